This is an optimization exercise on Yosys and OpenROAD, whose aim is small area and a short achievable clock period, not a production implementation. At most, simulation tests tie the RTL to the original design; equivalence was not proved. Runs are listed by start time; runs that overlapped did not see each other's results, and the first one shown may already differ from the original design. Not every run is shown, and edits may drop behaviour that the tests do not exercise. The RTL of runs 4, 5 and 10 was laid out without a check of its function. Power is estimated from default activity; no workload was simulated.

==> design/flow/config.mk <==
export PLATFORM = sky130hd
export DESIGN_NAME = Main
export DESIGN_NICKNAME = Main
export VERILOG_FILES = /design/flow/design.v
export SDC_FILE = /design/flow/constraint.sdc
export NUM_CORES = 8
export LEC_CHECK = 0
export CAP_MARGIN = 40
export CORE_MARGIN = 2
export CORE_UTILIZATION = 40
export SLEW_MARGIN = 40
==> design/flow/constraint.sdc <==
create_clock -name core_clock -period 9.0 [get_ports {clk}]
set_input_delay 1.8000 -clock core_clock [delete_from_list [all_inputs] [get_ports {clk}]]
set_output_delay 1.8000 -clock core_clock [all_outputs]
set_load 0.01 [all_outputs]
==> design/flow/design.v <==
module PipeIF(input clk, input reset,
    input [1:0] io_pcsource,
    input [31:0] io_bpc,
    input [31:0] io_jpc,
    input [31:0] io_jrpc,
    input  io_stall,
    input  io_brt,
    input [31:0] io_imem,
    output[31:0] io_inst,
    output[31:0] io_pc
);
  reg [31:0] pc_r;
  wire[31:0] T12;
  wire[31:0] T0;
  wire[31:0] next_pc;
  wire[31:0] T1;
  wire[31:0] T2;
  wire[31:0] T3;
  wire[31:0] T4;
  wire T5;
  wire T6;
  wire T7;
  wire[31:0] pc_plus_4;
  wire T8;
  wire T9;
  wire[31:0] T10;
  reg [31:0] inst_r;
  wire[31:0] T13;
  wire[31:0] T11;
  assign io_pc = pc_r;
  assign T12 = reset ? 32'h0 : T0;
  assign T0 = T9 ? next_pc : pc_r;
  assign next_pc = T1;
  assign T1 = T8 ? pc_plus_4 : T2;
  assign T2 = T7 ? io_jpc : T3;
  assign T3 = T6 ? io_bpc : T4;
  assign T4 = T5 ? io_jrpc : pc_plus_4;
  assign T5 = io_pcsource == 2'h3;
  assign T6 = io_pcsource == 2'h1;
  assign T7 = io_pcsource == 2'h2;
  assign pc_plus_4 = pc_r + 32'h4;
  assign T8 = io_pcsource == 2'h0;
  assign T9 = io_stall ^ 1'h1;
  assign io_inst = T10;
  assign T10 = io_brt ? 32'h0 : inst_r;
  assign T13 = reset ? 32'h0 : T11;
  assign T11 = T9 ? io_imem : inst_r;
  always @(posedge clk) begin
    if(reset) begin
      pc_r <= 32'h0;
    end else if(T9) begin
      pc_r <= next_pc;
    end
    if(reset) begin
      inst_r <= 32'h0;
    end else if(T9) begin
      inst_r <= io_imem;
    end
  end
endmodule
module RegisterFile(input clk, input reset,
    input [4:0] io_addr_a,
    output[31:0] io_data_a,
    input [4:0] io_addr_b,
    output[31:0] io_data_b,
    input [4:0] io_addr_t,
    output[31:0] io_data_t,
    input [4:0] io_addr_w,
    input [31:0] io_data_w,
    input  io_wen,
    output[1023:0] io_regs
);
  wire[1023:0] T0;
  wire[1023:0] T1;
  wire[511:0] T2;
  wire[255:0] T3;
  wire[127:0] T4;
  wire[63:0] T5;
  reg [31:0] regfile_0;
  wire[31:0] T325;
  wire[31:0] T6;
  wire T7;
  wire T8;
  wire[31:0] T9;
  wire[4:0] T10;
  wire T11;
  wire T12;
  reg [31:0] regfile_1;
  wire[31:0] T326;
  wire[31:0] T13;
  wire T14;
  wire T15;
  wire[63:0] T16;
  reg [31:0] regfile_2;
  wire[31:0] T327;
  wire[31:0] T17;
  wire T18;
  wire T19;
  reg [31:0] regfile_3;
  wire[31:0] T328;
  wire[31:0] T20;
  wire T21;
  wire T22;
  wire[127:0] T23;
  wire[63:0] T24;
  reg [31:0] regfile_4;
  wire[31:0] T329;
  wire[31:0] T25;
  wire T26;
  wire T27;
  reg [31:0] regfile_5;
  wire[31:0] T330;
  wire[31:0] T28;
  wire T29;
  wire T30;
  wire[63:0] T31;
  reg [31:0] regfile_6;
  wire[31:0] T331;
  wire[31:0] T32;
  wire T33;
  wire T34;
  reg [31:0] regfile_7;
  wire[31:0] T332;
  wire[31:0] T35;
  wire T36;
  wire T37;
  wire[255:0] T38;
  wire[127:0] T39;
  wire[63:0] T40;
  reg [31:0] regfile_8;
  wire[31:0] T333;
  wire[31:0] T41;
  wire T42;
  wire T43;
  reg [31:0] regfile_9;
  wire[31:0] T334;
  wire[31:0] T44;
  wire T45;
  wire T46;
  wire[63:0] T47;
  reg [31:0] regfile_10;
  wire[31:0] T335;
  wire[31:0] T48;
  wire T49;
  wire T50;
  reg [31:0] regfile_11;
  wire[31:0] T336;
  wire[31:0] T51;
  wire T52;
  wire T53;
  wire[127:0] T54;
  wire[63:0] T55;
  reg [31:0] regfile_12;
  wire[31:0] T337;
  wire[31:0] T56;
  wire T57;
  wire T58;
  reg [31:0] regfile_13;
  wire[31:0] T338;
  wire[31:0] T59;
  wire T60;
  wire T61;
  wire[63:0] T62;
  reg [31:0] regfile_14;
  wire[31:0] T339;
  wire[31:0] T63;
  wire T64;
  wire T65;
  reg [31:0] regfile_15;
  wire[31:0] T340;
  wire[31:0] T66;
  wire T67;
  wire T68;
  wire[511:0] T69;
  wire[255:0] T70;
  wire[127:0] T71;
  wire[63:0] T72;
  reg [31:0] regfile_16;
  wire[31:0] T341;
  wire[31:0] T73;
  wire T74;
  wire T75;
  reg [31:0] regfile_17;
  wire[31:0] T342;
  wire[31:0] T76;
  wire T77;
  wire T78;
  wire[63:0] T79;
  reg [31:0] regfile_18;
  wire[31:0] T343;
  wire[31:0] T80;
  wire T81;
  wire T82;
  reg [31:0] regfile_19;
  wire[31:0] T344;
  wire[31:0] T83;
  wire T84;
  wire T85;
  wire[127:0] T86;
  wire[63:0] T87;
  reg [31:0] regfile_20;
  wire[31:0] T345;
  wire[31:0] T88;
  wire T89;
  wire T90;
  reg [31:0] regfile_21;
  wire[31:0] T346;
  wire[31:0] T91;
  wire T92;
  wire T93;
  wire[63:0] T94;
  reg [31:0] regfile_22;
  wire[31:0] T347;
  wire[31:0] T95;
  wire T96;
  wire T97;
  reg [31:0] regfile_23;
  wire[31:0] T348;
  wire[31:0] T98;
  wire T99;
  wire T100;
  wire[255:0] T101;
  wire[127:0] T102;
  wire[63:0] T103;
  reg [31:0] regfile_24;
  wire[31:0] T349;
  wire[31:0] T104;
  wire T105;
  wire T106;
  reg [31:0] regfile_25;
  wire[31:0] T350;
  wire[31:0] T107;
  wire T108;
  wire T109;
  wire[63:0] T110;
  reg [31:0] regfile_26;
  wire[31:0] T351;
  wire[31:0] T111;
  wire T112;
  wire T113;
  reg [31:0] regfile_27;
  wire[31:0] T352;
  wire[31:0] T114;
  wire T115;
  wire T116;
  wire[127:0] T117;
  wire[63:0] T118;
  reg [31:0] regfile_28;
  wire[31:0] T353;
  wire[31:0] T119;
  wire T120;
  wire T121;
  reg [31:0] regfile_29;
  wire[31:0] T354;
  wire[31:0] T122;
  wire T123;
  wire T124;
  wire[63:0] T125;
  reg [31:0] regfile_30;
  wire[31:0] T355;
  wire[31:0] T126;
  wire T127;
  wire T128;
  reg [31:0] regfile_31;
  wire[31:0] T356;
  wire[31:0] T129;
  wire T130;
  wire T131;
  wire[31:0] T132;
  wire[31:0] T133;
  wire[31:0] T134;
  wire[31:0] T135;
  wire[31:0] T136;
  wire T137;
  wire[4:0] T138;
  wire[31:0] T139;
  wire T140;
  wire T141;
  wire[31:0] T142;
  wire[31:0] T143;
  wire T144;
  wire[31:0] T145;
  wire T146;
  wire T147;
  wire T148;
  wire[31:0] T149;
  wire[31:0] T150;
  wire[31:0] T151;
  wire T152;
  wire[31:0] T153;
  wire T154;
  wire T155;
  wire[31:0] T156;
  wire[31:0] T157;
  wire T158;
  wire[31:0] T159;
  wire T160;
  wire T161;
  wire T162;
  wire T163;
  wire[31:0] T164;
  wire[31:0] T165;
  wire[31:0] T166;
  wire[31:0] T167;
  wire T168;
  wire[31:0] T169;
  wire T170;
  wire T171;
  wire[31:0] T172;
  wire[31:0] T173;
  wire T174;
  wire[31:0] T175;
  wire T176;
  wire T177;
  wire T178;
  wire[31:0] T179;
  wire[31:0] T180;
  wire[31:0] T181;
  wire T182;
  wire[31:0] T183;
  wire T184;
  wire T185;
  wire[31:0] T186;
  wire[31:0] T187;
  wire T188;
  wire[31:0] T189;
  wire T190;
  wire T191;
  wire T192;
  wire T193;
  wire T194;
  wire[31:0] T195;
  wire[31:0] T196;
  wire[31:0] T197;
  wire[31:0] T198;
  wire[31:0] T199;
  wire[31:0] T200;
  wire T201;
  wire[4:0] T202;
  wire[31:0] T203;
  wire T204;
  wire T205;
  wire[31:0] T206;
  wire[31:0] T207;
  wire T208;
  wire[31:0] T209;
  wire T210;
  wire T211;
  wire T212;
  wire[31:0] T213;
  wire[31:0] T214;
  wire[31:0] T215;
  wire T216;
  wire[31:0] T217;
  wire T218;
  wire T219;
  wire[31:0] T220;
  wire[31:0] T221;
  wire T222;
  wire[31:0] T223;
  wire T224;
  wire T225;
  wire T226;
  wire T227;
  wire[31:0] T228;
  wire[31:0] T229;
  wire[31:0] T230;
  wire[31:0] T231;
  wire T232;
  wire[31:0] T233;
  wire T234;
  wire T235;
  wire[31:0] T236;
  wire[31:0] T237;
  wire T238;
  wire[31:0] T239;
  wire T240;
  wire T241;
  wire T242;
  wire[31:0] T243;
  wire[31:0] T244;
  wire[31:0] T245;
  wire T246;
  wire[31:0] T247;
  wire T248;
  wire T249;
  wire[31:0] T250;
  wire[31:0] T251;
  wire T252;
  wire[31:0] T253;
  wire T254;
  wire T255;
  wire T256;
  wire T257;
  wire T258;
  wire T259;
  wire[31:0] T260;
  wire[31:0] T261;
  wire[31:0] T262;
  wire[31:0] T263;
  wire[31:0] T264;
  wire[31:0] T265;
  wire T266;
  wire[4:0] T267;
  wire[31:0] T268;
  wire T269;
  wire T270;
  wire[31:0] T271;
  wire[31:0] T272;
  wire T273;
  wire[31:0] T274;
  wire T275;
  wire T276;
  wire T277;
  wire[31:0] T278;
  wire[31:0] T279;
  wire[31:0] T280;
  wire T281;
  wire[31:0] T282;
  wire T283;
  wire T284;
  wire[31:0] T285;
  wire[31:0] T286;
  wire T287;
  wire[31:0] T288;
  wire T289;
  wire T290;
  wire T291;
  wire T292;
  wire[31:0] T293;
  wire[31:0] T294;
  wire[31:0] T295;
  wire[31:0] T296;
  wire T297;
  wire[31:0] T298;
  wire T299;
  wire T300;
  wire[31:0] T301;
  wire[31:0] T302;
  wire T303;
  wire[31:0] T304;
  wire T305;
  wire T306;
  wire T307;
  wire[31:0] T308;
  wire[31:0] T309;
  wire[31:0] T310;
  wire T311;
  wire[31:0] T312;
  wire T313;
  wire T314;
  wire[31:0] T315;
  wire[31:0] T316;
  wire T317;
  wire[31:0] T318;
  wire T319;
  wire T320;
  wire T321;
  wire T322;
  wire T323;
  wire T324;
  assign io_regs = T0;
  assign T0 = T1;
  assign T1 = {T69, T2};
  assign T2 = {T38, T3};
  assign T3 = {T23, T4};
  assign T4 = {T16, T5};
  assign T5 = {regfile_1, regfile_0};
  assign T325 = reset ? 32'h0 : T6;
  assign T6 = T7 ? io_data_w : regfile_0;
  assign T7 = T11 & T8;
  assign T8 = T9[1'h0:1'h0];
  assign T9 = 1'h1 << T10;
  assign T10 = io_addr_w;
  assign T11 = io_wen & T12;
  assign T12 = io_addr_w != 5'h0;
  assign T326 = reset ? 32'h0 : T13;
  assign T13 = T14 ? io_data_w : regfile_1;
  assign T14 = T11 & T15;
  assign T15 = T9[1'h1:1'h1];
  assign T16 = {regfile_3, regfile_2};
  assign T327 = reset ? 32'h0 : T17;
  assign T17 = T18 ? io_data_w : regfile_2;
  assign T18 = T11 & T19;
  assign T19 = T9[2'h2:2'h2];
  assign T328 = reset ? 32'h0 : T20;
  assign T20 = T21 ? io_data_w : regfile_3;
  assign T21 = T11 & T22;
  assign T22 = T9[2'h3:2'h3];
  assign T23 = {T31, T24};
  assign T24 = {regfile_5, regfile_4};
  assign T329 = reset ? 32'h0 : T25;
  assign T25 = T26 ? io_data_w : regfile_4;
  assign T26 = T11 & T27;
  assign T27 = T9[3'h4:3'h4];
  assign T330 = reset ? 32'h0 : T28;
  assign T28 = T29 ? io_data_w : regfile_5;
  assign T29 = T11 & T30;
  assign T30 = T9[3'h5:3'h5];
  assign T31 = {regfile_7, regfile_6};
  assign T331 = reset ? 32'h0 : T32;
  assign T32 = T33 ? io_data_w : regfile_6;
  assign T33 = T11 & T34;
  assign T34 = T9[3'h6:3'h6];
  assign T332 = reset ? 32'h0 : T35;
  assign T35 = T36 ? io_data_w : regfile_7;
  assign T36 = T11 & T37;
  assign T37 = T9[3'h7:3'h7];
  assign T38 = {T54, T39};
  assign T39 = {T47, T40};
  assign T40 = {regfile_9, regfile_8};
  assign T333 = reset ? 32'h0 : T41;
  assign T41 = T42 ? io_data_w : regfile_8;
  assign T42 = T11 & T43;
  assign T43 = T9[4'h8:4'h8];
  assign T334 = reset ? 32'h0 : T44;
  assign T44 = T45 ? io_data_w : regfile_9;
  assign T45 = T11 & T46;
  assign T46 = T9[4'h9:4'h9];
  assign T47 = {regfile_11, regfile_10};
  assign T335 = reset ? 32'h0 : T48;
  assign T48 = T49 ? io_data_w : regfile_10;
  assign T49 = T11 & T50;
  assign T50 = T9[4'ha:4'ha];
  assign T336 = reset ? 32'h0 : T51;
  assign T51 = T52 ? io_data_w : regfile_11;
  assign T52 = T11 & T53;
  assign T53 = T9[4'hb:4'hb];
  assign T54 = {T62, T55};
  assign T55 = {regfile_13, regfile_12};
  assign T337 = reset ? 32'h0 : T56;
  assign T56 = T57 ? io_data_w : regfile_12;
  assign T57 = T11 & T58;
  assign T58 = T9[4'hc:4'hc];
  assign T338 = reset ? 32'h0 : T59;
  assign T59 = T60 ? io_data_w : regfile_13;
  assign T60 = T11 & T61;
  assign T61 = T9[4'hd:4'hd];
  assign T62 = {regfile_15, regfile_14};
  assign T339 = reset ? 32'h0 : T63;
  assign T63 = T64 ? io_data_w : regfile_14;
  assign T64 = T11 & T65;
  assign T65 = T9[4'he:4'he];
  assign T340 = reset ? 32'h0 : T66;
  assign T66 = T67 ? io_data_w : regfile_15;
  assign T67 = T11 & T68;
  assign T68 = T9[4'hf:4'hf];
  assign T69 = {T101, T70};
  assign T70 = {T86, T71};
  assign T71 = {T79, T72};
  assign T72 = {regfile_17, regfile_16};
  assign T341 = reset ? 32'h0 : T73;
  assign T73 = T74 ? io_data_w : regfile_16;
  assign T74 = T11 & T75;
  assign T75 = T9[5'h10:5'h10];
  assign T342 = reset ? 32'h0 : T76;
  assign T76 = T77 ? io_data_w : regfile_17;
  assign T77 = T11 & T78;
  assign T78 = T9[5'h11:5'h11];
  assign T79 = {regfile_19, regfile_18};
  assign T343 = reset ? 32'h0 : T80;
  assign T80 = T81 ? io_data_w : regfile_18;
  assign T81 = T11 & T82;
  assign T82 = T9[5'h12:5'h12];
  assign T344 = reset ? 32'h0 : T83;
  assign T83 = T84 ? io_data_w : regfile_19;
  assign T84 = T11 & T85;
  assign T85 = T9[5'h13:5'h13];
  assign T86 = {T94, T87};
  assign T87 = {regfile_21, regfile_20};
  assign T345 = reset ? 32'h0 : T88;
  assign T88 = T89 ? io_data_w : regfile_20;
  assign T89 = T11 & T90;
  assign T90 = T9[5'h14:5'h14];
  assign T346 = reset ? 32'h0 : T91;
  assign T91 = T92 ? io_data_w : regfile_21;
  assign T92 = T11 & T93;
  assign T93 = T9[5'h15:5'h15];
  assign T94 = {regfile_23, regfile_22};
  assign T347 = reset ? 32'h0 : T95;
  assign T95 = T96 ? io_data_w : regfile_22;
  assign T96 = T11 & T97;
  assign T97 = T9[5'h16:5'h16];
  assign T348 = reset ? 32'h0 : T98;
  assign T98 = T99 ? io_data_w : regfile_23;
  assign T99 = T11 & T100;
  assign T100 = T9[5'h17:5'h17];
  assign T101 = {T117, T102};
  assign T102 = {T110, T103};
  assign T103 = {regfile_25, regfile_24};
  assign T349 = reset ? 32'h0 : T104;
  assign T104 = T105 ? io_data_w : regfile_24;
  assign T105 = T11 & T106;
  assign T106 = T9[5'h18:5'h18];
  assign T350 = reset ? 32'h0 : T107;
  assign T107 = T108 ? io_data_w : regfile_25;
  assign T108 = T11 & T109;
  assign T109 = T9[5'h19:5'h19];
  assign T110 = {regfile_27, regfile_26};
  assign T351 = reset ? 32'h0 : T111;
  assign T111 = T112 ? io_data_w : regfile_26;
  assign T112 = T11 & T113;
  assign T113 = T9[5'h1a:5'h1a];
  assign T352 = reset ? 32'h0 : T114;
  assign T114 = T115 ? io_data_w : regfile_27;
  assign T115 = T11 & T116;
  assign T116 = T9[5'h1b:5'h1b];
  assign T117 = {T125, T118};
  assign T118 = {regfile_29, regfile_28};
  assign T353 = reset ? 32'h0 : T119;
  assign T119 = T120 ? io_data_w : regfile_28;
  assign T120 = T11 & T121;
  assign T121 = T9[5'h1c:5'h1c];
  assign T354 = reset ? 32'h0 : T122;
  assign T122 = T123 ? io_data_w : regfile_29;
  assign T123 = T11 & T124;
  assign T124 = T9[5'h1d:5'h1d];
  assign T125 = {regfile_31, regfile_30};
  assign T355 = reset ? 32'h0 : T126;
  assign T126 = T127 ? io_data_w : regfile_30;
  assign T127 = T11 & T128;
  assign T128 = T9[5'h1e:5'h1e];
  assign T356 = reset ? 32'h0 : T129;
  assign T129 = T130 ? io_data_w : regfile_31;
  assign T130 = T11 & T131;
  assign T131 = T9[5'h1f:5'h1f];
  assign io_data_t = T132;
  assign T132 = T194 ? T164 : T133;
  assign T133 = T163 ? T149 : T134;
  assign T134 = T148 ? T142 : T135;
  assign T135 = T141 ? T139 : T136;
  assign T136 = T137 ? regfile_1 : regfile_0;
  assign T137 = T138[1'h0:1'h0];
  assign T138 = io_addr_t;
  assign T139 = T140 ? regfile_3 : regfile_2;
  assign T140 = T138[1'h0:1'h0];
  assign T141 = T138[1'h1:1'h1];
  assign T142 = T147 ? T145 : T143;
  assign T143 = T144 ? regfile_5 : regfile_4;
  assign T144 = T138[1'h0:1'h0];
  assign T145 = T146 ? regfile_7 : regfile_6;
  assign T146 = T138[1'h0:1'h0];
  assign T147 = T138[1'h1:1'h1];
  assign T148 = T138[2'h2:2'h2];
  assign T149 = T162 ? T156 : T150;
  assign T150 = T155 ? T153 : T151;
  assign T151 = T152 ? regfile_9 : regfile_8;
  assign T152 = T138[1'h0:1'h0];
  assign T153 = T154 ? regfile_11 : regfile_10;
  assign T154 = T138[1'h0:1'h0];
  assign T155 = T138[1'h1:1'h1];
  assign T156 = T161 ? T159 : T157;
  assign T157 = T158 ? regfile_13 : regfile_12;
  assign T158 = T138[1'h0:1'h0];
  assign T159 = T160 ? regfile_15 : regfile_14;
  assign T160 = T138[1'h0:1'h0];
  assign T161 = T138[1'h1:1'h1];
  assign T162 = T138[2'h2:2'h2];
  assign T163 = T138[2'h3:2'h3];
  assign T164 = T193 ? T179 : T165;
  assign T165 = T178 ? T172 : T166;
  assign T166 = T171 ? T169 : T167;
  assign T167 = T168 ? regfile_17 : regfile_16;
  assign T168 = T138[1'h0:1'h0];
  assign T169 = T170 ? regfile_19 : regfile_18;
  assign T170 = T138[1'h0:1'h0];
  assign T171 = T138[1'h1:1'h1];
  assign T172 = T177 ? T175 : T173;
  assign T173 = T174 ? regfile_21 : regfile_20;
  assign T174 = T138[1'h0:1'h0];
  assign T175 = T176 ? regfile_23 : regfile_22;
  assign T176 = T138[1'h0:1'h0];
  assign T177 = T138[1'h1:1'h1];
  assign T178 = T138[2'h2:2'h2];
  assign T179 = T192 ? T186 : T180;
  assign T180 = T185 ? T183 : T181;
  assign T181 = T182 ? regfile_25 : regfile_24;
  assign T182 = T138[1'h0:1'h0];
  assign T183 = T184 ? regfile_27 : regfile_26;
  assign T184 = T138[1'h0:1'h0];
  assign T185 = T138[1'h1:1'h1];
  assign T186 = T191 ? T189 : T187;
  assign T187 = T188 ? regfile_29 : regfile_28;
  assign T188 = T138[1'h0:1'h0];
  assign T189 = T190 ? regfile_31 : regfile_30;
  assign T190 = T138[1'h0:1'h0];
  assign T191 = T138[1'h1:1'h1];
  assign T192 = T138[2'h2:2'h2];
  assign T193 = T138[2'h3:2'h3];
  assign T194 = T138[3'h4:3'h4];
  assign io_data_b = T195;
  assign T195 = T259 ? io_data_w : T196;
  assign T196 = T258 ? T228 : T197;
  assign T197 = T227 ? T213 : T198;
  assign T198 = T212 ? T206 : T199;
  assign T199 = T205 ? T203 : T200;
  assign T200 = T201 ? regfile_1 : regfile_0;
  assign T201 = T202[1'h0:1'h0];
  assign T202 = io_addr_b;
  assign T203 = T204 ? regfile_3 : regfile_2;
  assign T204 = T202[1'h0:1'h0];
  assign T205 = T202[1'h1:1'h1];
  assign T206 = T211 ? T209 : T207;
  assign T207 = T208 ? regfile_5 : regfile_4;
  assign T208 = T202[1'h0:1'h0];
  assign T209 = T210 ? regfile_7 : regfile_6;
  assign T210 = T202[1'h0:1'h0];
  assign T211 = T202[1'h1:1'h1];
  assign T212 = T202[2'h2:2'h2];
  assign T213 = T226 ? T220 : T214;
  assign T214 = T219 ? T217 : T215;
  assign T215 = T216 ? regfile_9 : regfile_8;
  assign T216 = T202[1'h0:1'h0];
  assign T217 = T218 ? regfile_11 : regfile_10;
  assign T218 = T202[1'h0:1'h0];
  assign T219 = T202[1'h1:1'h1];
  assign T220 = T225 ? T223 : T221;
  assign T221 = T222 ? regfile_13 : regfile_12;
  assign T222 = T202[1'h0:1'h0];
  assign T223 = T224 ? regfile_15 : regfile_14;
  assign T224 = T202[1'h0:1'h0];
  assign T225 = T202[1'h1:1'h1];
  assign T226 = T202[2'h2:2'h2];
  assign T227 = T202[2'h3:2'h3];
  assign T228 = T257 ? T243 : T229;
  assign T229 = T242 ? T236 : T230;
  assign T230 = T235 ? T233 : T231;
  assign T231 = T232 ? regfile_17 : regfile_16;
  assign T232 = T202[1'h0:1'h0];
  assign T233 = T234 ? regfile_19 : regfile_18;
  assign T234 = T202[1'h0:1'h0];
  assign T235 = T202[1'h1:1'h1];
  assign T236 = T241 ? T239 : T237;
  assign T237 = T238 ? regfile_21 : regfile_20;
  assign T238 = T202[1'h0:1'h0];
  assign T239 = T240 ? regfile_23 : regfile_22;
  assign T240 = T202[1'h0:1'h0];
  assign T241 = T202[1'h1:1'h1];
  assign T242 = T202[2'h2:2'h2];
  assign T243 = T256 ? T250 : T244;
  assign T244 = T249 ? T247 : T245;
  assign T245 = T246 ? regfile_25 : regfile_24;
  assign T246 = T202[1'h0:1'h0];
  assign T247 = T248 ? regfile_27 : regfile_26;
  assign T248 = T202[1'h0:1'h0];
  assign T249 = T202[1'h1:1'h1];
  assign T250 = T255 ? T253 : T251;
  assign T251 = T252 ? regfile_29 : regfile_28;
  assign T252 = T202[1'h0:1'h0];
  assign T253 = T254 ? regfile_31 : regfile_30;
  assign T254 = T202[1'h0:1'h0];
  assign T255 = T202[1'h1:1'h1];
  assign T256 = T202[2'h2:2'h2];
  assign T257 = T202[2'h3:2'h3];
  assign T258 = T202[3'h4:3'h4];
  assign T259 = io_addr_b == io_addr_w;
  assign io_data_a = T260;
  assign T260 = T324 ? io_data_w : T261;
  assign T261 = T323 ? T293 : T262;
  assign T262 = T292 ? T278 : T263;
  assign T263 = T277 ? T271 : T264;
  assign T264 = T270 ? T268 : T265;
  assign T265 = T266 ? regfile_1 : regfile_0;
  assign T266 = T267[1'h0:1'h0];
  assign T267 = io_addr_a;
  assign T268 = T269 ? regfile_3 : regfile_2;
  assign T269 = T267[1'h0:1'h0];
  assign T270 = T267[1'h1:1'h1];
  assign T271 = T276 ? T274 : T272;
  assign T272 = T273 ? regfile_5 : regfile_4;
  assign T273 = T267[1'h0:1'h0];
  assign T274 = T275 ? regfile_7 : regfile_6;
  assign T275 = T267[1'h0:1'h0];
  assign T276 = T267[1'h1:1'h1];
  assign T277 = T267[2'h2:2'h2];
  assign T278 = T291 ? T285 : T279;
  assign T279 = T284 ? T282 : T280;
  assign T280 = T281 ? regfile_9 : regfile_8;
  assign T281 = T267[1'h0:1'h0];
  assign T282 = T283 ? regfile_11 : regfile_10;
  assign T283 = T267[1'h0:1'h0];
  assign T284 = T267[1'h1:1'h1];
  assign T285 = T290 ? T288 : T286;
  assign T286 = T287 ? regfile_13 : regfile_12;
  assign T287 = T267[1'h0:1'h0];
  assign T288 = T289 ? regfile_15 : regfile_14;
  assign T289 = T267[1'h0:1'h0];
  assign T290 = T267[1'h1:1'h1];
  assign T291 = T267[2'h2:2'h2];
  assign T292 = T267[2'h3:2'h3];
  assign T293 = T322 ? T308 : T294;
  assign T294 = T307 ? T301 : T295;
  assign T295 = T300 ? T298 : T296;
  assign T296 = T297 ? regfile_17 : regfile_16;
  assign T297 = T267[1'h0:1'h0];
  assign T298 = T299 ? regfile_19 : regfile_18;
  assign T299 = T267[1'h0:1'h0];
  assign T300 = T267[1'h1:1'h1];
  assign T301 = T306 ? T304 : T302;
  assign T302 = T303 ? regfile_21 : regfile_20;
  assign T303 = T267[1'h0:1'h0];
  assign T304 = T305 ? regfile_23 : regfile_22;
  assign T305 = T267[1'h0:1'h0];
  assign T306 = T267[1'h1:1'h1];
  assign T307 = T267[2'h2:2'h2];
  assign T308 = T321 ? T315 : T309;
  assign T309 = T314 ? T312 : T310;
  assign T310 = T311 ? regfile_25 : regfile_24;
  assign T311 = T267[1'h0:1'h0];
  assign T312 = T313 ? regfile_27 : regfile_26;
  assign T313 = T267[1'h0:1'h0];
  assign T314 = T267[1'h1:1'h1];
  assign T315 = T320 ? T318 : T316;
  assign T316 = T317 ? regfile_29 : regfile_28;
  assign T317 = T267[1'h0:1'h0];
  assign T318 = T319 ? regfile_31 : regfile_30;
  assign T319 = T267[1'h0:1'h0];
  assign T320 = T267[1'h1:1'h1];
  assign T321 = T267[2'h2:2'h2];
  assign T322 = T267[2'h3:2'h3];
  assign T323 = T267[3'h4:3'h4];
  assign T324 = io_addr_a == io_addr_w;
  always @(posedge clk) begin
    if(reset) begin
      regfile_0 <= 32'h0;
    end else if(T7) begin
      regfile_0 <= io_data_w;
    end
    if(reset) begin
      regfile_1 <= 32'h0;
    end else if(T14) begin
      regfile_1 <= io_data_w;
    end
    if(reset) begin
      regfile_2 <= 32'h0;
    end else if(T18) begin
      regfile_2 <= io_data_w;
    end
    if(reset) begin
      regfile_3 <= 32'h0;
    end else if(T21) begin
      regfile_3 <= io_data_w;
    end
    if(reset) begin
      regfile_4 <= 32'h0;
    end else if(T26) begin
      regfile_4 <= io_data_w;
    end
    if(reset) begin
      regfile_5 <= 32'h0;
    end else if(T29) begin
      regfile_5 <= io_data_w;
    end
    if(reset) begin
      regfile_6 <= 32'h0;
    end else if(T33) begin
      regfile_6 <= io_data_w;
    end
    if(reset) begin
      regfile_7 <= 32'h0;
    end else if(T36) begin
      regfile_7 <= io_data_w;
    end
    if(reset) begin
      regfile_8 <= 32'h0;
    end else if(T42) begin
      regfile_8 <= io_data_w;
    end
    if(reset) begin
      regfile_9 <= 32'h0;
    end else if(T45) begin
      regfile_9 <= io_data_w;
    end
    if(reset) begin
      regfile_10 <= 32'h0;
    end else if(T49) begin
      regfile_10 <= io_data_w;
    end
    if(reset) begin
      regfile_11 <= 32'h0;
    end else if(T52) begin
      regfile_11 <= io_data_w;
    end
    if(reset) begin
      regfile_12 <= 32'h0;
    end else if(T57) begin
      regfile_12 <= io_data_w;
    end
    if(reset) begin
      regfile_13 <= 32'h0;
    end else if(T60) begin
      regfile_13 <= io_data_w;
    end
    if(reset) begin
      regfile_14 <= 32'h0;
    end else if(T64) begin
      regfile_14 <= io_data_w;
    end
    if(reset) begin
      regfile_15 <= 32'h0;
    end else if(T67) begin
      regfile_15 <= io_data_w;
    end
    if(reset) begin
      regfile_16 <= 32'h0;
    end else if(T74) begin
      regfile_16 <= io_data_w;
    end
    if(reset) begin
      regfile_17 <= 32'h0;
    end else if(T77) begin
      regfile_17 <= io_data_w;
    end
    if(reset) begin
      regfile_18 <= 32'h0;
    end else if(T81) begin
      regfile_18 <= io_data_w;
    end
    if(reset) begin
      regfile_19 <= 32'h0;
    end else if(T84) begin
      regfile_19 <= io_data_w;
    end
    if(reset) begin
      regfile_20 <= 32'h0;
    end else if(T89) begin
      regfile_20 <= io_data_w;
    end
    if(reset) begin
      regfile_21 <= 32'h0;
    end else if(T92) begin
      regfile_21 <= io_data_w;
    end
    if(reset) begin
      regfile_22 <= 32'h0;
    end else if(T96) begin
      regfile_22 <= io_data_w;
    end
    if(reset) begin
      regfile_23 <= 32'h0;
    end else if(T99) begin
      regfile_23 <= io_data_w;
    end
    if(reset) begin
      regfile_24 <= 32'h0;
    end else if(T105) begin
      regfile_24 <= io_data_w;
    end
    if(reset) begin
      regfile_25 <= 32'h0;
    end else if(T108) begin
      regfile_25 <= io_data_w;
    end
    if(reset) begin
      regfile_26 <= 32'h0;
    end else if(T112) begin
      regfile_26 <= io_data_w;
    end
    if(reset) begin
      regfile_27 <= 32'h0;
    end else if(T115) begin
      regfile_27 <= io_data_w;
    end
    if(reset) begin
      regfile_28 <= 32'h0;
    end else if(T120) begin
      regfile_28 <= io_data_w;
    end
    if(reset) begin
      regfile_29 <= 32'h0;
    end else if(T123) begin
      regfile_29 <= io_data_w;
    end
    if(reset) begin
      regfile_30 <= 32'h0;
    end else if(T127) begin
      regfile_30 <= io_data_w;
    end
    if(reset) begin
      regfile_31 <= 32'h0;
    end else if(T130) begin
      regfile_31 <= io_data_w;
    end
  end
endmodule
module PipeID(input clk, input reset,
    input [31:0] io_inst,
    input [31:0] io_pc4,
    output[1:0] io_pcsource,
    output[31:0] io_bpc,
    output[31:0] io_jpc,
    output[31:0] io_jrpc,
    input  io_stall,
    output[4:0] io_rs,
    output[4:0] io_rt,
    input  io_wb_rf_wen,
    input [4:0] io_wb_rf_addr,
    input [31:0] io_wb_rf_data,
    output[31:0] io_ctrl_inst,
    output[31:0] io_ctrl_data_a,
    output[31:0] io_ctrl_data_b,
    output[31:0] io_ctrl_imm,
    output[4:0] io_ctrl_shamt,
    output[31:0] io_ctrl_pc4,
    output[3:0] io_ctrl_alu_op,
    output io_ctrl_op1_sel,
    output io_ctrl_op2_sel,
    output[1:0] io_ctrl_wb_sel,
    output[4:0] io_ctrl_wb_dst,
    output[2:0] io_ctrl_br_type,
    output io_ctrl_rf_wen,
    output io_ctrl_mem_ren,
    output io_ctrl_mem_wen,
    output io_ctrl_brt,
    output[4:0] io_ctrl_rs,
    output[4:0] io_ctrl_rt,
    input [4:0] io_rf_addr_t,
    output[31:0] io_rf_data_t,
    output[1023:0] io_regs,
    input [31:0] io_exe_out,
    input [31:0] io_mem_out,
    input [4:0] io_mem_dst
);
  wire[4:0] rt;
  wire[4:0] rs;
  reg [4:0] reg_irt;
  wire[4:0] T386;
  wire[4:0] T0;
  reg [4:0] reg_irs;
  wire[4:0] T387;
  wire[4:0] T1;
  reg  reg_brt;
  wire T388;
  wire brt;
  wire T2;
  wire T3;
  wire T4;
  wire T5;
  wire[4:0] br_type;
  wire[4:0] T6;
  wire[4:0] T7;
  wire[4:0] T8;
  wire[4:0] T9;
  wire[4:0] T10;
  wire[4:0] T11;
  wire[4:0] T12;
  wire[4:0] T13;
  wire[4:0] T14;
  wire[4:0] T15;
  wire[4:0] T16;
  wire[4:0] T17;
  wire[4:0] T18;
  wire[4:0] T19;
  wire[4:0] T20;
  wire[4:0] T21;
  wire[4:0] T22;
  wire[4:0] T23;
  wire[4:0] T24;
  wire[4:0] T25;
  wire[4:0] T26;
  wire[4:0] T27;
  wire[4:0] T28;
  wire[4:0] T29;
  wire[4:0] T30;
  wire[4:0] T31;
  wire[4:0] T32;
  wire[4:0] T33;
  wire[4:0] T34;
  wire[4:0] T35;
  wire[4:0] T36;
  wire[4:0] T37;
  wire T38;
  wire[31:0] T39;
  wire[31:0] inst;
  wire T40;
  wire[31:0] T41;
  wire T42;
  wire[31:0] T43;
  wire T44;
  wire[31:0] T45;
  wire T46;
  wire[31:0] T47;
  wire T48;
  wire[31:0] T49;
  wire T50;
  wire[31:0] T51;
  wire T52;
  wire[31:0] T53;
  wire T54;
  wire[31:0] T55;
  wire T56;
  wire[31:0] T57;
  wire T58;
  wire[31:0] T59;
  wire T60;
  wire[31:0] T61;
  wire T62;
  wire[31:0] T63;
  wire T64;
  wire[31:0] T65;
  wire T66;
  wire[31:0] T67;
  wire T68;
  wire[31:0] T69;
  wire T70;
  wire[31:0] T71;
  wire T72;
  wire[31:0] T73;
  wire T74;
  wire[31:0] T75;
  wire T76;
  wire[31:0] T77;
  wire T78;
  wire[31:0] T79;
  wire T80;
  wire[31:0] T81;
  wire T82;
  wire[31:0] T83;
  wire T84;
  wire[31:0] T85;
  wire T86;
  wire[31:0] T87;
  wire T88;
  wire[31:0] T89;
  wire T90;
  wire[31:0] T91;
  wire T92;
  wire[31:0] T93;
  wire T94;
  wire[31:0] T95;
  wire T96;
  wire[31:0] T97;
  wire T98;
  wire[31:0] T99;
  wire T100;
  wire[31:0] T101;
  wire T102;
  wire T103;
  wire T104;
  wire T105;
  wire equ;
  wire[31:0] op2;
  wire[31:0] T106;
  wire[31:0] T107;
  wire T108;
  wire T109;
  reg [4:0] reg_wb_dst;
  wire[4:0] T389;
  wire[4:0] id_wb_addr;
  wire[4:0] T110;
  wire[4:0] T111;
  wire[4:0] rd;
  wire T112;
  wire[3:0] reg_dst;
  wire[3:0] T113;
  wire[3:0] T114;
  wire[3:0] T115;
  wire[3:0] T116;
  wire[3:0] T117;
  wire[3:0] T118;
  wire[3:0] T119;
  wire[3:0] T120;
  wire[3:0] T121;
  wire[3:0] T122;
  wire[3:0] T123;
  wire[3:0] T124;
  wire[3:0] T125;
  wire[3:0] T126;
  wire[3:0] T127;
  wire[3:0] T128;
  wire[3:0] T129;
  wire[3:0] T130;
  wire[3:0] T131;
  wire[3:0] T132;
  wire[3:0] T133;
  wire[3:0] T134;
  wire[3:0] T135;
  wire[3:0] T136;
  wire[3:0] T137;
  wire[3:0] T138;
  wire[3:0] T139;
  wire[3:0] T140;
  wire[3:0] T141;
  wire[3:0] T142;
  wire[3:0] T143;
  wire[3:0] T144;
  wire T145;
  wire T146;
  wire T147;
  wire T148;
  wire T149;
  wire T150;
  wire T151;
  wire[31:0] op1;
  wire[31:0] T152;
  wire[31:0] T153;
  wire T154;
  wire T155;
  wire T156;
  wire T157;
  wire T158;
  wire T159;
  wire T160;
  wire T161;
  wire T162;
  reg  reg_mem_wen;
  wire T390;
  wire mem_wen;
  wire T163;
  wire T164;
  wire T165;
  wire T166;
  wire T167;
  wire T168;
  wire T169;
  wire T170;
  wire T171;
  wire T172;
  wire T173;
  wire T174;
  wire T175;
  wire T176;
  wire T177;
  wire T178;
  wire T179;
  wire T180;
  wire T181;
  wire T182;
  wire T183;
  wire T184;
  wire T185;
  wire T186;
  wire T187;
  wire T188;
  reg  reg_mem_ren;
  wire T391;
  wire mem_ren;
  wire T189;
  wire T190;
  wire T191;
  wire T192;
  wire T193;
  wire T194;
  wire T195;
  wire T196;
  wire T197;
  wire T198;
  wire T199;
  wire T200;
  wire T201;
  wire T202;
  wire T203;
  wire T204;
  wire T205;
  wire T206;
  wire T207;
  wire T208;
  wire T209;
  wire T210;
  wire T211;
  wire T212;
  wire T213;
  reg  reg_rf_wen;
  wire T392;
  wire rf_wen;
  wire T214;
  wire T215;
  wire T216;
  wire T217;
  wire T218;
  wire T219;
  wire T220;
  wire T221;
  wire T222;
  wire T223;
  wire T224;
  wire T225;
  wire T226;
  wire T227;
  wire T228;
  wire T229;
  wire T230;
  wire T231;
  wire T232;
  wire T233;
  wire T234;
  wire T235;
  wire T236;
  wire T237;
  wire T238;
  wire T239;
  wire T240;
  wire T241;
  wire T242;
  wire T243;
  wire T244;
  wire[2:0] T393;
  reg [4:0] reg_br_type;
  wire[4:0] T394;
  wire[1:0] T395;
  reg [2:0] reg_wb_sel;
  wire[2:0] T396;
  wire[2:0] wb_sel;
  wire[2:0] T245;
  wire[2:0] T246;
  wire[2:0] T247;
  wire[2:0] T248;
  wire[2:0] T249;
  wire[2:0] T250;
  wire[2:0] T251;
  wire[2:0] T252;
  wire[2:0] T253;
  wire[2:0] T254;
  wire[2:0] T255;
  wire[2:0] T256;
  wire[2:0] T257;
  wire[2:0] T258;
  wire[2:0] T259;
  wire[2:0] T260;
  wire[2:0] T261;
  wire[2:0] T262;
  wire[2:0] T263;
  wire[2:0] T264;
  wire[2:0] T265;
  wire[2:0] T266;
  wire[2:0] T267;
  wire[2:0] T268;
  wire[2:0] T269;
  wire[2:0] T270;
  wire[2:0] T271;
  wire[2:0] T272;
  wire[2:0] T273;
  wire[2:0] T274;
  wire[2:0] T275;
  wire[2:0] T276;
  reg  reg_op2_sel;
  wire T397;
  wire op2_sel;
  wire T277;
  wire T278;
  wire T279;
  wire T280;
  wire T281;
  wire T282;
  wire T283;
  wire T284;
  wire T285;
  wire T286;
  wire T287;
  wire T288;
  wire T289;
  wire T290;
  wire T291;
  wire T292;
  wire T293;
  wire T294;
  wire T295;
  wire T296;
  wire T297;
  wire T298;
  wire T299;
  wire T300;
  wire T301;
  wire T302;
  wire T303;
  wire T304;
  wire T305;
  reg  reg_op1_sel;
  reg [3:0] reg_alu_op;
  wire[3:0] T398;
  wire[3:0] alu_op;
  wire[3:0] T306;
  wire[3:0] T307;
  wire[3:0] T308;
  wire[3:0] T309;
  wire[3:0] T310;
  wire[3:0] T311;
  wire[3:0] T312;
  wire[3:0] T313;
  wire[3:0] T314;
  wire[3:0] T315;
  wire[3:0] T316;
  wire[3:0] T317;
  wire[3:0] T318;
  wire[3:0] T319;
  wire[3:0] T320;
  wire[3:0] T321;
  wire[3:0] T322;
  wire[3:0] T323;
  wire[3:0] T324;
  wire[3:0] T325;
  wire[3:0] T326;
  wire[3:0] T327;
  wire[3:0] T328;
  wire[3:0] T329;
  wire[3:0] T330;
  wire[3:0] T331;
  wire[3:0] T332;
  wire[3:0] T333;
  wire[3:0] T334;
  wire[3:0] T335;
  reg [31:0] reg_pc4;
  wire[31:0] T399;
  reg [4:0] reg_shamt;
  wire[4:0] T400;
  wire[4:0] sa;
  reg [31:0] reg_imm;
  wire[31:0] T401;
  wire[31:0] id_ext_imm;
  wire[31:0] T336;
  wire[31:0] zero_imm;
  wire[15:0] imm;
  wire T337;
  wire extend_type;
  wire T338;
  wire T339;
  wire T340;
  wire T341;
  wire T342;
  wire T343;
  wire T344;
  wire T345;
  wire T346;
  wire T347;
  wire T348;
  wire T349;
  wire T350;
  wire T351;
  wire T352;
  wire T353;
  wire T354;
  wire T355;
  wire T356;
  wire T357;
  wire T358;
  wire T359;
  wire T360;
  wire T361;
  wire T362;
  wire T363;
  wire T364;
  wire T365;
  wire[31:0] sign_imm;
  wire[15:0] T366;
  wire[15:0] T402;
  wire sign;
  wire T367;
  reg [31:0] reg_data_b;
  wire[31:0] T403;
  reg [31:0] reg_data_a;
  wire[31:0] T404;
  reg [31:0] reg_inst;
  wire[31:0] T405;
  wire[4:0] T368;
  wire[4:0] T369;
  wire[31:0] T370;
  wire[27:0] T371;
  wire[25:0] addr;
  wire[3:0] T372;
  wire[31:0] T406;
  wire[33:0] T373;
  wire[33:0] T374;
  wire[33:0] T407;
  wire[1:0] T375;
  wire[1:0] T376;
  wire[1:0] T377;
  wire[1:0] T378;
  wire[1:0] T379;
  wire[1:0] T380;
  wire T381;
  wire T382;
  wire T383;
  wire T384;
  wire T385;
  wire[31:0] RegisterFile_io_data_a;
  wire[31:0] RegisterFile_io_data_b;
  wire[31:0] RegisterFile_io_data_t;
  wire[1023:0] RegisterFile_io_regs;
  assign rt = io_inst[5'h14:5'h10];
  assign rs = io_inst[5'h19:5'h15];
  assign io_regs = RegisterFile_io_regs;
  assign io_rf_data_t = RegisterFile_io_data_t;
  assign io_ctrl_rt = reg_irt;
  assign T386 = reset ? 5'h0 : T0;
  assign T0 = io_stall ? 5'h0 : rt;
  assign io_ctrl_rs = reg_irs;
  assign T387 = reset ? 5'h0 : T1;
  assign T1 = io_stall ? 5'h0 : rs;
  assign io_ctrl_brt = reg_brt;
  assign T388 = reset ? 1'h0 : brt;
  assign brt = T162 ? 1'h0 : T2;
  assign T2 = T161 ? equ : T3;
  assign T3 = T105 ? T104 : T4;
  assign T4 = T103 ? 1'h1 : T5;
  assign T5 = br_type == 5'h3;
  assign br_type = T102 ? 5'h0 : T6;
  assign T6 = T100 ? 5'h0 : T7;
  assign T7 = T98 ? 5'h0 : T8;
  assign T8 = T96 ? 5'h0 : T9;
  assign T9 = T94 ? 5'h0 : T10;
  assign T10 = T92 ? 5'h0 : T11;
  assign T11 = T90 ? 5'h0 : T12;
  assign T12 = T88 ? 5'h0 : T13;
  assign T13 = T86 ? 5'h0 : T14;
  assign T14 = T84 ? 5'h0 : T15;
  assign T15 = T82 ? 5'h0 : T16;
  assign T16 = T80 ? 5'h0 : T17;
  assign T17 = T78 ? 5'h0 : T18;
  assign T18 = T76 ? 5'h0 : T19;
  assign T19 = T74 ? 5'h0 : T20;
  assign T20 = T72 ? 5'h0 : T21;
  assign T21 = T70 ? 5'h0 : T22;
  assign T22 = T68 ? 5'h3 : T23;
  assign T23 = T66 ? 5'h3 : T24;
  assign T24 = T64 ? 5'h0 : T25;
  assign T25 = T62 ? 5'h0 : T26;
  assign T26 = T60 ? 5'h0 : T27;
  assign T27 = T58 ? 5'h0 : T28;
  assign T28 = T56 ? 5'h0 : T29;
  assign T29 = T54 ? 5'h0 : T30;
  assign T30 = T52 ? 5'h0 : T31;
  assign T31 = T50 ? 5'h0 : T32;
  assign T32 = T48 ? 5'h0 : T33;
  assign T33 = T46 ? 5'h1 : T34;
  assign T34 = T44 ? 5'h2 : T35;
  assign T35 = T42 ? 5'h0 : T36;
  assign T36 = T40 ? 5'h4 : T37;
  assign T37 = T38 ? 5'h4 : 5'h0;
  assign T38 = T39 == 32'hc000000;
  assign T39 = inst & 32'hfc000000;
  assign inst = io_stall ? 32'h0 : io_inst;
  assign T40 = T41 == 32'h8000000;
  assign T41 = inst & 32'hfc000000;
  assign T42 = T43 == 32'h3c000000;
  assign T43 = inst & 32'hfc000000;
  assign T44 = T45 == 32'h14000000;
  assign T45 = inst & 32'hfc000000;
  assign T46 = T47 == 32'h10000000;
  assign T47 = inst & 32'hfc000000;
  assign T48 = T49 == 32'hac000000;
  assign T49 = inst & 32'hfc000000;
  assign T50 = T51 == 32'h8c000000;
  assign T51 = inst & 32'hfc000000;
  assign T52 = T53 == 32'h24000000;
  assign T53 = inst & 32'hfc000000;
  assign T54 = T55 == 32'h2c000000;
  assign T55 = inst & 32'hfc000000;
  assign T56 = T57 == 32'h28000000;
  assign T57 = inst & 32'hfc000000;
  assign T58 = T59 == 32'h38000000;
  assign T59 = inst & 32'hfc000000;
  assign T60 = T61 == 32'h34000000;
  assign T61 = inst & 32'hfc000000;
  assign T62 = T63 == 32'h30000000;
  assign T63 = inst & 32'hfc000000;
  assign T64 = T65 == 32'h20000000;
  assign T65 = inst & 32'hfc000000;
  assign T66 = T67 == 32'h9;
  assign T67 = inst & 32'hfc00003f;
  assign T68 = T69 == 32'h8;
  assign T69 = inst & 32'hfc00003f;
  assign T70 = T71 == 32'h7;
  assign T71 = inst & 32'hfc00003f;
  assign T72 = T73 == 32'h6;
  assign T73 = inst & 32'hfc00003f;
  assign T74 = T75 == 32'h4;
  assign T75 = inst & 32'hfc00003f;
  assign T76 = T77 == 32'h2b;
  assign T77 = inst & 32'hfc00003f;
  assign T78 = T79 == 32'h3;
  assign T79 = inst & 32'hfc00003f;
  assign T80 = T81 == 32'h2;
  assign T81 = inst & 32'hfc00003f;
  assign T82 = T83 == 32'h0;
  assign T83 = inst & 32'hfc00003f;
  assign T84 = T85 == 32'h2a;
  assign T85 = inst & 32'hfc00003f;
  assign T86 = T87 == 32'h26;
  assign T87 = inst & 32'hfc00003f;
  assign T88 = T89 == 32'h27;
  assign T89 = inst & 32'hfc00003f;
  assign T90 = T91 == 32'h25;
  assign T91 = inst & 32'hfc00003f;
  assign T92 = T93 == 32'h24;
  assign T93 = inst & 32'hfc00003f;
  assign T94 = T95 == 32'h23;
  assign T95 = inst & 32'hfc00003f;
  assign T96 = T97 == 32'h21;
  assign T97 = inst & 32'hfc00003f;
  assign T98 = T99 == 32'h22;
  assign T99 = inst & 32'hfc00003f;
  assign T100 = T101 == 32'h20;
  assign T101 = inst & 32'hfc00003f;
  assign T102 = inst == 32'h0;
  assign T103 = br_type == 5'h4;
  assign T104 = equ ^ 1'h1;
  assign T105 = br_type == 5'h2;
  assign equ = op1 == op2;
  assign op2 = T106;
  assign T106 = T148 ? io_mem_out : T107;
  assign T107 = T108 ? io_exe_out : RegisterFile_io_data_b;
  assign T108 = T147 & T109;
  assign T109 = rt == reg_wb_dst;
  assign T389 = reset ? 5'h0 : id_wb_addr;
  assign id_wb_addr = T146 ? 5'h1f : T110;
  assign T110 = T145 ? rt : T111;
  assign T111 = T112 ? rd : 5'h0;
  assign rd = io_inst[4'hf:4'hb];
  assign T112 = reg_dst == 4'h2;
  assign reg_dst = T102 ? 4'h0 : T113;
  assign T113 = T100 ? 4'h2 : T114;
  assign T114 = T98 ? 4'h2 : T115;
  assign T115 = T96 ? 4'h2 : T116;
  assign T116 = T94 ? 4'h2 : T117;
  assign T117 = T92 ? 4'h2 : T118;
  assign T118 = T90 ? 4'h2 : T119;
  assign T119 = T88 ? 4'h2 : T120;
  assign T120 = T86 ? 4'h2 : T121;
  assign T121 = T84 ? 4'h2 : T122;
  assign T122 = T82 ? 4'h2 : T123;
  assign T123 = T80 ? 4'h2 : T124;
  assign T124 = T78 ? 4'h2 : T125;
  assign T125 = T76 ? 4'h2 : T126;
  assign T126 = T74 ? 4'h2 : T127;
  assign T127 = T72 ? 4'h2 : T128;
  assign T128 = T70 ? 4'h2 : T129;
  assign T129 = T68 ? 4'h0 : T130;
  assign T130 = T66 ? 4'h3 : T131;
  assign T131 = T64 ? 4'h1 : T132;
  assign T132 = T62 ? 4'h1 : T133;
  assign T133 = T60 ? 4'h1 : T134;
  assign T134 = T58 ? 4'h1 : T135;
  assign T135 = T56 ? 4'h1 : T136;
  assign T136 = T54 ? 4'h1 : T137;
  assign T137 = T52 ? 4'h1 : T138;
  assign T138 = T50 ? 4'h1 : T139;
  assign T139 = T48 ? 4'h0 : T140;
  assign T140 = T46 ? 4'h1 : T141;
  assign T141 = T44 ? 4'h1 : T142;
  assign T142 = T42 ? 4'h1 : T143;
  assign T143 = T40 ? 4'h0 : T144;
  assign T144 = T38 ? 4'h3 : 4'h0;
  assign T145 = reg_dst == 4'h1;
  assign T146 = reg_dst == 4'h3;
  assign T147 = rt != 5'h0;
  assign T148 = T147 & T149;
  assign T149 = T151 & T150;
  assign T150 = rt == io_mem_dst;
  assign T151 = T109 ^ 1'h1;
  assign op1 = T152;
  assign T152 = T157 ? io_mem_out : T153;
  assign T153 = T154 ? io_exe_out : RegisterFile_io_data_a;
  assign T154 = T156 & T155;
  assign T155 = rs == reg_wb_dst;
  assign T156 = rs != 5'h0;
  assign T157 = T156 & T158;
  assign T158 = T160 & T159;
  assign T159 = rs == io_mem_dst;
  assign T160 = T155 ^ 1'h1;
  assign T161 = br_type == 5'h1;
  assign T162 = br_type == 5'h0;
  assign io_ctrl_mem_wen = reg_mem_wen;
  assign T390 = reset ? 1'h0 : mem_wen;
  assign mem_wen = T102 ? 1'h0 : T163;
  assign T163 = T100 ? 1'h0 : T164;
  assign T164 = T98 ? 1'h0 : T165;
  assign T165 = T96 ? 1'h0 : T166;
  assign T166 = T94 ? 1'h0 : T167;
  assign T167 = T92 ? 1'h0 : T168;
  assign T168 = T90 ? 1'h0 : T169;
  assign T169 = T88 ? 1'h0 : T170;
  assign T170 = T86 ? 1'h0 : T171;
  assign T171 = T84 ? 1'h0 : T172;
  assign T172 = T82 ? 1'h0 : T173;
  assign T173 = T80 ? 1'h0 : T174;
  assign T174 = T78 ? 1'h0 : T175;
  assign T175 = T76 ? 1'h0 : T176;
  assign T176 = T74 ? 1'h0 : T177;
  assign T177 = T72 ? 1'h0 : T178;
  assign T178 = T70 ? 1'h0 : T179;
  assign T179 = T68 ? 1'h0 : T180;
  assign T180 = T66 ? 1'h0 : T181;
  assign T181 = T64 ? 1'h0 : T182;
  assign T182 = T62 ? 1'h0 : T183;
  assign T183 = T60 ? 1'h0 : T184;
  assign T184 = T58 ? 1'h0 : T185;
  assign T185 = T56 ? 1'h0 : T186;
  assign T186 = T54 ? 1'h0 : T187;
  assign T187 = T52 ? 1'h0 : T188;
  assign T188 = T50 ? 1'h0 : T48;
  assign io_ctrl_mem_ren = reg_mem_ren;
  assign T391 = reset ? 1'h0 : mem_ren;
  assign mem_ren = T102 ? 1'h0 : T189;
  assign T189 = T100 ? 1'h0 : T190;
  assign T190 = T98 ? 1'h0 : T191;
  assign T191 = T96 ? 1'h0 : T192;
  assign T192 = T94 ? 1'h0 : T193;
  assign T193 = T92 ? 1'h0 : T194;
  assign T194 = T90 ? 1'h0 : T195;
  assign T195 = T88 ? 1'h0 : T196;
  assign T196 = T86 ? 1'h0 : T197;
  assign T197 = T84 ? 1'h0 : T198;
  assign T198 = T82 ? 1'h0 : T199;
  assign T199 = T80 ? 1'h0 : T200;
  assign T200 = T78 ? 1'h0 : T201;
  assign T201 = T76 ? 1'h0 : T202;
  assign T202 = T74 ? 1'h0 : T203;
  assign T203 = T72 ? 1'h0 : T204;
  assign T204 = T70 ? 1'h0 : T205;
  assign T205 = T68 ? 1'h0 : T206;
  assign T206 = T66 ? 1'h0 : T207;
  assign T207 = T64 ? 1'h0 : T208;
  assign T208 = T62 ? 1'h0 : T209;
  assign T209 = T60 ? 1'h0 : T210;
  assign T210 = T58 ? 1'h0 : T211;
  assign T211 = T56 ? 1'h0 : T212;
  assign T212 = T54 ? 1'h0 : T213;
  assign T213 = T52 ? 1'h0 : T50;
  assign io_ctrl_rf_wen = reg_rf_wen;
  assign T392 = reset ? 1'h0 : rf_wen;
  assign rf_wen = T102 ? 1'h0 : T214;
  assign T214 = T100 ? 1'h1 : T215;
  assign T215 = T98 ? 1'h1 : T216;
  assign T216 = T96 ? 1'h1 : T217;
  assign T217 = T94 ? 1'h1 : T218;
  assign T218 = T92 ? 1'h1 : T219;
  assign T219 = T90 ? 1'h1 : T220;
  assign T220 = T88 ? 1'h1 : T221;
  assign T221 = T86 ? 1'h1 : T222;
  assign T222 = T84 ? 1'h1 : T223;
  assign T223 = T82 ? 1'h1 : T224;
  assign T224 = T80 ? 1'h1 : T225;
  assign T225 = T78 ? 1'h1 : T226;
  assign T226 = T76 ? 1'h1 : T227;
  assign T227 = T74 ? 1'h1 : T228;
  assign T228 = T72 ? 1'h1 : T229;
  assign T229 = T70 ? 1'h1 : T230;
  assign T230 = T68 ? 1'h0 : T231;
  assign T231 = T66 ? 1'h1 : T232;
  assign T232 = T64 ? 1'h1 : T233;
  assign T233 = T62 ? 1'h1 : T234;
  assign T234 = T60 ? 1'h1 : T235;
  assign T235 = T58 ? 1'h1 : T236;
  assign T236 = T56 ? 1'h1 : T237;
  assign T237 = T54 ? 1'h1 : T238;
  assign T238 = T52 ? 1'h1 : T239;
  assign T239 = T50 ? 1'h1 : T240;
  assign T240 = T48 ? 1'h0 : T241;
  assign T241 = T46 ? 1'h0 : T242;
  assign T242 = T44 ? 1'h0 : T243;
  assign T243 = T42 ? 1'h1 : T244;
  assign T244 = T40 ? 1'h0 : T38;
  assign io_ctrl_br_type = T393;
  assign T393 = reg_br_type[2'h2:1'h0];
  assign T394 = reset ? 5'h0 : br_type;
  assign io_ctrl_wb_dst = reg_wb_dst;
  assign io_ctrl_wb_sel = T395;
  assign T395 = reg_wb_sel[1'h1:1'h0];
  assign T396 = reset ? 3'h0 : wb_sel;
  assign wb_sel = T102 ? 3'h0 : T245;
  assign T245 = T100 ? 3'h0 : T246;
  assign T246 = T98 ? 3'h0 : T247;
  assign T247 = T96 ? 3'h0 : T248;
  assign T248 = T94 ? 3'h0 : T249;
  assign T249 = T92 ? 3'h0 : T250;
  assign T250 = T90 ? 3'h0 : T251;
  assign T251 = T88 ? 3'h0 : T252;
  assign T252 = T86 ? 3'h0 : T253;
  assign T253 = T84 ? 3'h0 : T254;
  assign T254 = T82 ? 3'h0 : T255;
  assign T255 = T80 ? 3'h0 : T256;
  assign T256 = T78 ? 3'h0 : T257;
  assign T257 = T76 ? 3'h0 : T258;
  assign T258 = T74 ? 3'h0 : T259;
  assign T259 = T72 ? 3'h0 : T260;
  assign T260 = T70 ? 3'h0 : T261;
  assign T261 = T68 ? 3'h0 : T262;
  assign T262 = T66 ? 3'h1 : T263;
  assign T263 = T64 ? 3'h0 : T264;
  assign T264 = T62 ? 3'h0 : T265;
  assign T265 = T60 ? 3'h0 : T266;
  assign T266 = T58 ? 3'h0 : T267;
  assign T267 = T56 ? 3'h0 : T268;
  assign T268 = T54 ? 3'h0 : T269;
  assign T269 = T52 ? 3'h0 : T270;
  assign T270 = T50 ? 3'h2 : T271;
  assign T271 = T48 ? 3'h2 : T272;
  assign T272 = T46 ? 3'h0 : T273;
  assign T273 = T44 ? 3'h0 : T274;
  assign T274 = T42 ? 3'h0 : T275;
  assign T275 = T40 ? 3'h0 : T276;
  assign T276 = T38 ? 3'h1 : 3'h0;
  assign io_ctrl_op2_sel = reg_op2_sel;
  assign T397 = reset ? 1'h0 : op2_sel;
  assign op2_sel = T102 ? 1'h0 : T277;
  assign T277 = T100 ? 1'h0 : T278;
  assign T278 = T98 ? 1'h0 : T279;
  assign T279 = T96 ? 1'h0 : T280;
  assign T280 = T94 ? 1'h0 : T281;
  assign T281 = T92 ? 1'h0 : T282;
  assign T282 = T90 ? 1'h0 : T283;
  assign T283 = T88 ? 1'h0 : T284;
  assign T284 = T86 ? 1'h0 : T285;
  assign T285 = T84 ? 1'h0 : T286;
  assign T286 = T82 ? 1'h0 : T287;
  assign T287 = T80 ? 1'h0 : T288;
  assign T288 = T78 ? 1'h0 : T289;
  assign T289 = T76 ? 1'h0 : T290;
  assign T290 = T74 ? 1'h0 : T291;
  assign T291 = T72 ? 1'h0 : T292;
  assign T292 = T70 ? 1'h0 : T293;
  assign T293 = T68 ? 1'h0 : T294;
  assign T294 = T66 ? 1'h0 : T295;
  assign T295 = T64 ? 1'h1 : T296;
  assign T296 = T62 ? 1'h1 : T297;
  assign T297 = T60 ? 1'h1 : T298;
  assign T298 = T58 ? 1'h1 : T299;
  assign T299 = T56 ? 1'h1 : T300;
  assign T300 = T54 ? 1'h1 : T301;
  assign T301 = T52 ? 1'h1 : T302;
  assign T302 = T50 ? 1'h1 : T303;
  assign T303 = T48 ? 1'h1 : T304;
  assign T304 = T46 ? 1'h1 : T305;
  assign T305 = T44 ? 1'h1 : T42;
  assign io_ctrl_op1_sel = reg_op1_sel;
  assign io_ctrl_alu_op = reg_alu_op;
  assign T398 = reset ? 4'h0 : alu_op;
  assign alu_op = T102 ? 4'h0 : T306;
  assign T306 = T100 ? 4'h0 : T307;
  assign T307 = T98 ? 4'h1 : T308;
  assign T308 = T96 ? 4'h0 : T309;
  assign T309 = T94 ? 4'h1 : T310;
  assign T310 = T92 ? 4'h3 : T311;
  assign T311 = T90 ? 4'h2 : T312;
  assign T312 = T88 ? 4'hb : T313;
  assign T313 = T86 ? 4'h4 : T314;
  assign T314 = T84 ? 4'h5 : T315;
  assign T315 = T82 ? 4'h7 : T316;
  assign T316 = T80 ? 4'h8 : T317;
  assign T317 = T78 ? 4'h9 : T318;
  assign T318 = T76 ? 4'h6 : T319;
  assign T319 = T74 ? 4'hc : T320;
  assign T320 = T72 ? 4'hd : T321;
  assign T321 = T70 ? 4'he : T322;
  assign T322 = T68 ? 4'h0 : T323;
  assign T323 = T66 ? 4'h0 : T324;
  assign T324 = T64 ? 4'h0 : T325;
  assign T325 = T62 ? 4'h3 : T326;
  assign T326 = T60 ? 4'h2 : T327;
  assign T327 = T58 ? 4'h4 : T328;
  assign T328 = T56 ? 4'h5 : T329;
  assign T329 = T54 ? 4'h6 : T330;
  assign T330 = T52 ? 4'h0 : T331;
  assign T331 = T50 ? 4'h0 : T332;
  assign T332 = T48 ? 4'h0 : T333;
  assign T333 = T46 ? 4'h0 : T334;
  assign T334 = T44 ? 4'h3 : T335;
  assign T335 = T42 ? 4'ha : 4'h0;
  assign io_ctrl_pc4 = reg_pc4;
  assign T399 = reset ? 32'h0 : io_pc4;
  assign io_ctrl_shamt = reg_shamt;
  assign T400 = reset ? 5'h0 : sa;
  assign sa = io_inst[4'ha:3'h6];
  assign io_ctrl_imm = reg_imm;
  assign T401 = reset ? 32'h0 : id_ext_imm;
  assign id_ext_imm = T367 ? sign_imm : T336;
  assign T336 = T337 ? zero_imm : sign_imm;
  assign zero_imm = {16'h0, imm};
  assign imm = io_inst[4'hf:1'h0];
  assign T337 = extend_type == 1'h0;
  assign extend_type = T102 ? 1'h0 : T338;
  assign T338 = T100 ? 1'h0 : T339;
  assign T339 = T98 ? 1'h0 : T340;
  assign T340 = T96 ? 1'h0 : T341;
  assign T341 = T94 ? 1'h0 : T342;
  assign T342 = T92 ? 1'h0 : T343;
  assign T343 = T90 ? 1'h0 : T344;
  assign T344 = T88 ? 1'h0 : T345;
  assign T345 = T86 ? 1'h0 : T346;
  assign T346 = T84 ? 1'h0 : T347;
  assign T347 = T82 ? 1'h0 : T348;
  assign T348 = T80 ? 1'h0 : T349;
  assign T349 = T78 ? 1'h0 : T350;
  assign T350 = T76 ? 1'h0 : T351;
  assign T351 = T74 ? 1'h0 : T352;
  assign T352 = T72 ? 1'h0 : T353;
  assign T353 = T70 ? 1'h0 : T354;
  assign T354 = T68 ? 1'h0 : T355;
  assign T355 = T66 ? 1'h0 : T356;
  assign T356 = T64 ? 1'h1 : T357;
  assign T357 = T62 ? 1'h0 : T358;
  assign T358 = T60 ? 1'h0 : T359;
  assign T359 = T58 ? 1'h0 : T360;
  assign T360 = T56 ? 1'h1 : T361;
  assign T361 = T54 ? 1'h1 : T362;
  assign T362 = T52 ? 1'h0 : T363;
  assign T363 = T50 ? 1'h1 : T364;
  assign T364 = T48 ? 1'h1 : T365;
  assign T365 = T46 ? 1'h1 : T44;
  assign sign_imm = {T366, imm};
  assign T366 = 16'h0 - T402;
  assign T402 = {15'h0, sign};
  assign sign = io_inst[4'hf:4'hf];
  assign T367 = extend_type == 1'h1;
  assign io_ctrl_data_b = reg_data_b;
  assign T403 = reset ? 32'h0 : op2;
  assign io_ctrl_data_a = reg_data_a;
  assign T404 = reset ? 32'h0 : op1;
  assign io_ctrl_inst = reg_inst;
  assign T405 = reset ? 32'h0 : inst;
  assign io_rt = T368;
  assign T368 = io_inst[5'h14:5'h10];
  assign io_rs = T369;
  assign T369 = io_inst[5'h19:5'h15];
  assign io_jrpc = op1;
  assign io_jpc = T370;
  assign T370 = {T372, T371};
  assign T371 = {addr, 2'h0};
  assign addr = io_inst[5'h19:1'h0];
  assign T372 = io_pc4[5'h1f:5'h1c];
  assign io_bpc = T406;
  assign T406 = T373[5'h1f:1'h0];
  assign T373 = T407 + T374;
  assign T374 = sign_imm << 2'h2;
  assign T407 = {2'h0, io_pc4};
  assign io_pcsource = T375;
  assign T375 = brt ? T376 : 2'h0;
  assign T376 = T385 ? 2'h1 : T377;
  assign T377 = T384 ? 2'h1 : T378;
  assign T378 = T383 ? 2'h2 : T379;
  assign T379 = T382 ? 2'h0 : T380;
  assign T380 = T381 ? 2'h3 : 2'h0;
  assign T381 = br_type == 5'h3;
  assign T382 = br_type == 5'h0;
  assign T383 = br_type == 5'h4;
  assign T384 = br_type == 5'h2;
  assign T385 = br_type == 5'h1;
  RegisterFile RegisterFile(.clk(clk), .reset(reset),
       .io_addr_a( rs ),
       .io_data_a( RegisterFile_io_data_a ),
       .io_addr_b( rt ),
       .io_data_b( RegisterFile_io_data_b ),
       .io_addr_t( io_rf_addr_t ),
       .io_data_t( RegisterFile_io_data_t ),
       .io_addr_w( io_wb_rf_addr ),
       .io_data_w( io_wb_rf_data ),
       .io_wen( io_wb_rf_wen ),
       .io_regs( RegisterFile_io_regs )
  );
  always @(posedge clk) begin
    if(reset) begin
      reg_irt <= 5'h0;
    end else if(io_stall) begin
      reg_irt <= 5'h0;
    end else begin
      reg_irt <= rt;
    end
    if(reset) begin
      reg_irs <= 5'h0;
    end else if(io_stall) begin
      reg_irs <= 5'h0;
    end else begin
      reg_irs <= rs;
    end
    if(reset) begin
      reg_brt <= 1'h0;
    end else if(T162) begin
      reg_brt <= 1'h0;
    end else if(T161) begin
      reg_brt <= equ;
    end else if(T105) begin
      reg_brt <= T104;
    end else if(T103) begin
      reg_brt <= 1'h1;
    end else begin
      reg_brt <= T5;
    end
    if(reset) begin
      reg_wb_dst <= 5'h0;
    end else if(T146) begin
      reg_wb_dst <= 5'h1f;
    end else if(T145) begin
      reg_wb_dst <= rt;
    end else if(T112) begin
      reg_wb_dst <= rd;
    end else begin
      reg_wb_dst <= 5'h0;
    end
    if(reset) begin
      reg_mem_wen <= 1'h0;
    end else if(T102) begin
      reg_mem_wen <= 1'h0;
    end else if(T100) begin
      reg_mem_wen <= 1'h0;
    end else if(T98) begin
      reg_mem_wen <= 1'h0;
    end else if(T96) begin
      reg_mem_wen <= 1'h0;
    end else if(T94) begin
      reg_mem_wen <= 1'h0;
    end else if(T92) begin
      reg_mem_wen <= 1'h0;
    end else if(T90) begin
      reg_mem_wen <= 1'h0;
    end else if(T88) begin
      reg_mem_wen <= 1'h0;
    end else if(T86) begin
      reg_mem_wen <= 1'h0;
    end else if(T84) begin
      reg_mem_wen <= 1'h0;
    end else if(T82) begin
      reg_mem_wen <= 1'h0;
    end else if(T80) begin
      reg_mem_wen <= 1'h0;
    end else if(T78) begin
      reg_mem_wen <= 1'h0;
    end else if(T76) begin
      reg_mem_wen <= 1'h0;
    end else if(T74) begin
      reg_mem_wen <= 1'h0;
    end else if(T72) begin
      reg_mem_wen <= 1'h0;
    end else if(T70) begin
      reg_mem_wen <= 1'h0;
    end else if(T68) begin
      reg_mem_wen <= 1'h0;
    end else if(T66) begin
      reg_mem_wen <= 1'h0;
    end else if(T64) begin
      reg_mem_wen <= 1'h0;
    end else if(T62) begin
      reg_mem_wen <= 1'h0;
    end else if(T60) begin
      reg_mem_wen <= 1'h0;
    end else if(T58) begin
      reg_mem_wen <= 1'h0;
    end else if(T56) begin
      reg_mem_wen <= 1'h0;
    end else if(T54) begin
      reg_mem_wen <= 1'h0;
    end else if(T52) begin
      reg_mem_wen <= 1'h0;
    end else if(T50) begin
      reg_mem_wen <= 1'h0;
    end else begin
      reg_mem_wen <= T48;
    end
    if(reset) begin
      reg_mem_ren <= 1'h0;
    end else if(T102) begin
      reg_mem_ren <= 1'h0;
    end else if(T100) begin
      reg_mem_ren <= 1'h0;
    end else if(T98) begin
      reg_mem_ren <= 1'h0;
    end else if(T96) begin
      reg_mem_ren <= 1'h0;
    end else if(T94) begin
      reg_mem_ren <= 1'h0;
    end else if(T92) begin
      reg_mem_ren <= 1'h0;
    end else if(T90) begin
      reg_mem_ren <= 1'h0;
    end else if(T88) begin
      reg_mem_ren <= 1'h0;
    end else if(T86) begin
      reg_mem_ren <= 1'h0;
    end else if(T84) begin
      reg_mem_ren <= 1'h0;
    end else if(T82) begin
      reg_mem_ren <= 1'h0;
    end else if(T80) begin
      reg_mem_ren <= 1'h0;
    end else if(T78) begin
      reg_mem_ren <= 1'h0;
    end else if(T76) begin
      reg_mem_ren <= 1'h0;
    end else if(T74) begin
      reg_mem_ren <= 1'h0;
    end else if(T72) begin
      reg_mem_ren <= 1'h0;
    end else if(T70) begin
      reg_mem_ren <= 1'h0;
    end else if(T68) begin
      reg_mem_ren <= 1'h0;
    end else if(T66) begin
      reg_mem_ren <= 1'h0;
    end else if(T64) begin
      reg_mem_ren <= 1'h0;
    end else if(T62) begin
      reg_mem_ren <= 1'h0;
    end else if(T60) begin
      reg_mem_ren <= 1'h0;
    end else if(T58) begin
      reg_mem_ren <= 1'h0;
    end else if(T56) begin
      reg_mem_ren <= 1'h0;
    end else if(T54) begin
      reg_mem_ren <= 1'h0;
    end else if(T52) begin
      reg_mem_ren <= 1'h0;
    end else begin
      reg_mem_ren <= T50;
    end
    if(reset) begin
      reg_rf_wen <= 1'h0;
    end else if(T102) begin
      reg_rf_wen <= 1'h0;
    end else if(T100) begin
      reg_rf_wen <= 1'h1;
    end else if(T98) begin
      reg_rf_wen <= 1'h1;
    end else if(T96) begin
      reg_rf_wen <= 1'h1;
    end else if(T94) begin
      reg_rf_wen <= 1'h1;
    end else if(T92) begin
      reg_rf_wen <= 1'h1;
    end else if(T90) begin
      reg_rf_wen <= 1'h1;
    end else if(T88) begin
      reg_rf_wen <= 1'h1;
    end else if(T86) begin
      reg_rf_wen <= 1'h1;
    end else if(T84) begin
      reg_rf_wen <= 1'h1;
    end else if(T82) begin
      reg_rf_wen <= 1'h1;
    end else if(T80) begin
      reg_rf_wen <= 1'h1;
    end else if(T78) begin
      reg_rf_wen <= 1'h1;
    end else if(T76) begin
      reg_rf_wen <= 1'h1;
    end else if(T74) begin
      reg_rf_wen <= 1'h1;
    end else if(T72) begin
      reg_rf_wen <= 1'h1;
    end else if(T70) begin
      reg_rf_wen <= 1'h1;
    end else if(T68) begin
      reg_rf_wen <= 1'h0;
    end else if(T66) begin
      reg_rf_wen <= 1'h1;
    end else if(T64) begin
      reg_rf_wen <= 1'h1;
    end else if(T62) begin
      reg_rf_wen <= 1'h1;
    end else if(T60) begin
      reg_rf_wen <= 1'h1;
    end else if(T58) begin
      reg_rf_wen <= 1'h1;
    end else if(T56) begin
      reg_rf_wen <= 1'h1;
    end else if(T54) begin
      reg_rf_wen <= 1'h1;
    end else if(T52) begin
      reg_rf_wen <= 1'h1;
    end else if(T50) begin
      reg_rf_wen <= 1'h1;
    end else if(T48) begin
      reg_rf_wen <= 1'h0;
    end else if(T46) begin
      reg_rf_wen <= 1'h0;
    end else if(T44) begin
      reg_rf_wen <= 1'h0;
    end else if(T42) begin
      reg_rf_wen <= 1'h1;
    end else if(T40) begin
      reg_rf_wen <= 1'h0;
    end else begin
      reg_rf_wen <= T38;
    end
    if(reset) begin
      reg_br_type <= 5'h0;
    end else if(T102) begin
      reg_br_type <= 5'h0;
    end else if(T100) begin
      reg_br_type <= 5'h0;
    end else if(T98) begin
      reg_br_type <= 5'h0;
    end else if(T96) begin
      reg_br_type <= 5'h0;
    end else if(T94) begin
      reg_br_type <= 5'h0;
    end else if(T92) begin
      reg_br_type <= 5'h0;
    end else if(T90) begin
      reg_br_type <= 5'h0;
    end else if(T88) begin
      reg_br_type <= 5'h0;
    end else if(T86) begin
      reg_br_type <= 5'h0;
    end else if(T84) begin
      reg_br_type <= 5'h0;
    end else if(T82) begin
      reg_br_type <= 5'h0;
    end else if(T80) begin
      reg_br_type <= 5'h0;
    end else if(T78) begin
      reg_br_type <= 5'h0;
    end else if(T76) begin
      reg_br_type <= 5'h0;
    end else if(T74) begin
      reg_br_type <= 5'h0;
    end else if(T72) begin
      reg_br_type <= 5'h0;
    end else if(T70) begin
      reg_br_type <= 5'h0;
    end else if(T68) begin
      reg_br_type <= 5'h3;
    end else if(T66) begin
      reg_br_type <= 5'h3;
    end else if(T64) begin
      reg_br_type <= 5'h0;
    end else if(T62) begin
      reg_br_type <= 5'h0;
    end else if(T60) begin
      reg_br_type <= 5'h0;
    end else if(T58) begin
      reg_br_type <= 5'h0;
    end else if(T56) begin
      reg_br_type <= 5'h0;
    end else if(T54) begin
      reg_br_type <= 5'h0;
    end else if(T52) begin
      reg_br_type <= 5'h0;
    end else if(T50) begin
      reg_br_type <= 5'h0;
    end else if(T48) begin
      reg_br_type <= 5'h0;
    end else if(T46) begin
      reg_br_type <= 5'h1;
    end else if(T44) begin
      reg_br_type <= 5'h2;
    end else if(T42) begin
      reg_br_type <= 5'h0;
    end else if(T40) begin
      reg_br_type <= 5'h4;
    end else if(T38) begin
      reg_br_type <= 5'h4;
    end else begin
      reg_br_type <= 5'h0;
    end
    if(reset) begin
      reg_wb_sel <= 3'h0;
    end else if(T102) begin
      reg_wb_sel <= 3'h0;
    end else if(T100) begin
      reg_wb_sel <= 3'h0;
    end else if(T98) begin
      reg_wb_sel <= 3'h0;
    end else if(T96) begin
      reg_wb_sel <= 3'h0;
    end else if(T94) begin
      reg_wb_sel <= 3'h0;
    end else if(T92) begin
      reg_wb_sel <= 3'h0;
    end else if(T90) begin
      reg_wb_sel <= 3'h0;
    end else if(T88) begin
      reg_wb_sel <= 3'h0;
    end else if(T86) begin
      reg_wb_sel <= 3'h0;
    end else if(T84) begin
      reg_wb_sel <= 3'h0;
    end else if(T82) begin
      reg_wb_sel <= 3'h0;
    end else if(T80) begin
      reg_wb_sel <= 3'h0;
    end else if(T78) begin
      reg_wb_sel <= 3'h0;
    end else if(T76) begin
      reg_wb_sel <= 3'h0;
    end else if(T74) begin
      reg_wb_sel <= 3'h0;
    end else if(T72) begin
      reg_wb_sel <= 3'h0;
    end else if(T70) begin
      reg_wb_sel <= 3'h0;
    end else if(T68) begin
      reg_wb_sel <= 3'h0;
    end else if(T66) begin
      reg_wb_sel <= 3'h1;
    end else if(T64) begin
      reg_wb_sel <= 3'h0;
    end else if(T62) begin
      reg_wb_sel <= 3'h0;
    end else if(T60) begin
      reg_wb_sel <= 3'h0;
    end else if(T58) begin
      reg_wb_sel <= 3'h0;
    end else if(T56) begin
      reg_wb_sel <= 3'h0;
    end else if(T54) begin
      reg_wb_sel <= 3'h0;
    end else if(T52) begin
      reg_wb_sel <= 3'h0;
    end else if(T50) begin
      reg_wb_sel <= 3'h2;
    end else if(T48) begin
      reg_wb_sel <= 3'h2;
    end else if(T46) begin
      reg_wb_sel <= 3'h0;
    end else if(T44) begin
      reg_wb_sel <= 3'h0;
    end else if(T42) begin
      reg_wb_sel <= 3'h0;
    end else if(T40) begin
      reg_wb_sel <= 3'h0;
    end else if(T38) begin
      reg_wb_sel <= 3'h1;
    end else begin
      reg_wb_sel <= 3'h0;
    end
    if(reset) begin
      reg_op2_sel <= 1'h0;
    end else if(T102) begin
      reg_op2_sel <= 1'h0;
    end else if(T100) begin
      reg_op2_sel <= 1'h0;
    end else if(T98) begin
      reg_op2_sel <= 1'h0;
    end else if(T96) begin
      reg_op2_sel <= 1'h0;
    end else if(T94) begin
      reg_op2_sel <= 1'h0;
    end else if(T92) begin
      reg_op2_sel <= 1'h0;
    end else if(T90) begin
      reg_op2_sel <= 1'h0;
    end else if(T88) begin
      reg_op2_sel <= 1'h0;
    end else if(T86) begin
      reg_op2_sel <= 1'h0;
    end else if(T84) begin
      reg_op2_sel <= 1'h0;
    end else if(T82) begin
      reg_op2_sel <= 1'h0;
    end else if(T80) begin
      reg_op2_sel <= 1'h0;
    end else if(T78) begin
      reg_op2_sel <= 1'h0;
    end else if(T76) begin
      reg_op2_sel <= 1'h0;
    end else if(T74) begin
      reg_op2_sel <= 1'h0;
    end else if(T72) begin
      reg_op2_sel <= 1'h0;
    end else if(T70) begin
      reg_op2_sel <= 1'h0;
    end else if(T68) begin
      reg_op2_sel <= 1'h0;
    end else if(T66) begin
      reg_op2_sel <= 1'h0;
    end else if(T64) begin
      reg_op2_sel <= 1'h1;
    end else if(T62) begin
      reg_op2_sel <= 1'h1;
    end else if(T60) begin
      reg_op2_sel <= 1'h1;
    end else if(T58) begin
      reg_op2_sel <= 1'h1;
    end else if(T56) begin
      reg_op2_sel <= 1'h1;
    end else if(T54) begin
      reg_op2_sel <= 1'h1;
    end else if(T52) begin
      reg_op2_sel <= 1'h1;
    end else if(T50) begin
      reg_op2_sel <= 1'h1;
    end else if(T48) begin
      reg_op2_sel <= 1'h1;
    end else if(T46) begin
      reg_op2_sel <= 1'h1;
    end else if(T44) begin
      reg_op2_sel <= 1'h1;
    end else begin
      reg_op2_sel <= T42;
    end
    reg_op1_sel <= 1'h0;
    if(reset) begin
      reg_alu_op <= 4'h0;
    end else if(T102) begin
      reg_alu_op <= 4'h0;
    end else if(T100) begin
      reg_alu_op <= 4'h0;
    end else if(T98) begin
      reg_alu_op <= 4'h1;
    end else if(T96) begin
      reg_alu_op <= 4'h0;
    end else if(T94) begin
      reg_alu_op <= 4'h1;
    end else if(T92) begin
      reg_alu_op <= 4'h3;
    end else if(T90) begin
      reg_alu_op <= 4'h2;
    end else if(T88) begin
      reg_alu_op <= 4'hb;
    end else if(T86) begin
      reg_alu_op <= 4'h4;
    end else if(T84) begin
      reg_alu_op <= 4'h5;
    end else if(T82) begin
      reg_alu_op <= 4'h7;
    end else if(T80) begin
      reg_alu_op <= 4'h8;
    end else if(T78) begin
      reg_alu_op <= 4'h9;
    end else if(T76) begin
      reg_alu_op <= 4'h6;
    end else if(T74) begin
      reg_alu_op <= 4'hc;
    end else if(T72) begin
      reg_alu_op <= 4'hd;
    end else if(T70) begin
      reg_alu_op <= 4'he;
    end else if(T68) begin
      reg_alu_op <= 4'h0;
    end else if(T66) begin
      reg_alu_op <= 4'h0;
    end else if(T64) begin
      reg_alu_op <= 4'h0;
    end else if(T62) begin
      reg_alu_op <= 4'h3;
    end else if(T60) begin
      reg_alu_op <= 4'h2;
    end else if(T58) begin
      reg_alu_op <= 4'h4;
    end else if(T56) begin
      reg_alu_op <= 4'h5;
    end else if(T54) begin
      reg_alu_op <= 4'h6;
    end else if(T52) begin
      reg_alu_op <= 4'h0;
    end else if(T50) begin
      reg_alu_op <= 4'h0;
    end else if(T48) begin
      reg_alu_op <= 4'h0;
    end else if(T46) begin
      reg_alu_op <= 4'h0;
    end else if(T44) begin
      reg_alu_op <= 4'h3;
    end else if(T42) begin
      reg_alu_op <= 4'ha;
    end else begin
      reg_alu_op <= 4'h0;
    end
    if(reset) begin
      reg_pc4 <= 32'h0;
    end else begin
      reg_pc4 <= io_pc4;
    end
    if(reset) begin
      reg_shamt <= 5'h0;
    end else begin
      reg_shamt <= sa;
    end
    if(reset) begin
      reg_imm <= 32'h0;
    end else if(T367) begin
      reg_imm <= sign_imm;
    end else if(T337) begin
      reg_imm <= zero_imm;
    end else begin
      reg_imm <= sign_imm;
    end
    if(reset) begin
      reg_data_b <= 32'h0;
    end else begin
      reg_data_b <= op2;
    end
    if(reset) begin
      reg_data_a <= 32'h0;
    end else begin
      reg_data_a <= op1;
    end
    if(reset) begin
      reg_inst <= 32'h0;
    end else if(io_stall) begin
      reg_inst <= 32'h0;
    end else begin
      reg_inst <= io_inst;
    end
  end
endmodule
module PipeEXE(input clk, input reset,
    input [31:0] io_id_inst,
    input [31:0] io_id_data_a,
    input [31:0] io_id_data_b,
    input [31:0] io_id_imm,
    input [4:0] io_id_shamt,
    input [31:0] io_id_pc4,
    input [3:0] io_id_alu_op,
    input  io_id_op1_sel,
    input  io_id_op2_sel,
    input [1:0] io_id_wb_sel,
    input [4:0] io_id_wb_dst,
    input [2:0] io_id_br_type,
    input  io_id_rf_wen,
    input  io_id_mem_ren,
    input  io_id_mem_wen,
    input  io_id_brt,
    input [4:0] io_id_rs,
    input [4:0] io_id_rt,
    output[31:0] io_ctrl_inst,
    output[31:0] io_ctrl_pc4,
    output[31:0] io_ctrl_alu_out,
    output[31:0] io_ctrl_data_b,
    output[4:0] io_ctrl_wb_dst,
    output[4:0] io_ctrl_rs,
    output[4:0] io_ctrl_rt,
    output[1:0] io_ctrl_wb_sel,
    output io_ctrl_rf_wen,
    output io_ctrl_mem_ren,
    output io_ctrl_mem_wen,
    output[4:0] io_rd,
    output io_wreg,
    output[31:0] io_exe_out
);
  wire[31:0] exec_alu_out;
  wire[31:0] T0;
  wire[31:0] T1;
  wire[31:0] T2;
  wire[31:0] T3;
  wire[31:0] T4;
  wire[31:0] T5;
  wire[31:0] T6;
  wire[31:0] T7;
  wire[31:0] T8;
  wire[31:0] T9;
  wire[31:0] T10;
  wire[31:0] T11;
  wire[31:0] T12;
  wire[31:0] T13;
  wire[31:0] T14;
  wire[31:0] T15;
  wire[15:0] T16;
  wire[31:0] op2;
  wire[31:0] T17;
  wire T18;
  wire T19;
  wire T20;
  wire[31:0] T21;
  wire[31:0] T22;
  wire[31:0] op1;
  wire T23;
  wire[31:0] T24;
  wire T25;
  wire[31:0] T26;
  wire[31:0] T27;
  wire[31:0] T28;
  wire T29;
  wire[31:0] T30;
  wire[31:0] T31;
  wire[31:0] T32;
  wire T33;
  wire[31:0] T34;
  wire[31:0] T35;
  wire[31:0] T36;
  wire T37;
  wire[31:0] T38;
  wire[31:0] T39;
  wire[31:0] T40;
  wire T41;
  wire[31:0] T42;
  wire[31:0] T43;
  wire[62:0] T44;
  wire T45;
  wire[31:0] T68;
  wire T46;
  wire T47;
  wire T48;
  wire[31:0] T69;
  wire T49;
  wire T50;
  wire[31:0] T51;
  wire[31:0] T52;
  wire T53;
  wire[31:0] T54;
  wire[31:0] T55;
  wire T56;
  wire[31:0] T57;
  wire T58;
  wire[31:0] T59;
  wire T60;
  wire[31:0] T61;
  wire T62;
  wire[31:0] T63;
  wire T64;
  wire[31:0] T65;
  wire[31:0] T66;
  wire T67;
  reg  reg_mem_wen;
  wire T70;
  reg  reg_mem_ren;
  wire T71;
  reg  reg_rf_wen;
  wire T72;
  reg [1:0] reg_wb_sel;
  wire[1:0] T73;
  reg [4:0] reg_rt;
  wire[4:0] T74;
  reg [4:0] reg_rs;
  wire[4:0] T75;
  reg [4:0] reg_wb_dst;
  wire[4:0] T76;
  reg [31:0] reg_data_b;
  wire[31:0] T77;
  reg [31:0] reg_exec_out;
  wire[31:0] T78;
  reg [31:0] reg_pc4;
  wire[31:0] T79;
  reg [31:0] reg_inst;
  wire[31:0] T80;
  assign io_exe_out = exec_alu_out;
  assign exec_alu_out = T0;
  assign T0 = T67 ? T65 : T1;
  assign T1 = T64 ? T63 : T2;
  assign T2 = T62 ? T61 : T3;
  assign T3 = T60 ? T59 : T4;
  assign T4 = T58 ? T57 : T5;
  assign T5 = T56 ? T54 : T6;
  assign T6 = T53 ? T69 : T7;
  assign T7 = T48 ? T68 : T8;
  assign T8 = T45 ? T42 : T9;
  assign T9 = T41 ? T38 : T10;
  assign T10 = T37 ? T34 : T11;
  assign T11 = T33 ? T30 : T12;
  assign T12 = T29 ? T26 : T13;
  assign T13 = T25 ? T21 : T14;
  assign T14 = T20 ? T15 : 32'h0;
  assign T15 = {T16, 16'h0};
  assign T16 = op2[4'hf:1'h0];
  assign op2 = T19 ? io_id_data_b : T17;
  assign T17 = T18 ? io_id_imm : 32'h0;
  assign T18 = io_id_op2_sel == 1'h1;
  assign T19 = io_id_op2_sel == 1'h0;
  assign T20 = io_id_alu_op == 4'ha;
  assign T21 = T22;
  assign T22 = $signed(T24) >>> op1;
  assign op1 = T23 ? io_id_data_a : 32'h0;
  assign T23 = io_id_op1_sel == 1'h0;
  assign T24 = op2;
  assign T25 = io_id_alu_op == 4'he;
  assign T26 = T27;
  assign T27 = T28[5'h1f:1'h0];
  assign T28 = op2 >> op1;
  assign T29 = io_id_alu_op == 4'hd;
  assign T30 = T31;
  assign T31 = T32[5'h1f:1'h0];
  assign T32 = op2 << op1;
  assign T33 = io_id_alu_op == 4'hc;
  assign T34 = T35;
  assign T35 = $signed(T36) >>> io_id_shamt;
  assign T36 = op2;
  assign T37 = io_id_alu_op == 4'h9;
  assign T38 = T39;
  assign T39 = T40[5'h1f:1'h0];
  assign T40 = op2 >> io_id_shamt;
  assign T41 = io_id_alu_op == 4'h8;
  assign T42 = T43;
  assign T43 = T44[5'h1f:1'h0];
  assign T44 = op2 << io_id_shamt;
  assign T45 = io_id_alu_op == 4'h7;
  assign T68 = {31'h0, T46};
  assign T46 = T47;
  assign T47 = op1 < op2;
  assign T48 = io_id_alu_op == 4'h6;
  assign T69 = {31'h0, T49};
  assign T49 = T50;
  assign T50 = $signed(T52) < $signed(T51);
  assign T51 = op2;
  assign T52 = op1;
  assign T53 = io_id_alu_op == 4'h5;
  assign T54 = ~ T55;
  assign T55 = op1 | op2;
  assign T56 = io_id_alu_op == 4'hb;
  assign T57 = op1 ^ op2;
  assign T58 = io_id_alu_op == 4'h4;
  assign T59 = op1 | op2;
  assign T60 = io_id_alu_op == 4'h2;
  assign T61 = op1 & op2;
  assign T62 = io_id_alu_op == 4'h3;
  assign T63 = op1 - op2;
  assign T64 = io_id_alu_op == 4'h1;
  assign T65 = T66[5'h1f:1'h0];
  assign T66 = op1 + op2;
  assign T67 = io_id_alu_op == 4'h0;
  assign io_wreg = io_id_rf_wen;
  assign io_rd = io_id_wb_dst;
  assign io_ctrl_mem_wen = reg_mem_wen;
  assign T70 = reset ? 1'h0 : io_id_mem_wen;
  assign io_ctrl_mem_ren = reg_mem_ren;
  assign T71 = reset ? 1'h0 : io_id_mem_ren;
  assign io_ctrl_rf_wen = reg_rf_wen;
  assign T72 = reset ? 1'h0 : io_id_rf_wen;
  assign io_ctrl_wb_sel = reg_wb_sel;
  assign T73 = reset ? 2'h0 : io_id_wb_sel;
  assign io_ctrl_rt = reg_rt;
  assign T74 = reset ? 5'h0 : io_id_rt;
  assign io_ctrl_rs = reg_rs;
  assign T75 = reset ? 5'h0 : io_id_rs;
  assign io_ctrl_wb_dst = reg_wb_dst;
  assign T76 = reset ? 5'h0 : io_id_wb_dst;
  assign io_ctrl_data_b = reg_data_b;
  assign T77 = reset ? 32'h0 : io_id_data_b;
  assign io_ctrl_alu_out = reg_exec_out;
  assign T78 = reset ? 32'h0 : exec_alu_out;
  assign io_ctrl_pc4 = reg_pc4;
  assign T79 = reset ? 32'h0 : io_id_pc4;
  assign io_ctrl_inst = reg_inst;
  assign T80 = reset ? 32'h0 : io_id_inst;
  always @(posedge clk) begin
    if(reset) begin
      reg_mem_wen <= 1'h0;
    end else begin
      reg_mem_wen <= io_id_mem_wen;
    end
    if(reset) begin
      reg_mem_ren <= 1'h0;
    end else begin
      reg_mem_ren <= io_id_mem_ren;
    end
    if(reset) begin
      reg_rf_wen <= 1'h0;
    end else begin
      reg_rf_wen <= io_id_rf_wen;
    end
    if(reset) begin
      reg_wb_sel <= 2'h0;
    end else begin
      reg_wb_sel <= io_id_wb_sel;
    end
    if(reset) begin
      reg_rt <= 5'h0;
    end else begin
      reg_rt <= io_id_rt;
    end
    if(reset) begin
      reg_rs <= 5'h0;
    end else begin
      reg_rs <= io_id_rs;
    end
    if(reset) begin
      reg_wb_dst <= 5'h0;
    end else begin
      reg_wb_dst <= io_id_wb_dst;
    end
    if(reset) begin
      reg_data_b <= 32'h0;
    end else begin
      reg_data_b <= io_id_data_b;
    end
    if(reset) begin
      reg_exec_out <= 32'h0;
    end else begin
      reg_exec_out <= exec_alu_out;
    end
    if(reset) begin
      reg_pc4 <= 32'h0;
    end else begin
      reg_pc4 <= io_id_pc4;
    end
    if(reset) begin
      reg_inst <= 32'h0;
    end else begin
      reg_inst <= io_id_inst;
    end
  end
endmodule
module PipeMEM(input clk, input reset,
    input [31:0] io_exe_inst,
    input [31:0] io_exe_pc4,
    input [31:0] io_exe_alu_out,
    input [31:0] io_exe_data_b,
    input [4:0] io_exe_wb_dst,
    input [4:0] io_exe_rs,
    input [4:0] io_exe_rt,
    input [1:0] io_exe_wb_sel,
    input  io_exe_rf_wen,
    input  io_exe_mem_ren,
    input  io_exe_mem_wen,
    output io_mem_wen,
    output[31:0] io_mem_addr,
    output[31:0] io_mem_data_a,
    input [31:0] io_mem_data_b,
    output[31:0] io_ctrl_inst,
    output[31:0] io_ctrl_pc4,
    output[31:0] io_ctrl_mem_data,
    output io_ctrl_mem_ren,
    output[4:0] io_ctrl_wb_dst,
    output[1:0] io_ctrl_wb_sel,
    output io_ctrl_rf_wen,
    output[4:0] io_rd,
    output io_wreg,
    output[31:0] io_mem_out,
    output[4:0] io_mem_dst
);
  wire[31:0] mem_out;
  wire[31:0] T0;
  wire[31:0] T1;
  wire T2;
  wire[2:0] T10;
  wire[31:0] T3;
  wire T4;
  wire[2:0] T11;
  wire T5;
  wire[2:0] T12;
  reg  reg_rf_wen;
  wire T13;
  reg [1:0] reg_wb_sel;
  wire[1:0] T14;
  reg [4:0] reg_wb_dst;
  wire[4:0] T15;
  reg  reg_mem_ren;
  wire T16;
  reg [31:0] reg_mem_out;
  wire[31:0] T17;
  reg [31:0] reg_pc4;
  wire[31:0] T18;
  reg [31:0] reg_inst;
  wire[31:0] T19;
  wire[31:0] T6;
  wire T7;
  wire T8;
  reg [4:0] reg_rd;
  wire[4:0] T20;
  wire[31:0] T21;
  wire[29:0] T9;
  assign io_mem_dst = io_exe_wb_dst;
  assign io_mem_out = mem_out;
  assign mem_out = T5 ? io_exe_alu_out : T0;
  assign T0 = T4 ? T3 : T1;
  assign T1 = T2 ? io_exe_pc4 : 32'h0;
  assign T2 = T10 == 3'h1;
  assign T10 = {1'h0, io_exe_wb_sel};
  assign T3 = io_exe_mem_wen ? io_exe_data_b : io_mem_data_b;
  assign T4 = T11 == 3'h2;
  assign T11 = {1'h0, io_exe_wb_sel};
  assign T5 = T12 == 3'h0;
  assign T12 = {1'h0, io_exe_wb_sel};
  assign io_wreg = io_exe_rf_wen;
  assign io_rd = io_exe_wb_dst;
  assign io_ctrl_rf_wen = reg_rf_wen;
  assign T13 = reset ? 1'h0 : io_exe_rf_wen;
  assign io_ctrl_wb_sel = reg_wb_sel;
  assign T14 = reset ? 2'h0 : io_exe_wb_sel;
  assign io_ctrl_wb_dst = reg_wb_dst;
  assign T15 = reset ? 5'h0 : io_exe_wb_dst;
  assign io_ctrl_mem_ren = reg_mem_ren;
  assign T16 = reset ? 1'h0 : io_exe_mem_ren;
  assign io_ctrl_mem_data = reg_mem_out;
  assign T17 = reset ? 32'h0 : mem_out;
  assign io_ctrl_pc4 = reg_pc4;
  assign T18 = reset ? 32'h0 : io_exe_pc4;
  assign io_ctrl_inst = reg_inst;
  assign T19 = reset ? 32'h0 : io_exe_inst;
  assign io_mem_data_a = T6;
  assign T6 = T7 ? reg_mem_out : io_exe_data_b;
  assign T7 = reg_mem_ren & T8;
  assign T8 = io_exe_rt == reg_rd;
  assign T20 = reset ? 5'h0 : io_exe_wb_dst;
  assign io_mem_addr = T21;
  assign T21 = {2'h0, T9};
  assign T9 = io_exe_alu_out >> 2'h2;
  assign io_mem_wen = io_exe_mem_wen;
  always @(posedge clk) begin
    if(reset) begin
      reg_rf_wen <= 1'h0;
    end else begin
      reg_rf_wen <= io_exe_rf_wen;
    end
    if(reset) begin
      reg_wb_sel <= 2'h0;
    end else begin
      reg_wb_sel <= io_exe_wb_sel;
    end
    if(reset) begin
      reg_wb_dst <= 5'h0;
    end else begin
      reg_wb_dst <= io_exe_wb_dst;
    end
    if(reset) begin
      reg_mem_ren <= 1'h0;
    end else begin
      reg_mem_ren <= io_exe_mem_ren;
    end
    if(reset) begin
      reg_mem_out <= 32'h0;
    end else if(T5) begin
      reg_mem_out <= io_exe_alu_out;
    end else if(T4) begin
      reg_mem_out <= T3;
    end else if(T2) begin
      reg_mem_out <= io_exe_pc4;
    end else begin
      reg_mem_out <= 32'h0;
    end
    if(reset) begin
      reg_pc4 <= 32'h0;
    end else begin
      reg_pc4 <= io_exe_pc4;
    end
    if(reset) begin
      reg_inst <= 32'h0;
    end else begin
      reg_inst <= io_exe_inst;
    end
    if(reset) begin
      reg_rd <= 5'h0;
    end else begin
      reg_rd <= io_exe_wb_dst;
    end
  end
endmodule
module PipeWB(input clk, input reset,
    input [31:0] io_mem_inst,
    input [31:0] io_mem_pc4,
    input [31:0] io_mem_mem_data,
    input  io_mem_mem_ren,
    input [4:0] io_mem_wb_dst,
    input [1:0] io_mem_wb_sel,
    input  io_mem_rf_wen,
    output io_ctrl_rf_wen,
    output[4:0] io_ctrl_rf_addr,
    output[31:0] io_ctrl_rf_data,
    output[31:0] io_inst,
    output[4:0] io_rd,
    output io_wreg
);
  reg [31:0] reg_inst;
  wire[31:0] T0;
  assign io_wreg = io_mem_rf_wen;
  assign io_rd = io_mem_wb_dst;
  assign io_inst = reg_inst;
  assign T0 = reset ? 32'h0 : io_mem_inst;
  assign io_ctrl_rf_data = io_mem_mem_data;
  assign io_ctrl_rf_addr = io_mem_wb_dst;
  assign io_ctrl_rf_wen = io_mem_rf_wen;
  always @(posedge clk) begin
    if(reset) begin
      reg_inst <= 32'h0;
    end else begin
      reg_inst <= io_mem_inst;
    end
  end
endmodule
module PipeStall(
    input [4:0] io_rs_id,
    input [4:0] io_rt_id,
    input [4:0] io_rd_mem,
    input [4:0] io_rd_exe,
    input [4:0] io_rd_wb,
    input  io_wreg_mem,
    input  io_wreg_exe,
    input  io_wreg_wb,
    input  io_exe_mem_ren,
    input [31:0] io_inst,
    output io_stall
);
  wire T0;
  wire T1;
  wire T2;
  wire T3;
  wire T4;
  wire T5;
  wire T6;
  wire T7;
  wire T8;
  wire[31:0] T9;
  assign io_stall = T0;
  assign T0 = T7 & T1;
  assign T1 = T3 & T2;
  assign T2 = io_rd_exe != 5'h0;
  assign T3 = io_exe_mem_ren & T4;
  assign T4 = T6 | T5;
  assign T5 = io_rt_id == io_rd_exe;
  assign T6 = io_rs_id == io_rd_exe;
  assign T7 = T8 == 1'h0;
  assign T8 = T9 == 32'hac000000;
  assign T9 = io_inst & 32'hfc000000;
endmodule
module CoreCPU(input clk, input reset,
    output io_mem_wen,
    output[31:0] io_mem_addr,
    output[31:0] io_mem_data_a,
    input [31:0] io_mem_data_b,
    output[31:0] io_pc,
    input [31:0] io_inst,
    output[1023:0] io_debug_regs,
    output[31:0] io_debug_if_inst,
    output[31:0] io_debug_id_inst,
    output[31:0] io_debug_exe_inst,
    output[31:0] io_debug_mem_inst,
    output[31:0] io_debug_wb_inst
);
  wire[31:0] PipeIF_io_inst;
  wire[31:0] PipeIF_io_pc;
  wire[31:0] PipeEXE_io_ctrl_inst;
  wire[31:0] PipeEXE_io_ctrl_pc4;
  wire[31:0] PipeEXE_io_ctrl_alu_out;
  wire[31:0] PipeEXE_io_ctrl_data_b;
  wire[4:0] PipeEXE_io_ctrl_wb_dst;
  wire[4:0] PipeEXE_io_ctrl_rs;
  wire[4:0] PipeEXE_io_ctrl_rt;
  wire[1:0] PipeEXE_io_ctrl_wb_sel;
  wire PipeEXE_io_ctrl_rf_wen;
  wire PipeEXE_io_ctrl_mem_ren;
  wire PipeEXE_io_ctrl_mem_wen;
  wire[4:0] PipeEXE_io_rd;
  wire PipeEXE_io_wreg;
  wire[31:0] PipeEXE_io_exe_out;
  wire PipeMEM_io_mem_wen;
  wire[31:0] PipeMEM_io_mem_addr;
  wire[31:0] PipeMEM_io_mem_data_a;
  wire[31:0] PipeMEM_io_ctrl_inst;
  wire[31:0] PipeMEM_io_ctrl_pc4;
  wire[31:0] PipeMEM_io_ctrl_mem_data;
  wire PipeMEM_io_ctrl_mem_ren;
  wire[4:0] PipeMEM_io_ctrl_wb_dst;
  wire[1:0] PipeMEM_io_ctrl_wb_sel;
  wire PipeMEM_io_ctrl_rf_wen;
  wire[4:0] PipeMEM_io_rd;
  wire PipeMEM_io_wreg;
  wire[31:0] PipeMEM_io_mem_out;
  wire[4:0] PipeMEM_io_mem_dst;
  wire PipeWB_io_ctrl_rf_wen;
  wire[4:0] PipeWB_io_ctrl_rf_addr;
  wire[31:0] PipeWB_io_ctrl_rf_data;
  wire[31:0] PipeWB_io_inst;
  wire[4:0] PipeWB_io_rd;
  wire PipeWB_io_wreg;
  wire PipeStall_io_stall;
  wire[1:0] PipeID_io_pcsource;
  wire[31:0] PipeID_io_bpc;
  wire[31:0] PipeID_io_jpc;
  wire[31:0] PipeID_io_jrpc;
  wire[4:0] PipeID_io_rs;
  wire[4:0] PipeID_io_rt;
  wire[31:0] PipeID_io_ctrl_inst;
  wire[31:0] PipeID_io_ctrl_data_a;
  wire[31:0] PipeID_io_ctrl_data_b;
  wire[31:0] PipeID_io_ctrl_imm;
  wire[4:0] PipeID_io_ctrl_shamt;
  wire[31:0] PipeID_io_ctrl_pc4;
  wire[3:0] PipeID_io_ctrl_alu_op;
  wire PipeID_io_ctrl_op1_sel;
  wire PipeID_io_ctrl_op2_sel;
  wire[1:0] PipeID_io_ctrl_wb_sel;
  wire[4:0] PipeID_io_ctrl_wb_dst;
  wire[2:0] PipeID_io_ctrl_br_type;
  wire PipeID_io_ctrl_rf_wen;
  wire PipeID_io_ctrl_mem_ren;
  wire PipeID_io_ctrl_mem_wen;
  wire PipeID_io_ctrl_brt;
  wire[4:0] PipeID_io_ctrl_rs;
  wire[4:0] PipeID_io_ctrl_rt;
  wire[1023:0] PipeID_io_regs;
  assign io_debug_wb_inst = PipeWB_io_inst;
  assign io_debug_mem_inst = PipeMEM_io_ctrl_inst;
  assign io_debug_exe_inst = PipeEXE_io_ctrl_inst;
  assign io_debug_id_inst = PipeID_io_ctrl_inst;
  assign io_debug_if_inst = PipeIF_io_inst;
  assign io_debug_regs = PipeID_io_regs;
  assign io_pc = PipeIF_io_pc;
  assign io_mem_data_a = PipeMEM_io_mem_data_a;
  assign io_mem_addr = PipeMEM_io_mem_addr;
  assign io_mem_wen = PipeMEM_io_mem_wen;
  PipeIF PipeIF(.clk(clk), .reset(reset),
       .io_pcsource( PipeID_io_pcsource ),
       .io_bpc( PipeID_io_bpc ),
       .io_jpc( PipeID_io_jpc ),
       .io_jrpc( PipeID_io_jrpc ),
       .io_stall( PipeStall_io_stall ),
       .io_brt( PipeID_io_ctrl_brt ),
       .io_imem( io_inst ),
       .io_inst( PipeIF_io_inst ),
       .io_pc( PipeIF_io_pc )
  );
  PipeID PipeID(.clk(clk), .reset(reset),
       .io_inst( PipeIF_io_inst ),
       .io_pc4( PipeIF_io_pc ),
       .io_pcsource( PipeID_io_pcsource ),
       .io_bpc( PipeID_io_bpc ),
       .io_jpc( PipeID_io_jpc ),
       .io_jrpc( PipeID_io_jrpc ),
       .io_stall( PipeStall_io_stall ),
       .io_rs( PipeID_io_rs ),
       .io_rt( PipeID_io_rt ),
       .io_wb_rf_wen( PipeWB_io_ctrl_rf_wen ),
       .io_wb_rf_addr( PipeWB_io_ctrl_rf_addr ),
       .io_wb_rf_data( PipeWB_io_ctrl_rf_data ),
       .io_ctrl_inst( PipeID_io_ctrl_inst ),
       .io_ctrl_data_a( PipeID_io_ctrl_data_a ),
       .io_ctrl_data_b( PipeID_io_ctrl_data_b ),
       .io_ctrl_imm( PipeID_io_ctrl_imm ),
       .io_ctrl_shamt( PipeID_io_ctrl_shamt ),
       .io_ctrl_pc4( PipeID_io_ctrl_pc4 ),
       .io_ctrl_alu_op( PipeID_io_ctrl_alu_op ),
       .io_ctrl_op1_sel( PipeID_io_ctrl_op1_sel ),
       .io_ctrl_op2_sel( PipeID_io_ctrl_op2_sel ),
       .io_ctrl_wb_sel( PipeID_io_ctrl_wb_sel ),
       .io_ctrl_wb_dst( PipeID_io_ctrl_wb_dst ),
       .io_ctrl_br_type( PipeID_io_ctrl_br_type ),
       .io_ctrl_rf_wen( PipeID_io_ctrl_rf_wen ),
       .io_ctrl_mem_ren( PipeID_io_ctrl_mem_ren ),
       .io_ctrl_mem_wen( PipeID_io_ctrl_mem_wen ),
       .io_ctrl_brt( PipeID_io_ctrl_brt ),
       .io_ctrl_rs( PipeID_io_ctrl_rs ),
       .io_ctrl_rt( PipeID_io_ctrl_rt ),
       .io_regs( PipeID_io_regs ),
       .io_exe_out( PipeEXE_io_exe_out ),
       .io_mem_out( PipeMEM_io_mem_out ),
       .io_mem_dst( PipeMEM_io_mem_dst )
  );
  PipeEXE PipeEXE(.clk(clk), .reset(reset),
       .io_id_inst( PipeID_io_ctrl_inst ),
       .io_id_data_a( PipeID_io_ctrl_data_a ),
       .io_id_data_b( PipeID_io_ctrl_data_b ),
       .io_id_imm( PipeID_io_ctrl_imm ),
       .io_id_shamt( PipeID_io_ctrl_shamt ),
       .io_id_pc4( PipeID_io_ctrl_pc4 ),
       .io_id_alu_op( PipeID_io_ctrl_alu_op ),
       .io_id_op1_sel( PipeID_io_ctrl_op1_sel ),
       .io_id_op2_sel( PipeID_io_ctrl_op2_sel ),
       .io_id_wb_sel( PipeID_io_ctrl_wb_sel ),
       .io_id_wb_dst( PipeID_io_ctrl_wb_dst ),
       .io_id_br_type( PipeID_io_ctrl_br_type ),
       .io_id_rf_wen( PipeID_io_ctrl_rf_wen ),
       .io_id_mem_ren( PipeID_io_ctrl_mem_ren ),
       .io_id_mem_wen( PipeID_io_ctrl_mem_wen ),
       .io_id_brt( PipeID_io_ctrl_brt ),
       .io_id_rs( PipeID_io_ctrl_rs ),
       .io_id_rt( PipeID_io_ctrl_rt ),
       .io_ctrl_inst( PipeEXE_io_ctrl_inst ),
       .io_ctrl_pc4( PipeEXE_io_ctrl_pc4 ),
       .io_ctrl_alu_out( PipeEXE_io_ctrl_alu_out ),
       .io_ctrl_data_b( PipeEXE_io_ctrl_data_b ),
       .io_ctrl_wb_dst( PipeEXE_io_ctrl_wb_dst ),
       .io_ctrl_rs( PipeEXE_io_ctrl_rs ),
       .io_ctrl_rt( PipeEXE_io_ctrl_rt ),
       .io_ctrl_wb_sel( PipeEXE_io_ctrl_wb_sel ),
       .io_ctrl_rf_wen( PipeEXE_io_ctrl_rf_wen ),
       .io_ctrl_mem_ren( PipeEXE_io_ctrl_mem_ren ),
       .io_ctrl_mem_wen( PipeEXE_io_ctrl_mem_wen ),
       .io_rd( PipeEXE_io_rd ),
       .io_wreg( PipeEXE_io_wreg ),
       .io_exe_out( PipeEXE_io_exe_out )
  );
  PipeMEM PipeMEM(.clk(clk), .reset(reset),
       .io_exe_inst( PipeEXE_io_ctrl_inst ),
       .io_exe_pc4( PipeEXE_io_ctrl_pc4 ),
       .io_exe_alu_out( PipeEXE_io_ctrl_alu_out ),
       .io_exe_data_b( PipeEXE_io_ctrl_data_b ),
       .io_exe_wb_dst( PipeEXE_io_ctrl_wb_dst ),
       .io_exe_rs( PipeEXE_io_ctrl_rs ),
       .io_exe_rt( PipeEXE_io_ctrl_rt ),
       .io_exe_wb_sel( PipeEXE_io_ctrl_wb_sel ),
       .io_exe_rf_wen( PipeEXE_io_ctrl_rf_wen ),
       .io_exe_mem_ren( PipeEXE_io_ctrl_mem_ren ),
       .io_exe_mem_wen( PipeEXE_io_ctrl_mem_wen ),
       .io_mem_wen( PipeMEM_io_mem_wen ),
       .io_mem_addr( PipeMEM_io_mem_addr ),
       .io_mem_data_a( PipeMEM_io_mem_data_a ),
       .io_mem_data_b( io_mem_data_b ),
       .io_ctrl_inst( PipeMEM_io_ctrl_inst ),
       .io_ctrl_pc4( PipeMEM_io_ctrl_pc4 ),
       .io_ctrl_mem_data( PipeMEM_io_ctrl_mem_data ),
       .io_ctrl_mem_ren( PipeMEM_io_ctrl_mem_ren ),
       .io_ctrl_wb_dst( PipeMEM_io_ctrl_wb_dst ),
       .io_ctrl_wb_sel( PipeMEM_io_ctrl_wb_sel ),
       .io_ctrl_rf_wen( PipeMEM_io_ctrl_rf_wen ),
       .io_rd( PipeMEM_io_rd ),
       .io_wreg( PipeMEM_io_wreg ),
       .io_mem_out( PipeMEM_io_mem_out ),
       .io_mem_dst( PipeMEM_io_mem_dst )
  );
  PipeWB PipeWB(.clk(clk), .reset(reset),
       .io_mem_inst( PipeMEM_io_ctrl_inst ),
       .io_mem_pc4( PipeMEM_io_ctrl_pc4 ),
       .io_mem_mem_data( PipeMEM_io_ctrl_mem_data ),
       .io_mem_mem_ren( PipeMEM_io_ctrl_mem_ren ),
       .io_mem_wb_dst( PipeMEM_io_ctrl_wb_dst ),
       .io_mem_wb_sel( PipeMEM_io_ctrl_wb_sel ),
       .io_mem_rf_wen( PipeMEM_io_ctrl_rf_wen ),
       .io_ctrl_rf_wen( PipeWB_io_ctrl_rf_wen ),
       .io_ctrl_rf_addr( PipeWB_io_ctrl_rf_addr ),
       .io_ctrl_rf_data( PipeWB_io_ctrl_rf_data ),
       .io_inst( PipeWB_io_inst ),
       .io_rd( PipeWB_io_rd ),
       .io_wreg( PipeWB_io_wreg )
  );
  PipeStall PipeStall(
       .io_rs_id( PipeID_io_rs ),
       .io_rt_id( PipeID_io_rt ),
       .io_rd_mem( PipeMEM_io_rd ),
       .io_rd_exe( PipeEXE_io_rd ),
       .io_rd_wb( PipeWB_io_rd ),
       .io_wreg_mem( PipeMEM_io_wreg ),
       .io_wreg_exe( PipeEXE_io_wreg ),
       .io_wreg_wb( PipeWB_io_wreg ),
       .io_exe_mem_ren( PipeID_io_ctrl_mem_ren ),
       .io_inst( PipeIF_io_inst ),
       .io_stall( PipeStall_io_stall )
  );
endmodule
module Memory(input clk, input reset,
    input  io_wen,
    input [31:0] io_addr,
    input [31:0] io_data_a,
    output[31:0] io_data_b
);
  wire[31:0] T0;
  wire[31:0] T1;
  wire[31:0] T2;
  wire[31:0] T3;
  wire[31:0] T4;
  wire[31:0] T5;
  reg [31:0] memory_0;
  wire[31:0] T163;
  wire[31:0] T6;
  wire T7;
  wire T8;
  wire[31:0] T9;
  wire[4:0] T10;
  wire[4:0] T164;
  reg [31:0] memory_1;
  wire[31:0] T165;
  wire[31:0] T11;
  wire T12;
  wire T13;
  wire T14;
  wire[31:0] T15;
  reg [31:0] memory_2;
  wire[31:0] T166;
  wire[31:0] T16;
  wire T17;
  wire T18;
  reg [31:0] memory_3;
  wire[31:0] T167;
  wire[31:0] T19;
  wire T20;
  wire T21;
  wire T22;
  wire T23;
  wire[31:0] T24;
  wire[31:0] T25;
  reg [31:0] memory_4;
  wire[31:0] T168;
  wire[31:0] T26;
  wire T27;
  wire T28;
  reg [31:0] memory_5;
  wire T31;
  wire T32;
  wire T33;
  wire[31:0] T34;
  reg [31:0] memory_6;
  wire T37;
  wire T38;
  reg [31:0] memory_7;
  wire[31:0] T173;
  wire[31:0] T39;
  wire T40;
  wire T41;
  wire T42;
  wire T43;
  wire T44;
  wire[31:0] T45;
  wire[31:0] T46;
  wire[31:0] T47;
  reg [31:0] memory_8;
  wire[31:0] T174;
  wire[31:0] T48;
  wire T49;
  wire T50;
  reg [31:0] memory_9;
  wire[31:0] T175;
  wire[31:0] T51;
  wire T52;
  wire T53;
  wire T54;
  wire[31:0] T55;
  reg [31:0] memory_10;
  wire[31:0] T176;
  wire[31:0] T56;
  wire T57;
  wire T58;
  reg [31:0] memory_11;
  wire[31:0] T177;
  wire[31:0] T59;
  wire T60;
  wire T61;
  wire T62;
  wire T63;
  wire[31:0] T64;
  wire[31:0] T65;
  reg [31:0] memory_12;
  wire[31:0] T178;
  wire[31:0] T66;
  wire T67;
  wire T68;
  reg [31:0] memory_13;
  wire[31:0] T179;
  wire[31:0] T69;
  wire T70;
  wire T71;
  wire T72;
  wire[31:0] T73;
  reg [31:0] memory_14;
  wire[31:0] T180;
  wire[31:0] T74;
  wire T75;
  wire T76;
  reg [31:0] memory_15;
  wire[31:0] T181;
  wire[31:0] T77;
  wire T78;
  wire T79;
  wire T80;
  wire T81;
  wire T82;
  wire T83;
  wire[31:0] T84;
  wire[31:0] T85;
  wire[31:0] T86;
  wire[31:0] T87;
  reg [31:0] memory_16;
  wire[31:0] T182;
  wire[31:0] T88;
  wire T89;
  wire T90;
  reg [31:0] memory_17;
  wire[31:0] T183;
  wire[31:0] T91;
  wire T92;
  wire T93;
  wire T94;
  wire[31:0] T95;
  reg [31:0] memory_18;
  wire[31:0] T184;
  wire[31:0] T96;
  wire T97;
  wire T98;
  reg [31:0] memory_19;
  wire[31:0] T185;
  wire[31:0] T99;
  wire T100;
  wire T101;
  wire T102;
  wire T103;
  wire[31:0] T104;
  wire[31:0] T105;
  reg [31:0] memory_20;
  wire[31:0] T186;
  wire[31:0] T106;
  wire T107;
  wire T108;
  reg [31:0] memory_21;
  wire[31:0] T187;
  wire[31:0] T109;
  wire T110;
  wire T111;
  wire T112;
  wire[31:0] T113;
  reg [31:0] memory_22;
  wire[31:0] T188;
  wire[31:0] T114;
  wire T115;
  wire T116;
  reg [31:0] memory_23;
  wire[31:0] T189;
  wire[31:0] T117;
  wire T118;
  wire T119;
  wire T120;
  wire T121;
  wire T122;
  wire[31:0] T123;
  wire[31:0] T124;
  wire[31:0] T125;
  reg [31:0] memory_24;
  wire[31:0] T190;
  wire[31:0] T126;
  wire T127;
  wire T128;
  reg [31:0] memory_25;
  wire[31:0] T191;
  wire[31:0] T129;
  wire T130;
  wire T131;
  wire T132;
  wire[31:0] T133;
  reg [31:0] memory_26;
  wire[31:0] T192;
  wire[31:0] T134;
  wire T135;
  wire T136;
  reg [31:0] memory_27;
  wire[31:0] T193;
  wire[31:0] T137;
  wire T138;
  wire T139;
  wire T140;
  wire T141;
  wire[31:0] T142;
  wire[31:0] T143;
  reg [31:0] memory_28;
  wire[31:0] T194;
  wire[31:0] T144;
  wire T145;
  wire T146;
  reg [31:0] memory_29;
  wire[31:0] T195;
  wire[31:0] T147;
  wire T148;
  wire T149;
  wire T150;
  wire[31:0] T151;
  reg [31:0] memory_30;
  wire[31:0] T196;
  wire[31:0] T152;
  wire T153;
  wire T154;
  reg [31:0] memory_31;
  wire[31:0] T197;
  wire[31:0] T155;
  wire T156;
  wire T157;
  wire T158;
  wire T159;
  wire T160;
  wire T161;
  wire T162;
  assign io_data_b = T0;
  assign T0 = io_wen ? 32'h0 : T1;
  assign T1 = T162 ? T84 : T2;
  assign T2 = T83 ? T45 : T3;
  assign T3 = T44 ? T24 : T4;
  assign T4 = T23 ? T15 : T5;
  assign T5 = T14 ? memory_1 : memory_0;
  assign T163 = reset ? 32'h0 : T6;
  assign T6 = T7 ? io_data_a : memory_0;
  assign T7 = io_wen & T8;
  assign T8 = T9[1'h0:1'h0];
  assign T9 = 1'h1 << T10;
  assign T10 = T164;
  assign T164 = io_addr[3'h4:1'h0];
  assign T165 = reset ? 32'h0 : T11;
  assign T11 = T12 ? io_data_a : memory_1;
  assign T12 = io_wen & T13;
  assign T13 = T9[1'h1:1'h1];
  assign T14 = T10[1'h0:1'h0];
  assign T15 = T22 ? memory_3 : memory_2;
  assign T166 = reset ? 32'h0 : T16;
  assign T16 = T17 ? io_data_a : memory_2;
  assign T17 = io_wen & T18;
  assign T18 = T9[2'h2:2'h2];
  assign T167 = reset ? 32'h0 : T19;
  assign T19 = T20 ? io_data_a : memory_3;
  assign T20 = io_wen & T21;
  assign T21 = T9[2'h3:2'h3];
  assign T22 = T10[1'h0:1'h0];
  assign T23 = T10[1'h1:1'h1];
  assign T24 = T43 ? T34 : T25;
  assign T25 = T33 ? memory_5 : memory_4;
  assign T168 = reset ? 32'h0 : T26;
  assign T26 = T27 ? io_data_a : memory_4;
  assign T27 = io_wen & T28;
  assign T28 = T9[3'h4:3'h4];
  assign T31 = io_wen & T32;
  assign T32 = T9[3'h5:3'h5];
  assign T33 = T10[1'h0:1'h0];
  assign T34 = T42 ? memory_7 : memory_6;
  assign T37 = io_wen & T38;
  assign T38 = T9[3'h6:3'h6];
  assign T173 = reset ? 32'h0 : T39;
  assign T39 = T40 ? io_data_a : memory_7;
  assign T40 = io_wen & T41;
  assign T41 = T9[3'h7:3'h7];
  assign T42 = T10[1'h0:1'h0];
  assign T43 = T10[1'h1:1'h1];
  assign T44 = T10[2'h2:2'h2];
  assign T45 = T82 ? T64 : T46;
  assign T46 = T63 ? T55 : T47;
  assign T47 = T54 ? memory_9 : memory_8;
  assign T174 = reset ? 32'h0 : T48;
  assign T48 = T49 ? io_data_a : memory_8;
  assign T49 = io_wen & T50;
  assign T50 = T9[4'h8:4'h8];
  assign T175 = reset ? 32'h0 : T51;
  assign T51 = T52 ? io_data_a : memory_9;
  assign T52 = io_wen & T53;
  assign T53 = T9[4'h9:4'h9];
  assign T54 = T10[1'h0:1'h0];
  assign T55 = T62 ? memory_11 : memory_10;
  assign T176 = reset ? 32'h0 : T56;
  assign T56 = T57 ? io_data_a : memory_10;
  assign T57 = io_wen & T58;
  assign T58 = T9[4'ha:4'ha];
  assign T177 = reset ? 32'h0 : T59;
  assign T59 = T60 ? io_data_a : memory_11;
  assign T60 = io_wen & T61;
  assign T61 = T9[4'hb:4'hb];
  assign T62 = T10[1'h0:1'h0];
  assign T63 = T10[1'h1:1'h1];
  assign T64 = T81 ? T73 : T65;
  assign T65 = T72 ? memory_13 : memory_12;
  assign T178 = reset ? 32'h0 : T66;
  assign T66 = T67 ? io_data_a : memory_12;
  assign T67 = io_wen & T68;
  assign T68 = T9[4'hc:4'hc];
  assign T179 = reset ? 32'h0 : T69;
  assign T69 = T70 ? io_data_a : memory_13;
  assign T70 = io_wen & T71;
  assign T71 = T9[4'hd:4'hd];
  assign T72 = T10[1'h0:1'h0];
  assign T73 = T80 ? memory_15 : memory_14;
  assign T180 = reset ? 32'h0 : T74;
  assign T74 = T75 ? io_data_a : memory_14;
  assign T75 = io_wen & T76;
  assign T76 = T9[4'he:4'he];
  assign T181 = reset ? 32'h0 : T77;
  assign T77 = T78 ? io_data_a : memory_15;
  assign T78 = io_wen & T79;
  assign T79 = T9[4'hf:4'hf];
  assign T80 = T10[1'h0:1'h0];
  assign T81 = T10[1'h1:1'h1];
  assign T82 = T10[2'h2:2'h2];
  assign T83 = T10[2'h3:2'h3];
  assign T84 = T161 ? T123 : T85;
  assign T85 = T122 ? T104 : T86;
  assign T86 = T103 ? T95 : T87;
  assign T87 = T94 ? memory_17 : memory_16;
  assign T182 = reset ? 32'h0 : T88;
  assign T88 = T89 ? io_data_a : memory_16;
  assign T89 = io_wen & T90;
  assign T90 = T9[5'h10:5'h10];
  assign T183 = reset ? 32'h0 : T91;
  assign T91 = T92 ? io_data_a : memory_17;
  assign T92 = io_wen & T93;
  assign T93 = T9[5'h11:5'h11];
  assign T94 = T10[1'h0:1'h0];
  assign T95 = T102 ? memory_19 : memory_18;
  assign T184 = reset ? 32'h0 : T96;
  assign T96 = T97 ? io_data_a : memory_18;
  assign T97 = io_wen & T98;
  assign T98 = T9[5'h12:5'h12];
  assign T185 = reset ? 32'h0 : T99;
  assign T99 = T100 ? io_data_a : memory_19;
  assign T100 = io_wen & T101;
  assign T101 = T9[5'h13:5'h13];
  assign T102 = T10[1'h0:1'h0];
  assign T103 = T10[1'h1:1'h1];
  assign T104 = T121 ? T113 : T105;
  assign T105 = T112 ? memory_21 : memory_20;
  assign T186 = reset ? 32'h0 : T106;
  assign T106 = T107 ? io_data_a : memory_20;
  assign T107 = io_wen & T108;
  assign T108 = T9[5'h14:5'h14];
  assign T187 = reset ? 32'h0 : T109;
  assign T109 = T110 ? io_data_a : memory_21;
  assign T110 = io_wen & T111;
  assign T111 = T9[5'h15:5'h15];
  assign T112 = T10[1'h0:1'h0];
  assign T113 = T120 ? memory_23 : memory_22;
  assign T188 = reset ? 32'h0 : T114;
  assign T114 = T115 ? io_data_a : memory_22;
  assign T115 = io_wen & T116;
  assign T116 = T9[5'h16:5'h16];
  assign T189 = reset ? 32'h0 : T117;
  assign T117 = T118 ? io_data_a : memory_23;
  assign T118 = io_wen & T119;
  assign T119 = T9[5'h17:5'h17];
  assign T120 = T10[1'h0:1'h0];
  assign T121 = T10[1'h1:1'h1];
  assign T122 = T10[2'h2:2'h2];
  assign T123 = T160 ? T142 : T124;
  assign T124 = T141 ? T133 : T125;
  assign T125 = T132 ? memory_25 : memory_24;
  assign T190 = reset ? 32'h0 : T126;
  assign T126 = T127 ? io_data_a : memory_24;
  assign T127 = io_wen & T128;
  assign T128 = T9[5'h18:5'h18];
  assign T191 = reset ? 32'h0 : T129;
  assign T129 = T130 ? io_data_a : memory_25;
  assign T130 = io_wen & T131;
  assign T131 = T9[5'h19:5'h19];
  assign T132 = T10[1'h0:1'h0];
  assign T133 = T140 ? memory_27 : memory_26;
  assign T192 = reset ? 32'h0 : T134;
  assign T134 = T135 ? io_data_a : memory_26;
  assign T135 = io_wen & T136;
  assign T136 = T9[5'h1a:5'h1a];
  assign T193 = reset ? 32'h0 : T137;
  assign T137 = T138 ? io_data_a : memory_27;
  assign T138 = io_wen & T139;
  assign T139 = T9[5'h1b:5'h1b];
  assign T140 = T10[1'h0:1'h0];
  assign T141 = T10[1'h1:1'h1];
  assign T142 = T159 ? T151 : T143;
  assign T143 = T150 ? memory_29 : memory_28;
  assign T194 = reset ? 32'h0 : T144;
  assign T144 = T145 ? io_data_a : memory_28;
  assign T145 = io_wen & T146;
  assign T146 = T9[5'h1c:5'h1c];
  assign T195 = reset ? 32'h0 : T147;
  assign T147 = T148 ? io_data_a : memory_29;
  assign T148 = io_wen & T149;
  assign T149 = T9[5'h1d:5'h1d];
  assign T150 = T10[1'h0:1'h0];
  assign T151 = T158 ? memory_31 : memory_30;
  assign T196 = reset ? 32'h0 : T152;
  assign T152 = T153 ? io_data_a : memory_30;
  assign T153 = io_wen & T154;
  assign T154 = T9[5'h1e:5'h1e];
  assign T197 = reset ? 32'h0 : T155;
  assign T155 = T156 ? io_data_a : memory_31;
  assign T156 = io_wen & T157;
  assign T157 = T9[5'h1f:5'h1f];
  assign T158 = T10[1'h0:1'h0];
  assign T159 = T10[1'h1:1'h1];
  assign T160 = T10[2'h2:2'h2];
  assign T161 = T10[2'h3:2'h3];
  assign T162 = T10[3'h4:3'h4];
  always @(posedge clk) begin
    if(reset) begin
      memory_0 <= 32'h0;
    end else if(T7) begin
      memory_0 <= io_data_a;
    end
    if(reset) begin
      memory_1 <= 32'h0;
    end else if(T12) begin
      memory_1 <= io_data_a;
    end
    if(reset) begin
      memory_2 <= 32'h0;
    end else if(T17) begin
      memory_2 <= io_data_a;
    end
    if(reset) begin
      memory_3 <= 32'h0;
    end else if(T20) begin
      memory_3 <= io_data_a;
    end
    if(reset) begin
      memory_4 <= 32'h0;
    end else if(T27) begin
      memory_4 <= io_data_a;
    end
    if(reset) begin
      memory_5 <= 32'h4;
    end else if(T31) begin
      memory_5 <= io_data_a;
    end
    if(reset) begin
      memory_6 <= 32'h10;
    end else if(T37) begin
      memory_6 <= io_data_a;
    end
    if(reset) begin
      memory_7 <= 32'h0;
    end else if(T40) begin
      memory_7 <= io_data_a;
    end
    if(reset) begin
      memory_8 <= 32'h0;
    end else if(T49) begin
      memory_8 <= io_data_a;
    end
    if(reset) begin
      memory_9 <= 32'h0;
    end else if(T52) begin
      memory_9 <= io_data_a;
    end
    if(reset) begin
      memory_10 <= 32'h0;
    end else if(T57) begin
      memory_10 <= io_data_a;
    end
    if(reset) begin
      memory_11 <= 32'h0;
    end else if(T60) begin
      memory_11 <= io_data_a;
    end
    if(reset) begin
      memory_12 <= 32'h0;
    end else if(T67) begin
      memory_12 <= io_data_a;
    end
    if(reset) begin
      memory_13 <= 32'h0;
    end else if(T70) begin
      memory_13 <= io_data_a;
    end
    if(reset) begin
      memory_14 <= 32'h0;
    end else if(T75) begin
      memory_14 <= io_data_a;
    end
    if(reset) begin
      memory_15 <= 32'h0;
    end else if(T78) begin
      memory_15 <= io_data_a;
    end
    if(reset) begin
      memory_16 <= 32'h0;
    end else if(T89) begin
      memory_16 <= io_data_a;
    end
    if(reset) begin
      memory_17 <= 32'h0;
    end else if(T92) begin
      memory_17 <= io_data_a;
    end
    if(reset) begin
      memory_18 <= 32'h0;
    end else if(T97) begin
      memory_18 <= io_data_a;
    end
    if(reset) begin
      memory_19 <= 32'h0;
    end else if(T100) begin
      memory_19 <= io_data_a;
    end
    if(reset) begin
      memory_20 <= 32'h0;
    end else if(T107) begin
      memory_20 <= io_data_a;
    end
    if(reset) begin
      memory_21 <= 32'h0;
    end else if(T110) begin
      memory_21 <= io_data_a;
    end
    if(reset) begin
      memory_22 <= 32'h0;
    end else if(T115) begin
      memory_22 <= io_data_a;
    end
    if(reset) begin
      memory_23 <= 32'h0;
    end else if(T118) begin
      memory_23 <= io_data_a;
    end
    if(reset) begin
      memory_24 <= 32'h0;
    end else if(T127) begin
      memory_24 <= io_data_a;
    end
    if(reset) begin
      memory_25 <= 32'h0;
    end else if(T130) begin
      memory_25 <= io_data_a;
    end
    if(reset) begin
      memory_26 <= 32'h0;
    end else if(T135) begin
      memory_26 <= io_data_a;
    end
    if(reset) begin
      memory_27 <= 32'h0;
    end else if(T138) begin
      memory_27 <= io_data_a;
    end
    if(reset) begin
      memory_28 <= 32'h0;
    end else if(T145) begin
      memory_28 <= io_data_a;
    end
    if(reset) begin
      memory_29 <= 32'h0;
    end else if(T148) begin
      memory_29 <= io_data_a;
    end
    if(reset) begin
      memory_30 <= 32'h0;
    end else if(T153) begin
      memory_30 <= io_data_a;
    end
    if(reset) begin
      memory_31 <= 32'h0;
    end else if(T156) begin
      memory_31 <= io_data_a;
    end
  end
endmodule
module Main(input clk, input reset,
    output[31:0] io_pc,
    input [31:0] io_inst,
    output[1023:0] io_debug_regs,
    output[31:0] io_debug_if_inst,
    output[31:0] io_debug_id_inst,
    output[31:0] io_debug_exe_inst,
    output[31:0] io_debug_mem_inst,
    output[31:0] io_debug_wb_inst
);
  wire[31:0] Memory_io_data_b;
  wire CoreCPU_io_mem_wen;
  wire[31:0] CoreCPU_io_mem_addr;
  wire[31:0] CoreCPU_io_mem_data_a;
  wire[31:0] CoreCPU_io_pc;
  wire[1023:0] CoreCPU_io_debug_regs;
  wire[31:0] CoreCPU_io_debug_if_inst;
  wire[31:0] CoreCPU_io_debug_id_inst;
  wire[31:0] CoreCPU_io_debug_exe_inst;
  wire[31:0] CoreCPU_io_debug_mem_inst;
  wire[31:0] CoreCPU_io_debug_wb_inst;
  assign io_debug_wb_inst = CoreCPU_io_debug_wb_inst;
  assign io_debug_mem_inst = CoreCPU_io_debug_mem_inst;
  assign io_debug_exe_inst = CoreCPU_io_debug_exe_inst;
  assign io_debug_id_inst = CoreCPU_io_debug_id_inst;
  assign io_debug_if_inst = CoreCPU_io_debug_if_inst;
  assign io_debug_regs = CoreCPU_io_debug_regs;
  assign io_pc = CoreCPU_io_pc;
  CoreCPU CoreCPU(.clk(clk), .reset(reset),
       .io_mem_wen( CoreCPU_io_mem_wen ),
       .io_mem_addr( CoreCPU_io_mem_addr ),
       .io_mem_data_a( CoreCPU_io_mem_data_a ),
       .io_mem_data_b( Memory_io_data_b ),
       .io_pc( CoreCPU_io_pc ),
       .io_inst( io_inst ),
       .io_debug_regs( CoreCPU_io_debug_regs ),
       .io_debug_if_inst( CoreCPU_io_debug_if_inst ),
       .io_debug_id_inst( CoreCPU_io_debug_id_inst ),
       .io_debug_exe_inst( CoreCPU_io_debug_exe_inst ),
       .io_debug_mem_inst( CoreCPU_io_debug_mem_inst ),
       .io_debug_wb_inst( CoreCPU_io_debug_wb_inst )
  );
  Memory Memory(.clk(clk), .reset(reset),
       .io_wen( CoreCPU_io_mem_wen ),
       .io_addr( CoreCPU_io_mem_addr ),
       .io_data_a( CoreCPU_io_mem_data_a ),
       .io_data_b( Memory_io_data_b )
  );
endmodule
==> design/flow/run.sh <==
#!/bin/bash
# synth_recipe.tcl (not shown) runs the flow's synth.tcl, then flattens the netlist and writes it again
# the make line also repeats each setting of config.mk as NAME=value (left out here)
make -C /OpenROAD-flow-scripts/flow DESIGN_CONFIG=/design/flow/config.mk WORK_HOME=/design/flow/orfs CLKGATE_MAP_FILE= SYNTH_SCRIPT=/design/flow/synth_recipe.tcl finish
==> results of run 1 <==
==> cells in the mapped netlist (65+ instances only) <==
master | count | share of area, %
a31oi_1 | 130 | 0.61
o221ai_1 | 85 | 0.56
a22oi_1 | 75 | 0.42
a221oi_1 | 122 | 0.80
xnor2_1 | 65 | 0.43
inv_1 | 162 | 0.46
nand2_1 | 2950 | 8.3
nor3_1 | 183 | 0.69
nand3_1 | 177 | 0.66
o211ai_1 | 103 | 0.58
mux4_2 | 547 | 9.2
o22ai_1 | 239 | 1.1
clkbuf_1 | 1324 | 3.7
a311oi_1 | 119 | 0.78
buf_1 | 147 | 0.41
mux2_2 | 71 | 0.60
o21ai_0 | 314 | 1.2
nand2b_1 | 76 | 0.36
nor2b_1 | 342 | 1.6
buf_2 | 163 | 0.61
a21oi_1 | 1635 | 6.1
a211oi_1 | 1226 | 6.9
ha_1 | 126 | 1.2
mux2i_1 | 354 | 2.7
nor2_1 | 1723 | 4.9
dfxtp_1 | 2524 | 38
==> power groups by stage <==
stage | Clock (mW) | Combinational, mW | Sequential [mW]
3_5_place_dp | 0 | 7.44 | 12.0
3_3_place_gp | 0 | 7.44 | 12.0
2_1_floorplan | 0 | 4.35 | 11.7
6_report | 12.7 | 7.93 | 11.8
5_1_grt | 13.1 | 7.98 | 11.8
4_1_cts | 12.7 | 7.47 | 11.8
==> metrics by stage <==
stage                     hold slack [ns]  utilization [%]
after floorplan                    0.4138                -
after global placement             0.4156            45.35
after detailed placement           0.4204            45.62
after CTS                          0.4169            48.63
after global routing               0.4347            48.71
final                              0.4125            48.74
==> layer usage <==
| metal | GRT usage (%) | vias to the layer above | routed length, um |
|---|---|---|---|
| met3 | 17.31 | 3009 | 111100 |
| met1 | 58.78 | 69770 | 307700 |
| met4 | 38.98 | 62 | 85920 |
| li1 | - | 59300 | - |
| met2 | 68.21 | 11150 | 345300 |
| met5 | 0.01417 | - | 622 |
==> critical path: cells and delay by family, from the launching register on <==
family	cells	cell delay (ns)
AO/OA/AOI/OAI	9	3.10
AND/OR/NAND/NOR	6	1.76
adder cells (fa/ha/maj)	1	0.63
multiplexers	1	0.16
buffers and inverters	5	1.53
flip-flops	1	0.72
==> path summary, 6_finish.rpt <==
path                                                 start                           to  cells after the start
worst max-delay path            CoreCPU.PipeID.reg_op2_sel       CoreCPU.PipeIF.pc_r[3]                     22
worst min-delay path            CoreCPU.PipeID.reg_pc4[15]  CoreCPU.PipeEXE.reg_pc4[15]                      1
worst max register to register  CoreCPU.PipeID.reg_op2_sel       CoreCPU.PipeIF.pc_r[3]                     22
worst min register to register  CoreCPU.PipeID.reg_pc4[15]  CoreCPU.PipeEXE.reg_pc4[15]                      1
==> layout make-up <==
class	instances	area (um2)	area share, %
multi-input combinational	11770	76850	47.63
sequential	2524	50650	31.39
timing repair buffer	1830	17610	10.91
clock buffer	429	8677	5.378
tap	4366	5463	3.386
clock inverter	91	1277	0.7917
inverter	179	704.4	0.4366
antenna	46	115.1	0.07134
==> cells by family (layout without fill, tap and decap cells) <==
group           after synthesis  after routing  synth area share, %
buf+inv                    1859           2529                5.530
other cells                   0             46                    0
xor+xnor                    106            106               0.6965
mux                         979            979                12.56
flops                      2524           2524                37.91
fa+ha+maj                   129            129                1.228
simple gates               5871           5871                18.76
compound gates             4684           4684                23.32
==> flow_summary_export.csv, run 1 <==
group,metric,value,unit
critical_path,path_max_fanout,48,
timing,slew_violations,0,
die,fp.coreArea,331100,um2
routing,drt-pass1-iter-count,10,
synth,synth_area,133300,um2
timing,maxSlewHeadroom,32.93,%
critical_path,crit_path_end_kind,"flip-flop",
critical_path,crit_top_cell,"buf_4",
cts,clkTransAtPathRegs,0.06,ns
routing,drc,0,
timing,setup_tns,0,ns
pwr,p_int,20.97,mW
cts,tritoncts,"yes",
critical_path,r2r_setup_slack,0.97,ns
cts,cts_resized,0,
routing,dr_total_vias,143300,
placement,dp_slack,1.312,ns
die,rows,211,
critical_path,startpoint_type,"flip-flop",
timing,rsz0062_at_grt,"false",
final_layout,instances_no_fill,21230,
run_status,status,"no timing/DRC/antenna violations",
synth,synth_sequential_area_ratio,37.91,%
timing,hold_violations,0,
cts,cts.path.max_buffers,4,
critical_path,crit_chain,"buf_4, clkinv_1, buf_4, a21oi_2, ha_1, a22oi_1, and3_1, o211ai_1, a2111oi_1, a211oi_1, nor3_1, o311ai_1, buf_4, mux2i_1, o221ai_1, and4bb_1, nand4_2, o21ai_1, nand3_1, buf_4, nor2_2, a32o_1",
cts,cts_made_buffers,291,
timing,tightest_slew,1.004,ns
final_layout,drive_gt1_share,12.47,%
routing,drt_wl_total,850700,um
critical_path,cp_slowest_cell,"a2111oi_1",
cts,cts_root_buf,"clkbuf_16",
cts,htreeDepth,5,
synth,ys_ff_latch,2524,
critical_path,max_stage_delay,0.73,ns
pwr,pwr-share-clk,39.1,%
final_layout,areaGrowthSynthToFinish,21.06,%
final_layout,fill_cells,32090,
placement,hpwl,615800,um
grt,gr-total-overflow,0,
critical_path,path_class,"flip-flop to flip-flop",
routing,wl_per_cell,40.06,um
cts,clk_latency,0.96,ns
placement,dp.cells,20660,
synth,synth-edff-count,0,
pwr,power_frac_comb,24.5,%
grt,antenna_found_initial,78,
grt,grt_pass1_vias,129300,
placement,gp_congestion,1.096,
routing,routed_via_density,6.748,
timing,clock_skew,0.05652,ns
synth,synthArstFlopShare,0,%
critical_path,arrival,8.90,ns
worst_hold_path,hold_path_class,"flip-flop to flip-flop",
synth,yosys_most_used_dff,"dfxtp_1",
die,die_x,581.3,um
timing,setup_slack,0.9716,ns
cts,cts_setup_buffers,0,
final_layout,fin_nets,16760,
pwr,power_density,201.0,nW/um2
timing,setup_viol_count_final,0,
flow_run,maxCapViolCount,0,
die,die_h,581.3,um
pwr,sw_frac_of_total,35.33,%
grt,grt_pass1_wl,1144000,um
critical_path,worstPathRequired,9.87,ns
pwr,power_frac_seq,36.4,%
synth,postSynthAreaPerCell,8.252,um2
grt,grt_max_degree,187,
pwr,p_switching,11.46,mW
die,io_pins,1250,
routing,drt_iter0_markers,24190,
die,start_util,40.26,%
timing,period_minus_slack,8.028,ns
timing,fin_crit_sh,89.20,%
synth,yosys_warnings,7,
synth,syn_inst,16150,
pwr,irDropWorstVdd,0.1618,mV
timing,fmax,0.1246,GHz
placement,port_buffers,1249,
pwr,p_leak,51.71,nW
synth,synth.distinct_cells,117,
placement,place_area,151000,um2
pwr,total_power,32.43,mW
die,die-area,337900,um2
routing,ant_nets,0,
final_layout,mostFrequentLayoutCell,"nand2_1",
cts,cts.sinks,2524,
final_layout,final_cell_mix,"nand2_1 (2922), dfxtp_1 (2458), nor2_1 (1667)",
cts,cts.hold.buffers_added,0,
grt,grt_util_all_layers,48.23,%
final_layout,stdcell_area,161400,um2
==> inputs of run 2 (changes only) <==
==> design/flow/design.v (replaced) <==
module Main(input clk, input reset,
    output [31:0] io_pc,
    input  [31:0] io_inst,
    output [1023:0] io_debug_regs,
    output [31:0] io_debug_if_inst,
    output [31:0] io_debug_id_inst,
    output [31:0] io_debug_exe_inst,
    output [31:0] io_debug_mem_inst,
    output [31:0] io_debug_wb_inst
);
  reg  [31:0] pc_r, inst_r;
  reg         brt_r;
  reg  [31:0] ifo_r;              
  reg  [31:0] a_r, b_r;           
  reg  [4:0]  d_dst;
  reg         d_rf_wen, d_lw, d_sw, d_beq, d_bne, d_jmp, d_jr, d_link;
  reg         d_op2, d_immhi;
  reg         d_sub, d_and, d_or, d_xor, d_nor, d_slt, d_sltu, d_lui;
  reg         d_sh, d_shv, d_shl, d_sha;
  reg         fe_a, fm_a, fw_a, fr_a;
  reg         fe_b, fm_b, fw_b, fr_b;
  reg         ye, ym, yw, yr, yi;     
  reg         stall_p;
  reg         r_op2, r_sub, r_add, r_and, r_or, r_xor, r_nor, r_slt, r_sltu;
  reg         r_lui, r_sh, r_link, r_sw;
  reg  [31:0] e_inst, e_res;
  reg  [4:0]  e_dst, e_addr;
  reg         e_rf_wen, e_mem_ren, e_mem_wen;
  reg  [31:0] m_inst, m_out;
  reg  [4:0]  m_dst, m_addr;
  reg         m_rf_wen, m_mem_ren, m_mem_wen;
  reg  [31:0] w_inst, w_out;
  reg  [4:0]  w_dst;
  reg         w_rf_wen, w_mem_ren;
  reg  [31:0] x_inst;
  reg  [1023:32] rfv;
  reg  [1023:0]  dmv;
  wire [1023:0]  rf_all = {rfv, 32'h0};
  function [31:0] rd32(input [1023:0] v, input [4:0] a);
    integer k;
    begin
      rd32 = 32'h0;
      for (k = 0; k < 32; k = k + 1)
        rd32 = rd32 | (v[k*32 +: 32] & {32{a == k}});
    end
  endfunction
  wire stall = stall_p & ~brt_r;
  wire kill  = stall_p | brt_r;         
  wire go    = ~kill;
  wire [31:0] if_inst = brt_r ? 32'h0 : inst_r;
  wire [31:0] opa = ({32{fe_a}} & e_res) | ({32{fm_a}} & m_out) |
                    ({32{fw_a}} & w_out) | ({32{fr_a}} & a_r);
  wire [31:0] opb = ({32{fe_b}} & e_res) | ({32{fm_b}} & m_out) |
                    ({32{fw_b}} & w_out) | ({32{fr_b}} & b_r);
  wire wz = w_dst == 5'd0;
  wire c_op2 = r_op2;
  wire c_sub = r_sub;
  wire ok    = ~brt_r & ~reset;
  wire [31:0] x = opa;
  wire [31:0] y = ({32{ye}} & e_res) | ({32{ym}} & m_out) |
                  ({32{yw}} & w_out) | ({32{yr}} & b_r) |
                  ({32{yi}} & {{16{d_immhi}}, inst_r[15:0]});
  wire [4:0]  sa = inst_r[10:6];
  wire [31:0] ya = y ^ {32{c_sub}};
  wire [31:0] pp = x ^ ya;
  wire [31:0] gk [0:5];
  wire [31:0] pk [0:5];
  assign gk[0] = (x & ya) | {31'h0, pp[0] & c_sub};
  assign pk[0] = pp;
  genvar kl, kb;
  for (kl = 0; kl < 5; kl = kl + 1) begin : g_ks
    for (kb = 0; kb < 32; kb = kb + 1) begin : g_b
      if (kb >= (1 << kl)) begin : g_c
        assign gk[kl+1][kb] = gk[kl][kb] | (pk[kl][kb] & gk[kl][kb - (1 << kl)]);
        assign pk[kl+1][kb] = pk[kl][kb] & pk[kl][kb - (1 << kl)];
      end else begin : g_p
        assign gk[kl+1][kb] = gk[kl][kb];
        assign pk[kl+1][kb] = pk[kl][kb];
      end
    end
  end
  wire [32:0] cy   = {gk[5], c_sub};       
  wire [31:0] sum  = pp ^ cy[31:0];
  wire        lt_u = ~cy[32];
  wire        lt_s = (x[31] ^ y[31]) ? x[31] : sum[31];
  wire        sh_var   = d_shv;
  wire        sh_left  = d_shl;
  wire        sh_fill  = d_sha & y[31];
  wire [4:0]  sh_n     = sh_var ? x[4:0] : sa;
  wire [31:0] y_rev, sr_rev, sr;
  genvar ri;
  for (ri = 0; ri < 32; ri = ri + 1) begin : g_rev
    assign y_rev[ri]  = y[31-ri];
    assign sr_rev[ri] = sr[31-ri];
  end
  wire [31:0] sh_in  = sh_left ? y_rev : y;
  wire [63:0] sh_ext = {{32{sh_fill}}, sh_in} >> sh_n;
  assign sr = sh_ext[31:0];
  wire        sh_big = sh_var & (|x[31:5]);
  wire [31:0] shv = sh_big ? {32{sh_fill}} : (sh_left ? sr_rev : sr);
  wire nr = ~reset;
  wire [31:0] e_res_d =
      ({32{ok & r_add}}  & sum) |
      ({32{ok & r_and}}  & (x & y)) |
      ({32{ok & r_or}}   & (x | y)) |
      ({32{ok & r_xor}}  & (x ^ y)) |
      ({32{ok & r_nor}}  & ~(x | y)) |
      ({32{ok & r_slt}}  & {31'h0, lt_s}) |
      ({32{ok & r_sltu}} & {31'h0, lt_u}) |
      ({32{ok & r_sh}}   & shv) |
      ({32{ok & r_lui}}  & {y[15:0], 16'h0}) |
      ({32{ok & r_link}} & pc_r) |
      ({32{ok & r_sw}}   & opb) |
      ({32{nr & brt_r & wz}} & {w_out[30:0], 1'b0});
  wire [4:0] e_addr_d = sum[6:2];
  wire equ = opa == opb;
  wire brt = go & (d_jmp | d_jr | (d_beq & equ) | (d_bne & ~equ));
  wire [31:0] pc_plus4 = pc_r + 32'd4;
  wire [31:0] bpc = pc_r + {{14{inst_r[15]}}, inst_r[15:0], 2'b00};
  wire [31:0] jpc = {pc_r[31:28], inst_r[25:0], 2'b00};
  wire [31:0] tgt = (d_beq | d_bne) ? bpc : d_jmp ? jpc : opa;
  wire [31:0] next_pc = brt ? tgt : pc_plus4;
  wire [4:0] dst_now = go ? d_dst : 5'd0;
  wire [31:0] n = io_inst;
  wire [4:0]  n_rs = n[25:21], n_rt = n[20:16], n_rd = n[15:11];
  wire [5:0]  n_op = n[31:26], n_fn = n[5:0];
  wire n_r = n_op == 6'h00;
  wire n_nz = n != 32'h0;
  wire n_add  = n_r & n_fn == 6'h20, n_subi = n_r & n_fn == 6'h22;
  wire n_addu = n_r & n_fn == 6'h21, n_subu = n_r & n_fn == 6'h23;
  wire n_and  = n_r & n_fn == 6'h24, n_or   = n_r & n_fn == 6'h25;
  wire n_nor  = n_r & n_fn == 6'h27, n_xor  = n_r & n_fn == 6'h26;
  wire n_slt  = n_r & n_fn == 6'h2a, n_sltu = n_r & n_fn == 6'h2b;
  wire n_sll  = n_r & n_fn == 6'h00 & n_nz;
  wire n_srl  = n_r & n_fn == 6'h02, n_sra  = n_r & n_fn == 6'h03;
  wire n_sllv = n_r & n_fn == 6'h04, n_srlv = n_r & n_fn == 6'h06;
  wire n_srav = n_r & n_fn == 6'h07;
  wire n_jr   = n_r & n_fn == 6'h08, n_jalr = n_r & n_fn == 6'h09;
  wire n_addi = n_op == 6'h08, n_andi = n_op == 6'h0c, n_ori  = n_op == 6'h0d;
  wire n_xori = n_op == 6'h0e, n_slti = n_op == 6'h0a, n_sltiu = n_op == 6'h0b;
  wire n_addiu = n_op == 6'h09, n_lw = n_op == 6'h23, n_sw = n_op == 6'h2b;
  wire n_beq  = n_op == 6'h04, n_bne = n_op == 6'h05, n_lui = n_op == 6'h0f;
  wire n_j    = n_op == 6'h02, n_jal = n_op == 6'h03;
  wire n_ralu = n_add | n_subi | n_addu | n_subu | n_and | n_or | n_nor | n_xor |
                n_slt | n_sltu | n_sll | n_srl | n_sra | n_sllv | n_srlv | n_srav;
  wire n_ialu = n_addi | n_andi | n_ori | n_xori | n_slti | n_sltiu | n_addiu;
  wire n_sext = n_addi | n_slti | n_sltiu | n_lw | n_sw | n_beq | n_bne;
  wire [4:0] n_dst = (n_jalr | n_jal) ? 5'd31 :
                     (n_ialu | n_lw | n_beq | n_bne | n_lui) ? n_rt :
                     n_ralu ? n_rd : 5'd0;
  wire        snp_a = w_rf_wen & (w_dst == n_rs) & (n_rs != 5'd0);
  wire        snp_b = w_rf_wen & (w_dst == n_rt) & (n_rt != 5'd0);
  wire [31:0] pre_a = snp_a ? w_out : rd32(rf_all, n_rs);
  wire [31:0] pre_b = snp_b ? w_out : rd32(rf_all, n_rt);
  wire [4:0]  rs_h = inst_r[25:21], rt_h = inst_r[20:16];
  wire        hld_a = w_rf_wen & (w_dst == rs_h) & (rs_h != 5'd0);
  wire        hld_b = w_rf_wen & (w_dst == rt_h) & (rt_h != 5'd0);
  wire [4:0] rs_x = stall ? rs_h : n_rs;
  wire [4:0] rt_x = stall ? rt_h : n_rt;
  wire fe_a_n = (rs_x != 5'd0) & (rs_x == dst_now);
  wire fm_a_n = (rs_x != 5'd0) & (rs_x == e_dst) & ~fe_a_n;
  wire fw_a_n = (rs_x == m_dst) & ~fe_a_n & ~fm_a_n;
  wire fr_a_n = ~(fe_a_n | fm_a_n | fw_a_n);
  wire fe_b_n = (rt_x != 5'd0) & (rt_x == dst_now);
  wire fm_b_n = (rt_x != 5'd0) & (rt_x == e_dst) & ~fe_b_n;
  wire fw_b_n = (rt_x == m_dst) & ~fe_b_n & ~fm_b_n;
  wire fr_b_n = ~(fe_b_n | fm_b_n | fw_b_n);
  wire stall_n = go & d_lw & (d_dst != 5'd0) & (n_op != 6'h2b) &
                 ((n_rs == d_dst) | (n_rt == d_dst));
  wire x_op2  = n_ialu | n_lw | n_sw | n_beq | n_bne | n_lui;
  wire x_sub  = n_subi | n_subu | n_slt | n_slti | n_sltu | n_sltiu;
  wire x_and  = n_and | n_andi | n_bne;
  wire x_or   = n_or | n_ori, x_xor = n_xor | n_xori, x_nor = n_nor;
  wire x_slt  = n_slt | n_slti, x_sltu = n_sltu | n_sltiu, x_lui = n_lui;
  wire x_sh   = n_sll | n_srl | n_sra | n_sllv | n_srlv | n_srav;
  wire x_link = n_jal | n_jalr, x_sw = n_sw;
  wire q_op2  = stall ? d_op2 : x_op2;
  wire q_sub  = stall ? (d_sub | d_slt | d_sltu) : x_sub;
  wire q_and  = stall ? d_and : x_and;
  wire q_or   = stall ? d_or : x_or;
  wire q_xor  = stall ? d_xor : x_xor;
  wire q_nor  = stall ? d_nor : x_nor;
  wire q_slt  = stall ? d_slt : x_slt;
  wire q_sltu = stall ? d_sltu : x_sltu;
  wire q_lui  = stall ? d_lui : x_lui;
  wire q_sh   = stall ? d_sh : x_sh;
  wire q_link = stall ? d_link : x_link;
  wire q_sw   = stall ? d_sw : x_sw;
  wire q_add  = ~(q_and | q_or | q_xor | q_nor | q_slt | q_sltu | q_lui | q_sh |
                  q_link | q_sw);
  wire ns = ~stall_n;
  wire yi_n = ns & q_op2;
  wire [31:0] st_data = (w_mem_ren && m_inst[20:16] == w_dst) ? w_out : m_out;
  wire [31:0] dm_rd = (m_mem_wen && m_addr == e_addr) ? st_data : rd32(dmv, e_addr);
  wire [31:0] e_out = e_mem_ren ? dm_rd : e_res;
  always @(posedge clk) begin
    e_res <= e_res_d;
    if (reset) begin
      pc_r <= 32'h0; inst_r <= 32'h0; brt_r <= 1'b0; ifo_r <= 32'h0;
      d_dst <= 5'd0; d_rf_wen <= 1'b0; d_lw <= 1'b0; d_sw <= 1'b0;
      d_beq <= 1'b0; d_bne <= 1'b0; d_jmp <= 1'b0; d_jr <= 1'b0; d_link <= 1'b0;
      d_op2 <= 1'b0; d_immhi <= 1'b0;
      d_sub <= 1'b0; d_and <= 1'b0; d_or <= 1'b0; d_xor <= 1'b0; d_nor <= 1'b0;
      d_slt <= 1'b0; d_sltu <= 1'b0; d_lui <= 1'b0;
      d_sh <= 1'b0; d_shv <= 1'b0; d_shl <= 1'b0; d_sha <= 1'b0;
      fe_a <= 1'b0; fm_a <= 1'b0; fw_a <= 1'b1; fr_a <= 1'b0;
      fe_b <= 1'b0; fm_b <= 1'b0; fw_b <= 1'b1; fr_b <= 1'b0;
      ye <= 1'b0; ym <= 1'b0; yw <= 1'b1; yr <= 1'b0; yi <= 1'b0;
      stall_p <= 1'b0;
      r_op2 <= 1'b0; r_sub <= 1'b0; r_add <= 1'b1; r_and <= 1'b0; r_or <= 1'b0;
      r_xor <= 1'b0; r_nor <= 1'b0; r_slt <= 1'b0; r_sltu <= 1'b0; r_lui <= 1'b0;
      r_sh <= 1'b0; r_link <= 1'b0; r_sw <= 1'b0;
      e_inst <= 32'h0; e_addr <= 5'd0; e_dst <= 5'd0;
      e_rf_wen <= 1'b0; e_mem_ren <= 1'b0; e_mem_wen <= 1'b0;
      m_inst <= 32'h0; m_out <= 32'h0; m_dst <= 5'd0; m_addr <= 5'd0;
      m_rf_wen <= 1'b0; m_mem_ren <= 1'b0; m_mem_wen <= 1'b0;
      w_inst <= 32'h0; w_out <= 32'h0; w_dst <= 5'd0;
      w_rf_wen <= 1'b0; w_mem_ren <= 1'b0;
      x_inst <= 32'h0;
    end else begin
      if (!stall) begin
        pc_r <= next_pc;
        inst_r <= n;
        d_dst <= n_dst;
        d_rf_wen <= n_ralu | n_jalr | n_ialu | n_lw | n_lui | n_jal;
        d_lw <= n_lw; d_sw <= n_sw;
        d_beq <= n_beq; d_bne <= n_bne; d_jmp <= n_j | n_jal; d_jr <= n_jr | n_jalr;
        d_link <= n_jal | n_jalr;
        d_op2 <= n_ialu | n_lw | n_sw | n_beq | n_bne | n_lui;
        d_immhi <= n_sext & n[15];
        d_sub <= n_subi | n_subu;
        d_and <= n_and | n_andi | n_bne;
        d_or <= n_or | n_ori; d_xor <= n_xor | n_xori; d_nor <= n_nor;
        d_slt <= n_slt | n_slti; d_sltu <= n_sltu | n_sltiu; d_lui <= n_lui;
        d_sh <= n_sll | n_srl | n_sra | n_sllv | n_srlv | n_srav;
        d_shv <= n_sllv | n_srlv | n_srav;
        d_shl <= n_sll | n_sllv;
        d_sha <= n_sra | n_srav;
      end
      brt_r <= brt;
      ifo_r <= brt ? 32'h0 : stall ? inst_r : n;
      fe_a <= fe_a_n; fm_a <= fm_a_n; fw_a <= fw_a_n; fr_a <= fr_a_n;
      fe_b <= fe_b_n; fm_b <= fm_b_n; fw_b <= fw_b_n; fr_b <= fr_b_n;
      ye <= fe_b_n & ~yi_n; ym <= fm_b_n & ~yi_n; yw <= fw_b_n & ~yi_n;
      yr <= fr_b_n & ~yi_n; yi <= yi_n;
      stall_p <= stall_n;
      r_op2 <= ns & q_op2; r_sub <= ns & q_sub; r_add <= ~ns | q_add;
      r_and <= ns & q_and; r_or <= ns & q_or; r_xor <= ns & q_xor; r_nor <= ns & q_nor;
      r_slt <= ns & q_slt; r_sltu <= ns & q_sltu; r_lui <= ns & q_lui; r_sh <= ns & q_sh;
      r_link <= ns & q_link; r_sw <= ns & q_sw;
      e_inst <= go ? inst_r : 32'h0; e_addr <= e_addr_d; e_dst <= dst_now;
      e_rf_wen <= go & d_rf_wen; e_mem_ren <= go & d_lw; e_mem_wen <= go & d_sw;
      m_inst <= e_inst; m_out <= e_out; m_dst <= e_dst; m_addr <= e_addr;
      m_rf_wen <= e_rf_wen; m_mem_ren <= e_mem_ren; m_mem_wen <= e_mem_wen;
      w_inst <= m_inst; w_out <= m_out; w_dst <= m_dst;
      w_rf_wen <= m_rf_wen; w_mem_ren <= m_mem_ren;
      x_inst <= w_inst;
    end
  end
  always @(posedge clk) begin
    if (stall) begin
      if (hld_a) a_r <= w_out;
      if (hld_b) b_r <= w_out;
    end else begin
      a_r <= pre_a;
      b_r <= pre_b;
    end
  end
  wire [31:0] rf_wd = w_out & {32{nr}};
  wire [31:0] dm_wd = st_data & {32{nr}};
  genvar gi;
  generate
    for (gi = 1; gi < 32; gi = gi + 1) begin : g_rf
      wire we = reset | (w_rf_wen & (w_dst == gi));
      always @(posedge clk) if (we) rfv[gi*32 +: 32] <= rf_wd;
    end
    for (gi = 0; gi < 32; gi = gi + 1) begin : g_dm
      wire we = reset | (m_mem_wen & (m_addr == gi));
      wire [31:0] wd = (gi == 5) ? (reset ? 32'h4  : st_data) :
                       (gi == 6) ? (reset ? 32'h10 : st_data) : dm_wd;
      always @(posedge clk) if (we) dmv[gi*32 +: 32] <= wd;
    end
  endgenerate
  assign io_pc = pc_r;
  assign io_debug_regs     = rf_all;
  assign io_debug_if_inst  = ifo_r;
  assign io_debug_id_inst  = e_inst;
  assign io_debug_exe_inst = m_inst;
  assign io_debug_mem_inst = w_inst;
  assign io_debug_wb_inst  = x_inst;
endmodule
==> design/flow/flow/run.sh (new file) <==
#!/bin/bash
# The standard layout (standard.sh, unchanged synthesis), with the
# smallest buffer, sky130_fd_sc_hd__buf_1, on the input and output ports.
# Each tool's output goes to standard.log in this folder.
export BUFFER_PORTS_ARGS="-buffer_cell sky130_fd_sc_hd__buf_1"
bash standard.sh > standard.log 2>&1
==> design/flow/standard.sh (new file) <==
#!/bin/bash
# synth_recipe.tcl (not shown) runs the flow's synth.tcl, then flattens the netlist and writes it again
# the make line also repeats each setting of config.mk as NAME=value (left out here)
make -C /OpenROAD-flow-scripts/flow DESIGN_CONFIG=/design/flow/config.mk WORK_HOME=/design/flow/orfs CLKGATE_MAP_FILE= SYNTH_SCRIPT=/design/flow/synth_recipe.tcl "${@:-finish}"
--- a/design/flow/config.mk
+++ b/design/flow/config.mk
@@ -8,4 +8,6 @@
 export CAP_MARGIN = 40
 export CORE_MARGIN = 2
 export CORE_UTILIZATION = 40
+export CTS_BUF_LIST = sky130_fd_sc_hd__clkbuf_8
+export SETUP_SLACK_MARGIN = 5.0
 export SLEW_MARGIN = 40
removed: design/flow/run.sh
==> run 2 against run 1 <==
Count of clock-buffer cells in the layout is 3 higher. Total power is 15% lower. Core utilization is 0.47 points lower. Clock skew is 0.075 ns higher. Critical path depth is 13 lower. Die area is 20% lower. Still clean.
==> flow_summary_export.csv, run 2 <==
group,metric,value,unit
placement,place_area,118100,um2
routing,wl_per_cell,56.56,um
critical_path,cp_slowest_cell,"nor2_4",
die,io_pins,1250,
timing,clock_skew,0.1312,ns
pwr,sw_frac_of_total,31.82,%
critical_path,worstPathRequired,9.82,ns
pwr,power_density,215.2,nW/um2
synth,netlist_top_cells_count,"edfxtp_1 (2080), a221oi_1 (571), a22o_1 (566), a22oi_1 (519), clkbuf_1 (496)",
timing,fin_crit_sh,47.52,%
cts,cts.sinks,2487,
timing,setup_slack,4.723,ns
cts,cts_made_buffers,407,
final_layout,stdcell_area,128200,um2
pwr,p_int,18.81,mW
synth,synth_area_leaders,"edfxtp_1 (58%), dfxtp_1 (7.6%), a221oi_1 (4.7%), a22o_1 (4.6%), a22oi_1 (3.6%)",
grt,grt_pass1_vias,88860,
timing,maxSlewHeadroom,29.62,%
die,start_util,40.26,%
timing,setup_viol_count_final,0,
synth,synth_largest_area_cell,"edfxtp_1",
synth,yosys_most_used_dff,"edfxtp_1",
routing,ant_nets,0,
cts,clk_latency,1.19,ns
final_layout,mostFrequentLayoutCell,"edfxtp_1",
pwr,power_frac_seq,51.7,%
pwr,pwr-share-clk,35.3,%
synth,yosys_warnings,1,
pwr,irDropWorstVdd,0.1489,mV
cts,cts_root_buf,"clkbuf_8",
pwr,p_switching,8.777,mW
cts,clkTransAtPathRegs,0.06,ns
synth,synth_area,106900,um2
critical_path,path_class,"input port to flip-flop",
flow_run,maxCapViolCount,0,
routing,drt_wl_total,757500,um
final_layout,largest_reg_flops,1024,
die,die_x,521.0,um
final_layout,top_register,"dmv",
routing,drt_iter0_markers,20000,
final_layout,fill_cells,23550,
pwr,power_frac_comb,13.0,%
final_layout,multi_input_area,35990,um2
grt,grt_max_degree,105,
synth,syn_inst,8014,
critical_path,arrival,5.10,ns
die,die_h,521.0,um
placement,dp_slack,3.182,ns
placement,hpwl,524500,um
timing,hold_violations,0,
synth,synth_top_area_share,58.42,%
final_layout,final_cell_mix,"edfxtp_1 (2080), buf_1 (1199), a22o_1 (565)",
routing,routed_via_density,7.432,
routing,drt-pass1-iter-count,13,
final_layout,areaGrowthSynthToFinish,19.89,%
die,rows,189,
synth,synth-edff-count,2080,
final_layout,fin_nets,9661,
critical_path,crit_path_end_kind,"flip-flop",
pwr,p_leak,45.39,nW
timing,setup_tns,0,ns
final_layout,top_regs,"dmv (1024), rfv (992)",
cts,cts.path.max_buffers,4,
synth,synth.distinct_cells,89,
worst_hold_path,hold_path_class,"flip-flop to flip-flop",
run_status,status,"no timing/DRC/antenna violations",
critical_path,path_delay_family,"simple AND/OR/NAND/NOR gates",
placement,gp_congestion,1.150,
cts,htreeDepth,5,
grt,antenna_found_initial,72,
final_layout,drive_gt1_share,15.14,%
routing,drc,0,
die,fp.coreArea,265600,um2
critical_path,crit_chain,"buf_1, buf_4, nand3b_1, nor2_4, buf_4, a222oi_1, nand3_1, nor4_4, o21ai_1",
die,die-area,271400,um2
timing,slew_violations,0,
timing,rsz0062_at_grt,"true",
cts,tritoncts,"yes",
synth,synthArstFlopShare,0,%
final_layout,seq_area,70670,um2
synth,synth_sequential_area_ratio,66.04,%
grt,grt_pass1_wl,954100,um
synth,synth_most_common_cell,"edfxtp_1",
grt,gr-total-overflow,0,
timing,tightest_slew,1.050,ns
critical_path,max_stage_delay,0.87,ns
cts,cts.hold.buffers_added,0,
timing,fmax,0.2338,GHz
placement,port_buffers,1217,
grt,grt_util_all_layers,53.92,%
synth,ys_ff_latch,2487,
critical_path,startpoint_type,"input port",
critical_path,crit_buf_inv,3,
routing,dr_total_vias,99540,
critical_path,path_max_fanout,15,
final_layout,postLayoutCoreUtil,48.27,%
synth,postSynthAreaPerCell,13.34,um2
timing,period_minus_slack,4.277,ns
critical_path,crit_top_cell,"buf_4",
## run 2: cell count changes in the layout (fill, tap and decap cells not counted), moves of 441 or more
| cell | change |
|---|---|
| clkdlybuf4s50_1 | -1243 |
| a22o_1 | +534 |
| dfxtp_1 | -2083 |
| mux4_2 | -515 |
| a21oi_1 | -1414 |
| buf_1 | +1199 |
| nand2_1 | -2484 |
| edfxtp_1 | +2080 |
| a211oi_1 | -1185 |
| nor2_1 | -1333 |
| a221oi_1 | +441 |
## run 2: final timing paths
| check | from | to | slack (ns) | cells after the start |
|---|---|---|---|---|
| setup / recovery | io_inst[20] | b_r[8] | 4.72 | 9 |
| hold / removal | m_mem_ren | w_mem_ren | 0.44 | 1 |
| setup reg to reg | fe_a | e_res[17] | 4.87 | 14 |
| hold reg to reg | m_mem_ren | w_mem_ren | 0.44 | 1 |
## run 2: per-stage QoR
stage	cells	hold slack, ns	total power [mW]
floorplan	8045	0.4138	15.21
global placement	12470	0.4329	17.55
detailed placement	12500	0.4273	17.60
CTS	13290	0.4419	27.11
global route	13360	0.4561	27.90
finish	13390	0.4428	27.59
## run 2: area by class of cell
cell class,count,area share (%)
diodes,45,0.08786
clock buffers,432,4.639
clock inverters,292,1.343
inverters,97,0.2948
multi-input cells,4828,28.08
flip-flops and latches,2487,55.14
well taps,3533,3.449
repair buffers,1679,6.975
## run 2: kinds of logic (layout without fill, tap and decap cells)
logic type                 Yosys count  count (layout)  share of synthesized area, %
DFF                               2487            2487                         66.04
AOI/OAI and AO/OA                 2442            2443                         17.74
and+or+nand+nor                   1902            1902                         8.737
buffers and inverters              731            2500                         2.753
xor gates and xnor gates           172             172                         1.409
muxes                              152             152                         1.816
adders and majority gates          127             127                         1.500
other                                1              77                      0.003508
## run 2: per-layer routing
metal | part of all wire [%] | track usage (%) | vias to the layer above
met5 | 0.16 | 2.562 | -
met4 | 11 | 47.49 | 38
met3 | 15 | 21.49 | 2911
met2 | 40 | 74.75 | 10850
met1 | 34 | 64.41 | 50420
li1 | - | - | 35320
## run 2: power by group through the flow
| stage | registers [mW] | clock network, mW | logic [mW] |
|---|---|---|---|
| after floorplan | 13.8 | 0 | 1.39 |
| after global placement | 14.4 | 0 | 3.15 |
| after detailed placement | 14.4 | 0 | 3.20 |
| after CTS | 14.1 | 9.66 | 3.30 |
| after global routing | 14.2 | 10.2 | 3.56 |
| final | 14.3 | 9.75 | 3.58 |
## run 2: what timing repair did
action | in CTS | in global routing
gates cloned | 1 | 2
pin swaps | 34 | 40
resized for setup | 136 | 118
setup buffers | 62 | 51
setup endpoints to repair | 202 | 70
==> inputs of run 3 (changes only) <==
--- a/design/flow/design.v
+++ b/design/flow/design.v
@@ -148,15 +148,13 @@
   wire [4:0] n_dst = (n_jalr | n_jal) ? 5'd31 :
                      (n_ialu | n_lw | n_beq | n_bne | n_lui) ? n_rt :
                      n_ralu ? n_rd : 5'd0;
-  wire        snp_a = w_rf_wen & (w_dst == n_rs) & (n_rs != 5'd0);
-  wire        snp_b = w_rf_wen & (w_dst == n_rt) & (n_rt != 5'd0);
-  wire [31:0] pre_a = snp_a ? w_out : rd32(rf_all, n_rs);
-  wire [31:0] pre_b = snp_b ? w_out : rd32(rf_all, n_rt);
   wire [4:0]  rs_h = inst_r[25:21], rt_h = inst_r[20:16];
-  wire        hld_a = w_rf_wen & (w_dst == rs_h) & (rs_h != 5'd0);
-  wire        hld_b = w_rf_wen & (w_dst == rt_h) & (rt_h != 5'd0);
-  wire [4:0] rs_x = stall ? rs_h : n_rs;
-  wire [4:0] rt_x = stall ? rt_h : n_rt;
+  wire [4:0]  rs_x = stall ? rs_h : n_rs;
+  wire [4:0]  rt_x = stall ? rt_h : n_rt;
+  wire        snp_a = w_rf_wen & (w_dst == rs_x) & (rs_x != 5'd0);
+  wire        snp_b = w_rf_wen & (w_dst == rt_x) & (rt_x != 5'd0);
+  wire [31:0] pre_a = snp_a ? w_out : rd32(rf_all, rs_x);
+  wire [31:0] pre_b = snp_b ? w_out : rd32(rf_all, rt_x);
   wire fe_a_n = (rs_x != 5'd0) & (rs_x == dst_now);
   wire fm_a_n = (rs_x != 5'd0) & (rs_x == e_dst) & ~fe_a_n;
   wire fw_a_n = (rs_x == m_dst) & ~fe_a_n & ~fm_a_n;
@@ -258,13 +256,8 @@
     end
   end
   always @(posedge clk) begin
-    if (stall) begin
-      if (hld_a) a_r <= w_out;
-      if (hld_b) b_r <= w_out;
-    end else begin
-      a_r <= pre_a;
-      b_r <= pre_b;
-    end
+    a_r <= pre_a;
+    b_r <= pre_b;
   end
   wire [31:0] rf_wd = w_out & {32{nr}};
   wire [31:0] dm_wd = st_data & {32{nr}};
--- a/design/flow/config.mk
+++ b/design/flow/config.mk
@@ -8,6 +8,7 @@
 export CAP_MARGIN = 40
 export CORE_MARGIN = 2
 export CORE_UTILIZATION = 40
-export CTS_BUF_LIST = sky130_fd_sc_hd__clkbuf_8
+export CTS_CLUSTER_DIAMETER = 80
+export CTS_CLUSTER_SIZE = 24
 export SETUP_SLACK_MARGIN = 5.0
 export SLEW_MARGIN = 40
==> run 3 against run 2 <==
Synthesized area fell by 0.26%. Via count down 1.1%. Worst hold slack worse by 0.033 ns. Global-route usage decreased by 0.46 points. Die area down 0.26%. Synthesized cell count is 0.30% higher. First-iteration DRC count is 1.5% higher. Non-clock buffer count is 3 higher. Wire length decreased by 1.1%. Clock skew down 0.028 ns. Total power decreased by 7.0%. Sequential share of layout area rose by 0.64 points.
==> flow_summary_export.csv, run 3 <==
group,metric,value,unit
final_layout,top_regs,"dmv (1024), rfv (992)",
critical_path,path_max_fanout,21,
critical_path,crit_path_end_kind,"flip-flop",
critical_path,crit_chain,"buf_6, a22oi_1, nand2_1, ha_1, a222oi_1, a41oi_4, a41o_1, a31o_2, a21o_1, a21oi_1, xor2_1, o211ai_1",
timing,hold_violations,0,
final_layout,drive_gt1_share,13.10,%
critical_path,worst_r2r_path_depth,12,
critical_path,arrival,5.05,ns
synth,synth_fa_ha_area_share,1.504,%
synth,ys_ff_latch,2487,
synth,synth.distinct_cells,96,
grt,met1_usage,63.71,%
cts,cts.hold.buffers_added,0,
routing,wl_per_cell,57.86,um
synth,netlist_top_cells_count,"edfxtp_1 (2016), a22oi_1 (581), a221oi_1 (543), a22o_1 (510), nor2_1 (508)",
routing,drt_iter0_markers,20300,
grt,grt_max_degree,156,
routing,dr_total_vias,98490,
synth,synth_largest_area_cell,"edfxtp_1",
grt,grt_util_all_layers,53.46,%
synth,synth_most_common_cell,"edfxtp_1",
synth,synth-simple-area-share,8.670,%
synth,synth-edff-count,2016,
synth,postSynthAreaPerCell,13.27,um2
die,die_x,520.3,um
synth,synth_area_leaders,"edfxtp_1 (57%), dfxtp_1 (8.8%), a221oi_1 (4.5%), a22o_1 (4.2%), a22oi_1 (4.1%)",
run_status,status,"no timing/DRC/antenna violations",
worst_hold_path,worstHoldPathCells,1,
cts,cts_root_buf,"clkbuf_16",
critical_path,worstPathRequired,9.77,ns
timing,tightest_slew,1.049,ns
pwr,p_leak,43.32,nW
synth,synthArstFlopShare,0,%
synth,synth_compound_area_share,17.98,%
die,io_pins,1250,
cts,htreeDepth,4,
routing,drt-pass1-iter-count,12,
flow_run,maxCapViolCount,0,
final_layout,mostFrequentLayoutCell,"edfxtp_1",
grt,use_met3,22.81,%
die,fp.coreArea,265100,um2
cts,cts.sinks,2487,
pwr,total_power,25.66,mW
timing,fin_crit_sh,47.56,%
cts,clkTransAtPathRegs,0.10,ns
final_layout,largest_reg_flops,1024,
timing,maxSlewHeadroom,29.32,%
worst_hold_path,hold_path_class,"flip-flop to flip-flop",
synth,yosys_most_used_dff,"edfxtp_1",
placement,port_buffers,1217,
final_layout,fin_nets,9429,
timing,slew_violations,0,
routing,drt_wl_total,749400,um
timing,clock_skew,0.1028,ns
timing,setup_tns,0,ns
die,die-area,270700,um2
cts,clk_latency,0.96,ns
synth,synth_top_family_by_area,"compound AO/OA/AOI/OAI gates",
final_layout,instances_no_fill,12950,
synth,synth.area.mux_share,1.948,%
final_layout,top_register,"dmv",
grt,gr-total-overflow,0,
placement,gp_congestion,1.114,
final_layout,areaGrowthSynthToFinish,17.76,%
cts,tritoncts,"yes",
cts,cts.path.max_buffers,3,
timing,setup_slack,4.720,ns
final_layout,final_cell_mix,"edfxtp_1 (2016), buf_1 (1202), a22oi_1 (574)",
timing,rsz0062_at_grt,"true",
synth,yosys_warnings,1,
critical_path,cp_slowest_cell,"a222oi_1",
pwr,power_density,204.3,nW/um2
placement,dp_slack,3.107,ns
routing,drc,0,
grt,grt_pass1_vias,87070,
synth,yosys.area_share.xor_xnor,1.331,%
routing,routed_via_density,7.605,
synth,synth_sequential_area_ratio,65.62,%
routing,ant_nets,0,
critical_path,startpoint_type,"flip-flop",
critical_path,max_stage_delay,0.77,ns
grt,busiest_layer,"met2",
synth,synth_area,106600,um2
timing,hold_ws,0.4096,ns
synth,synth_top_area_share,56.78,%
cts,cts_made_buffers,149,
critical_path,path_class,"flip-flop to flip-flop",
timing,setup_viol_count_final,0,
die,rows,189,
die,start_util,40.22,%
pwr,irDropWorstVdd,0.2448,mV
grt,grt_pass1_wl,943100,um
placement,dp.cells,12530,
placement,hpwl,515100,um
timing,period_minus_slack,4.280,ns
timing,fmax,0.2336,GHz
synth,syn_inst,8038,
grt,use_met2,74.62,%
grt,antenna_found_initial,91,
die,die_h,520.3,um
run 3: cell count changes after synthesis, moves of 19 or more:
cell	change
edfxtp_1	-64
nor2_1	+75
clkbuf_1	-89
a221oi_1	-28
nand3_1	-19
a22o_1	-56
a21oi_1	+78
o21ai_0	-87
buf_2	+98
a22oi_1	+62
nand2_1	-54
dfxtp_1	+64
run 3: where the power goes:
| group | total [mW] | internal [mW] | switching [mW] | leakage [nW] |
|---|---|---|---|---|
| combinational | 3.50 | 0.901 | 2.60 | 16.3 |
| clock | 7.87 | 3.42 | 4.45 | 2.40 |
| sequential | 14.3 | 13.1 | 1.16 | 24.7 |
run 3: critical path, delay by kind of cell, from the launching register on:
kind	cells	cell delay [ns]
DFF	1	0.44
adders and majority gates	1	0.41
xor gates and xnor gates	1	0.19
AOI/OAI and AO/OA	8	2.53
and+or+nand+nor	1	0.35
buffers and inverters	1	0.23
run 3: final timing paths:
kind,start,slack [ns],end
setup / recovery,fr_a,4.72,e_res[24]
hold / removal,w_inst[13],0.41,x_inst[13]
setup reg to reg,fr_a,4.72,e_res[24]
hold reg to reg,w_inst[13],0.41,x_inst[13]
run 3: timing repair:
item                                   in CTS  in global routing
gates resized for setup                   229                110
pin swaps                                  54                 47
buffers inserted                           76                 31
endpoints found under the hold margin       0                  0
setup endpoints to repair                 187                 97
gates cloned                                4                  3
run 3: area by class of cell:
| class | count | area [um2] |
|---|---|---|
| multi-input cells | 4849 | 36210 |
| clock inverters | 69 | 1225 |
| repair buffers | 1682 | 9304 |
| inverters | 99 | 380.4 |
| flip-flops and latches | 2487 | 70040 |
| clock buffers | 176 | 3850 |
| diodes | 56 | 140.1 |
| fillers | 23540 | 139500 |
| well taps | 3533 | 4420 |
run 3: per-layer routing:
metal,vias to the layer above,share of wire [%]
li1,34730,-
met1,50100,34
met2,10850,40
met3,2782,15
met4,30,11
met5,-,0.12
run 3: kinds of logic after synthesis:
logic type / count (synthesis)
buffers and inverters: 736
flip-flops: 2487
other: 1
multiplexers: 163
AO/OA/AOI/OAI: 2468
adder cells (fa/ha/maj): 127
XOR/XNOR: 162
AND/OR/NAND/NOR: 1894
run 3: through the flow:
step                      instance area [um2]  utilization (%)
after floorplan                        106800                -
after global placement                 116600            44.00
after detailed placement               117800            44.45
after CTS                              124500            46.98
after global routing                   125400            47.32
final                                  125600            47.37
==> inputs of run 4 (changes only) <==
--- a/design/flow/design.v
+++ b/design/flow/design.v
@@ -17,9 +17,8 @@
   reg         d_op2, d_immhi;
   reg         d_sub, d_and, d_or, d_xor, d_nor, d_slt, d_sltu, d_lui;
   reg         d_sh, d_shv, d_shl, d_sha;
-  reg         fe_a, fm_a, fw_a, fr_a;
-  reg         fe_b, fm_b, fw_b, fr_b;
-  reg         ye, ym, yw, yr, yi;     
+  reg         fe_a, fe_b;
+  reg         ye, yr, yi;             
   reg         stall_p;
   reg         r_op2, r_sub, r_add, r_and, r_or, r_xor, r_nor, r_slt, r_sltu;
   reg         r_lui, r_sh, r_link, r_sw;
@@ -48,17 +47,14 @@
   wire kill  = stall_p | brt_r;         
   wire go    = ~kill;
   wire [31:0] if_inst = brt_r ? 32'h0 : inst_r;
-  wire [31:0] opa = ({32{fe_a}} & e_res) | ({32{fm_a}} & m_out) |
-                    ({32{fw_a}} & w_out) | ({32{fr_a}} & a_r);
-  wire [31:0] opb = ({32{fe_b}} & e_res) | ({32{fm_b}} & m_out) |
-                    ({32{fw_b}} & w_out) | ({32{fr_b}} & b_r);
+  wire [31:0] opa = fe_a ? e_res : a_r;
+  wire [31:0] opb = fe_b ? e_res : b_r;
   wire wz = w_dst == 5'd0;
   wire c_op2 = r_op2;
   wire c_sub = r_sub;
   wire ok    = ~brt_r & ~reset;
   wire [31:0] x = opa;
-  wire [31:0] y = ({32{ye}} & e_res) | ({32{ym}} & m_out) |
-                  ({32{yw}} & w_out) | ({32{yr}} & b_r) |
+  wire [31:0] y = ({32{ye}} & e_res) | ({32{yr}} & b_r) |
                   ({32{yi}} & {{16{d_immhi}}, inst_r[15:0]});
   wire [4:0]  sa = inst_r[10:6];
   wire [31:0] ya = y ^ {32{c_sub}};
@@ -156,13 +152,13 @@
   wire [31:0] pre_a = snp_a ? w_out : rd32(rf_all, rs_x);
   wire [31:0] pre_b = snp_b ? w_out : rd32(rf_all, rt_x);
   wire fe_a_n = (rs_x != 5'd0) & (rs_x == dst_now);
-  wire fm_a_n = (rs_x != 5'd0) & (rs_x == e_dst) & ~fe_a_n;
-  wire fw_a_n = (rs_x == m_dst) & ~fe_a_n & ~fm_a_n;
-  wire fr_a_n = ~(fe_a_n | fm_a_n | fw_a_n);
+  wire fm_a_n = (rs_x != 5'd0) & (rs_x == e_dst);
+  wire fw_a_n = (rs_x == m_dst);
   wire fe_b_n = (rt_x != 5'd0) & (rt_x == dst_now);
-  wire fm_b_n = (rt_x != 5'd0) & (rt_x == e_dst) & ~fe_b_n;
-  wire fw_b_n = (rt_x == m_dst) & ~fe_b_n & ~fm_b_n;
-  wire fr_b_n = ~(fe_b_n | fm_b_n | fw_b_n);
+  wire fm_b_n = (rt_x != 5'd0) & (rt_x == e_dst);
+  wire fw_b_n = (rt_x == m_dst);
+  wire [31:0] a_n = fm_a_n ? e_out : fw_a_n ? m_out : pre_a;
+  wire [31:0] b_n = fm_b_n ? e_out : fw_b_n ? m_out : pre_b;
   wire stall_n = go & d_lw & (d_dst != 5'd0) & (n_op != 6'h2b) &
                  ((n_rs == d_dst) | (n_rt == d_dst));
   wire x_op2  = n_ialu | n_lw | n_sw | n_beq | n_bne | n_lui;
@@ -201,9 +197,8 @@
       d_sub <= 1'b0; d_and <= 1'b0; d_or <= 1'b0; d_xor <= 1'b0; d_nor <= 1'b0;
       d_slt <= 1'b0; d_sltu <= 1'b0; d_lui <= 1'b0;
       d_sh <= 1'b0; d_shv <= 1'b0; d_shl <= 1'b0; d_sha <= 1'b0;
-      fe_a <= 1'b0; fm_a <= 1'b0; fw_a <= 1'b1; fr_a <= 1'b0;
-      fe_b <= 1'b0; fm_b <= 1'b0; fw_b <= 1'b1; fr_b <= 1'b0;
-      ye <= 1'b0; ym <= 1'b0; yw <= 1'b1; yr <= 1'b0; yi <= 1'b0;
+      fe_a <= 1'b0; fe_b <= 1'b0;
+      ye <= 1'b0; yr <= 1'b1; yi <= 1'b0;
       stall_p <= 1'b0;
       r_op2 <= 1'b0; r_sub <= 1'b0; r_add <= 1'b1; r_and <= 1'b0; r_or <= 1'b0;
       r_xor <= 1'b0; r_nor <= 1'b0; r_slt <= 1'b0; r_sltu <= 1'b0; r_lui <= 1'b0;
@@ -237,10 +232,8 @@
       end
       brt_r <= brt;
       ifo_r <= brt ? 32'h0 : stall ? inst_r : n;
-      fe_a <= fe_a_n; fm_a <= fm_a_n; fw_a <= fw_a_n; fr_a <= fr_a_n;
-      fe_b <= fe_b_n; fm_b <= fm_b_n; fw_b <= fw_b_n; fr_b <= fr_b_n;
-      ye <= fe_b_n & ~yi_n; ym <= fm_b_n & ~yi_n; yw <= fw_b_n & ~yi_n;
-      yr <= fr_b_n & ~yi_n; yi <= yi_n;
+      fe_a <= fe_a_n; fe_b <= fe_b_n;
+      ye <= fe_b_n & ~yi_n; yr <= ~fe_b_n & ~yi_n; yi <= yi_n;
       stall_p <= stall_n;
       r_op2 <= ns & q_op2; r_sub <= ns & q_sub; r_add <= ~ns | q_add;
       r_and <= ns & q_and; r_or <= ns & q_or; r_xor <= ns & q_xor; r_nor <= ns & q_nor;
@@ -256,8 +249,8 @@
     end
   end
   always @(posedge clk) begin
-    a_r <= pre_a;
-    b_r <= pre_b;
+    a_r <= reset ? 32'h0 : a_n;
+    b_r <= reset ? 32'h0 : b_n;
   end
   wire [31:0] rf_wd = w_out & {32{nr}};
   wire [31:0] dm_wd = st_data & {32{nr}};
==> run 4 against run 3 <==
Total power decreased by 1.6%. Core utilization decreased by 0.21 points. Flip-flop and latch count decreased by 8. Still clean. Critical path depth decreased by 1. Wire length increased by 1.3%. First-iteration DRC count increased by 5.5%. Synthesized area increased by 2.0%. Sequential power about the same. Final cell count increased by 3.6%.
==> flow_summary_export.csv, run 4 <==
group,metric,value,unit
run_status,status,"no timing/DRC/antenna violations",
timing,setup_viol_count_final,0,
placement,gp_congestion,1.106,
die,rows,191,
synth,synth_most_common_cell,"edfxtp_1",
synth,synth-edff-count,2016,
worst_hold_path,hold_path_class,"flip-flop to flip-flop",
critical_path,max_stage_delay,0.79,ns
cts,clkTransAtPathRegs,0.09,ns
pwr,irDropWorstVdd,0.2154,mV
pwr,p_leak,44.50,nW
synth,synth_sequential_area_ratio,64.15,%
synth,yosys_most_used_dff,"edfxtp_1",
timing,tightest_slew,1.073,ns
critical_path,crit_path_end_kind,"flip-flop",
routing,drt-pass1-iter-count,11,
cts,clk_latency,0.93,ns
synth,synth_top_area_share,55.64,%
final_layout,fin_nets,9884,
timing,period_minus_slack,4.516,ns
die,start_util,40.19,%
final_layout,top_regs,"dmv (1024), rfv (992)",
routing,drt_iter0_markers,21410,
flow_run,maxCapViolCount,0,
final_layout,drive_gt1_share,12.51,%
final_layout,mostFrequentLayoutCell,"edfxtp_1",
synth,netlist_top_cells_count,"edfxtp_1 (2016), a22oi_1 (849), clkbuf_1 (534), nand2_1 (505), nor2_1 (496)",
cts,htreeDepth,4,
timing,fmax,0.2214,GHz
placement,hpwl,520000,um
timing,clock_skew,0.1008,ns
final_layout,final_cell_mix,"edfxtp_1 (2016), buf_1 (1199), a22oi_1 (846)",
grt,grt_pass1_vias,90080,
synth,synth.distinct_cells,85,
synth,syn_inst,8515,
die,die-area,276200,um2
grt,grt_util_all_layers,52.89,%
cts,cts.sinks,2479,
final_layout,areaGrowthSynthToFinish,17.34,%
timing,setup_slack,4.484,ns
critical_path,worstPathRequired,9.77,ns
routing,wl_per_cell,56.60,um
synth,synth_area,108800,um2
pwr,power_density,197.8,nW/um2
routing,routed_via_density,7.606,
critical_path,path_max_fanout,48,
final_layout,top_register,"dmv",
timing,maxSlewHeadroom,28.77,%
die,die_h,525.6,um
placement,port_buffers,1217,
critical_path,arrival,5.29,ns
cts,cts_made_buffers,156,
timing,slew_violations,0,
cts,tritoncts,"yes",
grt,gr-total-overflow,0,
synth,yosys_warnings,1,
critical_path,cp_slowest_cell,"nand4_1",
synth,synth_area_leaders,"edfxtp_1 (56%), dfxtp_1 (8.5%), a22oi_1 (5.9%), a221oi_1 (2.6%), a22o_1 (2.3%)",
final_layout,fill_cells,24110,
critical_path,path_class,"input port to flip-flop",
synth,synth_largest_area_cell,"edfxtp_1",
critical_path,crit_top_cell,"nand4_1",
routing,ant_nets,0,
die,io_pins,1250,
cts,cts.path.max_buffers,4,
grt,grt_max_degree,170,
die,fp.coreArea,270800,um2
synth,postSynthAreaPerCell,12.78,um2
final_layout,largest_reg_flops,1024,
routing,drt_wl_total,759400,um
timing,hold_violations,0,
grt,antenna_found_initial,75,
grt,grt_pass1_wl,959700,um
synth,synthArstFlopShare,0,%
routing,dr_total_vias,102000,
placement,dp_slack,2.788,ns
cts,cts_root_buf,"clkbuf_16",
synth,ys_ff_latch,2479,
timing,setup_tns,0,ns
routing,drc,0,
timing,fin_crit_sh,50.18,%
die,die_x,525.6,um
timing,rsz0062_at_grt,"true",
critical_path,crit_chain,"buf_6, mux2i_4, buf_12, and3_4, buf_8, a22oi_1, nand4_1, a21oi_4, nand4_1, o211ai_1, a31oi_1",
critical_path,startpoint_type,"input port",
[run 4: area by class of cell]
cell class	instances	area, um2	area share [%]
flip-flops and latches	2479	69850	54.71
multi-input cells	5211	38040	29.80
repair buffers	1716	9738	7.627
well taps	3570	4467	3.499
clock buffers	173	4010	3.141
clock inverters	54	788.3	0.6174
inverters	159	643.1	0.5037
diodes	54	135.1	0.1058
[run 4: path summary, 6_finish.rpt]
path / from / to / slack (ns) / cells after the start
setup / recovery: io_inst[20] / b_r[11] / 4.48 / 11
hold / removal: m_mem_ren / w_mem_ren / 0.46 / 1
setup reg to reg: stall_p / b_r[11] / 4.57 / 11
hold reg to reg: m_mem_ren / w_mem_ren / 0.46 / 1
[run 4: cell families (layout without fill, tap and decap cells)]
logic type	after synthesis	in the layout	share of synthesized area, %
AO/OA/AOI/OAI	2435	2436	17.15
XOR/XNOR	158	158	1.272
adder cells (fa/ha/maj)	127	127	1.474
buffers and inverters	866	2102	3.192
flip-flops	2479	2479	64.15
multiplexers	212	216	2.384
other	1	86	0.003446
AND/OR/NAND/NOR	2237	2242	10.37
[run 4: what timing repair did]
item	4_1_cts	5_1_grt
gates cloned	13	5
endpoints found under the setup margin	275	83
pin swaps	40	31
gates resized for setup	303	129
hold buffers	0	0
buffers inserted	82	59
[run 4: routing by layer]
metal / vias up / wire length, um / global-route usage (%)
li1: 36460 / - / -
met1: 51430 / 258300 / 64.32
met2: 11310 / 304500 / 73.57
met3: 2805 / 111000 / 19.75
met4: 32 / 85240 / 45.55
met5: - / 288 / 0.4329
[run 4: report_power, final]
group	switching, mW	internal (mW)
clock network	4.29	3.40
logic	2.60	0.900
registers	1.05	13.0
total	7.93	17.3
[run 4: metrics by stage]
step	cell area (um2)	total power [mW]	hold WS, ns	std cells	util [%]
after floorplan	109100	15.08	0.4138	8546	-
after global placement	118600	17.32	0.4188	12950	43.80
after detailed placement	119300	17.35	0.4382	12970	44.07
after CTS	126400	24.81	0.4526	13290	46.67
after global routing	127600	25.49	0.4780	13370	47.11
final	127700	25.26	0.4600	13420	47.15
[run 4: worst max-delay path, delay by kind of cell]
family                 cells  cell delay, ns
AOI/OAI and AO/OA          4            1.23
muxes                      1            0.12
buffers and inverters      3            0.68
and+or+nand+nor            3            1.25
==> inputs of run 5 (changes only) <==
--- a/design/flow/design.v
+++ b/design/flow/design.v
@@ -20,7 +20,7 @@
   reg         fe_a, fe_b;
   reg         ye, yr, yi;             
   reg         stall_p;
-  reg         r_op2, r_sub, r_add, r_and, r_or, r_xor, r_nor, r_slt, r_sltu;
+  reg         r_sub, r_add, r_and, r_or, r_xor, r_nor, r_slt, r_sltu;
   reg         r_lui, r_sh, r_link, r_sw;
   reg  [31:0] e_inst, e_res;
   reg  [4:0]  e_dst, e_addr;
@@ -50,7 +50,6 @@
   wire [31:0] opa = fe_a ? e_res : a_r;
   wire [31:0] opb = fe_b ? e_res : b_r;
   wire wz = w_dst == 5'd0;
-  wire c_op2 = r_op2;
   wire c_sub = r_sub;
   wire ok    = ~brt_r & ~reset;
   wire [31:0] x = opa;
@@ -190,22 +189,10 @@
   always @(posedge clk) begin
     e_res <= e_res_d;
     if (reset) begin
-      pc_r <= 32'h0; inst_r <= 32'h0; brt_r <= 1'b0; ifo_r <= 32'h0;
-      d_dst <= 5'd0; d_rf_wen <= 1'b0; d_lw <= 1'b0; d_sw <= 1'b0;
-      d_beq <= 1'b0; d_bne <= 1'b0; d_jmp <= 1'b0; d_jr <= 1'b0; d_link <= 1'b0;
-      d_op2 <= 1'b0; d_immhi <= 1'b0;
-      d_sub <= 1'b0; d_and <= 1'b0; d_or <= 1'b0; d_xor <= 1'b0; d_nor <= 1'b0;
-      d_slt <= 1'b0; d_sltu <= 1'b0; d_lui <= 1'b0;
-      d_sh <= 1'b0; d_shv <= 1'b0; d_shl <= 1'b0; d_sha <= 1'b0;
-      fe_a <= 1'b0; fe_b <= 1'b0;
-      ye <= 1'b0; yr <= 1'b1; yi <= 1'b0;
-      stall_p <= 1'b0;
-      r_op2 <= 1'b0; r_sub <= 1'b0; r_add <= 1'b1; r_and <= 1'b0; r_or <= 1'b0;
-      r_xor <= 1'b0; r_nor <= 1'b0; r_slt <= 1'b0; r_sltu <= 1'b0; r_lui <= 1'b0;
-      r_sh <= 1'b0; r_link <= 1'b0; r_sw <= 1'b0;
-      e_inst <= 32'h0; e_addr <= 5'd0; e_dst <= 5'd0;
+      pc_r <= 32'h0; inst_r <= 32'h0; brt_r <= 1'b1; ifo_r <= 32'h0;
+      e_inst <= 32'h0; e_dst <= 5'd0;
       e_rf_wen <= 1'b0; e_mem_ren <= 1'b0; e_mem_wen <= 1'b0;
-      m_inst <= 32'h0; m_out <= 32'h0; m_dst <= 5'd0; m_addr <= 5'd0;
+      m_inst <= 32'h0; m_out <= 32'h0; m_dst <= 5'd0;
       m_rf_wen <= 1'b0; m_mem_ren <= 1'b0; m_mem_wen <= 1'b0;
       w_inst <= 32'h0; w_out <= 32'h0; w_dst <= 5'd0;
       w_rf_wen <= 1'b0; w_mem_ren <= 1'b0;
@@ -214,34 +201,12 @@
       if (!stall) begin
         pc_r <= next_pc;
         inst_r <= n;
-        d_dst <= n_dst;
-        d_rf_wen <= n_ralu | n_jalr | n_ialu | n_lw | n_lui | n_jal;
-        d_lw <= n_lw; d_sw <= n_sw;
-        d_beq <= n_beq; d_bne <= n_bne; d_jmp <= n_j | n_jal; d_jr <= n_jr | n_jalr;
-        d_link <= n_jal | n_jalr;
-        d_op2 <= n_ialu | n_lw | n_sw | n_beq | n_bne | n_lui;
-        d_immhi <= n_sext & n[15];
-        d_sub <= n_subi | n_subu;
-        d_and <= n_and | n_andi | n_bne;
-        d_or <= n_or | n_ori; d_xor <= n_xor | n_xori; d_nor <= n_nor;
-        d_slt <= n_slt | n_slti; d_sltu <= n_sltu | n_sltiu; d_lui <= n_lui;
-        d_sh <= n_sll | n_srl | n_sra | n_sllv | n_srlv | n_srav;
-        d_shv <= n_sllv | n_srlv | n_srav;
-        d_shl <= n_sll | n_sllv;
-        d_sha <= n_sra | n_srav;
       end
       brt_r <= brt;
       ifo_r <= brt ? 32'h0 : stall ? inst_r : n;
-      fe_a <= fe_a_n; fe_b <= fe_b_n;
-      ye <= fe_b_n & ~yi_n; yr <= ~fe_b_n & ~yi_n; yi <= yi_n;
-      stall_p <= stall_n;
-      r_op2 <= ns & q_op2; r_sub <= ns & q_sub; r_add <= ~ns | q_add;
-      r_and <= ns & q_and; r_or <= ns & q_or; r_xor <= ns & q_xor; r_nor <= ns & q_nor;
-      r_slt <= ns & q_slt; r_sltu <= ns & q_sltu; r_lui <= ns & q_lui; r_sh <= ns & q_sh;
-      r_link <= ns & q_link; r_sw <= ns & q_sw;
-      e_inst <= go ? inst_r : 32'h0; e_addr <= e_addr_d; e_dst <= dst_now;
+      e_inst <= go ? inst_r : 32'h0; e_dst <= dst_now;
       e_rf_wen <= go & d_rf_wen; e_mem_ren <= go & d_lw; e_mem_wen <= go & d_sw;
-      m_inst <= e_inst; m_out <= e_out; m_dst <= e_dst; m_addr <= e_addr;
+      m_inst <= e_inst; m_out <= e_out; m_dst <= e_dst;
       m_rf_wen <= e_rf_wen; m_mem_ren <= e_mem_ren; m_mem_wen <= e_mem_wen;
       w_inst <= m_inst; w_out <= m_out; w_dst <= m_dst;
       w_rf_wen <= m_rf_wen; w_mem_ren <= m_mem_ren;
@@ -249,8 +214,33 @@
     end
   end
   always @(posedge clk) begin
-    a_r <= reset ? 32'h0 : a_n;
-    b_r <= reset ? 32'h0 : b_n;
+    if (!stall) begin
+      d_dst <= n_dst;
+      d_rf_wen <= n_ralu | n_jalr | n_ialu | n_lw | n_lui | n_jal;
+      d_lw <= n_lw; d_sw <= n_sw;
+      d_beq <= n_beq; d_bne <= n_bne; d_jmp <= n_j | n_jal; d_jr <= n_jr | n_jalr;
+      d_link <= n_jal | n_jalr;
+      d_op2 <= n_ialu | n_lw | n_sw | n_beq | n_bne | n_lui;
+      d_immhi <= n_sext & n[15];
+      d_sub <= n_subi | n_subu;
+      d_and <= n_and | n_andi | n_bne;
+      d_or <= n_or | n_ori; d_xor <= n_xor | n_xori; d_nor <= n_nor;
+      d_slt <= n_slt | n_slti; d_sltu <= n_sltu | n_sltiu; d_lui <= n_lui;
+      d_sh <= n_sll | n_srl | n_sra | n_sllv | n_srlv | n_srav;
+      d_shv <= n_sllv | n_srlv | n_srav;
+      d_shl <= n_sll | n_sllv;
+      d_sha <= n_sra | n_srav;
+    end
+    fe_a <= fe_a_n; fe_b <= fe_b_n;
+    ye <= fe_b_n & ~yi_n; yr <= ~fe_b_n & ~yi_n; yi <= yi_n;
+    stall_p <= stall_n;
+    r_sub <= ns & q_sub; r_add <= ~ns | q_add;
+    r_and <= ns & q_and; r_or <= ns & q_or; r_xor <= ns & q_xor; r_nor <= ns & q_nor;
+    r_slt <= ns & q_slt; r_sltu <= ns & q_sltu; r_lui <= ns & q_lui; r_sh <= ns & q_sh;
+    r_link <= ns & q_link; r_sw <= ns & q_sw;
+    e_addr <= e_addr_d; m_addr <= e_addr;
+    a_r <= a_n;
+    b_r <= b_n;
   end
   wire [31:0] rf_wd = w_out & {32{nr}};
   wire [31:0] dm_wd = st_data & {32{nr}};
==> design/flow/flow/run.sh (replaced) <==
#!/bin/bash
export BUFFER_PORTS_ARGS="-buffer_cell sky130_fd_sc_hd__buf_1"
bash standard.sh SETUP_SLACK_MARGIN=5.3 finish > standard.log 2>&1
==> design/flow/config.mk (replaced) <==
export PLATFORM = sky130hd
export DESIGN_NAME = Main
export DESIGN_NICKNAME = Main
export VERILOG_FILES = /design/flow/design.v
export SDC_FILE = /design/flow/constraint.sdc
export NUM_CORES = 8
export LEC_CHECK = 0
export CAP_MARGIN = 20
export CORE_MARGIN = 2
export CORE_UTILIZATION = 40
export CTS_CLUSTER_DIAMETER = 80
export CTS_CLUSTER_SIZE = 24
export SETUP_SLACK_MARGIN = 5.0
export SLEW_MARGIN = 20
export TNS_END_PERCENT = 10
==> run 5 against run 4 <==
Sequential share of layout area shrank 1.2 points. Cell area rose by 2.5%. Highest routed layer unchanged. Critical endpoint is now b_r[3]. Combinational power grew 82%. Via count down 2.1%. Clock power is 2% lower. Core utilization grew 1.7 points. First-iteration DRC count decreased by 6.8%.
==> flow_summary_export.csv, run 5 <==
group,metric,value,unit
synth,synth_largest_area_cell,"edfxtp_1",
synth,netlist_top_cells_count,"edfxtp_1 (2032), a22oi_1 (709), dfxtp_1 (447), a221oi_1 (442), nor2_1 (429)",
timing,hold_ws,0.4343,ns
final_layout,fin_nets,9821,
timing,rsz0062_at_grt,"true",
synth,synth-simple-area-share,8.432,%
die,io_pins,1250,
placement,gp_congestion,1.136,
timing,hold_violations,0,
synth,synth_fa_ha_area_share,1.485,%
pwr,power_frac_seq,52.2,%
synth,synth_compound_area_share,17.07,%
worst_hold_path,worstHoldStart,"m_mem_ren",
routing,drt_iter0_markers,19950,
final_layout,top_register,"dmv",
synth,yosys.area_share.xor_xnor,1.346,%
timing,fmax,0.2478,GHz
die,start_util,40.27,%
final_layout,stdcell_area,130900,um2
synth,yosys_most_used_dff,"edfxtp_1",
cts,clkTransAtPathRegs,0.10,ns
critical_path,path_class,"flip-flop to flip-flop",
routing,drt_wl_total,761100,um
grt,grt_pass1_wl,942900,um
routing,wl_per_cell,57.02,um
pwr,power_frac_comb,21.8,%
pwr,pwr-share-clk,26.0,%
cts,htreeDepth,4,
pwr,irDropWorstVdd,0.2335,mV
final_layout,mostFrequentLayoutCell,"edfxtp_1",
cts,clk_latency,0.92,ns
placement,dp.cells,12700,
final_layout,top_regs,"dmv (1024), rfv (992)",
critical_path,regToRegEndpoint,"b_r[3]",
cts,cts.sinks,2479,
final_layout,largest_reg_flops,1024,
critical_path,path_max_fanout,16,
grt,grt_max_degree,86,
synth,postSynthAreaPerCell,13.27,um2
timing,slew_violations,0,
synth,synth_most_common_cell,"edfxtp_1",
final_layout,instances_no_fill,13350,
timing,setup_tns,0,ns
die,fp.coreArea,268200,um2
synth,synth_area,108000,um2
synth,ys_ff_latch,2479,
critical_path,crit_path_end_kind,"flip-flop",
synth,yosys_warnings,1,
timing,tightest_slew,1.310,ns
placement,port_buffers,1217,
placement,dp_slack,2.309,ns
synth,synth_top_family_by_area,"compound AO/OA/AOI/OAI gates",
grt,grt_util_all_layers,53.07,%
die,die_h,523.6,um
timing,setup_slack,4.964,ns
critical_path,r2r_setup_slack,4.96,ns
grt,grt_pass1_vias,87060,
grt,antenna_found_initial,59,
flow_run,maxCapViolCount,0,
routing,routed_via_density,7.481,
placement,place_area,118700,um2
routing,ant_nets,0,
final_layout,final_cell_mix,"edfxtp_1 (2032), buf_1 (1203), a22oi_1 (688)",
placement,hpwl,522000,um
critical_path,worstPathRequired,9.83,ns
critical_path,reg2reg_from,"inst_r[19]",
pwr,p_int,18.57,mW
pwr,power_density,222.8,nW/um2
timing,maxSlewHeadroom,12.64,%
timing,setup_viol_count_final,0,
routing,dr_total_vias,99860,
critical_path,worst_r2r_path_depth,13,
cts,cts.path.max_buffers,3,
pwr,p_switching,10.59,mW
synth,syn_inst,8139,
timing,fin_crit_sh,44.84,%
grt,gr-total-overflow,0,
routing,drc,0,
worst_hold_path,hold_path_class,"flip-flop to flip-flop",
cts,cts_made_buffers,147,
die,die_x,523.6,um
timing,clock_skew,0.08477,ns
synth,synth_top_area_share,56.51,%
critical_path,arrival,4.87,ns
worst_hold_path,hold_end,"w_mem_ren",
die,die-area,274100,um2
synth,synth_area_leaders,"edfxtp_1 (57%), dfxtp_1 (8.3%), a22oi_1 (4.9%), a221oi_1 (3.6%), a22o_1 (2.9%)",
synth,synth_sequential_area_ratio,64.80,%
synth,synth-edff-count,2032,
critical_path,startpoint_type,"flip-flop",
final_layout,areaGrowthSynthToFinish,21.21,%
run_status,status,"no timing/DRC/antenna violations",
timing,period_minus_slack,4.036,ns
synth,synthArstFlopShare,0,%
final_layout,drive_gt1_share,16.11,%
final_layout,fill_cells,23660,
pwr,sw_frac_of_total,36.31,%
cts,cts_root_buf,"clkbuf_16",
worst_hold_path,worstHoldPathCells,1,
die,rows,190,
synth,synth.area.mux_share,3.799,%
synth,synth.distinct_cells,97,
routing,drt-pass1-iter-count,17,
cts,tritoncts,"yes",
pwr,p_leak,46.37,nW
run 5: cell types whose count changed in the layout (fill, tap and decap cells not counted), sizes merged, moves of 74 or more:
cell    change
nand4     -223
a22oi     -140
nand2      -86
a21oi      +93
buf       +207
a221oi    +117
mux2i     +152
a22o       +74
run 5: layout make-up:
cell class | instances | area [um2] | area share (%)
diodes | 47 | 117.6 | 0.08986
well taps | 3552 | 4444 | 3.396
repair buffers | 1936 | 12720 | 9.720
inverters | 171 | 701.9 | 0.5363
clock buffers | 177 | 3811 | 2.912
multi-input cells | 4924 | 38060 | 29.08
repair inverters | 1 | 16.27 | 0.01243
flip-flops and latches | 2479 | 70010 | 53.49
clock inverters | 61 | 998.5 | 0.7629
run 5: what timing repair did:
item,in CTS,in global routing
hold endpoints to repair,0,0
pin swaps,91,91
gates cloned,17,15
hold buffers,0,0
resized for setup,543,228
buffers inserted,162,164
setup endpoints to repair,2077,239
run 5: stage by stage:
stage          total power [mW]  util (%)
2_1_floorplan             16.95         -
3_3_place_gp              20.76     44.23
3_5_place_dp              20.80     44.25
4_1_cts                   28.44     47.71
5_1_grt                   29.41     48.77
6_report                  29.16     48.81
run 5: kinds of logic (layout without fill, tap and decap cells):
family / count (synthesis) / in the layout
AO/OA/AOI/OAI: 2421 / 2422
XOR/XNOR: 166 / 166
adder cells (fa/ha/maj): 127 / 127
buffers and inverters: 771 / 2346
flip-flops: 2479 / 2479
multiplexers: 360 / 361
other: 1 / 79
AND/OR/NAND/NOR: 1814 / 1816
run 5: power groups by stage:
stage	Sequential [mW]	Combinational (mW)	Clock (mW)
2_1_floorplan	14.3	2.62	0
3_3_place_gp	15.3	5.51	0
3_5_place_dp	15.3	5.55	0
4_1_cts	15.0	5.90	7.52
5_1_grt	15.1	6.39	7.91
6_report	15.2	6.36	7.57
run 5: routing by layer:
metal | vias up | share of wire, % | global-route usage (%)
met5 | - | 0.066 | 0.1559
met4 | 32 | 11 | 44.89
met3 | 2643 | 14 | 20.24
met2 | 10300 | 40 | 73.20
met1 | 51290 | 34 | 65.25
li1 | 35590 | - | -
run 5: critical path: stages, from the launching register on:
cell,delay [ns]
dfxtp_1,0.76
nor4bb_1,0.69
a31oi_4,0.06
buf_6,0.18
buf_4,0.14
nor3_4,0.25
buf_12,0.17
buf_6,0.40
a22o_1,0.23
a221oi_1,0.05
and4_1,0.23
a31oi_2,0.43
mux2i_1,0.16
mux2i_1,0.17
run 5: worst max path at each step:
stage	startpoint	to	slack, ns	depth (start not counted)
2_1_floorplan	reset	dmv[384]	5.03	5
3_5_place_dp	io_inst[18]	b_r[27]	2.31	13
3_3_place_gp	io_inst[18]	b_r[27]	2.29	13
4_1_cts	rfv[960]	io_debug_regs[960]	5.09	1
5_1_grt	inst_r[10]	e_res[30]	5.06	14
6_report	inst_r[19]	b_r[3]	4.96	13
==> inputs of run 6 (changes only) <==
==> design/flow/design.v: back to that of run 3 <==
==> run 6 against run 5 <==
Still clean. Synthesized cell count is 1.2% lower. Register-to-register slack worse by 0.20 ns. Clock skew is 0.011 ns lower. Maximum frequency is 4.8% lower. Global-route usage is 0.31 points higher. Cell area is 3.2% lower. Clock power is 5.4% higher. Critical path depth is 5 higher. Synthesized area is 1.3% lower. Die area is 1.2% lower. Via count is 1.4% lower. Largest power group unchanged.
==> flow_summary_export.csv, run 6 <==
group,metric,value,unit
placement,dp.cells,12520,
critical_path,crit_buf_inv,4,
die,die_x,520.3,um
placement,dp_slack,2.847,ns
cts,clkTransAtPathRegs,0.10,ns
critical_path,arrival,5.02,ns
timing,setup_tns,0,ns
synth,netlist_top_cells_count,"edfxtp_1 (2016), a22oi_1 (581), a221oi_1 (543), a22o_1 (510), nor2_1 (508)",
die,rows,189,
timing,period_minus_slack,4.237,ns
die,die-area,270700,um2
synth,synth_area_leaders,"edfxtp_1 (57%), dfxtp_1 (8.8%), a221oi_1 (4.5%), a22o_1 (4.2%), a22oi_1 (4.1%)",
timing,fin_crit_sh,47.08,%
die,start_util,40.22,%
pwr,pwr-share-clk,30.9,%
cts,cts_made_buffers,153,
cts,cts.path.max_buffers,3,
critical_path,crit_path_start,"yw",
timing,hold_violations,0,
final_layout,top_register,"dmv",
routing,drc,0,
final_layout,largest_reg_flops,1024,
final_layout,final_cell_mix,"edfxtp_1 (2016), buf_1 (1198), a22oi_1 (559)",
synth,yosys_most_used_dff,"edfxtp_1",
grt,grt_util_all_layers,53.38,%
final_layout,mostFrequentLayoutCell,"edfxtp_1",
die,io_pins,1250,
critical_path,cp_slowest_cell,"o211ai_4",
pwr,p_leak,43.98,nW
cts,cts_root_buf,"clkbuf_16",
final_layout,areaGrowthSynthToFinish,18.82,%
final_layout,postLayoutCoreUtil,47.79,%
pwr,power_frac_seq,55.0,%
critical_path,crit_chain,"buf_12, buf_4, buf_4, nand2_1, nand4_1, inv_2, xnor2_1, ha_2, and3_4, o211ai_1, a2111oi_4, a211oi_4, o211ai_4, and2_4, o22ai_4, o41ai_4, xnor2_2, o211ai_1",
die,die_h,520.3,um
critical_path,crit_path_end_kind,"flip-flop",
critical_path,reg2reg_from,"yw",
cts,tritoncts,"yes",
pwr,irDropWorstVdd,0.2288,mV
placement,place_area,116900,um2
cts,htreeDepth,4,
flow_run,maxCapViolCount,0,
grt,grt_pass1_wl,941600,um
critical_path,worstPathRequired,9.78,ns
timing,hold_ws,0.4490,ns
synth,ys_ff_latch,2487,
timing,rsz0062_at_grt,"true",
critical_path,path_max_fanout,5,
cts,cts.sinks,2487,
grt,antenna_found_initial,75,
grt,grt_max_degree,84,
routing,drt-pass1-iter-count,14,
timing,slew_violations,0,
timing,clock_skew,0.07330,ns
grt,gr-total-overflow,0,
timing,tightest_slew,1.381,ns
synth,syn_inst,8038,
synth,synth_area,106600,um2
pwr,sw_frac_of_total,32.22,%
die,fp.coreArea,265100,um2
cts,clk_latency,0.92,ns
synth,synth_most_common_cell,"edfxtp_1",
timing,setup_viol_count_final,0,
critical_path,path_class,"flip-flop to flip-flop",
routing,wl_per_cell,57.35,um
pwr,power_frac_comb,14.1,%
final_layout,instances_no_fill,13050,
placement,port_buffers,1217,
critical_path,max_stage_delay,0.40,ns
routing,drt_iter0_markers,19660,
routing,routed_via_density,7.544,
synth,synth-edff-count,2016,
pwr,total_power,25.85,mW
grt,grt_pass1_vias,87120,
timing,setup_slack,4.763,ns
pwr,power_density,204.0,nW/um2
pwr,p_int,17.52,mW
routing,ant_nets,0,
placement,hpwl,514400,um
final_layout,drive_gt1_share,15.26,%
routing,drt_wl_total,748400,um
critical_path,path_delay_family,"compound AO/OA/AOI/OAI gates",
synth,postSynthAreaPerCell,13.27,um2
run_status,status,"no timing/DRC/antenna violations",
critical_path,startpoint_type,"flip-flop",
placement,gp_congestion,1.134,
synth,synth.distinct_cells,96,
worst_hold_path,worstHoldStart,"w_inst[28]",
synth,synth_top_area_share,56.78,%
synth,synth_sequential_area_ratio,65.62,%
final_layout,stdcell_area,126700,um2
synth,synthArstFlopShare,0,%
routing,dr_total_vias,98460,
timing,maxSlewHeadroom,7.961,%
synth,yosys_warnings,1,
final_layout,fin_nets,9548,
final_layout,top_regs,"dmv (1024), rfv (992)",
timing,fmax,0.2360,GHz
pwr,p_switching,8.328,mW
synth,synth_largest_area_cell,"edfxtp_1",
worst_hold_path,hold_path_class,"flip-flop to flip-flop",
-- run 6: changes by cell type in the layout (fill, tap and decap cells not counted), sizes merged, moves of 60 or more --
cell    change
mux2i     -188
a22o      +147
a22oi     -126
buf       -124
a221oi    +107
nor2       +78
nand4      +68
inv        -60
-- run 6: final timing paths --
| check | slack, ns | cells after the start | end |
|---|---|---|---|
| max | 4.76 | 18 | e_res[29] |
| min | 0.45 | 1 | x_inst[28] |
| max reg2reg | 4.76 | 18 | e_res[29] |
| min reg2reg | 0.45 | 1 | x_inst[28] |
-- run 6: cell type report --
cell class | count | area, um2
Tap cell | 3533 | 4420
Clock inverter | 71 | 1264
Antenna cell | 43 | 107.6
Sequential cell | 2487 | 70070
Fill cell | 23590 | 138400
Timing Repair Buffer | 1796 | 9826
Clock buffer | 172 | 3931
Inverter | 99 | 386.6
Multi-Input combinational cell | 4850 | 36690
-- run 6: power groups by stage --
stage	registers (mW)	clock network (mW)	logic [mW]
6_report	14.2	7.98	3.65
5_1_grt	14.1	8.29	3.64
4_1_cts	14.1	7.93	3.36
3_5_place_dp	14.3	0	3.17
3_3_place_gp	14.3	0	3.16
2_1_floorplan	13.8	0	1.41
-- run 6: what timing repair did --
item / in CTS / in global routing
setup endpoints to repair: 444 / 591
buffers inserted: 147 / 80
hold buffers: 0 / 0
gates cloned: 9 / 4
gates resized for setup: 385 / 201
pin swaps: 124 / 58
-- run 6: logic make-up after synthesis --
kind of cell	synth area share [%]
compound gates	17.98
xor+xnor	1.331
fa+ha+maj	1.504
buf+inv	2.946
flops	65.62
mux	1.948
other cells	0.003517
simple gates	8.671
-- run 6: layer usage --
layer	global-route usage (%)	up-vias	part of all wire (%)
li1	-	34990	-
met1	62.93	50080	33
met2	73.92	10520	40
met3	22.89	2837	15
met4	46.87	34	12
met5	1.158	-	0.070
==> inputs of run 7 (changes only) <==
==> design/flow/flow/run.sh (replaced) <==
#!/bin/bash
# The standard layout (standard.sh, unchanged synthesis), with the
# smallest buffer, sky130_fd_sc_hd__buf_1, on the input and output ports.
# Up to clock tree synthesis the timing repair aims at config.mk's 5 ns of
# setup slack; the repair after global routing aims at 5.8 ns, to leave room
# for what detailed routing loses.  Each run's output goes to its own log.
export BUFFER_PORTS_ARGS="-buffer_cell sky130_fd_sc_hd__buf_1"
bash standard.sh cts > standard_cts.log 2>&1
bash standard.sh SETUP_SLACK_MARGIN=5.8 finish > standard_finish.log 2>&1
==> run 7 against run 6 <==
Setup slack improved by 0.14 ns. Via count is 4.7% higher. Register-to-register slack better by 0.14 ns. Sequential power is essentially flat. Flip-flop and latch count stayed put. Worst hold slack lost 0.016 ns. Critical path depth decreased by 3. First-iteration DRC count rose by 12%. Total power increased by 1.0%. Critical endpoint is now e_res[21].
==> flow_summary_export.csv, run 7 <==
group,metric,value,unit
final_layout,drive_gt1_share,21.88,%
die,rows,189,
synth,synth.distinct_cells,96,
final_layout,fill_cells,22790,
synth,synth_most_common_cell,"edfxtp_1",
final_layout,fin_nets,9932,
grt,grt_util_all_layers,53.26,%
synth,yosys_warnings,1,
final_layout,instances_no_fill,13440,
grt,gr-total-overflow,0,
cts,cts.hold.buffers_added,0,
routing,wl_per_cell,57.94,um
flow_run,maxCapViolCount,0,
timing,period_minus_slack,4.095,ns
final_layout,top_regs,"dmv (1024), rfv (992)",
synth,synth_top_area_share,56.78,%
timing,slew_violations,0,
cts,clk_latency,0.92,ns
timing,hold_ws,0.4325,ns
die,io_pins,1250,
critical_path,path_class,"flip-flop to flip-flop",
synth,yosys_most_used_dff,"edfxtp_1",
timing,tightest_slew,1.214,ns
cts,cts.sinks,2487,
timing,setup_slack,4.905,ns
die,start_util,40.22,%
die,fp.coreArea,265100,um2
routing,dr_total_vias,103000,
synth,syn_inst,8038,
critical_path,path_max_fanout,10,
final_layout,top_register,"dmv",
grt,grt_pass1_vias,86550,
pwr,p_leak,47.42,nW
run_status,status,"no timing/DRC/antenna violations",
pwr,irDropWorstVdd,0.2345,mV
timing,rsz0062_at_grt,"true",
synth,netlist_top_cells_count,"edfxtp_1 (2016), a22oi_1 (581), a221oi_1 (543), a22o_1 (510), nor2_1 (508)",
final_layout,seq_area,70090,um2
timing,maxSlewHeadroom,18.93,%
synth,synth_area,106600,um2
die,die-area,270700,um2
synth,synth_area_leaders,"edfxtp_1 (57%), dfxtp_1 (8.8%), a221oi_1 (4.5%), a22o_1 (4.2%), a22oi_1 (4.1%)",
final_layout,multi_input_area,39010,um2
final_layout,mostFrequentLayoutCell,"edfxtp_1",
timing,fin_crit_sh,45.50,%
synth,ys_ff_latch,2487,
worst_hold_path,worstHoldPathCells,1,
timing,fmax,0.2442,GHz
synth,postSynthAreaPerCell,13.27,um2
placement,dp.cells,12510,
routing,drt_wl_total,778400,um
synth,synthArstFlopShare,0,%
critical_path,crit_path_end_kind,"flip-flop",
cts,htreeDepth,4,
placement,port_buffers,1217,
synth,synth_largest_area_cell,"edfxtp_1",
grt,grt_max_degree,118,
final_layout,areaGrowthSynthToFinish,26.28,%
worst_hold_path,hold_path_class,"flip-flop to flip-flop",
placement,hpwl,509800,um
grt,grt_pass1_wl,939500,um
routing,drt_iter0_markers,22020,
routing,routed_via_density,7.670,
routing,drt-pass1-iter-count,15,
timing,setup_tns,0,ns
die,die_h,520.3,um
timing,clock_skew,0.1063,ns
critical_path,arrival,4.81,ns
synth,synth_sequential_area_ratio,65.62,%
final_layout,largest_reg_flops,1024,
placement,dp_slack,2.952,ns
pwr,power_density,193.9,nW/um2
grt,antenna_found_initial,80,
placement,gp_congestion,1.106,
synth,synth-edff-count,2016,
cts,cts.path.max_buffers,3,
cts,tritoncts,"yes",
final_layout,postLayoutCoreUtil,50.79,%
die,die_x,520.3,um
critical_path,worst_r2r_path_depth,15,
timing,hold_violations,0,
routing,ant_nets,0,
final_layout,final_cell_mix,"edfxtp_1 (2016), buf_1 (1176), buf_4 (618)",
timing,setup_viol_count_final,0,
cts,cts_root_buf,"clkbuf_16",
cts,cts_made_buffers,148,
routing,drc,0,
critical_path,startpoint_type,"flip-flop",
cts,clkTransAtPathRegs,0.10,ns
critical_path,worstPathRequired,9.71,ns
==> run 7: final timing paths <==
kind | from | end | slack (ns)
worst min register to register | m_inst[29] | w_inst[29] | 0.43
worst max register to register | ye | e_res[21] | 4.90
worst max-delay path | ye | e_res[21] | 4.90
worst min-delay path | m_inst[29] | w_inst[29] | 0.43
==> run 7: power breakdown <==
| part | internal (mW) | leakage [nW] | switching [mW] |
|---|---|---|---|
| sequential | 13.1 | 24.7 | 1.17 |
| clock | 3.41 | 2.41 | 4.47 |
| combinational | 1.15 | 20.3 | 2.78 |
| total | 17.7 | 47.4 | 8.42 |
==> run 7: area by class of cell <==
class	instances	share of cell area [%]
clock inverter	67	0.9469
antenna	42	0.07806
sequential	2487	52.06
timing repair buffer	2177	11.53
tap	3533	3.283
clock buffer	172	2.825
inverter	99	0.3066
multi-input combinational	4858	28.98
==> run 7: through the flow <==
stage | cell area (um2) | power (mW)
after floorplan | 106800 | 15.19
after global placement | 116700 | 17.50
after detailed placement | 116800 | 17.51
after CTS | 123500 | 25.17
after global routing | 134600 | 26.30
final | 134600 | 26.11
==> run 7: worst max-delay path, stage by stage, from the launching register on <==
cell and delay [ns]:
dfxtp_4 0.36, buf_12 0.16, a22oi_1 0.29, nand4_1 0.24
inv_2 0.15, xnor2_2 0.14, ha_4 0.36, and3_1 0.18
o211ai_1 0.15, a2111oi_4 0.30, a211oi_4 0.10, o211ai_4 0.35
and2_4 0.25, o22ai_4 0.09, xor2_2 0.17, o211ai_1 0.61
==> run 7: per-layer routing <==
layer  up-vias  wire length (um)  GRT usage [%]
li1      35750                 -              -
met1     52210            259600          64.67
met2     11740            306200          73.57
met3      3269            122100          21.77
met4        68             88470          44.22
met5         -              1987         0.9302
==> run 7: timing repair <==
action / in CTS / in global routing
gates cloned: 6 / 69
setup buffers: 86 / 486
resized for setup: 230 / 1297
endpoints found under the setup margin: 1104 / 4113
pin swaps: 74 / 375
==> run 7: logic make-up (layout without fill, tap and decap cells) <==
| kind of cell | count (synthesis) | after routing | synth area share (%) |
|---|---|---|---|
| XOR/XNOR | 162 | 162 | 1.331 |
| other | 1 | 74 | 0.003517 |
| multiplexers | 163 | 163 | 1.948 |
| AO/OA/AOI/OAI | 2468 | 2469 | 17.98 |
| flip-flops | 2487 | 2487 | 65.62 |
| buffers and inverters | 736 | 2515 | 2.946 |
| AND/OR/NAND/NOR | 1894 | 1905 | 8.671 |
| adder cells (fa/ha/maj) | 127 | 127 | 1.504 |
==> inputs of run 8 (changes only) <==
==> design/flow/flow/run.sh (replaced) <==
#!/bin/bash
# The standard layout (standard.sh, unchanged synthesis), with the
# smallest buffer, sky130_fd_sc_hd__buf_1, on the input and output ports.
# Up to clock tree synthesis the timing repair aims at 5.3 ns of
# setup slack; the repair after global routing aims at 5.6 ns, to leave room
# for what detailed routing loses.  Each run's output goes to its own log.
export BUFFER_PORTS_ARGS="-buffer_cell sky130_fd_sc_hd__buf_1"
bash standard.sh SETUP_SLACK_MARGIN=5.3 cts > standard_cts.log 2>&1
bash standard.sh SETUP_SLACK_MARGIN=5.6 finish > standard_finish.log 2>&1
==> run 8 against run 7 <==
Still clean on timing, DRC and antenna. Final cell count decreased by 0.30%. Global-route usage increased by 0.12 points. Via count decreased by 2.1%. Sequential power about the same. Setup slack got worse by 0.13 ns. Maximum frequency decreased by 3.0%. Clock skew decreased by 0.036 ns. Non-clock buffer count decreased by 32. Synthesized area unchanged. Register-to-register slack got worse by 0.13 ns. Total power increased by 0.11%. Flip-flop and latch count unchanged. Critical path type unchanged. Largest power group unchanged.
==> flow_summary_export.csv, run 8 <==
group,metric,value,unit
routing,dr_total_vias,100800,
synth,postSynthAreaPerCell,13.27,um2
pwr,power_density,196.6,nW/um2
routing,ant_nets,0,
pwr,irDropWorstVdd,0.2319,mV
cts,htreeDepth,4,
routing,drt-pass1-iter-count,23,
synth,synthArstFlopShare,0,%
timing,setup_tns,0,ns
critical_path,worst_r2r_path_depth,20,
final_layout,top_register,"dmv",
cts,cts.path.max_buffers,3,
flow_run,maxCapViolCount,0,
timing,period_minus_slack,4.221,ns
critical_path,r2r_setup_slack,4.78,ns
final_layout,instances_no_fill,13400,
grt,grt_util_all_layers,53.38,%
final_layout,top_regs,"dmv (1024), rfv (992)",
critical_path,crit_buf_inv,7,
worst_hold_path,worstHoldPathCells,1,
pwr,p_leak,46.92,nW
synth,synth_most_common_cell,"edfxtp_1",
synth,synth-edff-count,2016,
routing,routed_via_density,7.528,
cts,cts.sinks,2487,
grt,gr-total-overflow,0,
die,io_pins,1250,
placement,gp_congestion,1.134,
timing,tightest_slew,1.380,ns
die,fp.coreArea,265100,um2
timing,clock_skew,0.07074,ns
die,die-area,270700,um2
placement,dp_slack,2.847,ns
synth,synth.distinct_cells,96,
timing,setup_viol_count_final,0,
worst_hold_path,worstHoldStart,"m_mem_ren",
critical_path,regToRegEndpoint,"e_res[18]",
die,die_x,520.3,um
critical_path,crit_chain,"buf_12, buf_4, buf_4, nand2_1, nand4_1, inv_2, xnor2_1, ha_2, buf_4, o21ai_1, o21ai_4, nand4_1, a41oi_2, buf_6, buf_12, a21oi_4, o21ai_2, o22ai_1, a211oi_2, o221ai_2",
critical_path,reg2reg_from,"yw",
die,rows,189,
synth,synth_largest_area_cell,"edfxtp_1",
critical_path,startpoint_type,"flip-flop",
timing,maxSlewHeadroom,8.025,%
synth,yosys_warnings,1,
placement,hpwl,514400,um
critical_path,crit_path_end_kind,"flip-flop",
routing,wl_per_cell,56.98,um
cts,clk_latency,0.92,ns
timing,setup_slack,4.779,ns
critical_path,path_delay_family,"compound AO/OA/AOI/OAI gates",
critical_path,arrival,4.93,ns
synth,synth_top_area_share,56.78,%
routing,drt_wl_total,763200,um
final_layout,drive_gt1_share,21.20,%
routing,drt_iter0_markers,20640,
worst_hold_path,hold_path_class,"flip-flop to flip-flop",
routing,drc,0,
synth,yosys_most_used_dff,"edfxtp_1",
cts,tritoncts,"yes",
synth,synth_sequential_area_ratio,65.62,%
synth,netlist_top_cells_count,"edfxtp_1 (2016), a22oi_1 (581), a221oi_1 (543), a22o_1 (510), nor2_1 (508)",
critical_path,crit_top_cell,"buf_4",
die,start_util,40.22,%
cts,clkTransAtPathRegs,0.09,ns
synth,synth_area_leaders,"edfxtp_1 (57%), dfxtp_1 (8.8%), a221oi_1 (4.5%), a22o_1 (4.2%), a22oi_1 (4.1%)",
final_layout,final_cell_mix,"edfxtp_1 (2016), buf_1 (1134), buf_4 (692)",
die,die_h,520.3,um
final_layout,postLayoutCoreUtil,50.16,%
timing,hold_violations,0,
cts,cts_root_buf,"clkbuf_16",
final_layout,fill_cells,23120,
grt,grt_pass1_wl,941600,um
critical_path,path_max_fanout,5,
timing,fmax,0.2369,GHz
final_layout,areaGrowthSynthToFinish,24.69,%
cts,cts.hold.buffers_added,0,
worst_hold_path,hold_end,"w_mem_ren",
final_layout,fin_nets,9900,
timing,rsz0062_at_grt,"true",
grt,grt_pass1_vias,87120,
grt,antenna_found_initial,69,
synth,ys_ff_latch,2487,
critical_path,cp_slowest_cell,"a211oi_2",
placement,dp.cells,12520,
final_layout,mostFrequentLayoutCell,"edfxtp_1",
critical_path,path_class,"flip-flop to flip-flop",
final_layout,largest_reg_flops,1024,
critical_path,worstPathRequired,9.71,ns
cts,cts_made_buffers,153,
timing,slew_violations,0,
synth,synth_area,106600,um2
synth,syn_inst,8038,
placement,port_buffers,1217,
run_status,status,"no timing/DRC/antenna violations",
critical_path,max_stage_delay,0.42,ns
grt,grt_max_degree,84,
timing,fin_crit_sh,46.90,%
==> run 8: kinds of logic (layout without fill, tap and decap cells) <==
group           Yosys count  after routing  share of synthesized area (%)
buf+inv                 736           2487                          2.946
flops                  2487           2487                          65.62
compound gates         2468           2469                          17.98
simple gates           1894           1900                          8.671
mux                     163            163                          1.948
fa+ha+maj               127            127                          1.504
other cells               1             67                       0.003517
xor+xnor                162            162                          1.331
==> run 8: worst max path at each step <==
stage | cells after the start | to | slack (ns) | from
after floorplan | 4 | rfv[640] | 4.94 | reset
after global placement | 11 | b_r[3] | 2.86 | io_inst[17]
after detailed placement | 10 | b_r[6] | 2.85 | io_inst[19]
after CTS | 16 | e_res[31] | 5.04 | yw
after global routing | 16 | e_res[31] | 4.82 | yw
final | 20 | e_res[18] | 4.78 | yw
==> run 8: layout make-up <==
class / instances / area, um2 / share of cell area [%]
clock buffers: 172 / 3931 / 2.957
diodes: 35 / 87.58 / 0.06587
well taps: 3533 / 4420 / 3.325
clock inverters: 71 / 1264 / 0.9505
flip-flops and latches: 2487 / 70080 / 52.71
inverters: 99 / 401.6 / 0.3021
multi-input cells: 4853 / 38360 / 28.85
repair buffers: 2145 / 14410 / 10.84
==> run 8: through the flow <==
step,power (mW),area [um2],hold WS [ns]
2_1_floorplan,15.19,106800,0.4138
3_3_place_gp,17.50,116900,0.4265
3_5_place_dp,17.51,116900,0.4390
4_1_cts,25.37,124900,0.4383
5_1_grt,26.35,132900,0.4659
6_report,26.14,133000,0.4458
==> run 8: what timing repair did <==
item / in CTS / in global routing
gates resized for setup: 385 / 1068
endpoints found under the setup margin: 444 / 2421
buffers inserted: 147 / 402
pin swaps: 124 / 210
cloned: 9 / 34
==> run 8: power breakdown <==
group | switching [mW] | internal (mW)
Clock | 4.55 | 3.43
Combinational | 2.83 | 1.14
Sequential | 1.07 | 13.1
Total | 8.44 | 17.7
==> run 8: layer usage <==
metal  global-route usage, %  up-vias  part of all wire [%]
li1                        -    35710                     -
met2                   73.92    11150                    40
met5                   1.158        -                  0.16
met3                   22.89     3080                    15
met1                   62.93    50850                    33
met4                   46.87       36                    12
==> inputs of run 9 (changes only) <==
==> design/flow/flow/run.sh (replaced) <==
#!/bin/bash
# The standard layout (standard.sh, unchanged synthesis), with the
# smallest buffer, sky130_fd_sc_hd__buf_1, on the input and output ports.
# Up to clock tree synthesis the timing repair aims at config.mk's 5 ns of
# setup slack; the repair after global routing aims at 5.4 ns, to leave room
# for what detailed routing loses.  Each run's output goes to its own log.
export BUFFER_PORTS_ARGS="-buffer_cell sky130_fd_sc_hd__buf_1"
bash standard.sh cts > standard_cts.log 2>&1
bash standard.sh SETUP_SLACK_MARGIN=5.4 finish > standard_finish.log 2>&1
==> run 9 against run 8 <==
Largest cell class unchanged. First-iteration DRC count rose by 4.4%. Worst hold slack worse by 0.0070 ns. Critical path depth decreased by 19. Clock power shrank 1%. Final cell count fell by 2.0%. Sequential share of layout area increased by 1.9 points. Sequential power hardly changed. Critical path type is now flip-flop to primary output. Global-route usage fell by 0.12 points. Combinational power decreased by 6.8%.
==> flow_summary_export.csv, run 9 <==
group,metric,value,unit
run_status,status,"no timing/DRC/antenna violations",
cts,tritoncts,"yes",
routing,ant_nets,0,
timing,maxSlewHeadroom,16.04,%
cts,cts.path.max_buffers,3,
critical_path,path_class,"flip-flop to primary output",
critical_path,path_max_fanout,3,
routing,dr_total_vias,99850,
timing,tightest_slew,1.259,ns
placement,gp_congestion,1.106,
synth,synth_most_common_cell,"edfxtp_1",
synth,synth-edff-count,2016,
grt,grt_pass1_wl,939500,um
critical_path,startpoint_type,"flip-flop",
synth,postSynthAreaPerCell,13.27,um2
cts,clk_latency,0.92,ns
timing,period_minus_slack,4.124,ns
pwr,power_density,201.7,nW/um2
placement,port_buffers,1217,
synth,netlist_top_cells_count,"edfxtp_1 (2016), a22oi_1 (581), a221oi_1 (543), a22o_1 (510), nor2_1 (508)",
critical_path,max_stage_delay,0.90,ns
grt,antenna_found_initial,82,
die,start_util,40.22,%
routing,drt-pass1-iter-count,12,
final_layout,areaGrowthSynthToFinish,20.25,%
synth,yosys_warnings,1,
flow_run,maxCapViolCount,0,
critical_path,crit_buf_inv,1,
synth,yosys_most_used_dff,"edfxtp_1",
timing,clock_skew,0.1056,ns
grt,grt_pass1_vias,86550,
critical_path,worstPathRequired,7.20,ns
routing,drc,0,
die,rows,189,
critical_path,arrival,2.32,ns
critical_path,path_delay_family,"buffers and inverters",
final_layout,fin_nets,9629,
grt,gr-total-overflow,0,
placement,hpwl,509800,um
synth,syn_inst,8038,
routing,wl_per_cell,57.44,um
timing,setup_viol_count_final,0,
grt,grt_util_all_layers,53.26,%
critical_path,cp_slowest_cell,"buf_1",
pwr,irDropWorstVdd,0.2304,mV
final_layout,drive_gt1_share,16.52,%
synth,synth.distinct_cells,96,
final_layout,fill_cells,23350,
grt,grt_max_degree,118,
worst_hold_path,hold_path_class,"flip-flop to flip-flop",
final_layout,seq_area,70080,um2
die,fp.coreArea,265100,um2
timing,rsz0062_at_grt,"true",
timing,fmax,0.2425,GHz
cts,cts_root_buf,"clkbuf_16",
die,io_pins,1250,
routing,drt_wl_total,754200,um
final_layout,final_cell_mix,"edfxtp_1 (2016), buf_1 (1207), a22oi_1 (555)",
final_layout,mostFrequentLayoutCell,"edfxtp_1",
synth,synth_top_area_share,56.78,%
routing,routed_via_density,7.604,
critical_path,crit_path_end_kind,"primary output",
cts,cts.sinks,2487,
die,die-area,270700,um2
timing,fin_crit_sh,45.82,%
synth,synth_area,106600,um2
synth,synth_sequential_area_ratio,65.62,%
timing,slew_violations,0,
synth,synth_largest_area_cell,"edfxtp_1",
timing,setup_tns,0,ns
die,die_x,520.3,um
final_layout,multi_input_area,37190,um2
routing,drt_iter0_markers,21540,
final_layout,top_register,"dmv",
cts,htreeDepth,4,
final_layout,largest_reg_flops,1024,
cts,clkTransAtPathRegs,0.09,ns
critical_path,crit_chain,"buf_1",
critical_path,r2r_setup_slack,4.94,ns
synth,ys_ff_latch,2487,
synth,synthArstFlopShare,0,%
cts,cts_made_buffers,148,
pwr,p_leak,44.56,nW
timing,hold_violations,0,
synth,synth_area_leaders,"edfxtp_1 (57%), dfxtp_1 (8.8%), a221oi_1 (4.5%), a22o_1 (4.2%), a22oi_1 (4.1%)",
final_layout,top_regs,"dmv (1024), rfv (992)",
die,die_h,520.3,um
timing,hold_ws,0.4389,ns
[run 9: changes by cell type in the layout (fill, tap and decap cells not counted), moves of 23 or more]
cell and change:
buf_6 -86, buf_4 -183, a221oi_1 +43, buf_12 -42
a221oi_2 -39, nor3_1 +23, buf_1 +73
[run 9: cells by family (layout without fill, tap and decap cells)]
logic type | Yosys count | count (layout) | share of synthesized area, %
AO/OA/AOI/OAI | 2468 | 2469 | 17.98
multiplexers | 163 | 163 | 1.948
buffers and inverters | 736 | 2217 | 2.946
flip-flops | 2487 | 2487 | 65.62
adder cells (fa/ha/maj) | 127 | 127 | 1.504
AND/OR/NAND/NOR | 1894 | 1900 | 8.671
XOR/XNOR | 162 | 162 | 1.331
other | 1 | 73 | 0.003517
[run 9: final timing paths]
check	cells past startpoint	endpoint	from
worst max-delay path	1	io_debug_regs[768]	rfv[768]
worst min-delay path	1	x_inst[28]	w_inst[28]
worst max register to register	15	e_res[24]	ye
worst min register to register	1	x_inst[28]	w_inst[28]
[run 9: layout make-up]
cell class / count / area share [%]
tap: 3533 / 3.448
sequential: 2487 / 54.66
clock inverter: 67 / 0.9943
antenna: 41 / 0.08002
inverter: 99 / 0.3152
timing repair buffer: 1879 / 8.533
clock buffer: 172 / 2.966
multi-input combinational: 4853 / 29.00
[run 9: per-stage QoR]
step	util, %	instances	power, mW	worst slack, ns	area (um2)
after floorplan	-	8069	15.19	4.393	106800
after global placement	44.02	12500	17.50	1.868	116700
after detailed placement	44.06	12510	17.51	2.952	116800
after CTS	46.60	12840	25.17	4.847	123500
after global routing	48.33	13090	26.07	4.927	128100
final	48.37	13130	25.86	4.877	128200
[run 9: layer usage]
metal / wire length, um / share of wire (%) / GRT usage, %
met1: 255600 / 34 / 64.67
met2: 300400 / 40 / 73.57
met3: 114100 / 15 / 21.77
met4: 83550 / 11 / 44.22
met5: 596 / 0.079 / 0.9302
[run 9: timing repair]
action / in CTS / in global routing
gates cloned: 6 / 22
pin swaps: 74 / 167
hold buffers: 0 / 0
hold endpoints to repair: 0 / 0
setup endpoints to repair: 1104 / 1605
resized for setup: 230 / 550
buffers inserted: 86 / 230
[run 9: power by group]
group          switching, mW  internal [mW]
Combinational           2.68           1.01
Clock                   4.46           3.41
Sequential              1.16           13.1
==> inputs of run 10 (changes only) <==
--- a/design/flow/design.v
+++ b/design/flow/design.v
@@ -10,7 +10,7 @@
 );
   reg  [31:0] pc_r, inst_r;
   reg         brt_r;
-  reg  [31:0] ifo_r;              
+  reg         nbrt_o;             
   reg  [31:0] a_r, b_r;           
   reg  [4:0]  d_dst;
   reg         d_rf_wen, d_lw, d_sw, d_beq, d_bne, d_jmp, d_jr, d_link;
@@ -194,7 +194,7 @@
   always @(posedge clk) begin
     e_res <= e_res_d;
     if (reset) begin
-      pc_r <= 32'h0; inst_r <= 32'h0; brt_r <= 1'b0; ifo_r <= 32'h0;
+      pc_r <= 32'h0; inst_r <= 32'h0; brt_r <= 1'b0; nbrt_o <= 1'b1;
       d_dst <= 5'd0; d_rf_wen <= 1'b0; d_lw <= 1'b0; d_sw <= 1'b0;
       d_beq <= 1'b0; d_bne <= 1'b0; d_jmp <= 1'b0; d_jr <= 1'b0; d_link <= 1'b0;
       d_op2 <= 1'b0; d_immhi <= 1'b0;
@@ -236,7 +236,7 @@
         d_sha <= n_sra | n_srav;
       end
       brt_r <= brt;
-      ifo_r <= brt ? 32'h0 : stall ? inst_r : n;
+      nbrt_o <= ~brt;
       fe_a <= fe_a_n; fm_a <= fm_a_n; fw_a <= fw_a_n; fr_a <= fr_a_n;
       fe_b <= fe_b_n; fm_b <= fm_b_n; fw_b <= fw_b_n; fr_b <= fr_b_n;
       ye <= fe_b_n & ~yi_n; ym <= fm_b_n & ~yi_n; yw <= fw_b_n & ~yi_n;
@@ -276,7 +276,7 @@
   endgenerate
   assign io_pc = pc_r;
   assign io_debug_regs     = rf_all;
-  assign io_debug_if_inst  = ifo_r;
+  assign io_debug_if_inst  = inst_r & {32{nbrt_o}};
   assign io_debug_id_inst  = e_inst;
   assign io_debug_exe_inst = m_inst;
   assign io_debug_mem_inst = w_inst;
==> run 10 against run 9 <==
Largest power group unchanged. Wire length increased by 1.5%. Combinational power grew 1%. Non-clock buffer count is 28 lower. Synthesized area about the same. Still clean on timing, DRC and antenna. Critical endpoint is now e_res[26]. Clock power decreased by 0.5%. Setup slack got worse by 0.036 ns. Global-route usage increased by 0.78 points. First-iteration DRC count down 1.6%. Sequential share of layout area down 0.36 points. Synthesized cell count up 0.78%. Worst hold slack got worse by 0.015 ns. Final cell count is 0.38% higher.
==> flow_summary_export.csv, run 10 <==
group,metric,value,unit
run_status,status,"no timing/DRC/antenna violations",
worst_hold_path,hold_path_class,"flip-flop to flip-flop",
timing,setup_tns,0,ns
timing,hold_violations,0,
synth,synth_most_common_cell,"edfxtp_1",
timing,maxSlewHeadroom,12.34,%
grt,gr-total-overflow,0,
cts,cts.path.max_buffers,3,
cts,cts.hold.buffers_added,0,
routing,ant_nets,0,
die,io_pins,1250,
placement,place_area,116800,um2
routing,drt_iter0_markers,21190,
final_layout,mostFrequentLayoutCell,"edfxtp_1",
grt,grt_max_degree,182,
timing,period_minus_slack,4.160,ns
synth,ys_ff_latch,2456,
routing,drt_wl_total,765900,um
grt,grt_pass1_vias,87090,
critical_path,worstPathRequired,9.75,ns
timing,clock_skew,0.1089,ns
critical_path,crit_chain,"a22o_1, or2_1, ha_2, nand3_2, a21oi_2, nor2_2, or3_4, a311o_1, nand2b_1, nand3_2, mux2_4, o211ai_1",
critical_path,path_class,"flip-flop to flip-flop",
grt,use_met3,25.51,%
synth,netlist_top_cells_count,"edfxtp_1 (2016), a22oi_1 (641), a22o_1 (525), nor2_1 (505), a221oi_1 (481)",
pwr,power_frac_comb,14.5,%
synth,synthArstFlopShare,0,%
critical_path,regToRegEndpoint,"e_res[26]",
critical_path,crit_buf_inv,0,
synth,synth_sequential_area_ratio,65.08,%
flow_run,maxCapViolCount,0,
timing,slew_violations,0,
pwr,p_switching,8.356,mW
pwr,pwr-share-clk,30.4,%
synth,yosys_most_used_dff,"edfxtp_1",
synth,synth_largest_area_cell,"edfxtp_1",
final_layout,fin_nets,9681,
final_layout,top_register,"dmv",
final_layout,postLayoutCoreUtil,48.29,%
critical_path,worst_r2r_path_depth,12,
synth,syn_inst,8101,
synth,synth.distinct_cells,99,
routing,drt-pass1-iter-count,15,
cts,cts_made_buffers,151,
final_layout,largest_reg_flops,1024,
critical_path,path_delay_family,"compound AO/OA/AOI/OAI gates",
timing,fin_crit_sh,46.22,%
cts,clk_latency,0.92,ns
cts,htreeDepth,4,
grt,use_met2,74.07,%
worst_hold_path,worstHoldPathCells,1,
synth,synth_area,106600,um2
critical_path,crit_top_cell,"nand3_2",
timing,tightest_slew,1.315,ns
pwr,power_density,201.6,nW/um2
routing,dr_total_vias,100700,
cts,tritoncts,"yes",
timing,setup_viol_count_final,0,
final_layout,multi_input_area,37700,um2
grt,met1_usage,63.72,%
final_layout,final_cell_mix,"edfxtp_1 (2016), buf_1 (1206), a22oi_1 (604)",
die,die_x,520.1,um
die,die-area,270600,um2
grt,grt_pass1_wl,951900,um
grt,busiest_layer,"met2",
cts,clkTransAtPathRegs,0.10,ns
final_layout,seq_area,69510,um2
placement,port_buffers,1217,
routing,drc,0,
pwr,p_int,17.45,mW
critical_path,crit_path_end_kind,"flip-flop",
final_layout,instances_no_fill,13180,
die,start_util,40.20,%
synth,synth_top_area_share,56.81,%
cts,cts.sinks,2456,
critical_path,cp_slowest_cell,"dfxtp_2",
pwr,irDropWorstVdd,0.2419,mV
timing,rsz0062_at_grt,"true",
placement,gp_congestion,1.142,
pwr,p_leak,44.08,nW
routing,routed_via_density,7.638,
critical_path,startpoint_type,"flip-flop",
pwr,sw_frac_of_total,32.38,%
synth,yosys_warnings,1,
cts,cts_root_buf,"clkbuf_16",
final_layout,areaGrowthSynthToFinish,20.13,%
timing,setup_slack,4.840,ns
critical_path,r2r_setup_slack,4.84,ns
synth,synth-edff-count,2016,
final_layout,fill_cells,23470,
synth,postSynthAreaPerCell,13.15,um2
placement,hpwl,518000,um
critical_path,arrival,4.91,ns
routing,wl_per_cell,58.11,um
critical_path,path_max_fanout,8,
die,rows,189,
worst_hold_path,worstHoldStart,"e_rf_wen",
critical_path,reg2reg_from,"w_out[8]",
die,fp.coreArea,265100,um2
critical_path,max_stage_delay,0.72,ns
worst_hold_path,hold_end,"m_rf_wen",
die,die_h,520.1,um
synth,synth_area_leaders,"edfxtp_1 (57%), dfxtp_1 (8.3%), a22oi_1 (4.5%), a22o_1 (4.3%), a221oi_1 (4.0%)",
final_layout,top_regs,"dmv (1024), rfv (992)",
final_layout,drive_gt1_share,16.15,%
pwr,power_frac_seq,55.2,%
grt,antenna_found_initial,86,
timing,fmax,0.2404,GHz
final_layout,stdcell_area,128000,um2
placement,dp_slack,3.067,ns
placement,dp.cells,12590,
grt,grt_util_all_layers,54.04,%
## run 10: cell count changes after synthesis, sizes merged, moves of 32 or more
cell / before / now
a221oi: 551 / 481
a22oi: 583 / 645
nand3: 153 / 212
nor3: 143 / 92
a21oi: 300 / 254
nand4: 236 / 202
buf: 228 / 196
## run 10: cell families after synthesis
logic type	Yosys count	share of synthesized area, %
DFF	2456	65.08
adders and majority gates	127	1.505
muxes	137	1.707
buffers and inverters	718	2.870
AOI/OAI and AO/OA	2551	18.57
xor gates and xnor gates	122	1.003
and+or+nand+nor	1989	9.264
other	1	0.003519
## run 10: final cells by class
class / count / share of cell area [%]
timing repair buffer: 1851 / 8.395
sequential: 2456 / 54.29
clock inverter: 69 / 0.9969
antenna: 47 / 0.09187
inverter: 99 / 0.3098
tap: 3533 / 3.453
clock buffer: 165 / 3.008
multi-input combinational: 4961 / 29.45
## run 10: worst register-to-register path, stage by stage (launching register included)
cell and delay, ns:
dfxtp_2 0.72, a22o_1 0.33, or2_1 0.47, ha_2 0.39, nand3_2 0.09, a21oi_2 0.15
nor2_2 0.07, or3_4 0.36, a311o_1 0.37, nand2b_1 0.14, nand3_2 0.11, mux2_4 0.39
o211ai_1 0.46
## run 10: metrics by stage
step	hold slack [ns]	power [mW]
3_5_place_dp	0.4268	17.45
3_3_place_gp	0.4250	17.44
2_1_floorplan	0.4138	15.07
4_1_cts	0.4216	25.10
6_report	0.4238	25.81
5_1_grt	0.4582	25.99
## run 10: repair_timing
action,4_1_cts,5_1_grt
gates cloned,1,21
endpoints found under the setup margin,1196,2594
pin swaps,60,158
gates resized for setup,228,585
buffers inserted,92,196
endpoints found under the hold margin,0,0
## run 10: how the worst max path moves through the flow
stage,cells after the start,from,end,slack [ns]
after floorplan,5,reset,rfv[640],4.66
after global placement,10,io_inst[21],a_r[23],2.60
after detailed placement,9,io_inst[21],a_r[20],3.07
after CTS,11,fe_a,e_res[13],4.90
after global routing,1,rfv[932],io_debug_regs[932],4.95
final,12,w_out[8],e_res[26],4.84
## run 10: layer usage
metal,part of all wire (%),routed length (um),vias to the layer above
li1,-,-,35500
met5,0.17,1274,-
met4,11,86720,58
met1,33,255700,51010
met3,16,121800,3198
met2,39,300400,10900
## run 10: power by group through the flow
stage	clock, mW	combinational (mW)	sequential [mW]
floorplan	0	1.42	13.7
global placement	0	3.12	14.3
detailed placement	0	3.14	14.3
CTS	7.79	3.25	14.1
global route	8.15	3.71	14.1
finish	7.84	3.73	14.2
==> inputs of run 11 (changes only) <==
--- a/design/flow/design.v
+++ b/design/flow/design.v
@@ -10,7 +10,7 @@
 );
   reg  [31:0] pc_r, inst_r;
   reg         brt_r;
-  reg         nbrt_o;             
+  reg  [31:0] ifo_r;              
   reg  [31:0] a_r, b_r;           
   reg  [4:0]  d_dst;
   reg         d_rf_wen, d_lw, d_sw, d_beq, d_bne, d_jmp, d_jr, d_link;
@@ -194,7 +194,7 @@
   always @(posedge clk) begin
     e_res <= e_res_d;
     if (reset) begin
-      pc_r <= 32'h0; inst_r <= 32'h0; brt_r <= 1'b0; nbrt_o <= 1'b1;
+      pc_r <= 32'h0; inst_r <= 32'h0; brt_r <= 1'b0; ifo_r <= 32'h0;
       d_dst <= 5'd0; d_rf_wen <= 1'b0; d_lw <= 1'b0; d_sw <= 1'b0;
       d_beq <= 1'b0; d_bne <= 1'b0; d_jmp <= 1'b0; d_jr <= 1'b0; d_link <= 1'b0;
       d_op2 <= 1'b0; d_immhi <= 1'b0;
@@ -236,7 +236,7 @@
         d_sha <= n_sra | n_srav;
       end
       brt_r <= brt;
-      nbrt_o <= ~brt;
+      ifo_r <= brt ? 32'h0 : stall ? inst_r : n;
       fe_a <= fe_a_n; fm_a <= fm_a_n; fw_a <= fw_a_n; fr_a <= fr_a_n;
       fe_b <= fe_b_n; fm_b <= fm_b_n; fw_b <= fw_b_n; fr_b <= fr_b_n;
       ye <= fe_b_n & ~yi_n; ym <= fm_b_n & ~yi_n; yw <= fw_b_n & ~yi_n;
@@ -276,7 +276,7 @@
   endgenerate
   assign io_pc = pc_r;
   assign io_debug_regs     = rf_all;
-  assign io_debug_if_inst  = inst_r & {32{nbrt_o}};
+  assign io_debug_if_inst  = ifo_r;
   assign io_debug_id_inst  = e_inst;
   assign io_debug_exe_inst = m_inst;
   assign io_debug_mem_inst = w_inst;
==> design/flow/flow/run.sh (replaced) <==
#!/bin/bash
# The standard layout (standard.sh, unchanged synthesis), with the
# smallest buffer, sky130_fd_sc_hd__buf_1, on the input and output ports.
# Up to clock tree synthesis the timing repair aims at 4.8 ns of
# setup slack; the repair after global routing aims at 5.3 ns, to leave room
# for what detailed routing loses.  Each run's output goes to its own log.
export BUFFER_PORTS_ARGS="-buffer_cell sky130_fd_sc_hd__buf_1"
bash standard.sh SETUP_SLACK_MARGIN=4.8 cts > standard_cts.log 2>&1
bash standard.sh SETUP_SLACK_MARGIN=5.3 finish > standard_finish.log 2>&1
==> run 11 against run 10 <==
First-iteration DRC count is 4.4% lower. Synthesized area hardly changed. Final cell count is 1.0% lower. Core utilization is 0.52 points lower. Total power is 0.33% higher. Global-route usage is 0.91 points lower. Combinational power is 4% lower. Clock power is 2% higher. Synthesized cell count is 0.78% lower. Critical path type unchanged.
==> flow_summary_export.csv, run 11 <==
group,metric,value,unit
grt,grt_pass1_wl,936700,um
routing,drt_wl_total,750900,um
synth,yosys_warnings,1,
synth,synth_sequential_area_ratio,65.62,%
timing,setup_tns,0,ns
synth,syn_inst,8038,
die,start_util,40.22,%
die,die_h,520.3,um
grt,gr-total-overflow,0,
critical_path,path_class,"flip-flop to flip-flop",
synth,synth_most_common_cell,"edfxtp_1",
routing,drt_iter0_markers,20270,
final_layout,final_cell_mix,"edfxtp_1 (2016), buf_1 (1206), a22oi_1 (560)",
grt,antenna_found_initial,76,
worst_hold_path,hold_path_class,"flip-flop to flip-flop",
synth,synth.distinct_cells,96,
placement,place_area,116800,um2
pwr,irDropWorstVdd,0.1600,mV
flow_run,maxCapViolCount,0,
timing,maxSlewHeadroom,11.02,%
synth,synth_area,106600,um2
cts,htreeDepth,4,
final_layout,areaGrowthSynthToFinish,18.78,%
timing,setup_slack,4.755,ns
cts,cts_made_buffers,161,
critical_path,worstPathRequired,9.74,ns
synth,yosys_most_used_dff,"edfxtp_1",
pwr,p_leak,43.93,nW
synth,netlist_top_cells_count,"edfxtp_1 (2016), a22oi_1 (581), a221oi_1 (543), a22o_1 (510), nor2_1 (508)",
final_layout,top_regs,"dmv (1024), rfv (992)",
critical_path,path_max_fanout,5,
routing,wl_per_cell,57.56,um
final_layout,mostFrequentLayoutCell,"edfxtp_1",
critical_path,reg2reg_from,"yw",
final_layout,seq_area,70050,um2
final_layout,top_register,"dmv",
cts,cts_root_buf,"clkbuf_16",
final_layout,multi_input_area,36710,um2
timing,period_minus_slack,4.245,ns
placement,hpwl,527100,um
timing,setup_viol_count_final,0,
placement,gp_congestion,1.118,
critical_path,arrival,4.98,ns
placement,dp_slack,2.686,ns
die,rows,189,
worst_hold_path,worstHoldStart,"m_mem_ren",
cts,clk_latency,0.93,ns
die,die-area,270700,um2
synth,synthArstFlopShare,0,%
timing,hold_violations,0,
placement,port_buffers,1217,
grt,grt_max_degree,97,
synth,ys_ff_latch,2487,
routing,drt-pass1-iter-count,12,
cts,cts.hold.buffers_added,0,
die,die_x,520.3,um
final_layout,fin_nets,9552,
grt,grt_pass1_vias,86340,
cts,cts.sinks,2487,
synth,synth_largest_area_cell,"edfxtp_1",
timing,tightest_slew,1.332,ns
cts,tritoncts,"yes",
routing,routed_via_density,7.543,
critical_path,crit_path_end_kind,"flip-flop",
routing,ant_nets,0,
final_layout,fill_cells,23420,
synth,synth-edff-count,2016,
timing,fin_crit_sh,47.17,%
cts,cts.path.max_buffers,4,
grt,grt_util_all_layers,53.12,%
timing,clock_skew,0.09419,ns
synth,synth_area_leaders,"edfxtp_1 (57%), dfxtp_1 (8.8%), a221oi_1 (4.5%), a22o_1 (4.2%), a22oi_1 (4.1%)",
routing,dr_total_vias,98410,
die,fp.coreArea,265100,um2
critical_path,crit_path_start,"yw",
synth,synth_top_area_share,56.78,%
run_status,status,"no timing/DRC/antenna violations",
synth,postSynthAreaPerCell,13.27,um2
final_layout,largest_reg_flops,1024,
routing,drc,0,
final_layout,drive_gt1_share,15.10,%
final_layout,stdcell_area,126600,um2
timing,rsz0062_at_grt,"true",
cts,clkTransAtPathRegs,0.08,ns
critical_path,startpoint_type,"flip-flop",
timing,slew_violations,0,
die,io_pins,1250,
pwr,power_density,204.5,nW/um2
timing,fmax,0.2356,GHz
run 11: cell count changes after synthesis, moves of 33 or more:
| cell | previous run | this run |
|---|---|---|
| a21oi_1 | 254 | 299 |
| a221oi_1 | 481 | 543 |
| a22oi_1 | 641 | 581 |
| buf_2 | 90 | 139 |
| nand3_1 | 212 | 152 |
| nand4_1 | 202 | 235 |
| nor3_1 | 92 | 141 |
run 11: area by class of cell:
cell class                      count  share of cell area [%]
Sequential cell                  2487                   55.31
Tap cell                         3533                   3.490
Multi-Input combinational cell   4848                   28.99
Inverter                           99                  0.3092
Antenna cell                       45                 0.08891
Timing Repair Buffer             1794                   7.795
Clock buffer                      181                   3.285
Clock inverter                     60                  0.7350
run 11: per-layer routing:
metal	GRT usage [%]	vias up	part of all wire [%]	wire length, um
li1	-	34950	-	-
met1	64.72	49990	34	256100
met2	74.22	10700	40	301300
met3	19.92	2746	15	109600
met4	44.67	28	11	83610
met5	1.000	-	0.054	402
run 11: repair_timing:
action                     CTS  global route
setup endpoints to repair  162           927
gates resized for setup    124           478
cloned                       0            12
pin swaps                   42           112
buffers inserted            57           181
run 11: kinds of logic (layout without fill, tap and decap cells):
kind of cell               after synthesis  count (layout)  synth area share (%)
AOI/OAI and AO/OA                     2468            2469                 17.98
xor gates and xnor gates               162             162                 1.331
adders and majority gates              127             127                 1.504
buffers and inverters                  736            2134                 2.946
DFF                                   2487            2487                 65.62
muxes                                  163             163                 1.948
other                                    1              77              0.003517
and+or+nand+nor                       1894            1895                 8.671
run 11: path summary, 6_finish.rpt:
path	end	slack, ns	depth (start not counted)
max	e_res[0]	4.75	16
min	w_mem_ren	0.44	1
max reg2reg	e_res[0]	4.75	16
min reg2reg	w_mem_ren	0.44	1
run 11: report_power, final:
part | internal, mW | switching [mW] | leakage [nW]
Sequential | 13.1 | 1.20 | 24.7
Clock | 3.55 | 4.43 | 2.45
Combinational | 0.970 | 2.61 | 16.8
Total | 17.7 | 8.24 | 43.9
run 11: metrics by stage:
| step | util [%] | hold WS (ns) | std cells | power [mW] |
|---|---|---|---|---|
| detailed placement | 44.06 | 0.4291 | 12510 | 17.53 |
| floorplan | - | 0.4138 | 8069 | 15.19 |
| CTS | 46.33 | 0.4461 | 12810 | 25.26 |
| global route | 47.74 | 0.4655 | 13010 | 26.09 |
| global placement | 44.04 | 0.4216 | 12510 | 17.52 |
| finish | 47.78 | 0.4444 | 13050 | 25.90 |
run 11: worst max-delay path: stages, from the launching register on:
cell	delay, ns
dfxtp_4	0.36
buf_12	0.14
a222oi_1	0.50
nand2_1	0.15
buf_8	0.17
xor2_1	0.14
ha_1	0.35
o21a_1	0.20
o21a_2	0.23
a21o_1	0.21
a211oi_4	0.34
o211ai_4	0.18
a221oi_4	0.39
o21ai_4	0.13
a31oi_4	0.21
xor2_2	0.24
o2111ai_2	0.14
==> inputs of run 12 (changes only) <==
==> design/flow/flow/run.sh (replaced) <==
#!/bin/bash
# The standard layout (standard.sh, unchanged synthesis), with the
# smallest buffer, sky130_fd_sc_hd__buf_1, on the input and output ports.
# Up to clock tree synthesis the timing repair aims at config.mk's 5 ns of
# setup slack; the repair after global routing aims at 5.2 ns, to leave room
# for what detailed routing loses.  Each run's output goes to its own log.
export BUFFER_PORTS_ARGS="-buffer_cell sky130_fd_sc_hd__buf_1"
bash standard.sh cts > standard_cts.log 2>&1
bash standard.sh SETUP_SLACK_MARGIN=5.2 finish > standard_finish.log 2>&1
==> run 12 against run 11 <==
Die area is the same. Setup slack improved by 0.13 ns. Sequential power is essentially flat. Total power shrank 0.78%. Combinational power shrank 1%. Register-to-register slack better by 0.13 ns. Global-route usage grew 0.14 points. Clock skew increased by 0.014 ns. Non-clock buffer count fell by 37. Clock power down 1%. Flip-flop and latch count unchanged. Critical path type is now flip-flop to primary output. Largest cell class unchanged. Largest power group unchanged.
==> flow_summary_export.csv, run 12 <==
group,metric,value,unit
timing,clock_skew,0.1083,ns
pwr,sw_frac_of_total,32.03,%
synth,synth_compound_area_share,17.98,%
die,fp.coreArea,265100,um2
worst_hold_path,hold_path_class,"flip-flop to flip-flop",
critical_path,cp_slowest_cell,"buf_1",
cts,cts.path.max_buffers,3,
grt,antenna_found_initial,85,
synth,synthArstFlopShare,0,%
critical_path,worst_r2r_path_depth,14,
routing,ant_nets,0,
critical_path,regToRegEndpoint,"e_res[21]",
final_layout,instances_no_fill,13010,
die,start_util,40.22,%
cts,cts_made_buffers,148,
grt,grt_util_all_layers,53.26,%
pwr,p_leak,43.58,nW
placement,dp.cells,12510,
placement,gp_congestion,1.106,
synth,netlist_top_cells_count,"edfxtp_1 (2016), a22oi_1 (581), a221oi_1 (543), a22o_1 (510), nor2_1 (508)",
synth,yosys_most_used_dff,"edfxtp_1",
die,io_pins,1250,
pwr,p_switching,8.228,mW
worst_hold_path,worstHoldPathCells,1,
critical_path,reg2reg_from,"b_r[12]",
critical_path,path_delay_family,"buffers and inverters",
routing,drt_wl_total,749200,um
routing,wl_per_cell,57.58,um
timing,tightest_slew,1.256,ns
die,die_x,520.3,um
cts,clk_latency,0.92,ns
final_layout,fill_cells,23550,
final_layout,drive_gt1_share,14.08,%
cts,cts.sinks,2487,
pwr,p_int,17.46,mW
critical_path,path_max_fanout,3,
worst_hold_path,worstHoldStart,"w_inst[28]",
cts,clkTransAtPathRegs,0.09,ns
pwr,irDropWorstVdd,0.2301,mV
routing,drt_iter0_markers,21450,
synth,yosys_warnings,1,
final_layout,largest_reg_flops,1024,
timing,maxSlewHeadroom,16.26,%
pwr,power_frac_seq,55.6,%
synth,synth-simple-area-share,8.670,%
cts,tritoncts,"yes",
grt,gr-total-overflow,0,
critical_path,crit_cells,1,
timing,setup_viol_count_final,0,
worst_hold_path,hold_end,"x_inst[28]",
pwr,power_density,204.1,nW/um2
critical_path,path_class,"flip-flop to primary output",
final_layout,areaGrowthSynthToFinish,18.03,%
pwr,power_frac_comb,13.8,%
critical_path,crit_path_end_kind,"primary output",
critical_path,crit_buf_inv,1,
die,rows,189,
timing,period_minus_slack,4.113,ns
grt,grt_pass1_wl,939500,um
synth,synth.distinct_cells,96,
synth,synth-edff-count,2016,
synth,synth_most_common_cell,"edfxtp_1",
synth,synth.area.mux_share,1.948,%
timing,fmax,0.2432,GHz
critical_path,crit_chain,"buf_1",
placement,port_buffers,1217,
timing,rsz0062_at_grt,"true",
timing,setup_tns,0,ns
synth,synth_fa_ha_area_share,1.504,%
grt,grt_pass1_vias,86550,
synth,syn_inst,8038,
final_layout,top_regs,"dmv (1024), rfv (992)",
synth,synth_area_leaders,"edfxtp_1 (57%), dfxtp_1 (8.8%), a221oi_1 (4.5%), a22o_1 (4.2%), a22oi_1 (4.1%)",
synth,synth_top_area_share,56.78,%
synth,postSynthAreaPerCell,13.27,um2
cts,cts_root_buf,"clkbuf_16",
final_layout,top_register,"dmv",
synth,ys_ff_latch,2487,
run_status,status,"no timing/DRC/antenna violations",
pwr,pwr-share-clk,30.6,%
routing,routed_via_density,7.615,
timing,slew_violations,0,
routing,dr_total_vias,99080,
cts,cts.hold.buffers_added,0,
synth,synth_sequential_area_ratio,65.62,%
flow_run,maxCapViolCount,0,
synth,yosys.area_share.xor_xnor,1.331,%
critical_path,r2r_setup_slack,4.89,ns
final_layout,fin_nets,9506,
timing,fin_crit_sh,45.70,%
die,die_h,520.3,um
final_layout,final_cell_mix,"edfxtp_1 (2016), buf_1 (1207), a22oi_1 (565)",
grt,grt_max_degree,118,
critical_path,arrival,2.31,ns
critical_path,worstPathRequired,7.20,ns
synth,synth_largest_area_cell,"edfxtp_1",
placement,hpwl,509800,um
final_layout,mostFrequentLayoutCell,"edfxtp_1",
critical_path,max_stage_delay,0.90,ns
synth,synth_area,106600,um2
timing,hold_violations,0,
routing,drc,0,
cts,htreeDepth,4,
die,die-area,270700,um2
synth,synth_top_family_by_area,"compound AO/OA/AOI/OAI gates",
routing,drt-pass1-iter-count,13,
critical_path,startpoint_type,"flip-flop",
[run 12: what timing repair did]
action / CTS / global route
endpoints found under the setup margin: 1104 / 579
gates cloned: 6 / 8
pin swaps: 74 / 82
buffers inserted: 86 / 121
gates resized for setup: 230 / 266
[run 12: cell families after synthesis]
logic type / Yosys count
AO/OA/AOI/OAI: 2468
XOR/XNOR: 162
adder cells (fa/ha/maj): 127
buffers and inverters: 736
flip-flops: 2487
multiplexers: 163
other: 1
AND/OR/NAND/NOR: 1894
[run 12: layer usage]
layer | routed length [um] | global-route usage (%) | vias to the layer above | share of wire [%]
met4 | 81820 | 44.22 | 32 | 11
met2 | 299500 | 73.57 | 10780 | 40
met3 | 112400 | 21.77 | 2789 | 15
met5 | 681 | 0.9302 | - | 0.091
met1 | 254800 | 64.67 | 50580 | 34
li1 | - | - | 34890 | -
[run 12: power by group through the flow]
stage,Combinational (mW),Clock [mW],Sequential [mW]
global route,3.52,8.20,14.2
CTS,3.23,7.82,14.1
floorplan,1.41,0,13.8
global placement,3.11,0,14.4
finish,3.54,7.87,14.3
detailed placement,3.13,0,14.4
[run 12: per-stage QoR]
| step | util (%) | area (um2) | hold slack [ns] | worst slack (ns) | power (mW) |
|---|---|---|---|---|---|
| 2_1_floorplan | - | 106800 | 0.4138 | 4.393 | 15.19 |
| 3_3_place_gp | 44.02 | 116700 | 0.4339 | 1.868 | 17.50 |
| 3_5_place_dp | 44.06 | 116800 | 0.4299 | 2.952 | 17.51 |
| 4_1_cts | 46.60 | 123500 | 0.4320 | 4.847 | 25.17 |
| 5_1_grt | 47.44 | 125700 | 0.4436 | 4.871 | 25.92 |
| 6_report | 47.48 | 125900 | 0.4388 | 4.887 | 25.69 |
[run 12: worst max-delay path by stage]
stage / from / to
after floorplan: m_addr[3] / dmv[768]
after global placement: io_inst[22] / a_r[0]
after detailed placement: io_inst[18] / b_r[0]
after CTS: io_inst[30] / r_add
after global routing: ye / e_res[26]
final: rfv[768] / io_debug_regs[768]
[run 12: worst reg2reg max path, stage by stage (launching register included)]
cell and delay (ns):
dfxtp_1 0.74, nand2_1 0.11, nand4_1 0.22, inv_2 0.10
xnor2_1 0.13, ha_1 0.41, a21o_1 0.19, a21o_1 0.18
a211o_1 0.33, a21oi_2 0.20, o211ai_4 0.17, and2_4 0.22
o22ai_2 0.16, xor2_1 0.13, o211ai_1 0.61
[run 12: cell type report]
cell class	instances	area [um2]	share of cell area [%]
diodes	44	110.1	0.08749
clock buffers	172	3804	3.022
clock inverters	67	1275	1.013
inverters	99	389.1	0.3092
multi-input cells	4852	36280	28.83
flip-flops and latches	2487	70060	55.67
well taps	3533	4420	3.512
repair buffers	1757	9513	7.559

[re-timing with driven ports]
No port has a modelled driver above. Below, the same layouts with a new extraction and two added sets of constraints.
Step 1, drivers: a clkbuf_16 drives clk and a buf_2 each remaining input, both assumed.
Step 2 times the ports against the registers' clock, not the clock port: input delays grow and output delays shrink by t, the midpoint of the rising clock arrivals with the driver on.
Slacks: no drivers / after step 1 / after step 2; pairs: no drivers / after step 1.
run | t (ns) | setup slack, ns | worst setup path after step 2 | pins driven straight from the clock port
run 1 | 1.060 | 0.972 / 0.972 / 0.972 | register to register | 1
run 2 | 1.240 | 4.723 / 4.777 / 3.567 | input to register | 1
run 3 | 1.023 | 4.720 / 4.720 / 3.755 | input to register | 1
run 4 | 1.010 | 4.484 / 4.560 / 3.550 | input to register | 1
run 5 | 1.000 | 4.964 / 4.892 / 4.127 | input to register | 1
run 6 | 1.012 | 4.763 / 4.763 / 3.979 | input to register | 1
run 7 | 1.002 | 4.905 / 4.905 / 4.129 | input to register | 1
run 8 | 1.018 | 4.779 / 4.779 / 4.246 | input to register | 1
run 9 | 0.999 | 4.877 / 4.752 / 4.299 | input to register | 1
run 10 | 0.999 | 4.840 / 4.724 / 3.961 | input to register | 1
run 11 | 1.027 | 4.755 / 4.755 / 4.039 | input to register | 1
run 12 | 0.993 | 4.887 / 4.764 / 4.078 | input to register | 1
After both steps every run listed still meets setup and hold. The setup slack of run 2, which loses most, moves by +0.054 ns with the drivers and by -1.156 ns with both steps.
